Source: an optimization exercise on an open RTL-to-GDS flow (aim: small area, a short achievable clock period and few clock cycles). Production flows keep margins and buffers that such runs may drop.
Function was checked by simulation only, so behaviour that the tests miss may differ from the original.
Runs are listed by start time; runs that overlapped did not see each other's results, and the first one shown may already differ from the original design.
Some runs may be left out. An edit can pass the tests and still lose a function that they never use.
Power is estimated from default activity; no workload was simulated.

### flow/run.sh
#!/bin/bash
# synth_recipe.tcl (not shown) runs the flow's synth.tcl, then flattens the netlist and writes it again
# the make line also repeats each setting of config.mk as NAME=value (left out here)
make -C /OpenROAD-flow-scripts/flow DESIGN_CONFIG=/design/flow/config.mk WORK_HOME=/design/flow/orfs CLKGATE_MAP_FILE= SYNTH_SCRIPT=/design/flow/synth_recipe.tcl finish
### flow/config.mk
export PLATFORM = sky130hd
export DESIGN_NAME = cpu
export DESIGN_NICKNAME = cpu
export VERILOG_FILES = /design/flow/design.v
export SDC_FILE = /design/flow/constraint.sdc
export NUM_CORES = 4
export LEC_CHECK = 0
export CAP_MARGIN = 20
export CORE_MARGIN = 2
export CORE_UTILIZATION = 30
export PLACE_DENSITY = 0.45
export SLEW_MARGIN = 20
### flow/constraint.sdc
create_clock -name core_clock -period 18.0 [get_ports {CLOCK}]
set_input_delay 3.6000 -clock core_clock [delete_from_list [all_inputs] [get_ports {CLOCK}]]
set_output_delay 3.6000 -clock core_clock [all_outputs]
set_load 0.01 [all_outputs]
### flow/design.v
module Banco_reg (
    input  wire        Clk,
    input  wire        Reset,
    input  wire        RegWrite,
    input  wire [4:0]  ReadReg1,
    input  wire [4:0]  ReadReg2,
    input  wire [4:0]  WriteReg,
    input  wire [31:0] WriteData,
    output wire [31:0] ReadData1,
    output wire [31:0] ReadData2
);
reg [31:0] Reg [0:31];
integer i;
assign ReadData1 = Reg[ReadReg1];
assign ReadData2 = Reg[ReadReg2];
always @(posedge Clk or posedge Reset) begin
    if (Reset) begin
        for (i = 0; i < 32; i = i + 1)
            Reg[i] <= 32'd0;
    end else if (RegWrite) begin
        Reg[WriteReg] <= WriteData;
    end
end
endmodule
module Instr_Reg (
    input  wire        Clk,
    input  wire        Reset,
    input  wire        Load_ir,
    input  wire [31:0] Entrada,
    output reg  [5:0]  Instr31_26,
    output reg  [4:0]  Instr25_21,
    output reg  [4:0]  Instr20_16,
    output reg  [15:0] Instr15_0
);
always @(posedge Clk or posedge Reset) begin
    if (Reset) begin
        Instr31_26 <= 6'd0;
        Instr25_21 <= 5'd0;
        Instr20_16 <= 5'd0;
        Instr15_0  <= 16'd0;
    end else if (Load_ir) begin
        Instr31_26 <= Entrada[31:26];
        Instr25_21 <= Entrada[25:21];
        Instr20_16 <= Entrada[20:16];
        Instr15_0  <= Entrada[15:0];
    end
end
endmodule
module RegDesloc (
    input  wire        Clk,
    input  wire        Reset,
    input  wire [2:0]  Shift,
    input  wire [4:0]  N,
    input  wire [31:0] Entrada,
    output wire [31:0] Saida
);
reg [31:0] temp;
assign Saida = temp;
always @(posedge Clk or posedge Reset) begin
    if (Reset)
        temp <= 32'd0;
    else begin
        case (Shift)
            3'b001: temp <= Entrada;
            3'b010: temp <= temp << N;
            3'b011: temp <= temp >> N;
            3'b100: temp <= $signed(temp) >>> N;
            3'b101: temp <= (temp >> N) | (temp << (6'd32 - {1'b0, N}));
            3'b110: temp <= (temp << N) | (temp >> (6'd32 - {1'b0, N}));
            default: temp <= temp;
        endcase
    end
end
endmodule
module Registrador (
    input  wire        Clk,
    input  wire        Reset,
    input  wire        Load,
    input  wire [31:0] Entrada,
    output reg  [31:0] Saida
);
always @(posedge Clk or posedge Reset) begin
    if (Reset)
        Saida <= 32'd0;
    else if (Load)
        Saida <= Entrada;
end
endmodule
module Ula32 (
    input  wire [31:0] A,
    input  wire [31:0] B,
    input  wire [2:0]  Seletor,
    output wire [31:0] S,
    output wire        Overflow,
    output wire        Negativo,
    output wire        z,
    output wire        Igual,
    output wire        Maior,
    output wire        Menor
);
reg  [31:0] s_temp;
reg  [31:0] novo_B;
wire [31:0] soma_temp;
wire [31:0] carry_temp;
wire        igual_temp;
wire        overflow_temp;
always @(*) begin
    case (Seletor)
        3'b001:  novo_B = B;
        3'b100:  novo_B = 32'd1;
        default: novo_B = ~B;
    endcase
end
genvar k;
assign soma_temp[0]  = A[0] ^ novo_B[0] ^ Seletor[1];
assign carry_temp[0] = (Seletor[1] & (A[0] | novo_B[0])) | (A[0] & novo_B[0]);
generate
    for (k = 1; k < 32; k = k + 1) begin : g_add
        assign soma_temp[k]  = A[k] ^ novo_B[k] ^ carry_temp[k-1];
        assign carry_temp[k] = (carry_temp[k-1] & (A[k] | novo_B[k])) | (A[k] & novo_B[k]);
    end
endgenerate
always @(*) begin
    case (Seletor)
        3'b000:  s_temp = A;
        3'b001:  s_temp = soma_temp;
        3'b010:  s_temp = soma_temp;
        3'b011:  s_temp = A & B;
        3'b110:  s_temp = A ^ B;
        3'b101:  s_temp = ~A;
        3'b100:  s_temp = soma_temp;
        default: s_temp = 32'd0;
    endcase
end
assign S             = s_temp;
assign Negativo      = s_temp[31];
assign z             = (s_temp == 32'd0);
assign overflow_temp = carry_temp[31] ^ carry_temp[30];
assign Overflow      = overflow_temp;
assign igual_temp    = (soma_temp == 32'd0) ? ~overflow_temp : 1'b0;
assign Igual         = igual_temp;
assign Maior         = ((~soma_temp[31] & ~overflow_temp) | (overflow_temp & ~A[31])) & ~igual_temp;
assign Menor         = (soma_temp[31] & ~overflow_temp) | (overflow_temp & A[31]);
endmodule
module concatena_pc (
    input wire [27:0] shift_left_2_out,
    input wire [31:28] pc_out,
    output reg [31:0] concatena_pc_out
);
always @(*) begin
    concatena_pc_out <= {pc_out,shift_left_2_out};
end
endmodule
module controle(
    input clk,  
    input reset,
    input [5:0] opcode,  
    input [5:0] funct,
    input greater,  
    input equals,
    input lesser,
    input overflow,
    input zeroDiv,
    output reg memControl,  
    output reg PCControl, 
    output reg regControl,  
    output reg multControl, 
    output reg divControl,
    output reg memData,  
    output reg epcControl, 
    output reg aluOutControl,
    output reg IRControl,  
    output reg shiftSource,
    output reg shiftArtSource,
    output reg AControl,
    output reg BControl,
    output reg HILOControl,
    output reg muxHI,
    output reg muxLO,
    output reg[1:0] slsControl,  
    output reg[1:0] sssControl,  
    output reg[1:0] IorD, 
    output reg[1:0] muxAControl,
    output reg[1:0] muxBControl, 
    output reg[1:0] excptControl,  
    output reg[2:0] regDest,  
    output reg[2:0] PCSource, 
    output reg[2:0] shiftControl,  
    output reg[2:0] aluControl,  
    output reg[3:0] dataSource,  
    output reg [6:0] state 
);
    integer contador;
    parameter opADDI = 6'h8;
    parameter opADDIU = 6'h9;
	parameter opBEQ = 6'h4; 
    parameter opBNE = 6'h5; 
    parameter opBLE = 6'h6; 
    parameter opBGT = 6'h7;
    parameter opBLM = 6'h1;
	parameter opLB = 6'h20;
    parameter opLH = 6'h21; 
    parameter opLUI = 6'hF; 
    parameter opLW = 6'h23;
	parameter opSB = 6'h28; 
    parameter opSH = 6'h29; 
    parameter opSLTI = 6'hA; 
    parameter opSW = 6'h2B;
	parameter opJ = 6'h2; 
    parameter opJAL = 6'h3;
    parameter opRTYPE = 6'h0;  
    parameter fADD = 6'h20;
    parameter fSUB = 6'h22; 
    parameter fAND = 6'h24;
	parameter fDIV = 6'h1A;
    parameter fMULT = 6'h18;
	parameter fMFHI = 6'h10;
    parameter fMFLO = 6'h12;
    parameter fSLL = 6'h0;
    parameter fSLLV = 6'h4; 
    parameter fSLT = 6'h2a;
	parameter fSRA = 6'h3;
    parameter fSRAV = 6'h7;
    parameter fSRL = 6'h2;
    parameter fJR = 6'h8;
	parameter fBREAK = 6'hD;
	parameter fRTE = 6'h13;
    parameter fXCHG = 6'h5; 
    parameter START = 7'b0000000;
    parameter ADD = 7'b0000001;
    parameter ADD_AND_SUB = 7'b0000010;  
    parameter ADDI = 7'b0000011; 
    parameter ADDI_ADDIU = 7'b0000100;  
    parameter ADDIU = 7'b0000101;
    parameter AND = 7'b0000110;
    parameter BEQ = 7'b0000111;
    parameter BEQ2 = 7'b1010101;
    parameter BGT = 7'b0001000;
    parameter BGT2 = 7'b0111011;
    parameter BLE = 7'b0001001;
    parameter BLE2 = 7'b0111010;
    parameter BLM = 7'b0001010;
    parameter BLM2 = 7'b0001011;
    parameter BLM3 = 7'b0111101;
    parameter BLM_WAIT = 7'b0001100;
    parameter BNE = 7'b0001101;
    parameter BNE2 = 7'b1101011;
    parameter BREAK = 7'b00001111;
    parameter DECODE = 7'b0010000;
    parameter DIV = 7'b0010001;
    parameter DIV2 = 7'b1000011;
    parameter DIV_WAIT = 7'b1000001;
    parameter DIV0 = 7'b0010010;
    parameter EXCEPTION = 7'b0010011;
    parameter FETCH = 7'b0010100; 
    parameter FETCH2 = 7'b0010101;
    parameter FINAL_EXCEPTION = 7'b0001110;
    parameter J = 7'b0010110;
    parameter JAL1 = 7'b0010111;
    parameter JAL2 = 7'b0011000;
    parameter JR = 7'b0011001;
    parameter LOAD_WAIT = 7'b0011100;
    parameter LOAD_WAIT2 = 7'b1011100;
    parameter LOAD_SET = 7'b0111111; 
    parameter LUI = 7'b0011101;
    parameter LW_LH_LB = 7'b0011111;
    parameter MFHI = 7'b0100000;
    parameter MFLO = 7'b0100001;
    parameter MULT = 7'b0100010;
    parameter MULT2 = 7'b1000010;
    parameter MULT_WAIT = 7'b1000000;
    parameter NO_OPCODE = 7'b0100011;
    parameter OVERFLOWS = 7'b0100100;
    parameter RTE = 7'b0100101;
    parameter SB = 7'b0100110;  
    parameter SH = 7'b0100111;  
    parameter SHIFT_WAIT = 7'b1010111;
    parameter SLL = 7'b0101000;
    parameter SLLV = 7'b0101001;
    parameter SLT = 7'b0101010;
    parameter SLTI = 7'b0101011;
    parameter SRA = 7'b0101100;
    parameter SRAV = 7'b0101101;
    parameter SREG_OUT = 7'b0101110;  
    parameter SRL = 7'b0101111;
    parameter STORE_PC = 7'b0110000;  
    parameter STORE_SET = 7'b011110;
    parameter STORE_WAIT = 7'b0110001;
    parameter STORE_WAIT2 = 7'b1011101;
    parameter SUB = 7'b0110010;
    parameter SW = 7'b0110011;  
    parameter SW_SH_SB1 = 7'b0110100;
    parameter SW_SH_SB2 = 7'b0110101;
    parameter WAIT = 7'b0110110;
    parameter WAIT_FINAL = 7'b0111001;
    parameter XCHG1 = 7'b0110111;
    parameter XCHG2 = 7'b0111000;
    parameter EXC_WAIT = 7'b1111110;
    parameter BLM_WAIT2 = 7'b1111101;
    always @(posedge clk) begin
        if(reset) begin  
            memControl <= 1'b0;
            PCControl <= 1'b0; 
            regControl <= 1'b1; 
            multControl <= 1'b0;
            divControl <= 1'b0;
            memData <= 1'b0;
            epcControl <= 1'b0; 
            aluOutControl <= 1'b0;
            IRControl <= 1'b0; 
            shiftSource <= 1'b0;
            shiftArtSource <= 1'b0;            
            AControl <= 1'b0;
            BControl <= 1'b0;
            HILOControl <= 1'b0;
            muxHI <= 1'b0;
            muxLO <= 1'b0;
            slsControl <= 2'b0; 
            sssControl <= 2'b0; 
            IorD <= 2'b0; 
            muxAControl <= 2'b0;
            muxBControl <= 2'b0; 
            excptControl <= 2'b0; 
            regDest <= 3'b011; 
            PCSource <= 3'b0; 
            shiftControl <= 3'b0;
            aluControl <= 3'b0;   
            dataSource <= 4'b1010; 
            state <= FETCH;
        end
        else begin
            case(state)
               FETCH: begin
                    memControl <= 1'b0; 
                    PCControl <= 1'b1; 
                    regControl <= 1'b0;
                    multControl <= 1'b0;
                    divControl <= 1'b0;
                    memData <= 1'b0;
                    epcControl <= 1'b0; 
                    aluOutControl <= 1'b0;
                    IRControl <= 1'b0; 
                    shiftSource <= 1'b0;
                    shiftArtSource <= 1'b0;                    
                    AControl <= 1'b0;
                    BControl <= 1'b0;
                    HILOControl <= 1'b0;
                    muxHI <= 1'b0;
                    muxLO <= 1'b0;
                    slsControl <= 2'b0; 
                    sssControl <= 2'b0; 
                    IorD <= 2'b0; 
                    muxAControl <= 2'b0; 
                    muxBControl <= 2'b01; 
                    excptControl <= 2'b0; 
                    regDest <= 3'b0; 
                    PCSource <= 3'b0; 
                    shiftControl <= 3'b0;
                    aluControl <= 3'b001; 
                    dataSource <= 4'b0;
                    state <= FETCH2;
                end
                FETCH2: begin
                    memControl <= 1'b0; 
                    PCControl <= 1'b1; 
                    regControl <= 1'b0;
                    multControl <= 1'b0;
                    divControl <= 1'b0;
                    memData <= 1'b0;
                    epcControl <= 1'b0; 
                    aluOutControl <= 1'b0;
                    IRControl <= 1'b0; 
                    shiftSource <= 1'b0;
                    shiftArtSource <= 1'b0;                    
                    AControl <= 1'b0;
                    BControl <= 1'b0;
                    HILOControl <= 1'b0;
                    muxHI <= 1'b0;
                    muxLO <= 1'b0;
                    slsControl <= 2'b0; 
                    sssControl <= 2'b0; 
                    IorD <= 2'b0; 
                    muxAControl <= 2'b0;
                    muxBControl <= 2'b0; 
                    excptControl <= 2'b0; 
                    regDest <= 3'b0; 
                    PCSource <= 3'b0; 
                    shiftControl <= 3'b0;
                    aluControl <= 3'b0;   
                    dataSource <= 4'b0;
                    state <= WAIT;
                end
                WAIT: begin
                    memControl <= 1'b0;
                    PCControl <= 1'b0; 
                    regControl <= 1'b0;
                    multControl <= 1'b0;
                    divControl <= 1'b0;
                    memData <= 1'b0;
                    epcControl <= 1'b0; 
                    aluOutControl <= 1'b0;
                    IRControl <= 1'b1; 
                    shiftSource <= 1'b0;
                    shiftArtSource <= 1'b0;                    
                    AControl <= 1'b0;
                    BControl <= 1'b0;
                    HILOControl <= 1'b0;
                    muxHI <= 1'b0;
                    muxLO <= 1'b0;
                    slsControl <= 2'b0; 
                    sssControl <= 2'b0; 
                    IorD <= 2'b0; 
                    muxAControl <= 2'b0;
                    muxBControl <= 2'b0; 
                    excptControl <= 2'b0; 
                    regDest <= 3'b00; 
                    PCSource <= 3'b0; 
                    shiftControl <= 3'b0;
                    aluControl <= 3'b0;   
                    dataSource <= 4'b0;
                    state <= DECODE;
                end
                DECODE: begin
                    memControl <= 1'b0;
                    PCControl <= 1'b0; 
                    regControl <= 1'b0; 
                    multControl <= 1'b0;
                    divControl <= 1'b0;
                    memData <= 1'b0;
                    epcControl <= 1'b0; 
                    aluOutControl <= 1'b1; 
                    IRControl <= 1'b0; 
                    shiftSource <= 1'b0;
                    shiftArtSource <= 1'b0;                    
                    AControl <= 1'b1; 
                    BControl <= 1'b1;
                    HILOControl <= 1'b0;
                    muxHI <= 1'b0;
                    muxLO <= 1'b0;
                    slsControl <= 2'b0; 
                    sssControl <= 2'b0; 
                    IorD <= 2'b0; 
                    muxAControl <= 2'b0; 
                    muxBControl <= 2'b11; 
                    excptControl <= 2'b0; 
                    regDest <= 3'b0; 
                    PCSource <= 3'b0; 
                    shiftControl <= 3'b0;
                    aluControl <= 3'b001; 
                    dataSource <= 4'b0;
                    state <= START;
                end
                START: begin
                    case(opcode)
                        opRTYPE: begin
                            case(funct)
                                fADD: begin
                                    state <= ADD;
                                end
                                fSUB: begin
                                    state <= SUB;
                                end
                                fAND: begin
                                    state <= AND;
                                end
                                fDIV: begin
                                    state <= DIV;
                                end
                                fMULT: begin
                                    state <= MULT;
                                end
                                fMFHI: begin
                                    state <= MFHI;
                                end
                                fMFLO: begin
                                    state <= MFLO;
                                end
                                fSLL: begin
                                    state <= SLL;
                                end
                                fSRA: begin
                                    state <= SRA;
                                end
                                fSRAV: begin
                                    state <= SRAV;
                                end
                                fSRL: begin
                                    state <=SRL;
                                end
                                fSLLV: begin
                                    state <= SLLV;
                                end
                                fSLT: begin
                                    state <= SLT;
                                end
                                fJR: begin
                                    state <= JR;
                                end
                                fBREAK: begin
                                    state <= BREAK;
                                end
                                fRTE: begin
                                    state <= RTE;
                                end
                                fXCHG: begin
                                    state <= XCHG1;
                                end
                            endcase
                        end
                        opADDI: begin
                            state <= ADDI;
                        end
                        opADDIU: begin
                            state <= ADDIU;
                        end
                        opBEQ: begin
                            state <= BEQ;
                        end
                        opBNE: begin
                            state <= BNE;
                        end
                        opBLE: begin
                            state <= BLE;
                        end
                        opBGT: begin
                            state <= BGT;
                        end
                        opBLM: begin
                            state <= BLM;
                        end
                        opLB: begin
                            state <= LW_LH_LB;
                        end
                        opLH: begin
                            state <= LW_LH_LB;
                        end
                        opLW: begin
                            state <= LW_LH_LB;
                        end
                        opSB: begin
                            state <= SW_SH_SB1;
                        end
                        opSW: begin
                            state <= SW_SH_SB1;
                        end  
                        opSH: begin
                            state <= SW_SH_SB1;
                        end
                        opLUI: begin
                            state <= LUI;
                        end    
                        opSLTI: begin
                            state <= SLTI;
                        end
                        opJ: begin
                            state <= J;
                        end
                        opJAL: begin
                            state <= JAL1;
                        end 
                        default: begin  
							state <= NO_OPCODE;
                        end       
                    endcase                    
                end
                ADD: begin
                    memControl <= 1'b0; 
                    PCControl <= 1'b0;  
                    regControl <= 1'b0;
                    multControl <= 1'b0;
                    divControl <= 1'b0;
                    memData <= 1'b0;
                    epcControl <= 1'b0; 
                    aluOutControl <= 1'b1;
                    IRControl <= 1'b0; 
                    shiftSource <= 1'b0;
                    shiftArtSource <= 1'b0;                    
                    AControl <= 1'b0;
                    BControl <= 1'b0;
                    HILOControl <= 1'b0;
                    muxHI <= 1'b0;
                    muxLO <= 1'b0;
                    slsControl <= 2'b0; 
                    sssControl <= 2'b0; 
                    IorD <= 2'b0; 
                    muxAControl <= 2'b01;
                    muxBControl <= 2'b0; 
                    excptControl <= 2'b0; 
                    regDest <= 3'b00; 
                    PCSource <= 3'b0; 
                    shiftControl <= 3'b0;
                    aluControl <= 3'b001;
                    dataSource <= 4'b0;
                    state <= ADD_AND_SUB;
                end
                AND: begin
                    memControl <= 1'b0; 
                    PCControl <= 1'b0;  
                    regControl <= 1'b0;
                    multControl <= 1'b0;
                    divControl <= 1'b0;
                    memData <= 1'b0;
                    epcControl <= 1'b0; 
                    aluOutControl <= 1'b1;
                    IRControl <= 1'b0; 
                    shiftSource <= 1'b0;
                    shiftArtSource <= 1'b0;                    
                    AControl <= 1'b0;
                    BControl <= 1'b0;
                    HILOControl <= 1'b0;
                    muxHI <= 1'b0;
                    muxLO <= 1'b0;
                    slsControl <= 2'b0; 
                    sssControl <= 2'b0; 
                    IorD <= 2'b0; 
                    muxAControl <= 2'b01;
                    muxBControl <= 2'b0; 
                    excptControl <= 2'b0; 
                    regDest <= 3'b0; 
                    PCSource <= 3'b0; 
                    shiftControl <= 3'b0;
                    aluControl <= 3'b011; 
                    dataSource <= 4'b0;
                    state <= ADD_AND_SUB;
                end
                SUB: begin
                    memControl <= 1'b0; 
                    PCControl <= 1'b0;  
                    regControl <= 1'b0;
                    multControl <= 1'b0;
                    divControl <= 1'b0;
                    memData <= 1'b0;
                    epcControl <= 1'b0; 
                    aluOutControl <= 1'b1;
                    IRControl <= 1'b0; 
                    shiftSource <= 1'b0;
                    shiftArtSource <= 1'b0;                    
                    AControl <= 1'b0;
                    BControl <= 1'b0;
                    HILOControl <= 1'b0;
                    muxHI <= 1'b0;
                    muxLO <= 1'b0;
                    slsControl <= 2'b0; 
                    sssControl <= 2'b0; 
                    IorD <= 2'b0; 
                    muxAControl <= 2'b01; 
                    muxBControl <= 2'b0; 
                    excptControl <= 2'b0; 
                    regDest <= 3'b0; 
                    PCSource <= 3'b0; 
                    shiftControl <= 3'b0;
                    aluControl <= 3'b010;
                    dataSource <= 4'b0;
                    state <= ADD_AND_SUB;
                end
                ADD_AND_SUB: begin
                    memControl <= 1'b0; 
                    PCControl <= 1'b0;  
                    regControl <= 1'b1;
                    multControl <= 1'b0;
                    divControl <= 1'b0;
                    memData <= 1'b0;
                    epcControl <= 1'b0; 
                    aluOutControl <= 1'b0;
                    IRControl <= 1'b0; 
                    shiftSource <= 1'b0;
                    shiftArtSource <= 1'b0;                    
                    AControl <= 1'b0;
                    BControl <= 1'b0;
                    HILOControl <= 1'b0;
                    muxHI <= 1'b0;
                    muxLO <= 1'b0;
                    slsControl <= 2'b0; 
                    sssControl <= 2'b0; 
                    IorD <= 2'b0; 
                    muxAControl <= 2'b0;
                    muxBControl <= 2'b0; 
                    excptControl <= 2'b0; 
                    regDest <= 3'b001;
                    PCSource <= 3'b0; 
                    shiftControl <= 3'b0;
                    aluControl <= 3'b0;   
                    dataSource <= 4'b0;
                    if(overflow && funct != fAND) begin  
                        state <= OVERFLOWS;
                    end
                    else begin
						state <= WAIT_FINAL;                        
                    end
                end
                ADDI: begin
                    memControl <= 1'b0; 
                    PCControl <= 1'b0;  
                    regControl <= 1'b0;
                    multControl <= 1'b0;
                    divControl <= 1'b0;
                    memData <= 1'b0;
                    epcControl <= 1'b0; 
                    aluOutControl <= 1'b1;
                    IRControl <= 1'b0; 
                    shiftSource <= 1'b0;
                    shiftArtSource <= 1'b0;                      
                    AControl <= 1'b0;
                    BControl <= 1'b0;
                    HILOControl <= 1'b0;
                    muxHI <= 1'b0;
                    muxLO <= 1'b0;
                    slsControl <= 2'b0; 
                    sssControl <= 2'b0; 
                    IorD <= 2'b0; 
                    muxAControl <= 2'b01;
                    muxBControl <= 2'b10;
                    excptControl <= 2'b0; 
                    regDest <= 3'b0; 
                    PCSource <= 3'b0; 
                    shiftControl <= 3'b0;
                    aluControl <= 3'b001;
                    dataSource <= 4'b0;
                    state <= ADDI_ADDIU;
                end
                ADDIU: begin
                    memControl <= 1'b0; 
                    PCControl <= 1'b0;  
                    regControl <= 1'b0;
                    multControl <= 1'b0;
                    divControl <= 1'b0;
                    memData <= 1'b0;
                    epcControl <= 1'b0; 
                    aluOutControl <= 1'b1; 
                    IRControl <= 1'b0; 
                    shiftSource <= 1'b0;
                    shiftArtSource <= 1'b0;                    
                    AControl <= 1'b0;
                    BControl <= 1'b0;
                    HILOControl <= 1'b0;
                    muxHI <= 1'b0;
                    muxLO <= 1'b0;
                    slsControl <= 2'b0; 
                    sssControl <= 2'b0; 
                    IorD <= 2'b0; 
                    muxAControl <= 2'b01; 
                    muxBControl <= 2'b10; 
                    excptControl <= 2'b0; 
                    regDest <= 3'b0; 
                    PCSource <= 3'b0; 
                    shiftControl <= 3'b0;
                    aluControl <= 3'b001; 
                    dataSource <= 4'b0;
                    state <= ADDI_ADDIU;
                end
                ADDI_ADDIU: begin
                    memControl <= 1'b0; 
                    PCControl <= 1'b0;  
                    regControl <= 1'b1;
                    multControl <= 1'b0;
                    divControl <= 1'b0;
                    memData <= 1'b0;
                    epcControl <= 1'b0; 
                    aluOutControl <= 1'b0;
                    IRControl <= 1'b0; 
                    shiftSource <= 1'b0;
                    shiftArtSource <= 1'b0;                    
                    AControl <= 1'b0;
                    BControl <= 1'b0;
                    HILOControl <= 1'b0;
                    muxHI <= 1'b0;
                    muxLO <= 1'b0;
                    slsControl <= 2'b0; 
                    sssControl <= 2'b0; 
                    IorD <= 2'b0; 
                    muxAControl <= 2'b0;
                    muxBControl <= 2'b0; 
                    excptControl <= 2'b0; 
                    regDest <= 3'b0; 
                    PCSource <= 3'b0; 
                    shiftControl <= 3'b0;
                    aluControl <= 3'b0;   
                    dataSource <= 4'b0;
                    if(opcode == opADDI && overflow == 1'b1) begin
                        state <= OVERFLOWS;
                    end
                    else begin
                        state <= WAIT_FINAL;
                    end
                end
                JR: begin
                    memControl <= 1'b0; 
                    PCControl <= 1'b1;
                    regControl <= 1'b0;
                    multControl <= 1'b0;
                    divControl <= 1'b0;
                    memData <= 1'b0;
                    epcControl <= 1'b0; 
                    aluOutControl <= 1'b0;
                    IRControl <= 1'b0; 
                    shiftSource <= 1'b0;
                    shiftArtSource <= 1'b0;                    
                    AControl <= 1'b0;
                    BControl <= 1'b0;
                    HILOControl <= 1'b0;
                    muxHI <= 1'b0;
                    muxLO <= 1'b0;
                    slsControl <= 2'b0; 
                    sssControl <= 2'b0; 
                    IorD <= 2'b0; 
                    muxAControl <= 2'b01;
                    muxBControl <= 2'b0; 
                    excptControl <= 2'b0; 
                    regDest <= 3'b0; 
                    PCSource <= 3'b0; 
                    shiftControl <= 3'b0;
                    aluControl <= 3'b0; 
                    dataSource <= 4'b0;
                    state <= WAIT_FINAL;
                end
                MFHI: begin
                    memControl <= 1'b0; 
                    PCControl <= 1'b0;  
                    regControl <= 1'b1;
                    multControl <= 1'b0;
                    divControl <= 1'b0;
                    memData <= 1'b0;
                    epcControl <= 1'b0; 
                    aluOutControl <= 1'b0;
                    IRControl <= 1'b0; 
                    shiftSource <= 1'b0;
                    shiftArtSource <= 1'b0;                    
                    AControl <= 1'b0;
                    BControl <= 1'b0;
                    HILOControl <= 1'b0;
                    muxHI <= 1'b0;
                    muxLO <= 1'b0;
                    slsControl <= 2'b0; 
                    sssControl <= 2'b0; 
                    IorD <= 2'b0; 
                    muxAControl <= 2'b0;
                    muxBControl <= 2'b0; 
                    excptControl <= 2'b0; 
                    regDest <= 3'b001;
                    PCSource <= 3'b0; 
                    shiftControl <= 3'b0;
                    aluControl <= 3'b0;   
                    dataSource <= 4'b0011;
                    state <= WAIT_FINAL;
                end
                MFLO: begin
                    memControl <= 1'b0; 
                    PCControl <= 1'b0;  
                    regControl <= 1'b1;
                    multControl <= 1'b0;
                    divControl <= 1'b0;
                    memData <= 1'b0;
                    epcControl <= 1'b0; 
                    aluOutControl <= 1'b0;
                    IRControl <= 1'b0; 
                    shiftSource <= 1'b0;
                    shiftArtSource <= 1'b0;                    
                    AControl <= 1'b0;
                    BControl <= 1'b0;
                    HILOControl <= 1'b0;
                    muxHI <= 1'b0;
                    muxLO <= 1'b0;
                    slsControl <= 2'b0; 
                    sssControl <= 2'b0; 
                    IorD <= 2'b0; 
                    muxAControl <= 2'b0;
                    muxBControl <= 2'b0; 
                    excptControl <= 2'b0; 
                    regDest <= 3'b001;
                    PCSource <= 3'b0; 
                    shiftControl <= 3'b0;
                    aluControl <= 3'b0;   
                    dataSource <= 4'b0010;
                    state <= WAIT_FINAL;
                end
                SLL: begin
                    memControl <= 1'b0; 
                    PCControl <= 1'b0;  
                    regControl <= 1'b0;
                    multControl <= 1'b0;
                    divControl <= 1'b0;
                    memData <= 1'b0;
                    epcControl <= 1'b0; 
                    aluOutControl <= 1'b0;
                    IRControl <= 1'b0; 
                    shiftSource <= 1'b1;
                    shiftArtSource <= 1'b1;
                    AControl <= 1'b0;
                    BControl <= 1'b0;
                    HILOControl <= 1'b0;
                    muxHI <= 1'b0;
                    muxLO <= 1'b0;
                    slsControl <= 2'b0; 
                    sssControl <= 2'b0; 
                    IorD <= 2'b0; 
                    muxAControl <= 2'b0;
                    muxBControl <= 2'b0; 
                    excptControl <= 2'b0; 
                    regDest <= 3'b0; 
                    PCSource <= 3'b0; 
                    shiftControl <= 3'b1;
                    aluControl <= 3'b0;   
                    dataSource <= 4'b0;
                    state <= SHIFT_WAIT;
                end
                SRA: begin
                    memControl <= 1'b0; 
                    PCControl <= 1'b0;  
                    regControl <= 1'b0;
                    multControl <= 1'b0;
                    divControl <= 1'b0;
                    memData <= 1'b0;
                    epcControl <= 1'b0; 
                    aluOutControl <= 1'b0;
                    IRControl <= 1'b0; 
                    shiftSource <= 1'b1;
                    shiftArtSource <= 1'b1;
                    AControl <= 1'b0;
                    BControl <= 1'b0;
                    HILOControl <= 1'b0;
                    muxHI <= 1'b0;
                    muxLO <= 1'b0;
                    slsControl <= 2'b0; 
                    sssControl <= 2'b0; 
                    IorD <= 2'b0; 
                    muxAControl <= 2'b0;
                    muxBControl <= 2'b0; 
                    excptControl <= 2'b0; 
                    regDest <= 3'b0; 
                    PCSource <= 3'b0; 
                    shiftControl <= 3'b1;
                    aluControl <= 3'b0;   
                    dataSource <= 4'b0;
                    state <= SHIFT_WAIT;
                end
                SRL: begin
                    memControl <= 1'b0; 
                    PCControl <= 1'b0;  
                    regControl <= 1'b0;
                    multControl <= 1'b0;
                    divControl <= 1'b0;
                    memData <= 1'b0;
                    epcControl <= 1'b0; 
                    aluOutControl <= 1'b0;
                    IRControl <= 1'b0; 
                    shiftSource <= 1'b1;
                    shiftArtSource <= 1'b1;
                    AControl <= 1'b0;
                    BControl <= 1'b0;
                    HILOControl <= 1'b0;
                    muxHI <= 1'b0;
                    muxLO <= 1'b0;
                    slsControl <= 2'b0; 
                    sssControl <= 2'b0; 
                    IorD <= 2'b0; 
                    muxAControl <= 2'b0;
                    muxBControl <= 2'b0; 
                    excptControl <= 2'b0; 
                    regDest <= 3'b0; 
                    PCSource <= 3'b0; 
                    shiftControl <= 3'b1;
                    aluControl <= 3'b0;   
                    dataSource <= 4'b0;
                    state <= SHIFT_WAIT;
                end
                SLLV: begin 
                    memControl <= 1'b0; 
                    PCControl <= 1'b0;  
                    regControl <= 1'b0;
                    multControl <= 1'b0;
                    divControl <= 1'b0;
                    memData <= 1'b0;
                    epcControl <= 1'b0; 
                    aluOutControl <= 1'b0;
                    IRControl <= 1'b0; 
                    shiftSource <= 1'b0;
                    shiftArtSource <= 1'b0;
                    AControl <= 1'b0;
                    BControl <= 1'b0;
                    HILOControl <= 1'b0;
                    muxHI <= 1'b0;
                    muxLO <= 1'b0;
                    slsControl <= 2'b0; 
                    sssControl <= 2'b0; 
                    IorD <= 2'b0; 
                    muxAControl <= 2'b0;
                    muxBControl <= 2'b0; 
                    excptControl <= 2'b0; 
                    regDest <= 3'b0; 
                    PCSource <= 3'b0; 
                    shiftControl <= 3'b1;
                    aluControl <= 3'b0;   
                    dataSource <= 4'b0;
                    state <= SHIFT_WAIT;
                end
                SRAV: begin
                    memControl <= 1'b0; 
                    PCControl <= 1'b0;  
                    regControl <= 1'b0;
                    multControl <= 1'b0;
                    divControl <= 1'b0;
                    memData <= 1'b0;
                    epcControl <= 1'b0; 
                    aluOutControl <= 1'b0;
                    IRControl <= 1'b0; 
                    shiftSource <= 1'b0;
                    shiftArtSource <= 1'b0;
                    AControl <= 1'b0;
                    BControl <= 1'b0;
                    HILOControl <= 1'b0;
                    muxHI <= 1'b0;
                    muxLO <= 1'b0;
                    slsControl <= 2'b0; 
                    sssControl <= 2'b0; 
                    IorD <= 2'b0; 
                    muxAControl <= 2'b0;
                    muxBControl <= 2'b0; 
                    excptControl <= 2'b0; 
                    regDest <= 3'b0; 
                    PCSource <= 3'b0; 
                    shiftControl <= 3'b1;
                    aluControl <= 3'b0;   
                    dataSource <= 4'b0;
                    state <= SHIFT_WAIT;
                end
                SHIFT_WAIT: begin  
                    case(funct)
                        fSLL: begin  
                            memControl <= 1'b0; 
                            PCControl <= 1'b0;  
                            regControl <= 1'b0;
                            multControl <= 1'b0;
                            divControl <= 1'b0;
                            memData <= 1'b0;
                            epcControl <= 1'b0; 
                            aluOutControl <= 1'b0;
                            IRControl <= 1'b0; 
                            shiftSource <= 1'b1;
                            shiftArtSource <= 1'b1;
                            AControl <= 1'b0;
                            BControl <= 1'b0;
                            HILOControl <= 1'b0;
                            muxHI <= 1'b0;
                            muxLO <= 1'b0;
                            slsControl <= 2'b0; 
                            sssControl <= 2'b0; 
                            IorD <= 2'b0; 
                            muxAControl <= 2'b0;
                            muxBControl <= 2'b0; 
                            excptControl <= 2'b0; 
                            regDest <= 3'b0; 
                            PCSource <= 3'b0; 
                            shiftControl <= 3'b010;
                            aluControl <= 3'b0;   
                            dataSource <= 4'b0;
                        end
                        fSRA: begin  
                            memControl <= 1'b0; 
                            PCControl <= 1'b0;  
                            regControl <= 1'b0;
                            multControl <= 1'b0;
                            divControl <= 1'b0;
                            memData <= 1'b0;
                            epcControl <= 1'b0; 
                            aluOutControl <= 1'b0;
                            IRControl <= 1'b0; 
                            shiftSource <= 1'b1;
                            shiftArtSource <= 1'b1;
                            AControl <= 1'b0;
                            BControl <= 1'b0;
                            HILOControl <= 1'b0;
                            muxHI <= 1'b0;
                            muxLO <= 1'b0;
                            slsControl <= 2'b0; 
                            sssControl <= 2'b0; 
                            IorD <= 2'b0; 
                            muxAControl <= 2'b0;
                            muxBControl <= 2'b0; 
                            excptControl <= 2'b0; 
                            regDest <= 3'b0; 
                            PCSource <= 3'b0; 
                            shiftControl <= 3'b100;
                            aluControl <= 3'b0;   
                            dataSource <= 4'b0;
                        end
                        fSRL: begin  
                            memControl <= 1'b0; 
                            PCControl <= 1'b0;  
                            regControl <= 1'b0;
                            multControl <= 1'b0;
                            divControl <= 1'b0;
                            memData <= 1'b0;
                            epcControl <= 1'b0; 
                            aluOutControl <= 1'b0;
                            IRControl <= 1'b0; 
                            shiftSource <= 1'b1;
                            shiftArtSource <= 1'b1;
                            AControl <= 1'b0;
                            BControl <= 1'b0;
                            HILOControl <= 1'b0;
                            muxHI <= 1'b0;
                            muxLO <= 1'b0;
                            slsControl <= 2'b0; 
                            sssControl <= 2'b0; 
                            IorD <= 2'b0; 
                            muxAControl <= 2'b0;
                            muxBControl <= 2'b0; 
                            excptControl <= 2'b0; 
                            regDest <= 3'b0; 
                            PCSource <= 3'b0; 
                            shiftControl <= 3'b011;
                            aluControl <= 3'b0;   
                            dataSource <= 4'b0;
                        end
                        fSLLV: begin  
                            memControl <= 1'b0; 
                            PCControl <= 1'b0;  
                            regControl <= 1'b0;
                            multControl <= 1'b0;
                            divControl <= 1'b0;
                            memData <= 1'b0;
                            epcControl <= 1'b0; 
                            aluOutControl <= 1'b0;
                            IRControl <= 1'b0; 
                            shiftSource <= 1'b0;
                            shiftArtSource <= 1'b0;
                            AControl <= 1'b0;
                            BControl <= 1'b0;
                            HILOControl <= 1'b0;
                            muxHI <= 1'b0;
                            muxLO <= 1'b0;
                            slsControl <= 2'b0; 
                            sssControl <= 2'b0; 
                            IorD <= 2'b0; 
                            muxAControl <= 2'b0;
                            muxBControl <= 2'b0; 
                            excptControl <= 2'b0; 
                            regDest <= 3'b0; 
                            PCSource <= 3'b0; 
                            shiftControl <= 3'b010;
                            aluControl <= 3'b0;   
                            dataSource <= 4'b0;
                        end
                        fSRAV: begin  
                            memControl <= 1'b0; 
                            PCControl <= 1'b0;  
                            regControl <= 1'b0;
                            multControl <= 1'b0;
                            divControl <= 1'b0;
                            memData <= 1'b0;
                            epcControl <= 1'b0; 
                            aluOutControl <= 1'b0;
                            IRControl <= 1'b0; 
                            shiftSource <= 1'b0;
                            shiftArtSource <= 1'b0;
                            AControl <= 1'b0;
                            BControl <= 1'b0;
                            HILOControl <= 1'b0;
                            muxHI <= 1'b0;
                            muxLO <= 1'b0;
                            slsControl <= 2'b0; 
                            sssControl <= 2'b0; 
                            IorD <= 2'b0; 
                            muxAControl <= 2'b0;
                            muxBControl <= 2'b0; 
                            excptControl <= 2'b0; 
                            regDest <= 3'b0; 
                            PCSource <= 3'b0; 
                            shiftControl <= 3'b100;
                            aluControl <= 3'b0;   
                            dataSource <= 4'b0;
                        end
                    endcase
                    state <= SREG_OUT;                  
                end
                SREG_OUT: begin
                    memControl <= 1'b0; 
                    PCControl <= 1'b0;  
                    regControl <= 1'b1;
                    multControl <= 1'b0;
                    divControl <= 1'b0;
                    memData <= 1'b0;
                    epcControl <= 1'b0; 
                    aluOutControl <= 1'b0;
                    IRControl <= 1'b0; 
                    shiftSource <= 1'b0;
                    shiftArtSource <= 1'b0;                    
                    AControl <= 1'b0;
                    BControl <= 1'b0;
                    HILOControl <= 1'b0;
                    muxHI <= 1'b0;
                    muxLO <= 1'b0;
                    slsControl <= 2'b0; 
                    sssControl <= 2'b0; 
                    IorD <= 2'b0; 
                    muxAControl <= 2'b0;
                    muxBControl <= 2'b0; 
                    excptControl <= 2'b0; 
                    regDest <= 3'b001;
                    PCSource <= 3'b0; 
                    shiftControl <= 3'b0;
                    aluControl <= 3'b0;   
                    dataSource <= 4'b0100; 
                    state <= WAIT_FINAL;
                end
                SLT: begin
                    memControl <= 1'b0; 
                    PCControl <= 1'b0;  
                    regControl <= 1'b1;
                    multControl <= 1'b0;
                    divControl <= 1'b0;
                    memData <= 1'b0;
                    epcControl <= 1'b0; 
                    aluOutControl <= 1'b0;
                    IRControl <= 1'b0; 
                    shiftSource <= 1'b0;
                    shiftArtSource <= 1'b0;                    
                    AControl <= 1'b0;
                    BControl <= 1'b0;
                    HILOControl <= 1'b0;
                    muxHI <= 1'b0;
                    muxLO <= 1'b0;
                    slsControl <= 2'b0; 
                    sssControl <= 2'b0; 
                    IorD <= 2'b0; 
                    muxAControl <= 2'b01;
                    muxBControl <= 2'b00; 
                    excptControl <= 2'b0; 
                    regDest <= 3'b001;
                    PCSource <= 3'b0; 
                    shiftControl <= 3'b0;
                    aluControl <= 3'b111; 
                    dataSource <= 4'b0101;
                    state <= WAIT_FINAL;
                end
                BREAK: begin
                    memControl <= 1'b0; 
                    PCControl <= 1'b1; 
                    regControl <= 1'b0;
                    multControl <= 1'b0;
                    divControl <= 1'b0;
                    memData <= 1'b0;
                    epcControl <= 1'b0; 
                    aluOutControl <= 1'b0;
                    IRControl <= 1'b0; 
                    shiftSource <= 1'b0;
                    shiftArtSource <= 1'b0;                    
                    AControl <= 1'b0;
                    BControl <= 1'b0;
                    HILOControl <= 1'b0;
                    muxHI <= 1'b0;
                    muxLO <= 1'b0;
                    slsControl <= 2'b0; 
                    sssControl <= 2'b0; 
                    IorD <= 2'b0; 
                    muxAControl <= 2'b0; 
                    muxBControl <= 2'b01; 
                    excptControl <= 2'b0; 
                    regDest <= 3'b0; 
                    PCSource <= 3'b0; 
                    shiftControl <= 3'b0;
                    aluControl <= 3'b010;
                    dataSource <= 4'b0;
                    state <= WAIT_FINAL;
                end
                RTE: begin
                    memControl <= 1'b0; 
                    PCControl <= 1'b1; 
                    regControl <= 1'b0;
                    multControl <= 1'b0;
                    divControl <= 1'b0;
                    memData <= 1'b0;
                    epcControl <= 1'b0; 
                    aluOutControl <= 1'b0;
                    IRControl <= 1'b0; 
                    shiftSource <= 1'b0;
                    shiftArtSource <= 1'b0;                    
                    AControl <= 1'b0;
                    BControl <= 1'b0;
                    HILOControl <= 1'b0;
                    muxHI <= 1'b0;
                    muxLO <= 1'b0;
                    slsControl <= 2'b0; 
                    sssControl <= 2'b0; 
                    IorD <= 2'b0; 
                    muxAControl <= 2'b0;
                    muxBControl <= 2'b0; 
                    excptControl <= 2'b0; 
                    regDest <= 3'b0; 
                    PCSource <= 3'b100; 
                    shiftControl <= 3'b0;
                    aluControl <= 3'b0;   
                    dataSource <= 4'b0;
                    state <= WAIT_FINAL;
                end
                LUI: begin
                    memControl <= 1'b0; 
                    PCControl <= 1'b0;  
                    regControl <= 1'b1; 
                    multControl <= 1'b0;
                    divControl <= 1'b0;
                    memData <= 1'b0;
                    epcControl <= 1'b0; 
                    aluOutControl <= 1'b0;
                    IRControl <= 1'b0; 
                    shiftSource <= 1'b0;
                    shiftArtSource <= 1'b0;                    
                    AControl <= 1'b0;
                    BControl <= 1'b0;
                    HILOControl <= 1'b0;
                    muxHI <= 1'b0;
                    muxLO <= 1'b0;
                    slsControl <= 2'b0; 
                    sssControl <= 2'b0; 
                    IorD <= 2'b0; 
                    muxAControl <= 2'b0;
                    muxBControl <= 2'b0; 
                    excptControl <= 2'b0; 
                    regDest <= 3'b0; 
                    PCSource <= 3'b0; 
                    shiftControl <= 3'b0;
                    aluControl <= 3'b0;   
                    dataSource <= 4'b0111;
                    state <= WAIT_FINAL;
                end
                J: begin
                    memControl <= 1'b0; 
                    PCControl <= 1'b1;
                    regControl <= 1'b0;
                    multControl <= 1'b0;
                    divControl <= 1'b0;
                    memData <= 1'b0;
                    epcControl <= 1'b0; 
                    aluOutControl <= 1'b0;
                    IRControl <= 1'b0; 
                    shiftSource <= 1'b0;
                    shiftArtSource <= 1'b0;                    
                    AControl <= 1'b0;
                    BControl <= 1'b0;
                    HILOControl <= 1'b0;
                    muxHI <= 1'b0;
                    muxLO <= 1'b0;
                    slsControl <= 2'b0; 
                    sssControl <= 2'b0; 
                    IorD <= 2'b0; 
                    muxAControl <= 2'b0;
                    muxBControl <= 2'b0; 
                    excptControl <= 2'b0; 
                    regDest <= 3'b0; 
                    PCSource <= 3'b010;
                    shiftControl <= 3'b0;
                    aluControl <= 3'b0;   
                    dataSource <= 4'b0;
                    state <= WAIT_FINAL;
                end
                SLTI: begin
                    memControl <= 1'b0; 
                    PCControl <= 1'b0;  
                    regControl <= 1'b1;
                    multControl <= 1'b0;
                    divControl <= 1'b0;
                    memData <= 1'b0;
                    epcControl <= 1'b0; 
                    aluOutControl <= 1'b0;
                    IRControl <= 1'b0; 
                    shiftSource <= 1'b0;
                    shiftArtSource <= 1'b0;                    
                    AControl <= 1'b0;
                    BControl <= 1'b0;
                    HILOControl <= 1'b0;
                    muxHI <= 1'b0;
                    muxLO <= 1'b0;
                    slsControl <= 2'b0; 
                    sssControl <= 2'b0; 
                    IorD <= 2'b0; 
                    muxAControl <= 2'b01;
                    muxBControl <= 2'b10;
                    excptControl <= 2'b0; 
                    regDest <= 3'b0;
                    PCSource <= 3'b0; 
                    shiftControl <= 3'b0;
                    aluControl <= 3'b111;
                    dataSource <= 4'b0101;
                    state <= WAIT_FINAL;
                end
                JAL1: begin
                    memControl <= 1'b0; 
                    PCControl <= 1'b0;  
                    regControl <= 1'b0;
                    multControl <= 1'b0;
                    divControl <= 1'b0;
                    memData <= 1'b0;
                    epcControl <= 1'b0; 
                    aluOutControl <= 1'b1;
                    IRControl <= 1'b0; 
                    shiftSource <= 1'b0;
                    shiftArtSource <= 1'b0;                    
                    AControl <= 1'b0;
                    BControl <= 1'b0;
                    HILOControl <= 1'b0;
                    muxHI <= 1'b0;
                    muxLO <= 1'b0;
                    slsControl <= 2'b0; 
                    sssControl <= 2'b0; 
                    IorD <= 2'b0; 
                    muxAControl <= 2'b0;
                    muxBControl <= 2'b0; 
                    excptControl <= 2'b0; 
                    regDest <= 3'b0; 
                    PCSource <= 3'b0; 
                    shiftControl <= 3'b0;
                    aluControl <= 3'b0; 
                    dataSource <= 4'b0;
                    state <= JAL2;
                end
                JAL2: begin
                    memControl <= 1'b0; 
                    PCControl <= 1'b1;
                    regControl <= 1'b1;
                    multControl <= 1'b0;
                    divControl <= 1'b0;
                    memData <= 1'b0;
                    epcControl <= 1'b0; 
                    aluOutControl <= 1'b0;
                    IRControl <= 1'b0; 
                    shiftSource <= 1'b0;
                    shiftArtSource <= 1'b0;                    
                    AControl <= 1'b0;
                    BControl <= 1'b0;
                    HILOControl <= 1'b0;
                    muxHI <= 1'b0;
                    muxLO <= 1'b0;
                    slsControl <= 2'b0; 
                    sssControl <= 2'b0; 
                    IorD <= 2'b0; 
                    muxAControl <= 2'b0;
                    muxBControl <= 2'b0; 
                    excptControl <= 2'b0; 
                    regDest <= 3'b010;
                    PCSource <= 3'b010;
                    shiftControl <= 3'b0;
                    aluControl <= 3'b0;   
                    dataSource <= 4'b0;
                    state <= WAIT_FINAL;
                end
                XCHG2: begin
                    memControl <= 1'b0; 
                    PCControl <= 1'b0;  
                    regControl <= 1'b1;
                    multControl <= 1'b0;
                    divControl <= 1'b0;
                    memData <= 1'b0;
                    epcControl <= 1'b0; 
                    aluOutControl <= 1'b0;
                    IRControl <= 1'b0; 
                    shiftSource <= 1'b0;
                    shiftArtSource <= 1'b0;                    
                    AControl <= 1'b0;
                    BControl <= 1'b0;
                    HILOControl <= 1'b0;
                    muxHI <= 1'b0;
                    muxLO <= 1'b0;
                    slsControl <= 2'b0; 
                    sssControl <= 2'b0; 
                    IorD <= 2'b0; 
                    muxAControl <= 2'b0;
                    muxBControl <= 2'b0; 
                    excptControl <= 2'b0; 
                    regDest <= 3'b100;
                    PCSource <= 3'b0; 
                    shiftControl <= 3'b0;
                    aluControl <= 3'b0;   
                    dataSource <= 4'b1001;
                    state <= WAIT_FINAL;
                end
                XCHG1: begin
                    memControl <= 1'b0; 
                    PCControl <= 1'b0;  
                    regControl <= 1'b1;
                    multControl <= 1'b0;
                    divControl <= 1'b0;
                    memData <= 1'b0;
                    epcControl <= 1'b0; 
                    aluOutControl <= 1'b0;
                    IRControl <= 1'b0; 
                    shiftSource <= 1'b0;
                    shiftArtSource <= 1'b0;                    
                    AControl <= 1'b0;
                    BControl <= 1'b0;
                    HILOControl <= 1'b0;
                    muxHI <= 1'b0;
                    muxLO <= 1'b0;
                    slsControl <= 2'b0; 
                    sssControl <= 2'b0; 
                    IorD <= 2'b0; 
                    muxAControl <= 2'b0;
                    muxBControl <= 2'b0; 
                    excptControl <= 2'b0; 
                    regDest <= 3'b0; 
                    PCSource <= 3'b0; 
                    shiftControl <= 3'b0;
                    aluControl <= 3'b0;   
                    dataSource <= 4'b1000;
                    state <= XCHG2;
                end
                LW_LH_LB: begin
                    memControl <= 1'b0; 
                    PCControl <= 1'b0;  
                    regControl <= 1'b0;
                    multControl <= 1'b0;
                    divControl <= 1'b0;
                    memData <= 1'b0; 
                    epcControl <= 1'b0; 
                    aluOutControl <= 1'b0;
                    IRControl <= 1'b0; 
                    shiftSource <= 1'b0;
                    shiftArtSource <= 1'b0;                    
                    AControl <= 1'b0;
                    BControl <= 1'b0;
                    HILOControl <= 1'b0;
                    muxHI <= 1'b0;
                    muxLO <= 1'b0;
                    slsControl <= 2'b0; 
                    sssControl <= 2'b0; 
                    IorD <= 2'b10; 
                    muxAControl <= 2'b01;
                    muxBControl <= 2'b10; 
                    excptControl <= 2'b0; 
                    regDest <= 3'b0; 
                    PCSource <= 3'b0; 
                    shiftControl <= 3'b0;
                    aluControl <= 3'b001;
                    dataSource <= 4'b0;
                    state <= LOAD_WAIT;
                end
                LOAD_WAIT: begin
                    memControl <= 1'b0; 
                    PCControl <= 1'b0;  
                    regControl <= 1'b0;
                    multControl <= 1'b0;
                    divControl <= 1'b0;
                    memData <= 1'b0;
                    epcControl <= 1'b0; 
                    aluOutControl <= 1'b0;
                    IRControl <= 1'b0; 
                    shiftSource <= 1'b0;
                    shiftArtSource <= 1'b0;                    
                    AControl <= 1'b0;
                    BControl <= 1'b0;
                    HILOControl <= 1'b0;
                    muxHI <= 1'b0;
                    muxLO <= 1'b0;
                    slsControl <= 2'b0; 
                    sssControl <= 2'b0; 
                    IorD <= 2'b0; 
                    muxAControl <= 2'b0;
                    muxBControl <= 2'b0; 
                    excptControl <= 2'b0; 
                    regDest <= 3'b0; 
                    PCSource <= 3'b0; 
                    shiftControl <= 3'b0;
                    aluControl <= 3'b0;   
                    dataSource <= 4'b0;
                    state <= LOAD_WAIT2;
                end
                LOAD_WAIT2: begin  
                    memControl <= 1'b0; 
                    PCControl <= 1'b0;  
                    regControl <= 1'b0;
                    multControl <= 1'b0;
                    divControl <= 1'b0;
                    memData <= 1'b1;
                    epcControl <= 1'b0; 
                    aluOutControl <= 1'b0;
                    IRControl <= 1'b0; 
                    shiftSource <= 1'b0;
                    shiftArtSource <= 1'b0;                    
                    AControl <= 1'b0;
                    BControl <= 1'b0;
                    HILOControl <= 1'b0;
                    muxHI <= 1'b0;
                    muxLO <= 1'b0;
                    slsControl <= 2'b0; 
                    sssControl <= 2'b0; 
                    IorD <= 2'b0; 
                    muxAControl <= 2'b0;
                    muxBControl <= 2'b0; 
                    excptControl <= 2'b0; 
                    regDest <= 3'b0; 
                    PCSource <= 3'b0; 
                    shiftControl <= 3'b0;
                    aluControl <= 3'b0;   
                    dataSource <= 4'b0;
                    state <= LOAD_SET;
                end
                LOAD_SET: begin  
                    case(opcode)
                        opLB: begin  
                            memControl <= 1'b0; 
                            PCControl <= 1'b0;  
                            regControl <= 1'b1;
                            multControl <= 1'b0;
                            divControl <= 1'b0;
                            memData <= 1'b0;
                            epcControl <= 1'b0; 
                            aluOutControl <= 1'b0;
                            IRControl <= 1'b0; 
                            shiftSource <= 1'b0;
                            shiftArtSource <= 1'b0;                            
                            AControl <= 1'b0;
                            BControl <= 1'b0;
                            HILOControl <= 1'b0;
                            muxHI <= 1'b0;
                            muxLO <= 1'b0;
                            slsControl <= 2'b0; 
                            sssControl <= 2'b0; 
                            IorD <= 2'b0; 
                            muxAControl <= 2'b0;
                            muxBControl <= 2'b0; 
                            excptControl <= 2'b0; 
                            regDest <= 3'b0; 
                            PCSource <= 3'b0; 
                            shiftControl <= 3'b0;
                            aluControl <= 3'b0;   
                            dataSource <= 4'b0001; 
                        end
                        opLH: begin  
                            memControl <= 1'b0; 
                            PCControl <= 1'b0;  
                            regControl <= 1'b1;
                            multControl <= 1'b0;
                            divControl <= 1'b0;
                            memData <= 1'b0;
                            epcControl <= 1'b0; 
                            aluOutControl <= 1'b0;
                            IRControl <= 1'b0; 
                            shiftSource <= 1'b0;
                            shiftArtSource <= 1'b0;                            
                            AControl <= 1'b0;
                            BControl <= 1'b0;
                            HILOControl <= 1'b0;
                            muxHI <= 1'b0;
                            muxLO <= 1'b0;
                            slsControl <= 2'b01;
                            sssControl <= 2'b0; 
                            IorD <= 2'b0; 
                            muxAControl <= 2'b0;
                            muxBControl <= 2'b0; 
                            excptControl <= 2'b0; 
                            regDest <= 3'b0; 
                            PCSource <= 3'b0; 
                            shiftControl <= 3'b0;
                            aluControl <= 3'b0;   
                            dataSource <= 4'b0001;
                        end
                        opLW: begin  
                            memControl <= 1'b0; 
                            PCControl <= 1'b0;  
                            regControl <= 1'b1;
                            multControl <= 1'b0;
                            divControl <= 1'b0;
                            memData <= 1'b0;
                            epcControl <= 1'b0; 
                            aluOutControl <= 1'b0;
                            IRControl <= 1'b0; 
                            shiftSource <= 1'b0;
                            shiftArtSource <= 1'b0;                            
                            AControl <= 1'b0;
                            BControl <= 1'b0;
                            HILOControl <= 1'b0;
                            muxHI <= 1'b0;
                            muxLO <= 1'b0;
                            slsControl <= 2'b11; 
                            sssControl <= 2'b0; 
                            IorD <= 2'b0; 
                            muxAControl <= 2'b0;
                            muxBControl <= 2'b0; 
                            excptControl <= 2'b0; 
                            regDest <= 3'b0; 
                            PCSource <= 3'b0; 
                            shiftControl <= 3'b0;
                            aluControl <= 3'b0;   
                            dataSource <= 4'b0001;
                        end
                    endcase
                    state <= WAIT_FINAL;                  
                end
                SW_SH_SB1: begin  
                    memControl <= 1'b0; 
                    PCControl <= 1'b0;  
                    regControl <= 1'b0;
                    multControl <= 1'b0;
                    divControl <= 1'b0;
                    memData <= 1'b0;
                    epcControl <= 1'b0; 
                    aluOutControl <= 1'b1;
                    IRControl <= 1'b0; 
                    shiftSource <= 1'b0;
                    shiftArtSource <= 1'b0;                    
                    AControl <= 1'b0;
                    BControl <= 1'b0;
                    HILOControl <= 1'b0;
                    muxHI <= 1'b0;
                    muxLO <= 1'b0;
                    slsControl <= 2'b0; 
                    sssControl <= 2'b0; 
                    IorD <= 2'b0; 
                    muxAControl <= 2'b01;
                    muxBControl <= 2'b10; 
                    excptControl <= 2'b0; 
                    regDest <= 3'b0; 
                    PCSource <= 3'b0; 
                    shiftControl <= 3'b0;
                    aluControl <= 3'b001; 
                    dataSource <= 4'b0;
                    state <= SW_SH_SB2;
                end
                SW_SH_SB2: begin  
                    memControl <= 1'b0;
                    PCControl <= 1'b0;  
                    regControl <= 1'b0;
                    multControl <= 1'b0;
                    divControl <= 1'b0;
                    memData <= 1'b1; 
                    epcControl <= 1'b0; 
                    aluOutControl <= 1'b0;
                    IRControl <= 1'b0; 
                    shiftSource <= 1'b0;
                    shiftArtSource <= 1'b0;                    
                    AControl <= 1'b0;
                    BControl <= 1'b0;
                    HILOControl <= 1'b0;
                    muxHI <= 1'b0;
                    muxLO <= 1'b0;
                    slsControl <= 2'b0; 
                    sssControl <= 2'b0; 
                    IorD <= 2'b01; 
                    muxAControl <= 2'b0;
                    muxBControl <= 2'b0; 
                    excptControl <= 2'b0; 
                    regDest <= 3'b0; 
                    PCSource <= 3'b0; 
                    shiftControl <= 3'b0;
                    aluControl <= 3'b0;   
                    dataSource <= 4'b0;
                    state <= STORE_WAIT;
                end
                STORE_WAIT: begin  
                    memControl <= 1'b0; 
                    PCControl <= 1'b0;  
                    regControl <= 1'b0;
                    multControl <= 1'b0;
                    divControl <= 1'b0;
                    memData <= 1'b0; 
                    epcControl <= 1'b0; 
                    aluOutControl <= 1'b0;
                    IRControl <= 1'b0; 
                    shiftSource <= 1'b0;
                    shiftArtSource <= 1'b0;                    
                    AControl <= 1'b0;
                    BControl <= 1'b0;
                    HILOControl <= 1'b0;
                    muxHI <= 1'b0;
                    muxLO <= 1'b0;
                    slsControl <= 2'b0; 
                    sssControl <= 2'b0; 
                    IorD <= 2'b0; 
                    muxAControl <= 2'b0;
                    muxBControl <= 2'b0; 
                    excptControl <= 2'b0; 
                    regDest <= 3'b0; 
                    PCSource <= 3'b0; 
                    shiftControl <= 3'b0;
                    aluControl <= 3'b0;   
                    dataSource <= 4'b0;
                    state <= STORE_WAIT2;
                end
                STORE_WAIT2: begin  
                    memControl <= 1'b0; 
                    PCControl <= 1'b0;  
                    regControl <= 1'b0;
                    multControl <= 1'b0;
                    divControl <= 1'b0;
                    memData <= 1'b1;
                    epcControl <= 1'b0; 
                    aluOutControl <= 1'b0;
                    IRControl <= 1'b0; 
                    shiftSource <= 1'b0;
                    shiftArtSource <= 1'b0;                    
                    AControl <= 1'b0;
                    BControl <= 1'b0;
                    HILOControl <= 1'b0;
                    muxHI <= 1'b0;
                    muxLO <= 1'b0;
                    slsControl <= 2'b0; 
                    sssControl <= 2'b0; 
                    IorD <= 2'b0; 
                    muxAControl <= 2'b0;
                    muxBControl <= 2'b0; 
                    excptControl <= 2'b0; 
                    regDest <= 3'b0; 
                    PCSource <= 3'b0; 
                    shiftControl <= 3'b0;
                    aluControl <= 3'b0;   
                    dataSource <= 4'b0;
                    state <= STORE_SET;
                end
                STORE_SET: begin  
                    case(opcode)
                        opSB: begin  
                            memControl <= 1'b1;
                            PCControl <= 1'b0;  
                            regControl <= 1'b0;
                            multControl <= 1'b0;
                            divControl <= 1'b0;
                            memData <= 1'b0; 
                            epcControl <= 1'b0; 
                            aluOutControl <= 1'b0;
                            IRControl <= 1'b0; 
                            shiftSource <= 1'b0;
                            shiftArtSource <= 1'b0;                            
                            AControl <= 1'b0;
                            BControl <= 1'b0;
                            HILOControl <= 1'b0;
                            muxHI <= 1'b0;
                            muxLO <= 1'b0;
                            slsControl <= 2'b0; 
                            sssControl <= 2'b0; 
                            IorD <= 2'b01; 
                            muxAControl <= 2'b0;
                            muxBControl <= 2'b0; 
                            excptControl <= 2'b0; 
                            regDest <= 3'b0; 
                            PCSource <= 3'b0; 
                            shiftControl <= 3'b0;
                            aluControl <= 3'b0;   
                            dataSource <= 4'b0; 
                        end
                        opSH: begin  
                            memControl <= 1'b1;
                            PCControl <= 1'b0;  
                            regControl <= 1'b0;
                            multControl <= 1'b0;
                            divControl <= 1'b0;
                            memData <= 1'b0; 
                            epcControl <= 1'b0; 
                            aluOutControl <= 1'b0;
                            IRControl <= 1'b0; 
                            shiftSource <= 1'b0;
                            shiftArtSource <= 1'b0;                            
                            AControl <= 1'b0;
                            BControl <= 1'b0;
                            HILOControl <= 1'b0;
                            muxHI <= 1'b0;
                            muxLO <= 1'b0;
                            slsControl <= 2'b0;
                            sssControl <= 2'b01; 
                            IorD <= 2'b01;
                            muxAControl <= 2'b0;
                            muxBControl <= 2'b0; 
                            excptControl <= 2'b0; 
                            regDest <= 3'b0; 
                            PCSource <= 3'b0; 
                            shiftControl <= 3'b0;
                            aluControl <= 3'b0;   
                            dataSource <= 4'b0;
                        end
                        opSW: begin  
                            memControl <= 1'b1; 
                            PCControl <= 1'b0;  
                            regControl <= 1'b0;
                            multControl <= 1'b0;
                            divControl <= 1'b0;
                            memData <= 1'b0; 
                            epcControl <= 1'b0; 
                            aluOutControl <= 1'b0;
                            IRControl <= 1'b0; 
                            shiftSource <= 1'b0;
                            shiftArtSource <= 1'b0;                            
                            AControl <= 1'b0;
                            BControl <= 1'b0;
                            HILOControl <= 1'b0;
                            muxHI <= 1'b0;
                            muxLO <= 1'b0;
                            slsControl <= 2'b0; 
                            sssControl <= 2'b10; 
                            IorD <= 2'b01; 
                            muxAControl <= 2'b0;
                            muxBControl <= 2'b0; 
                            excptControl <= 2'b0; 
                            regDest <= 3'b0; 
                            PCSource <= 3'b0; 
                            shiftControl <= 3'b0;
                            aluControl <= 3'b0;   
                            dataSource <= 4'b0;
                        end
                    endcase
                    state <= WAIT_FINAL;                  
                end
                BEQ: begin
                    memControl <= 1'b0; 
                    PCControl <= 1'b0;  
                    regControl <= 1'b0;
                    multControl <= 1'b0;
                    divControl <= 1'b0;
                    memData <= 1'b0;
                    epcControl <= 1'b0; 
                    aluOutControl <= 1'b0;
                    IRControl <= 1'b0; 
                    shiftSource <= 1'b0;
                    shiftArtSource <= 1'b0;                    
                    AControl <= 1'b0;
                    BControl <= 1'b0;
                    HILOControl <= 1'b0;
                    muxHI <= 1'b0;
                    muxLO <= 1'b0;
                    slsControl <= 2'b0; 
                    sssControl <= 2'b0; 
                    IorD <= 2'b0; 
                    muxAControl <= 2'b01;
                    muxBControl <= 2'b0;
                    excptControl <= 2'b0; 
                    regDest <= 3'b0; 
                    PCSource <= 3'b0; 
                    shiftControl <= 3'b0;
                    aluControl <= 3'b111;
                    dataSource <= 4'b0;
                    state <= BEQ2;
                end
                BEQ2: begin
                    if(equals) begin
                        memControl <= 1'b0; 
                        PCControl <= 1'b1;
                        regControl <= 1'b0;
                        multControl <= 1'b0;
                        divControl <= 1'b0;
                        memData <= 1'b0;
                        epcControl <= 1'b0; 
                        aluOutControl <= 1'b0;
                        IRControl <= 1'b0; 
                        shiftSource <= 1'b0;
                        shiftArtSource <= 1'b0;                        
                        AControl <= 1'b0;
                        BControl <= 1'b0;
                        HILOControl <= 1'b0;
                        muxHI <= 1'b0;
                        muxLO <= 1'b0;
                        slsControl <= 2'b0; 
                        sssControl <= 2'b0; 
                        IorD <= 2'b0; 
                        muxAControl <= 2'b0;
                        muxBControl <= 2'b0; 
                        excptControl <= 2'b0; 
                        regDest <= 3'b0; 
                        PCSource <= 3'b001;
                        shiftControl <= 3'b0;
                        aluControl <= 3'b0;   
                        dataSource <= 4'b0; 
                    end
                    else begin
                        memControl <= 1'b0; 
                        PCControl <= 1'b0;  
                        regControl <= 1'b0;
                        multControl <= 1'b0;
                        divControl <= 1'b0;
                        memData <= 1'b0;
                        epcControl <= 1'b0; 
                        aluOutControl <= 1'b0;
                        IRControl <= 1'b0; 
                        shiftSource <= 1'b0;
                        shiftArtSource <= 1'b0;                        
                        AControl <= 1'b0;
                        BControl <= 1'b0;
                        HILOControl <= 1'b0;
                        muxHI <= 1'b0;
                        muxLO <= 1'b0;
                        slsControl <= 2'b0; 
                        sssControl <= 2'b0; 
                        IorD <= 2'b0; 
                        muxAControl <= 2'b0;
                        muxBControl <= 2'b0; 
                        excptControl <= 2'b0; 
                        regDest <= 3'b0; 
                        PCSource <= 3'b0; 
                        shiftControl <= 3'b0;
                        aluControl <= 3'b0;   
                        dataSource <= 4'b0;
                    end
                    state <= WAIT_FINAL;
                end
                BNE: begin
                    memControl <= 1'b0; 
                    PCControl <= 1'b0;  
                    regControl <= 1'b0;
                    multControl <= 1'b0;
                    divControl <= 1'b0;
                    memData <= 1'b0;
                    epcControl <= 1'b0; 
                    aluOutControl <= 1'b0;
                    IRControl <= 1'b0; 
                    shiftSource <= 1'b0;
                    shiftArtSource <= 1'b0;                    
                    AControl <= 1'b0;
                    BControl <= 1'b0;
                    HILOControl <= 1'b0;
                    muxHI <= 1'b0;
                    muxLO <= 1'b0;
                    slsControl <= 2'b0; 
                    sssControl <= 2'b0; 
                    IorD <= 2'b0; 
                    muxAControl <= 2'b01;
                    muxBControl <= 2'b0;
                    excptControl <= 2'b0; 
                    regDest <= 3'b0; 
                    PCSource <= 3'b0; 
                    shiftControl <= 3'b0;
                    aluControl <= 3'b111;
                    dataSource <= 4'b0;
                    state <= BNE2;
                end
                BNE2: begin
                    if(equals == 1'b0) begin
                        memControl <= 1'b0; 
                        PCControl <= 1'b1;
                        regControl <= 1'b0;
                        multControl <= 1'b0;
                        divControl <= 1'b0;
                        memData <= 1'b0;
                        epcControl <= 1'b0; 
                        aluOutControl <= 1'b0;
                        IRControl <= 1'b0; 
                        shiftSource <= 1'b0;
                        shiftArtSource <= 1'b0;                        
                        AControl <= 1'b0;
                        BControl <= 1'b0;
                        HILOControl <= 1'b0;
                        muxHI <= 1'b0;
                        muxLO <= 1'b0;
                        slsControl <= 2'b0; 
                        sssControl <= 2'b0; 
                        IorD <= 2'b0; 
                        muxAControl <= 2'b0;
                        muxBControl <= 2'b0; 
                        excptControl <= 2'b0; 
                        regDest <= 3'b0; 
                        PCSource <= 3'b001;
                        shiftControl <= 3'b0;
                        aluControl <= 3'b0;   
                        dataSource <= 4'b0; 
                    end
                    else begin
                        memControl <= 1'b0; 
                        PCControl <= 1'b0;  
                        regControl <= 1'b0;
                        multControl <= 1'b0;
                        divControl <= 1'b0;
                        memData <= 1'b0;
                        epcControl <= 1'b0; 
                        aluOutControl <= 1'b0;
                        IRControl <= 1'b0; 
                        shiftSource <= 1'b0;
                        shiftArtSource <= 1'b0;                        
                        AControl <= 1'b0;
                        BControl <= 1'b0;
                        HILOControl <= 1'b0;
                        muxHI <= 1'b0;
                        muxLO <= 1'b0;
                        slsControl <= 2'b0; 
                        sssControl <= 2'b0; 
                        IorD <= 2'b0; 
                        muxAControl <= 2'b0;
                        muxBControl <= 2'b0; 
                        excptControl <= 2'b0; 
                        regDest <= 3'b0; 
                        PCSource <= 3'b0; 
                        shiftControl <= 3'b0;
                        aluControl <= 3'b0;   
                        dataSource <= 4'b0;
                    end
                    state <= WAIT_FINAL;
                end
                BLE: begin
                    memControl <= 1'b0; 
                    PCControl <= 1'b0;  
                    regControl <= 1'b0;
                    multControl <= 1'b0;
                    divControl <= 1'b0;
                    memData <= 1'b0;
                    epcControl <= 1'b0; 
                    aluOutControl <= 1'b0;
                    IRControl <= 1'b0; 
                    shiftSource <= 1'b0;
                    shiftArtSource <= 1'b0;                    
                    AControl <= 1'b0;
                    BControl <= 1'b0;
                    HILOControl <= 1'b0;
                    muxHI <= 1'b0;
                    muxLO <= 1'b0;
                    slsControl <= 2'b0; 
                    sssControl <= 2'b0; 
                    IorD <= 2'b0; 
                    muxAControl <= 2'b01;
                    muxBControl <= 2'b0;
                    excptControl <= 2'b0; 
                    regDest <= 3'b0; 
                    PCSource <= 3'b0; 
                    shiftControl <= 3'b0;
                    aluControl <= 3'b111;
                    dataSource <= 4'b0;
                    state <= BLE2;
                end
                BLE2: begin
                    if(greater == 1'b0) begin
                        memControl <= 1'b0; 
                        PCControl <= 1'b1;
                        regControl <= 1'b0;
                        multControl <= 1'b0;
                        divControl <= 1'b0;
                        memData <= 1'b0;
                        epcControl <= 1'b0; 
                        aluOutControl <= 1'b0;
                        IRControl <= 1'b0; 
                        shiftSource <= 1'b0;
                        shiftArtSource <= 1'b0;                        
                        AControl <= 1'b0;
                        BControl <= 1'b0;
                        HILOControl <= 1'b0;
                        muxHI <= 1'b0;
                        muxLO <= 1'b0;
                        slsControl <= 2'b0; 
                        sssControl <= 2'b0; 
                        IorD <= 2'b0; 
                        muxAControl <= 2'b0;
                        muxBControl <= 2'b0; 
                        excptControl <= 2'b0; 
                        regDest <= 3'b0; 
                        PCSource <= 3'b001;
                        shiftControl <= 3'b0;
                        aluControl <= 3'b0;   
                        dataSource <= 4'b0; 
                    end
                    else begin
                        memControl <= 1'b0; 
                        PCControl <= 1'b0;  
                        regControl <= 1'b0;
                        multControl <= 1'b0;
                        divControl <= 1'b0;
                        memData <= 1'b0;
                        epcControl <= 1'b0; 
                        aluOutControl <= 1'b0;
                        IRControl <= 1'b0; 
                        shiftSource <= 1'b0;
                        shiftArtSource <= 1'b0;                        
                        AControl <= 1'b0;
                        BControl <= 1'b0;
                        HILOControl <= 1'b0;
                        muxHI <= 1'b0;
                        muxLO <= 1'b0;
                        slsControl <= 2'b0; 
                        sssControl <= 2'b0; 
                        IorD <= 2'b0; 
                        muxAControl <= 2'b0;
                        muxBControl <= 2'b0; 
                        excptControl <= 2'b0; 
                        regDest <= 3'b0; 
                        PCSource <= 3'b0; 
                        shiftControl <= 3'b0;
                        aluControl <= 3'b0;   
                        dataSource <= 4'b0;
                    end
                    state <= WAIT_FINAL;
                end
                BGT: begin
                    memControl <= 1'b0; 
                    PCControl <= 1'b0;  
                    regControl <= 1'b0;
                    multControl <= 1'b0;
                    divControl <= 1'b0;
                    memData <= 1'b0;
                    epcControl <= 1'b0; 
                    aluOutControl <= 1'b0;
                    IRControl <= 1'b0; 
                    shiftSource <= 1'b0;
                    shiftArtSource <= 1'b0;                    
                    AControl <= 1'b0;
                    BControl <= 1'b0;
                    HILOControl <= 1'b0;
                    muxHI <= 1'b0;
                    muxLO <= 1'b0;
                    slsControl <= 2'b0; 
                    sssControl <= 2'b0; 
                    IorD <= 2'b0; 
                    muxAControl <= 2'b01;
                    muxBControl <= 2'b0;
                    excptControl <= 2'b0; 
                    regDest <= 3'b0; 
                    PCSource <= 3'b0; 
                    shiftControl <= 3'b0;
                    aluControl <= 3'b111;
                    dataSource <= 4'b0;
                    state <= BGT2;
                end
                BGT2: begin
                    if(greater) begin
                        memControl <= 1'b0; 
                        PCControl <= 1'b1;
                        regControl <= 1'b0;
                        multControl <= 1'b0;
                        divControl <= 1'b0;
                        memData <= 1'b0;
                        epcControl <= 1'b0; 
                        aluOutControl <= 1'b0;
                        IRControl <= 1'b0; 
                        shiftSource <= 1'b0;
                        shiftArtSource <= 1'b0;                        
                        AControl <= 1'b0;
                        BControl <= 1'b0;
                        HILOControl <= 1'b0;
                        muxHI <= 1'b0;
                        muxLO <= 1'b0;
                        slsControl <= 2'b0; 
                        sssControl <= 2'b0; 
                        IorD <= 2'b0; 
                        muxAControl <= 2'b0;
                        muxBControl <= 2'b0; 
                        excptControl <= 2'b0; 
                        regDest <= 3'b0; 
                        PCSource <= 3'b001;
                        shiftControl <= 3'b0;
                        aluControl <= 3'b0;   
                        dataSource <= 4'b0; 
                    end
                    else begin
                        memControl <= 1'b0; 
                        PCControl <= 1'b0;  
                        regControl <= 1'b0;
                        multControl <= 1'b0;
                        divControl <= 1'b0;
                        memData <= 1'b0;
                        epcControl <= 1'b0; 
                        aluOutControl <= 1'b0;
                        IRControl <= 1'b0; 
                        shiftSource <= 1'b0;
                        shiftArtSource <= 1'b0;                        
                        AControl <= 1'b0;
                        BControl <= 1'b0;
                        HILOControl <= 1'b0;
                        muxHI <= 1'b0;
                        muxLO <= 1'b0;
                        slsControl <= 2'b0; 
                        sssControl <= 2'b0; 
                        IorD <= 2'b0; 
                        muxAControl <= 2'b0;
                        muxBControl <= 2'b0; 
                        excptControl <= 2'b0; 
                        regDest <= 3'b0; 
                        PCSource <= 3'b0; 
                        shiftControl <= 3'b0;
                        aluControl <= 3'b0;   
                        dataSource <= 4'b0;
                    end
                    state <= WAIT_FINAL;
                end
                BLM: begin
                    memControl <= 1'b0; 
                    PCControl <= 1'b0;  
                    regControl <= 1'b0;
                    multControl <= 1'b0;
                    divControl <= 1'b0;
                    memData <= 1'b0;  
                    epcControl <= 1'b0; 
                    aluOutControl <= 1'b0;
                    IRControl <= 1'b0; 
                    shiftSource <= 1'b0;
                    shiftArtSource <= 1'b0;                    
                    AControl <= 1'b0;
                    BControl <= 1'b0;
                    HILOControl <= 1'b0;
                    muxHI <= 1'b0;
                    muxLO <= 1'b0;
                    slsControl <= 2'b0; 
                    sssControl <= 2'b0; 
                    IorD <= 2'b10; 
                    muxAControl <= 2'b01;
                    muxBControl <= 2'b0; 
                    excptControl <= 2'b0; 
                    regDest <= 3'b0; 
                    PCSource <= 3'b0; 
                    shiftControl <= 3'b0;
                    aluControl <= 3'b0;   
                    dataSource <= 4'b0;
                    state <= BLM_WAIT;
                end
                BLM_WAIT: begin
                    memControl <= 1'b0; 
                    PCControl <= 1'b0;  
                    regControl <= 1'b0;
                    multControl <= 1'b0;
                    divControl <= 1'b0;
                    memData <= 1'b0;
                    epcControl <= 1'b0; 
                    aluOutControl <= 1'b0;
                    IRControl <= 1'b0; 
                    shiftSource <= 1'b0;
                    shiftArtSource <= 1'b0;                    
                    AControl <= 1'b0;
                    BControl <= 1'b0;
                    HILOControl <= 1'b0;
                    muxHI <= 1'b0;
                    muxLO <= 1'b0;
                    slsControl <= 2'b0; 
                    sssControl <= 2'b0; 
                    IorD <= 2'b0; 
                    muxAControl <= 2'b0;
                    muxBControl <= 2'b0; 
                    excptControl <= 2'b0; 
                    regDest <= 3'b0; 
                    PCSource <= 3'b0; 
                    shiftControl <= 3'b0;
                    aluControl <= 3'b0;   
                    dataSource <= 4'b0;
                    state <= BLM_WAIT2;
                end
                BLM_WAIT2: begin  
                    memControl <= 1'b0; 
                    PCControl <= 1'b0;  
                    regControl <= 1'b0;
                    multControl <= 1'b0;
                    divControl <= 1'b0;
                    memData <= 1'b1;
                    epcControl <= 1'b0; 
                    aluOutControl <= 1'b0;
                    IRControl <= 1'b0; 
                    shiftSource <= 1'b0;
                    shiftArtSource <= 1'b0;                    
                    AControl <= 1'b0;
                    BControl <= 1'b0;
                    HILOControl <= 1'b0;
                    muxHI <= 1'b0;
                    muxLO <= 1'b0;
                    slsControl <= 2'b0; 
                    sssControl <= 2'b0; 
                    IorD <= 2'b0; 
                    muxAControl <= 2'b0;
                    muxBControl <= 2'b0; 
                    excptControl <= 2'b0; 
                    regDest <= 3'b0; 
                    PCSource <= 3'b0; 
                    shiftControl <= 3'b0;
                    aluControl <= 3'b0;   
                    dataSource <= 4'b0;
                    state <= BLM2;
                end
                BLM2: begin
                    memControl <= 1'b0; 
                    PCControl <= 1'b0;  
                    regControl <= 1'b0;
                    multControl <= 1'b0;
                    divControl <= 1'b0;
                    memData <= 1'b0;
                    epcControl <= 1'b0; 
                    aluOutControl <= 1'b0;
                    IRControl <= 1'b0; 
                    shiftSource <= 1'b0;
                    shiftArtSource <= 1'b0;                    
                    AControl <= 1'b0;
                    BControl <= 1'b0;
                    HILOControl <= 1'b0;
                    muxHI <= 1'b0;
                    muxLO <= 1'b0;
                    slsControl <= 2'b0; 
                    sssControl <= 2'b0; 
                    IorD <= 2'b0; 
                    muxAControl <= 2'b10;
                    muxBControl <= 2'b0; 
                    excptControl <= 2'b0; 
                    regDest <= 3'b0; 
                    PCSource <= 3'b0; 
                    shiftControl <= 3'b0;
                    aluControl <= 3'b111;
                    dataSource <= 4'b0;
                    state <= BLM3;
                end
                BLM3: begin
                    if(lesser) begin
                        memControl <= 1'b0; 
                        PCControl <= 1'b1;
                        regControl <= 1'b0;
                        multControl <= 1'b0;
                        divControl <= 1'b0;
                        memData <= 1'b0;
                        epcControl <= 1'b0; 
                        aluOutControl <= 1'b0;
                        IRControl <= 1'b0; 
                        shiftSource <= 1'b0;
                        shiftArtSource <= 1'b0;                        
                        AControl <= 1'b0;
                        BControl <= 1'b0;
                        HILOControl <= 1'b0;
                        muxHI <= 1'b0;
                        muxLO <= 1'b0;
                        slsControl <= 2'b0; 
                        sssControl <= 2'b0; 
                        IorD <= 2'b0; 
                        muxAControl <= 2'b0;
                        muxBControl <= 2'b0; 
                        excptControl <= 2'b0; 
                        regDest <= 3'b0; 
                        PCSource <= 3'b001;
                        shiftControl <= 3'b0;
                        aluControl <= 3'b0;   
                        dataSource <= 4'b0; 
                    end
                    else begin
                        memControl <= 1'b0; 
                        PCControl <= 1'b0;  
                        regControl <= 1'b0;
                        multControl <= 1'b0;
                        divControl <= 1'b0;
                        memData <= 1'b0;
                        epcControl <= 1'b0; 
                        aluOutControl <= 1'b0;
                        IRControl <= 1'b0; 
                        shiftSource <= 1'b0;
                        shiftArtSource <= 1'b0;                        
                        AControl <= 1'b0;
                        BControl <= 1'b0;
                        HILOControl <= 1'b0;
                        muxHI <= 1'b0;
                        muxLO <= 1'b0;
                        slsControl <= 2'b0; 
                        sssControl <= 2'b0; 
                        IorD <= 2'b0; 
                        muxAControl <= 2'b0;
                        muxBControl <= 2'b0; 
                        excptControl <= 2'b0; 
                        regDest <= 3'b0; 
                        PCSource <= 3'b0; 
                        shiftControl <= 3'b0;
                        aluControl <= 3'b0;   
                        dataSource <= 4'b0;
                    end
                    state <= WAIT_FINAL;
                end
                DIV: begin
                    memControl <= 1'b0; 
                    PCControl <= 1'b0;  
                    regControl <= 1'b0;
                    multControl <= 1'b0;
                    divControl <= 1'b1;
                    memData <= 1'b0;
                    epcControl <= 1'b0; 
                    aluOutControl <= 1'b0;
                    IRControl <= 1'b0; 
                    shiftSource <= 1'b0;
                    shiftArtSource <= 1'b0;                    
                    AControl <= 1'b0;
                    BControl <= 1'b0;
                    HILOControl <= 1'b0;
                    muxHI <= 1'b0;
                    muxLO <= 1'b0;
                    slsControl <= 2'b0; 
                    sssControl <= 2'b0; 
                    IorD <= 2'b0; 
                    muxAControl <= 2'b0;
                    muxBControl <= 2'b0; 
                    excptControl <= 2'b0; 
                    regDest <= 3'b0; 
                    PCSource <= 3'b0; 
                    shiftControl <= 3'b0;
                    aluControl <= 3'b0;   
                    dataSource <= 4'b0;
                    contador = 0; 
                    state <= DIV_WAIT;
                end
                DIV_WAIT: begin 
                    memControl <= 1'b0; 
                    PCControl <= 1'b0;  
                    regControl <= 1'b0;
                    multControl <= 1'b0;
                    divControl <= 1'b0;
                    memData <= 1'b0;
                    epcControl <= 1'b0; 
                    aluOutControl <= 1'b0;
                    IRControl <= 1'b0; 
                    shiftSource <= 1'b0;
                    shiftArtSource <= 1'b0;                    
                    AControl <= 1'b0;
                    BControl <= 1'b0;
                    HILOControl <= 1'b1;
                    muxHI <= 1'b0;
                    muxLO <= 1'b0;
                    slsControl <= 2'b0; 
                    sssControl <= 2'b0; 
                    IorD <= 2'b0; 
                    muxAControl <= 2'b0;
                    muxBControl <= 2'b0; 
                    excptControl <= 2'b0; 
                    regDest <= 3'b0; 
                    PCSource <= 3'b0; 
                    shiftControl <= 3'b0;
                    aluControl <= 3'b0;   
                    dataSource <= 4'b0;
                    contador = contador + 1;
                    if(contador >= 33) begin
                        state <= DIV2;
                    end
                    else begin
                        state <= DIV_WAIT;
                    end
                end
                DIV2: begin
                    memControl <= 1'b0; 
                    PCControl <= 1'b0;  
                    regControl <= 1'b0;
                    multControl <= 1'b0;
                    divControl <= 1'b0;
                    memData <= 1'b0;
                    epcControl <= 1'b0; 
                    aluOutControl <= 1'b0;
                    IRControl <= 1'b0; 
                    shiftSource <= 1'b0;
                    shiftArtSource <= 1'b0;                    
                    AControl <= 1'b0;
                    BControl <= 1'b0;
                    HILOControl <= 1'b1;
                    muxHI <= 1'b0;
                    muxLO <= 1'b0;
                    slsControl <= 2'b0; 
                    sssControl <= 2'b0; 
                    IorD <= 2'b0; 
                    muxAControl <= 2'b0;
                    muxBControl <= 2'b0; 
                    excptControl <= 2'b0; 
                    regDest <= 3'b0; 
                    PCSource <= 3'b0; 
                    shiftControl <= 3'b0;
                    aluControl <= 3'b0;   
                    dataSource <= 4'b0;
                    if(zeroDiv) begin  
                       state <=  DIV0;
                    end
                    else begin
                       state <= WAIT_FINAL;
                    end
                end
                MULT: begin
                    memControl <= 1'b0; 
                    PCControl <= 1'b0;  
                    regControl <= 1'b0;
                    multControl <= 1'b1;
                    divControl <= 1'b0;
                    memData <= 1'b0;
                    epcControl <= 1'b0; 
                    aluOutControl <= 1'b0;
                    IRControl <= 1'b0; 
                    shiftSource <= 1'b0;
                    shiftArtSource <= 1'b0;                    
                    AControl <= 1'b0;
                    BControl <= 1'b0;
                    HILOControl <= 1'b0;
                    muxHI <= 1'b0;
                    muxLO <= 1'b0;
                    slsControl <= 2'b0; 
                    sssControl <= 2'b0; 
                    IorD <= 2'b0; 
                    muxAControl <= 2'b0;
                    muxBControl <= 2'b0; 
                    excptControl <= 2'b0; 
                    regDest <= 3'b0; 
                    PCSource <= 3'b0; 
                    shiftControl <= 3'b0;
                    aluControl <= 3'b0;   
                    dataSource <= 4'b0;
                    contador = 0; 
                    state <= MULT_WAIT;
                end
                MULT_WAIT: begin 
                    memControl <= 1'b0; 
                    PCControl <= 1'b0;  
                    regControl <= 1'b0;
                    multControl <= 1'b0;
                    divControl <= 1'b0;
                    memData <= 1'b0;
                    epcControl <= 1'b0; 
                    aluOutControl <= 1'b0;
                    IRControl <= 1'b0; 
                    shiftSource <= 1'b0;
                    shiftArtSource <= 1'b0;                    
                    AControl <= 1'b0;
                    BControl <= 1'b0;
                    HILOControl <= 1'b1;
                    muxHI <= 1'b1;
                    muxLO <= 1'b1;
                    slsControl <= 2'b0; 
                    sssControl <= 2'b0; 
                    IorD <= 2'b0; 
                    muxAControl <= 2'b0;
                    muxBControl <= 2'b0; 
                    excptControl <= 2'b0; 
                    regDest <= 3'b0; 
                    PCSource <= 3'b0; 
                    shiftControl <= 3'b0;
                    aluControl <= 3'b0;   
                    dataSource <= 4'b0;
                    contador = contador + 1;
                    if(contador >= 32) begin
                        state <= MULT2;
                    end
                    else begin
                        state <= MULT_WAIT;
                    end
                end
                MULT2: begin
                    memControl <= 1'b0; 
                    PCControl <= 1'b0;  
                    regControl <= 1'b0;
                    multControl <= 1'b0;
                    divControl <= 1'b0;
                    memData <= 1'b0;
                    epcControl <= 1'b0; 
                    aluOutControl <= 1'b0;
                    IRControl <= 1'b0; 
                    shiftSource <= 1'b0;
                    shiftArtSource <= 1'b0;                    
                    AControl <= 1'b0;
                    BControl <= 1'b0;
                    HILOControl <= 1'b1;
                    muxHI <= 1'b1;
                    muxLO <= 1'b1;
                    slsControl <= 2'b0; 
                    sssControl <= 2'b0; 
                    IorD <= 2'b0; 
                    muxAControl <= 2'b0;
                    muxBControl <= 2'b0; 
                    excptControl <= 2'b0; 
                    regDest <= 3'b0; 
                    PCSource <= 3'b0; 
                    shiftControl <= 3'b0;
                    aluControl <= 3'b0;   
                    dataSource <= 4'b0;
                    state <= WAIT_FINAL;
                end
                OVERFLOWS: begin  
                    memControl <= 1'b0; 
                    PCControl <= 1'b0;  
                    regControl <= 1'b0;
                    multControl <= 1'b0;
                    divControl <= 1'b0;
                    memData <= 1'b0;
                    epcControl <= 1'b1; 
                    aluOutControl <= 1'b0;
                    IRControl <= 1'b0; 
                    shiftSource <= 1'b0;
                    shiftArtSource <= 1'b0;                    
                    AControl <= 1'b0;
                    BControl <= 1'b0;
                    HILOControl <= 1'b0;
                    muxHI <= 1'b0;
                    muxLO <= 1'b0;
                    slsControl <= 2'b0; 
                    sssControl <= 2'b0; 
                    IorD <= 2'b11; 
                    muxAControl <= 2'b0;
                    muxBControl <= 2'b01; 
                    excptControl <= 2'b01; 
                    regDest <= 3'b0; 
                    PCSource <= 3'b0; 
                    shiftControl <= 3'b0;
                    aluControl <= 3'b001; 
                    dataSource <= 4'b0;
                    state <= EXC_WAIT;
                end
                NO_OPCODE: begin  
                    memControl <= 1'b0; 
                    PCControl <= 1'b0;  
                    regControl <= 1'b0;
                    multControl <= 1'b0;
                    divControl <= 1'b0;
                    memData <= 1'b0;
                    epcControl <= 1'b1; 
                    aluOutControl <= 1'b0;
                    IRControl <= 1'b0; 
                    shiftSource <= 1'b0;
                    shiftArtSource <= 1'b0;                    
                    AControl <= 1'b0;
                    BControl <= 1'b0;
                    HILOControl <= 1'b0;
                    muxHI <= 1'b0;
                    muxLO <= 1'b0;
                    slsControl <= 2'b0; 
                    sssControl <= 2'b0; 
                    IorD <= 2'b11; 
                    muxAControl <= 2'b0;
                    muxBControl <= 2'b01; 
                    excptControl <= 2'b00; 
                    regDest <= 3'b0; 
                    PCSource <= 3'b0; 
                    shiftControl <= 3'b0;
                    aluControl <= 3'b001; 
                    dataSource <= 4'b0;
                    state <= EXC_WAIT;
                end
                DIV0: begin  
                    memControl <= 1'b0; 
                    PCControl <= 1'b0;  
                    regControl <= 1'b0;
                    multControl <= 1'b0;
                    divControl <= 1'b0;
                    memData <= 1'b0;
                    epcControl <= 1'b1; 
                    aluOutControl <= 1'b0;
                    IRControl <= 1'b0; 
                    shiftSource <= 1'b0;
                    shiftArtSource <= 1'b0;                    
                    AControl <= 1'b0;
                    BControl <= 1'b0;
                    HILOControl <= 1'b0;
                    muxHI <= 1'b0;
                    muxLO <= 1'b0;
                    slsControl <= 2'b0; 
                    sssControl <= 2'b0; 
                    IorD <= 2'b11; 
                    muxAControl <= 2'b0;
                    muxBControl <= 2'b01; 
                    excptControl <= 2'b10; 
                    regDest <= 3'b0; 
                    PCSource <= 3'b0; 
                    shiftControl <= 3'b0;
                    aluControl <= 3'b001; 
                    dataSource <= 4'b0;
                    state <= EXC_WAIT;
                end
                EXC_WAIT: begin  
                    memControl <= 1'b0; 
                    PCControl <= 1'b0;  
                    regControl <= 1'b0;
                    multControl <= 1'b0;
                    divControl <= 1'b0;
                    memData <= 1'b0;
                    epcControl <= 1'b0; 
                    aluOutControl <= 1'b0;
                    IRControl <= 1'b0; 
                    shiftSource <= 1'b0;
                    shiftArtSource <= 1'b0;                    
                    AControl <= 1'b0;
                    BControl <= 1'b0;
                    HILOControl <= 1'b0;
                    muxHI <= 1'b0;
                    muxLO <= 1'b0;
                    slsControl <= 2'b0; 
                    sssControl <= 2'b0; 
                    IorD <= 2'b0; 
                    muxAControl <= 2'b0;
                    muxBControl <= 2'b0; 
                    excptControl <= 2'b0; 
                    regDest <= 3'b0; 
                    PCSource <= 3'b0; 
                    shiftControl <= 3'b0;
                    aluControl <= 3'b0;   
                    dataSource <= 4'b0;
                    state <= EXCEPTION;
                end
                EXCEPTION: begin
                    memControl <= 1'b0; 
                    PCControl <= 1'b0;  
                    regControl <= 1'b0;
                    multControl <= 1'b0;
                    divControl <= 1'b0;
                    memData <= 1'b1;
                    epcControl <= 1'b0; 
                    aluOutControl <= 1'b0;
                    IRControl <= 1'b0; 
                    shiftSource <= 1'b0;
                    shiftArtSource <= 1'b0;                    
                    AControl <= 1'b0;
                    BControl <= 1'b0;
                    HILOControl <= 1'b0;
                    muxHI <= 1'b0;
                    muxLO <= 1'b0;
                    slsControl <= 2'b0; 
                    sssControl <= 2'b0; 
                    IorD <= 2'b0; 
                    muxAControl <= 2'b0;
                    muxBControl <= 2'b0; 
                    excptControl <= 2'b0; 
                    regDest <= 3'b0; 
                    PCSource <= 3'b0; 
                    shiftControl <= 3'b0;
                    aluControl <= 3'b0;   
                    dataSource <= 4'b0;
                    state <= FINAL_EXCEPTION;
                end
                FINAL_EXCEPTION: begin
                    memControl <= 1'b0; 
                    PCControl <= 1'b1;
                    regControl <= 1'b0;
                    multControl <= 1'b0;
                    divControl <= 1'b0;
                    memData <= 1'b0;
                    epcControl <= 1'b0; 
                    aluOutControl <= 1'b0;
                    IRControl <= 1'b0; 
                    shiftSource <= 1'b0;
                    shiftArtSource <= 1'b0;                    
                    AControl <= 1'b0;
                    BControl <= 1'b0;
                    HILOControl <= 1'b0;
                    muxHI <= 1'b0;
                    muxLO <= 1'b0;
                    slsControl <= 2'b0; 
                    sssControl <= 2'b0; 
                    IorD <= 2'b0; 
                    muxAControl <= 2'b0;
                    muxBControl <= 2'b0; 
                    excptControl <= 2'b0; 
                    regDest <= 3'b0; 
                    PCSource <= 3'b011;
                    shiftControl <= 3'b0;
                    aluControl <= 3'b0;   
                    dataSource <= 4'b0;
                    state <= WAIT_FINAL;
                end
                WAIT_FINAL: begin  
                    memControl <= 1'b0; 
                    PCControl <= 1'b0; 
                    regControl <= 1'b0;
                    multControl <= 1'b0;
                    divControl <= 1'b0;
                    memData <= 1'b0;
                    epcControl <= 1'b0; 
                    aluOutControl <= 1'b0;
                    IRControl <= 1'b0; 
                    shiftSource <= 1'b0;
                    shiftArtSource <= 1'b0;                    
                    AControl <= 1'b0;
                    BControl <= 1'b0;
                    HILOControl <= 1'b0;
                    muxHI <= 1'b0;
                    muxLO <= 1'b0;
                    slsControl <= 2'b0; 
                    sssControl <= 2'b0; 
                    IorD <= 2'b0; 
                    muxAControl <= 2'b0;
                    muxBControl <= 2'b0; 
                    excptControl <= 2'b0; 
                    regDest <= 3'b0; 
                    PCSource <= 3'b0; 
                    shiftControl <= 3'b0;
                    aluControl <= 3'b0;   
                    dataSource <= 4'b0;
                    state <= FETCH;
                end
            endcase                 
        end
    end
endmodule
module div (
    input wire [31:0] regA_out,
    input wire [31:0] regB_out,
    input wire clock,
    input wire reset,
    input wire divControl,
    output reg zeroDiv,
    output reg [31:0] hi_entrance,
    output reg [31:0] lo_entrance
);
reg signed[63:0] Divisor;
reg signed[63:0] Resto;
reg signed[63:0] RestoAux;
reg signed[31:0] Quociente;
reg ativado;
integer Ciclos;
reg[31:0] aux;
reg[31:0] aux1;
reg zd_v;
reg [31:0] hi_v;
reg [31:0] lo_v;
always @(posedge clock) begin
        if (reset == 1) begin
                hi_v = 32'b0;
                lo_v = 32'b0;
                Resto = 64'b0;
                Divisor = 64'b0;
                Ciclos = 0;
                RestoAux = 64'b0;
                ativado = 1'b0;
                zd_v = 1'b0;
                end
        if (divControl == 1) begin
                zd_v = 0;
                Divisor = {regB_out,32'b0};
                Resto = {32'b0,regA_out};
                RestoAux = 64'b0;
                Quociente = 32'b0;
                Ciclos = 0;
                ativado = 1'b1;
                if (regB_out[31] == 1'b1) begin
                        aux = ~regB_out + 1;
                        Divisor = {aux, 32'b0};
                        end
                if (regA_out[31] == 1'b1) begin
                        aux1 = ~regA_out + 1;
                        Resto = {32'b0,aux1};
                        end
                end
        if(ativado && regB_out == 32'b0) begin
                zd_v = 1'b1;
                hi_v = 32'b0;
                lo_v = 32'b0;
                end
        if (ativado == 1'b1 && zd_v == 1'b0) begin             
                if (Ciclos < 33) begin
                        RestoAux = ~Divisor + 1;
                        Ciclos = Ciclos + 1;
                        RestoAux = RestoAux + Resto;
                        case(RestoAux[63])
                                        1'b1: begin
                                                Quociente = Quociente <<< 1;                                             
                                                Divisor = Divisor >> 1;
                                                Quociente[0] = 1'b0;
                                                end
                                        1'b0: begin
                                                Quociente = Quociente <<< 1;
                                                Resto = RestoAux;
                                                Divisor = Divisor >> 1;
                                                Quociente[0] = 1'b1;
                                                end
                                endcase
                        end
                else begin                     
                        hi_v = Resto;
                        lo_v = Quociente;
                        ativado = 1'b0;
                        if (regA_out[31] == 1'b1 && regB_out[31] == 1'b1) begin
                                hi_v = ~hi_v + 1;
                                end
                        else if (regB_out[31] == 1'b1) begin
                                lo_v = ~lo_v+ 1;
                                end
                        else if (regA_out[31] == 1'b1) begin
                                hi_v = ~hi_v + 1;
                                lo_v= ~lo_v + 1;
                                end
                        end
                end
                zeroDiv <= zd_v;
        hi_entrance <= hi_v;
        lo_entrance <= lo_v;
        end
endmodule
module inst_concatener (
    input wire [15:0] Instr15_0,
    input wire [4:0] Instr20_16,
    input wire [4:0] Instr25_21,
    output reg [25:0] inst_concatener_out
);
always @(*) begin
    inst_concatener_out <= {Instr25_21, Instr20_16, Instr15_0};
end
endmodule
module mult (
    input wire [31:0] regA_out,
    input wire [31:0] regB_out,
    input wire multControl,
    input wire clock,
    input wire reset,
    output reg [31:0] hi_entrance,
    output reg [31:0] lo_entrance
);
reg [65:0] A_aux;    
reg [32:0] Negativ;
reg [65:0] ANeg;
reg [65:0] Produto;
integer counter;
reg [31:0] hi_v;   
reg [31:0] lo_v;
always @ (posedge clock) begin
    if(reset) begin
        hi_v = 32'd0;
        lo_v = 32'd0;
        A_aux = 66'd0;
        Negativ = 33'd0;
        ANeg = 66'd0;
        Produto = 66'd0;
        counter = -1;
    end
    if(multControl) begin
        counter = 32;
        Negativ = ~{regA_out[31], regA_out} + 1;
        A_aux = {regA_out[31], regA_out[31:0], 33'd0};
        ANeg = {Negativ[32:0], 33'd0};
        Produto = {33'd0, regB_out[31:0], 1'b0};
    end
    case(Produto[1:0])
        2'b01: begin
         Produto = Produto + A_aux;
        end
        2'b10: begin
         Produto = Produto + ANeg;
        end
    endcase
    Produto = {Produto[65], Produto[65:1]};
    if(counter > 0) begin
        counter = counter - 1;
    end
    if(counter == 0) begin
        hi_v = Produto[64:33];
        lo_v = Produto[32:1];
        counter = -1;
    end
    if(counter == -1) begin
        A_aux = 66'd0;
        ANeg = 66'd0;
        Produto = 66'd0;
        Negativ = 33'd0;
    end
    hi_entrance <= hi_v;
    lo_entrance <= lo_v;
end
endmodule
module mux_a (
    input wire  [1:0]  mux_a_control,
    input wire  [31:0] pc_out,
    input wire  [31:0] regA_out,
    input wire  [31:0] mdr_out,
    output reg [31:0] mux_a_out
);
always @(*) begin
    case(mux_a_control)
        2'b00 : mux_a_out <= pc_out;
        2'b01 : mux_a_out <= regA_out;
        2'b10 : mux_a_out <= mdr_out;
        default : mux_a_out <= 32'd0;
    endcase
end
endmodule
module mux_b (
    input wire  [1:0]  mux_b_control,
    input wire  [31:0] regB_out,
    input wire  [31:0] singExtend16_32_out,
    input wire  [31:0] shift_left_2_mux_out,
    output reg [31:0] mux_b_out
);
always @(*) begin
    case(mux_b_control)
        2'b00 : mux_b_out <= regB_out;
        2'b01 : mux_b_out <= 32'd4;
        2'b10 : mux_b_out <= singExtend16_32_out;
        2'b11 : mux_b_out <= shift_left_2_mux_out;
    endcase
end
endmodule
module mux_data_source (
    input wire [3:0] mux_dataSource_control,
    input wire [31:0] AluOut_out,
    input wire [31:0] SLS_out,
    input wire [31:0] LO_out,
    input wire [31:0] HI_out,
    input wire [31:0] shiftReg_out,
    input wire [31:0] LT_out,
    input wire [31:0] signalExtend_out,
    input wire [31:0] shiftleft16_out,
    input wire [31:0] regA_out,
    input wire [31:0] regB_out,
    output reg [31:0] mux_dataSource_out
);
always @(*) begin
    case (mux_dataSource_control)
        4'b0000 : mux_dataSource_out <= AluOut_out;
        4'b0001 : mux_dataSource_out <= SLS_out;
        4'b0010 : mux_dataSource_out <= LO_out;
        4'b0011 : mux_dataSource_out <= HI_out;
        4'b0100 : mux_dataSource_out <= shiftReg_out;
        4'b0101 : mux_dataSource_out <= LT_out;
        4'b0110 : mux_dataSource_out <= signalExtend_out;
        4'b0111 : mux_dataSource_out <= shiftleft16_out;
        4'b1000 : mux_dataSource_out <= regA_out;
        4'b1001 : mux_dataSource_out <= regB_out;
        4'b1010 : mux_dataSource_out <= 32'd227;
        default : mux_dataSource_out <= 32'd0;
    endcase
end
endmodule
module mux_excpt (
    input wire [1:0] excpt_Control,
    output reg [31:0] mux_excpt_out
);
always @(*) begin
    case (excpt_Control)
        2'b00 : mux_excpt_out <= 32'd253;
        2'b01 : mux_excpt_out <= 32'd254;
        2'b10 : mux_excpt_out <= 32'd255;
        default : mux_excpt_out <= 32'd0;
    endcase
end
endmodule
module mux_hi (
    input wire mux_hi_control,
    input wire [31:0] hi_div_out,
    input wire [31:0] hi_mult_out,
    output reg [31:0] mux_hi_out
);
    always @* begin
        case (mux_hi_control)
            1'b0: mux_hi_out <= hi_div_out;
            1'b1: mux_hi_out <= hi_mult_out;
        endcase
    end
endmodule
module mux_iord(
    input wire  [1:0]  mux_iord_control,
    input wire  [31:0] pc_out,
    input wire  [31:0] aluOut_out,
    input wire  [31:0] ula_out,
    input wire  [31:0] exec_out,
    output reg [31:0] mux_iord_out
);
always @(*) begin
    case (mux_iord_control)
        2'b00 : mux_iord_out <= pc_out;
        2'b01 : mux_iord_out <= aluOut_out;
        2'b10 : mux_iord_out <= ula_out;
        2'b11 : mux_iord_out <= exec_out;
    endcase
end
endmodule
module mux_lo (
    input wire mux_lo_control,
    input wire [31:0] lo_div_out,
    input wire [31:0] lo_mult_out,
    output reg [31:0] mux_lo_out
);
    always @* begin
        case (mux_lo_control)
            1'b0: mux_lo_out <= lo_div_out;
            1'b1: mux_lo_out <= lo_mult_out;
        endcase
    end
endmodule
module mux_pc_source (
    input wire [2:0] mux_pc_source_control,
    input wire [31:0] ULA_out,
    input wire [31:0] AluOut_out,
    input wire [31:0] concatena_pc_out,
    input wire [31:0] mdr_out,
    input wire [31:0] epc_out,
    output reg [31:0] mux_pc_source_out
);
always @(*) begin
    case (mux_pc_source_control)
        3'b000 : mux_pc_source_out <= ULA_out;
        3'b001 : mux_pc_source_out <= AluOut_out;
        3'b010 : mux_pc_source_out <= concatena_pc_out;
        3'b011 : mux_pc_source_out <= mdr_out;
        3'b100 : mux_pc_source_out <= epc_out;
        default : mux_pc_source_out <= 32'd0;
    endcase
end
endmodule
module mux_regDest(
    input wire  [2:0]  mux_regDest_control,
    input wire [25:21] inst25_21_out,
    input wire  [20:16] inst20_16_out,
    input wire  [15:11] inst15_11_out,
    output reg [4:0] mux_regDest_out
);
always @(*) begin
    case (mux_regDest_control)
        3'b000 : mux_regDest_out <= inst20_16_out;
        3'b001 : mux_regDest_out <= inst15_11_out;
        3'b010 : mux_regDest_out <= 5'd31;
        3'b011 : mux_regDest_out <= 5'd29;
        3'b100 : mux_regDest_out <= inst25_21_out;
        default : mux_regDest_out <= 5'd0;
    endcase
end
endmodule
module mux_shiftART(
    input wire  mux_shiftART_control,
    input wire  [4:0] regB_out,
    input wire  [10:6] Instr15_0,
    output reg [4:0] mux_shiftART_out
);
always @(*) begin
    case (mux_shiftART_control)
        1'b0 : mux_shiftART_out <= regB_out;
        1'b1 : mux_shiftART_out <= Instr15_0;
    endcase
end
endmodule
module mux_shiftSource(
    input wire  mux_shiftSource_control,
    input wire  [31:0] regA_out,
    input wire  [31:0] regB_out,
    output reg [31:0] mux_shiftSource_out
);
always @(*) begin
    case (mux_shiftSource_control)
        1'b0 : mux_shiftSource_out <= regA_out;
        1'b1 : mux_shiftSource_out <= regB_out;
    endcase
end
endmodule
module set_load_size (
    input wire [31:0] memory_data_register_out,
    input wire [1:0] set_load_size_control,
    output reg [31:0] set_load_size_out
);
always @(*) begin
    case (set_load_size_control)
        2'b00 : set_load_size_out <= {24'd0,memory_data_register_out[7:0]};
        2'b01 : set_load_size_out <= {16'd0,memory_data_register_out[15:0]};
        default : set_load_size_out <= memory_data_register_out;
    endcase
end
endmodule
module set_store_size (
    input wire [1:0] set_store_size_control,
    input wire [31:0] b_out,
    input wire [31:0] memory_data_register_out,
    output reg [31:0] set_store_size_out
);
    always @(*) begin
        case (set_store_size_control)
            2'b00 : set_store_size_out <= {memory_data_register_out[31:8],b_out[7:0]};
            2'b01 : set_store_size_out <= {memory_data_register_out[31:16],b_out[15:0]};
            2'b10 : set_store_size_out <= b_out[31:0];
            default : set_store_size_out <= 32'd0;
        endcase
    end
endmodule
module shift_left_16 (
    input wire [15:0] Instr15_0,
    output reg [31:0] shift_left_16_out
);
    always @(*) begin
        shift_left_16_out <= {Instr15_0, 16'd0};
    end
endmodule
module shift_left_2 (
    input wire [25:0] inst_concatener_out,
    output reg [27:0] shift_left_2_out
);
always @(*) begin
    shift_left_2_out <= inst_concatener_out << 2;
end
endmodule
module shift_left_2_mux (
    input wire [31:0] inst_concatener_out,
    output reg [31:0] shift_left_2_mux_out
);
always @(*) begin
    shift_left_2_mux_out <= inst_concatener_out << 2;
end
endmodule
module sign_extend_16_32 (
    input wire [15:0] Instr15_0,
    output reg [31:0] sign_extend_16_32_out
);
    always @(*) sign_extend_16_32_out <= $signed(Instr15_0);
endmodule
module sign_extend_1_32(
    input wire onebit_LT_out,
    output reg [31:0] sign_extend_out
);
always @(*) sign_extend_out <= {31'd0, onebit_LT_out};
endmodule
module cpu(
	CLOCK,
	RESET,
	mem_address,
	mem_wr,
	mem_wdata,
	mem_rdata
);
input	CLOCK;
input	RESET;
output wire	[31:0] mem_address;
output wire	mem_wr;
output wire	[31:0] mem_wdata;
input wire	[31:0] mem_rdata;
wire	[15:0] Instr15_0;
wire	[31:0] Saida;
wire	[31:0] Saida_b;
wire	SYNTHESIZED_WIRE_0;
wire	[31:0] SYNTHESIZED_WIRE_1;
wire	SYNTHESIZED_WIRE_2;
wire	[31:0] SYNTHESIZED_WIRE_90;
wire	SYNTHESIZED_WIRE_4;
wire	[31:0] SYNTHESIZED_WIRE_5;
wire	SYNTHESIZED_WIRE_6;
wire	SYNTHESIZED_WIRE_91;
 wire	[31:0] HI_in;
wire	SYNTHESIZED_WIRE_10;
 wire	[31:0] SYNTHESIZED_WIRE_11;
wire	[31:0] Mem_in;
wire	[31:0] SYNTHESIZED_WIRE_92;
wire	[1:0] SYNTHESIZED_WIRE_14;
wire	[1:0] SYNTHESIZED_WIRE_16;
 wire	[31:0] SYNTHESIZED_WIRE_17;
  wire	[4:0] SYNTHESIZED_WIRE_18;
wire	[2:0] SYNTHESIZED_WIRE_19;
wire	SYNTHESIZED_WIRE_20;
wire	SYNTHESIZED_WIRE_22;
wire	[4:0] Instr20_16;
wire	[4:0] Instr25_21;
wire	[25:0] SYNTHESIZED_WIRE_26;
wire	SYNTHESIZED_WIRE_27;
 wire	[31:0] SYNTHESIZED_WIRE_95;
wire	[27:0] SYNTHESIZED_WIRE_29;
 wire	[31:0] SYNTHESIZED_WIRE_96;
wire	SYNTHESIZED_WIRE_97;
wire	[1:0] SYNTHESIZED_WIRE_32;
wire	[31:0] SYNTHESIZED_WIRE_98;
wire	[31:0] SYNTHESIZED_WIRE_34;
wire	[1:0] SYNTHESIZED_WIRE_35;
wire	SYNTHESIZED_WIRE_37;
wire	SYNTHESIZED_WIRE_39;
 wire	Reg_write;
wire	[31:0] Write_data;
wire	[4:0] Write_reg;
wire	[31:0] SYNTHESIZED_WIRE_46;
wire	[31:0] SYNTHESIZED_WIRE_47;
wire	[31:0] SYNTHESIZED_WIRE_48;
wire	[3:0] SYNTHESIZED_WIRE_49;
wire	[31:0] SYNTHESIZED_WIRE_51;
 wire	[31:0] SYNTHESIZED_WIRE_52;
wire	[31:0] SYNTHESIZED_WIRE_54;
wire	[1:0] SYNTHESIZED_WIRE_56;
 wire	[31:0] SYNTHESIZED_WIRE_57;
wire	SYNTHESIZED_WIRE_58;
  wire	[31:0] SYNTHESIZED_WIRE_59;
wire	[31:0] SYNTHESIZED_WIRE_60;
wire	SYNTHESIZED_WIRE_61;
  wire	[31:0] SYNTHESIZED_WIRE_62;
wire	[31:0] SYNTHESIZED_WIRE_63;
wire	[31:0] SYNTHESIZED_WIRE_65;
 wire	[31:0] EPC_out;
wire	[2:0] SYNTHESIZED_WIRE_68;
wire	[1:0] SYNTHESIZED_WIRE_70;
wire	[31:0] SYNTHESIZED_WIRE_71;
wire	[2:0] SYNTHESIZED_WIRE_74;
 wire	[31:0] muxA_out;
 wire	[31:0] muxB_out;
wire	[2:0] SYNTHESIZED_WIRE_77;
wire	SYNTHESIZED_WIRE_78;
wire	SYNTHESIZED_WIRE_79;
wire	SYNTHESIZED_WIRE_81;
wire	SYNTHESIZED_WIRE_82;
wire	[5:0] Instr31_26;
 wire	[31:0] LO_in;
wire	SYNTHESIZED_WIRE_86;
wire	SYNTHESIZED_WIRE_88;
 wire	[31:0] PC_in;
Registrador	b2v_A(
	.Clk(CLOCK),
	.Reset(RESET),
	.Load(SYNTHESIZED_WIRE_0),
	.Entrada(SYNTHESIZED_WIRE_1),
	.Saida(SYNTHESIZED_WIRE_57));
Registrador	b2v_ALUout(
	.Clk(CLOCK),
	.Reset(RESET),
	.Load(SYNTHESIZED_WIRE_2),
	.Entrada(SYNTHESIZED_WIRE_90),
	.Saida(SYNTHESIZED_WIRE_98));
Registrador	b2v_B(
	.Clk(CLOCK),
	.Reset(RESET),
	.Load(SYNTHESIZED_WIRE_4),
	.Entrada(SYNTHESIZED_WIRE_5),
	.Saida(Saida_b));
Registrador	b2v_EPC(
	.Clk(CLOCK),
	.Reset(RESET),
	.Load(SYNTHESIZED_WIRE_6),
	.Entrada(SYNTHESIZED_WIRE_90),
	.Saida(EPC_out));
Registrador	b2v_HI(
	.Clk(CLOCK),
	.Reset(RESET),
	.Load(SYNTHESIZED_WIRE_91),
	.Entrada(HI_in),
	.Saida(SYNTHESIZED_WIRE_46));
assign	mem_address = SYNTHESIZED_WIRE_11;
assign	mem_wr = SYNTHESIZED_WIRE_10;
assign	mem_wdata = Mem_in;
assign	SYNTHESIZED_WIRE_95 = mem_rdata;
set_store_size	b2v_inst10(
	.b_out(Saida_b),
	.memory_data_register_out(SYNTHESIZED_WIRE_92),
	.set_store_size_control(SYNTHESIZED_WIRE_14),
	.set_store_size_out(Mem_in));
set_load_size	b2v_inst11(
	.memory_data_register_out(SYNTHESIZED_WIRE_92),
	.set_load_size_control(SYNTHESIZED_WIRE_16),
	.set_load_size_out(SYNTHESIZED_WIRE_54));
RegDesloc	b2v_inst12(
	.Clk(CLOCK),
	.Reset(RESET),
	.Entrada(SYNTHESIZED_WIRE_17),
	.N(SYNTHESIZED_WIRE_18),
	.Shift(SYNTHESIZED_WIRE_19),
	.Saida(SYNTHESIZED_WIRE_52));
mult	b2v_inst14(
	.multControl(SYNTHESIZED_WIRE_20),
	.clock(CLOCK),
	.reset(RESET),
	.regA_out(SYNTHESIZED_WIRE_57),
	.regB_out(Saida_b),
	.hi_entrance(SYNTHESIZED_WIRE_60),
	.lo_entrance(SYNTHESIZED_WIRE_63));
div	b2v_inst15(
	.clock(CLOCK),
	.reset(RESET),
	.divControl(SYNTHESIZED_WIRE_22),
	.regA_out(SYNTHESIZED_WIRE_57),
	.regB_out(Saida_b),
	.zeroDiv(SYNTHESIZED_WIRE_82),
	.hi_entrance(SYNTHESIZED_WIRE_59),
	.lo_entrance(SYNTHESIZED_WIRE_62));
inst_concatener	b2v_inst18(
	.Instr15_0(Instr15_0),
	.Instr20_16(Instr20_16),
	.Instr25_21(Instr25_21),
	.inst_concatener_out(SYNTHESIZED_WIRE_26));
shift_left_2	b2v_inst19(
	.inst_concatener_out(SYNTHESIZED_WIRE_26),
	.shift_left_2_out(SYNTHESIZED_WIRE_29));
Instr_Reg	b2v_inst2(
	.Clk(CLOCK),
	.Reset(RESET),
	.Load_ir(SYNTHESIZED_WIRE_27),
	.Entrada(SYNTHESIZED_WIRE_95),
	.Instr15_0(Instr15_0),
	.Instr20_16(Instr20_16),
	.Instr25_21(Instr25_21),
	.Instr31_26(Instr31_26));
concatena_pc	b2v_inst20(
	.pc_out(Saida[31:28]),
	.shift_left_2_out(SYNTHESIZED_WIRE_29),
	.concatena_pc_out(SYNTHESIZED_WIRE_65));
shift_left_2_mux	b2v_inst21(
	.inst_concatener_out(SYNTHESIZED_WIRE_96),
	.shift_left_2_mux_out(SYNTHESIZED_WIRE_71));
sign_extend_1_32	b2v_inst22(
	.onebit_LT_out(SYNTHESIZED_WIRE_97),
	.sign_extend_out(SYNTHESIZED_WIRE_48));
shift_left_16	b2v_inst23(
	.Instr15_0(Instr15_0),
	.shift_left_16_out(SYNTHESIZED_WIRE_51));
mux_excpt	b2v_inst25(
	.excpt_Control(SYNTHESIZED_WIRE_32),
	.mux_excpt_out(SYNTHESIZED_WIRE_34));
mux_iord	b2v_inst26(
	.aluOut_out(SYNTHESIZED_WIRE_98),
	.exec_out(SYNTHESIZED_WIRE_34),
	.mux_iord_control(SYNTHESIZED_WIRE_35),
	.pc_out(Saida),
	.ula_out(SYNTHESIZED_WIRE_90),
	.mux_iord_out(SYNTHESIZED_WIRE_11));
mux_shiftSource	b2v_inst27(
	.mux_shiftSource_control(SYNTHESIZED_WIRE_37),
	.regA_out(SYNTHESIZED_WIRE_57),
	.regB_out(Saida_b),
	.mux_shiftSource_out(SYNTHESIZED_WIRE_17));
mux_shiftART	b2v_inst28(
	.mux_shiftART_control(SYNTHESIZED_WIRE_39),
	.Instr15_0(Instr15_0[10:6]),
	.regB_out(Saida_b[4:0]),
	.mux_shiftART_out(SYNTHESIZED_WIRE_18));
Banco_reg	b2v_inst3(
	.Clk(CLOCK),
	.Reset(RESET),
	.RegWrite(Reg_write),
	.ReadReg1(Instr25_21),
	.ReadReg2(Instr20_16),
	.WriteData(Write_data),
	.WriteReg(Write_reg),
	.ReadData1(SYNTHESIZED_WIRE_1),
	.ReadData2(SYNTHESIZED_WIRE_5));
mux_data_source	b2v_inst30(
	.AluOut_out(SYNTHESIZED_WIRE_98),
	.HI_out(SYNTHESIZED_WIRE_46),
	.LO_out(SYNTHESIZED_WIRE_47),
	.LT_out(SYNTHESIZED_WIRE_48),
	.mux_dataSource_control(SYNTHESIZED_WIRE_49),
	.regA_out(SYNTHESIZED_WIRE_57),
	.regB_out(Saida_b),
	.shiftleft16_out(SYNTHESIZED_WIRE_51),
	.shiftReg_out(SYNTHESIZED_WIRE_52),
	.signalExtend_out(SYNTHESIZED_WIRE_96),
	.SLS_out(SYNTHESIZED_WIRE_54),
	.mux_dataSource_out(Write_data));
mux_a	b2v_inst31(
	.mdr_out(SYNTHESIZED_WIRE_92),
	.mux_a_control(SYNTHESIZED_WIRE_56),
	.pc_out(Saida),
	.regA_out(SYNTHESIZED_WIRE_57),
	.mux_a_out(muxA_out));
mux_hi	b2v_inst33(
	.mux_hi_control(SYNTHESIZED_WIRE_58),
	.hi_div_out(SYNTHESIZED_WIRE_59),
	.hi_mult_out(SYNTHESIZED_WIRE_60),
	.mux_hi_out(HI_in));
mux_lo	b2v_inst34(
	.mux_lo_control(SYNTHESIZED_WIRE_61),
	.lo_div_out(SYNTHESIZED_WIRE_62),
	.lo_mult_out(SYNTHESIZED_WIRE_63),
	.mux_lo_out(LO_in));
mux_pc_source	b2v_inst35(
	.AluOut_out(SYNTHESIZED_WIRE_98),
	.concatena_pc_out(SYNTHESIZED_WIRE_65),
	.epc_out(EPC_out),
	.mdr_out(SYNTHESIZED_WIRE_92),
	.mux_pc_source_control(SYNTHESIZED_WIRE_68),
	.ULA_out(SYNTHESIZED_WIRE_90),
	.mux_pc_source_out(PC_in));
mux_b	b2v_inst36(
	.mux_b_control(SYNTHESIZED_WIRE_70),
	.regB_out(Saida_b),
	.shift_left_2_mux_out(SYNTHESIZED_WIRE_71),
	.singExtend16_32_out(SYNTHESIZED_WIRE_96),
	.mux_b_out(muxB_out));
mux_regDest	b2v_inst37(
	.inst15_11_out(Instr15_0[15:11]),
	.inst20_16_out(Instr20_16),
	.inst25_21_out(Instr25_21),
	.mux_regDest_control(SYNTHESIZED_WIRE_74),
	.mux_regDest_out(Write_reg));
sign_extend_16_32	b2v_inst38(
	.Instr15_0(Instr15_0),
	.sign_extend_16_32_out(SYNTHESIZED_WIRE_96));
Ula32	b2v_inst6(
	.A(muxA_out),
	.B(muxB_out),
	.Seletor(SYNTHESIZED_WIRE_77),
	.Overflow(SYNTHESIZED_WIRE_81),
	.Igual(SYNTHESIZED_WIRE_79),
	.Maior(SYNTHESIZED_WIRE_78),
	.Menor(SYNTHESIZED_WIRE_97),
	.S(SYNTHESIZED_WIRE_90));
controle	b2v_inst7(
	.clk(CLOCK),
	.reset(RESET),
	.greater(SYNTHESIZED_WIRE_78),
	.equals(SYNTHESIZED_WIRE_79),
	.lesser(SYNTHESIZED_WIRE_97),
	.overflow(SYNTHESIZED_WIRE_81),
	.zeroDiv(SYNTHESIZED_WIRE_82),
	.funct(Instr15_0[5:0]),
	.opcode(Instr31_26),
	.memControl(SYNTHESIZED_WIRE_10),
	.PCControl(SYNTHESIZED_WIRE_88),
	.regControl(Reg_write),
	.multControl(SYNTHESIZED_WIRE_20),
	.divControl(SYNTHESIZED_WIRE_22),
	.memData(SYNTHESIZED_WIRE_86),
	.epcControl(SYNTHESIZED_WIRE_6),
	.aluOutControl(SYNTHESIZED_WIRE_2),
	.IRControl(SYNTHESIZED_WIRE_27),
	.shiftSource(SYNTHESIZED_WIRE_37),
	.shiftArtSource(SYNTHESIZED_WIRE_39),
	.AControl(SYNTHESIZED_WIRE_0),
	.BControl(SYNTHESIZED_WIRE_4),
	.HILOControl(SYNTHESIZED_WIRE_91),
	.muxHI(SYNTHESIZED_WIRE_58),
	.muxLO(SYNTHESIZED_WIRE_61),
	.aluControl(SYNTHESIZED_WIRE_77),
	.dataSource(SYNTHESIZED_WIRE_49),
	.excptControl(SYNTHESIZED_WIRE_32),
	.IorD(SYNTHESIZED_WIRE_35),
	.muxAControl(SYNTHESIZED_WIRE_56),
	.muxBControl(SYNTHESIZED_WIRE_70),
	.PCSource(SYNTHESIZED_WIRE_68),
	.regDest(SYNTHESIZED_WIRE_74),
	.shiftControl(SYNTHESIZED_WIRE_19),
	.slsControl(SYNTHESIZED_WIRE_16),
	.sssControl(SYNTHESIZED_WIRE_14));
	defparam	b2v_inst7.ADD = 7'b0000001;
	defparam	b2v_inst7.ADD_AND_SUB = 7'b0000010;
	defparam	b2v_inst7.ADDI = 7'b0000011;
	defparam	b2v_inst7.ADDI_ADDIU = 7'b0000100;
	defparam	b2v_inst7.ADDIU = 7'b0000101;
	defparam	b2v_inst7.AND = 7'b0000110;
	defparam	b2v_inst7.BEQ = 7'b0000111;
	defparam	b2v_inst7.BEQ2 = 7'b1010101;
	defparam	b2v_inst7.BGT = 7'b0001000;
	defparam	b2v_inst7.BGT2 = 7'b0111011;
	defparam	b2v_inst7.BLE = 7'b0001001;
	defparam	b2v_inst7.BLE2 = 7'b0111010;
	defparam	b2v_inst7.BLM = 7'b0001010;
	defparam	b2v_inst7.BLM2 = 7'b0001011;
	defparam	b2v_inst7.BLM3 = 7'b0111101;
	defparam	b2v_inst7.BLM_WAIT = 7'b0001100;
	defparam	b2v_inst7.BNE = 7'b0001101;
	defparam	b2v_inst7.BNE2 = 7'b1101011;
	defparam	b2v_inst7.BREAK = 7'b0001111;
	defparam	b2v_inst7.DECODE = 7'b0010000;
	defparam	b2v_inst7.DIV = 7'b0010001;
	defparam	b2v_inst7.DIV0 = 7'b0010010;
	defparam	b2v_inst7.DIV2 = 7'b1000011;
	defparam	b2v_inst7.DIV_WAIT = 7'b1000001;
	defparam	b2v_inst7.EXCEPTION = 7'b0010011;
	defparam	b2v_inst7.fADD = 6'b100000;
	defparam	b2v_inst7.fAND = 6'b100100;
	defparam	b2v_inst7.fBREAK = 6'b001101;
	defparam	b2v_inst7.fDIV = 6'b011010;
	defparam	b2v_inst7.FETCH = 7'b0010100;
	defparam	b2v_inst7.FETCH2 = 7'b0010101;
	defparam	b2v_inst7.FINAL_EXCEPTION = 7'b0001110;
	defparam	b2v_inst7.fJR = 6'b001000;
	defparam	b2v_inst7.fMFHI = 6'b010000;
	defparam	b2v_inst7.fMFLO = 6'b010010;
	defparam	b2v_inst7.fMULT = 6'b011000;
	defparam	b2v_inst7.fRTE = 6'b010011;
	defparam	b2v_inst7.fSLL = 6'b000000;
	defparam	b2v_inst7.fSLLV = 6'b000100;
	defparam	b2v_inst7.fSLT = 6'b101010;
	defparam	b2v_inst7.fSRA = 6'b000011;
	defparam	b2v_inst7.fSRAV = 6'b000111;
	defparam	b2v_inst7.fSRL = 6'b000010;
	defparam	b2v_inst7.fSUB = 6'b100010;
	defparam	b2v_inst7.fXCHG = 6'b000101;
	defparam	b2v_inst7.J = 7'b0010110;
	defparam	b2v_inst7.JAL1 = 7'b0010111;
	defparam	b2v_inst7.JAL2 = 7'b0011000;
	defparam	b2v_inst7.JR = 7'b0011001;
	defparam	b2v_inst7.LOAD_SET = 7'b0111111;
	defparam	b2v_inst7.LOAD_WAIT = 7'b0011100;
	defparam	b2v_inst7.LUI = 7'b0011101;
	defparam	b2v_inst7.LW_LH_LB = 7'b0011111;
	defparam	b2v_inst7.MFHI = 7'b0100000;
	defparam	b2v_inst7.MFLO = 7'b0100001;
	defparam	b2v_inst7.MULT = 7'b0100010;
	defparam	b2v_inst7.MULT2 = 7'b1000010;
	defparam	b2v_inst7.MULT_WAIT = 7'b1000000;
	defparam	b2v_inst7.NO_OPCODE = 7'b0100011;
	defparam	b2v_inst7.opADDI = 6'b001000;
	defparam	b2v_inst7.opADDIU = 6'b001001;
	defparam	b2v_inst7.opBEQ = 6'b000100;
	defparam	b2v_inst7.opBGT = 6'b000111;
	defparam	b2v_inst7.opBLE = 6'b000110;
	defparam	b2v_inst7.opBLM = 6'b000001;
	defparam	b2v_inst7.opBNE = 6'b000101;
	defparam	b2v_inst7.opJ = 6'b000010;
	defparam	b2v_inst7.opJAL = 6'b000011;
	defparam	b2v_inst7.opLB = 6'b100000;
	defparam	b2v_inst7.opLH = 6'b100001;
	defparam	b2v_inst7.opLUI = 6'b001111;
	defparam	b2v_inst7.opLW = 6'b100011;
	defparam	b2v_inst7.opRTYPE = 6'b000000;
	defparam	b2v_inst7.opSB = 6'b101000;
	defparam	b2v_inst7.opSH = 6'b101001;
	defparam	b2v_inst7.opSLTI = 6'b001010;
	defparam	b2v_inst7.opSW = 6'b101011;
	defparam	b2v_inst7.OVERFLOWS = 7'b0100100;
	defparam	b2v_inst7.RTE = 7'b0100101;
	defparam	b2v_inst7.SB = 7'b0100110;
	defparam	b2v_inst7.SH = 7'b0100111;
	defparam	b2v_inst7.SLL = 7'b0101000;
	defparam	b2v_inst7.SLLV = 7'b0101001;
	defparam	b2v_inst7.SLT = 7'b0101010;
	defparam	b2v_inst7.SLTI = 7'b0101011;
	defparam	b2v_inst7.SRA = 7'b0101100;
	defparam	b2v_inst7.SRAV = 7'b0101101;
	defparam	b2v_inst7.SREG_OUT = 7'b0101110;
	defparam	b2v_inst7.SRL = 7'b0101111;
	defparam	b2v_inst7.START = 7'b0000000;
	defparam	b2v_inst7.STORE_PC = 7'b0110000;
	defparam	b2v_inst7.STORE_SET = 7'b0011110;
	defparam	b2v_inst7.STORE_WAIT = 7'b0110001;
	defparam	b2v_inst7.SUB = 7'b0110010;
	defparam	b2v_inst7.SW = 7'b0110011;
	defparam	b2v_inst7.SW_SH_SB1 = 7'b0110100;
	defparam	b2v_inst7.SW_SH_SB2 = 7'b0110101;
	defparam	b2v_inst7.WAIT = 7'b0110110;
	defparam	b2v_inst7.WAIT_FINAL = 7'b0111001;
	defparam	b2v_inst7.XCHG1 = 7'b0110111;
	defparam	b2v_inst7.XCHG2 = 7'b0111000;
Registrador	b2v_LO(
	.Clk(CLOCK),
	.Reset(RESET),
	.Load(SYNTHESIZED_WIRE_91),
	.Entrada(LO_in),
	.Saida(SYNTHESIZED_WIRE_47));
Registrador	b2v_Memory_Data_Register(
	.Clk(CLOCK),
	.Reset(RESET),
	.Load(SYNTHESIZED_WIRE_86),
	.Entrada(SYNTHESIZED_WIRE_95),
	.Saida(SYNTHESIZED_WIRE_92));
Registrador	b2v_PC(
	.Clk(CLOCK),
	.Reset(RESET),
	.Load(SYNTHESIZED_WIRE_88),
	.Entrada(PC_in),
	.Saida(Saida));
endmodule
==> run_results.csv, run 1 <==
group,metric,value,unit
status,status,"no timing/DRC/antenna violations",
placement,dp_hpwl,433,mm
grt,grt_busiest_layer,"met2",
job,cap_violations,0,
drt,avgViaCountPerCell,6.19,
clock_network,path_clk_slew,0.06,ns
clock_network,clkLatencyLatePin,1.01,ns
setup_path,cp_max_fo,16,
drt,ant_nets,0,
grt,use_met1,0.422,
floorplanning,die_w,618,um
synth,syn_inst,13400,
setup_path,cp.required,14.40,ns
clock_network,ctsHoldBuffers,0,
sta,finalHoldViolations,0,
floorplanning,io_pins,99,
clock_network,clockBufferDepth,4,
synth,ys_ff_latch,1975,
synth,synth_top_area_share,0.297,
sta,timing.final.crit_share,0.971,
synth,post-synth-top-area-cell,"dfrtp_1",
drt,route.vias.total,113000,
sta,clock.fmax,57.2,MHz
synth,synthArstFlopShare,0.681,
layout,multiInputGateArea,0.0617,sq mm
pwr,pwr-share-seq,0.278,
sta,drv_slew,0,
setup_path,cpMaxStageDelayCell,"fa_1",
placement,port_buffers,98,
setup_path,critical_path.max_stage_delay,0.64,ns
grt,grt_pass1_wl,882,mm
pwr,swShare,0.502,
grt,gr-usage-met2,0.472,
placement,gp_congestion,0.987,
drt,wl_per_cell,35.5,um
sta,finClkSkew,0.127,ns
clock_network,htreeDepth,4,
pwr,power_density,206,mW/mm^2
floorplanning,start_util,0.301,
floorplanning,core-area,0.376,sq mm
synth,synth_flop_cell,"dfrtp_1",
layout,seq_area,0.0473,sq mm
grt,antenna_found_initial,59,
sta,rsz0062_at_grt,"false",
synth,syn_area_per_cell,8.45,sq um
setup_path,end_kind,"primary output",
floorplanning,die-area,0.382,sq mm
pwr,power.switching,13.4,mW
synth,syn_area,0.113,sq mm
clock_network,cts_inserted_buffers,238,
grt,grt_overflow,0,
layout,final_area,0.129,sq mm
setup_path,critPathKind,"flip-flop to primary output",
synth,yosys_warnings,29,
grt,grt_max_degree,145,
setup_path,cp-start-kind,"flip-flop",
layout,postLayoutCoreUtil,0.344,
clock_network,root_buffer,"clkbuf_16",
synth,synth-seq-area-share,0.417,
floorplanning,num_rows,225,
placement,place_area,0.120,sq mm
synth,syn-num-nets,13600,
layout,nNetsFinal,13200,
drt,wirelength,646,mm
floorplanning,die_height,618,um
setup_path,cp.arrival,13.87,ns
clock_network,cts_num_sinks,1975,
drt,drc,0,
layout,nFillCells,39100,
pwr,p_leak,51.7,nW
layout,area_delta_synth_final,14.0,%
grt,grtUsageTotal,0.326,
synth,synth-edff-count,96,
pwr,p_comb_frac,0.523,
setup_path,crit_family,"adder cells",
setup_path,critPathMostFrequentCell,"fa_1",
sta,setup_viol,0,
sta,tns,0,ns
pwr,vdd.ir_drop.worst,0.182,mV
drt,drt-initial-drc-count,15500,
sta,worst_pin_slew,1.28,ns
setup_path,path_buf_inv,4,
grt,grt_pass1_vias,104000,
pwr,clockPowerShare,0.199,
layout,drive_gt1_frac,0.0898,
clock_network,cts_tree,"built",
pwr,internal-power,13.3,mW
synth,synthTopCellsByArea,"dfrtp_1, dfxtp_1, a21oi_1",
pwr,fin_total_pwr,26.6,mW
sta,fin_crit,17.47,ns
drt,firstDrtPassIters,7,
sta,relSlewSlack,0.150,
min_path,hold_class,"flip-flop to flip-flop",
grt,met3_usage,0.0997,
synth,ys_types,99,
state kept, by name (all words and copies together) (netlist names), 64 cells and up:
name,flops
b2v_inst3.Reg,1024
b2v_inst14.ANeg,66
b2v_inst14.A_aux,66
b2v_inst14.Produto,65
b2v_inst15.Divisor,64
b2v_inst15.Resto,64
placed cells by master (no fill, tap or decap), types with 47 or more instances in the layout:
cell	Yosys	routed
a211oi_1	66	59
a21o_1	125	125
a21oi_1	1308	1298
a221oi_1	566	566
a22o_1	507	507
a22oi_1	200	200
a31oi_1	78	78
and2_1	98	96
and3_1	129	128
buf_4	5	430
clkbuf_16	0	246
clkbuf_8	0	50
clkdlybuf4s50_1	0	97
dfrtp_1	1344	1342
dfxtp_1	535	518
edfxtp_1	96	96
ha_1	174	173
inv_1	227	225
mux2_2	89	88
mux2i_1	495	493
nand2_1	1585	1570
nand2b_1	47	47
nand3_1	177	177
nand4_1	203	203
nor2_1	1624	1542
nor2_4	0	79
nor2b_1	57	55
nor3_1	157	149
nor4_1	59	56
o21ai_0	984	974
o221ai_1	78	65
o22ai_1	175	175
o31ai_1	64	64
or3_1	52	50
xnor2_1	217	212
xor2_1	117	116
logic make-up (layout without fill, tap and decap cells):
kind of cell | Yosys count | after routing | share of synthesized area
compound gates | 4515 | 4515 | 0.262
simple gates | 4331 | 4331 | 0.167
flops | 1975 | 1975 | 0.417
buf+inv | 1437 | 1219 | 0.0484
mux | 590 | 590 | 0.0538
xor+xnor | 334 | 334 | 0.0258
fa+ha+maj | 209 | 209 | 0.0254
other cells | 0 | 28 | 0
worst register-to-register path, delay by kind of cell (launching register included):
| kind | cells | cell delay, ns |
|---|---|---|
| and+or+nand+nor | 3 | 0.72 |
| adders and majority gates | 32 | 9.97 |
| AOI/OAI and AO/OA | 6 | 1.25 |
| DFF | 1 | 0.57 |
| muxes | 1 | 0.13 |
| buffers and inverters | 3 | 0.20 |
| xor gates and xnor gates | 1 | 0.65 |
layer usage:
metal | routed length, um | part of all wire
met1 | 259000 | 0.40
met3 | 72800 | 0.11
met4 | 48100 | 0.074
met5 | 477 | 0.00074
met2 | 266000 | 0.41
power groups by stage:
stage               clock (mW)  combinational [mW]  sequential, mW
global placement             0                13.4            7.42
CTS                       5.34                13.4            7.35
global route              5.53                14.6            7.52
finish                    5.30                13.9            7.42
floorplan                    0                8.31            6.58
detailed placement           0                13.3            7.42
repair_timing:
item                       CTS  global route
gates resized for setup      0             2
setup buffers                0             1
setup endpoints to repair    0             1
final cells by class:
cell class              count  area share
multi-input cells        9979       0.478
flip-flops and latches   1975       0.366
clock buffers             338      0.0543
well taps                4994      0.0484
repair buffers            540      0.0345
clock inverters           106      0.0108
inverters                 235     0.00690
diodes                     28    0.000543
metrics by stage:
stage / std cells / worst slack [ns] / hold WS [ns]
finish: 18200 / 0.530 / 0.451
global route: 18200 / 0.0361 / 0.470
CTS: 18200 / 0.324 / 0.454
detailed placement: 17700 / 1.39 / 0.441
global placement: 17700 / 1.36 / 0.435
floorplan: 13400 / 2.47 / 0.424
cell usage after synthesis, drive strengths merged, types with 217 or more instances:
library cell / n
a21oi: 1309
a221oi: 566
a22o: 507
clkbuf: 1079
dfrtp: 1344
dfxtp: 535
inv: 229
mux2i: 495
nand2: 1585
nor2: 1625
o21ai: 995
xnor2: 217
worst paths after layout:
kind | start | endpoint | slack, ns | cells past startpoint
worst max-delay path | b2v_inst7.muxAControl[0] | mem_address[31] | 0.53 | 44
worst min-delay path | b2v_inst15.lo_entrance[2] | b2v_inst15.lo_entrance[2] | 0.45 | 2
worst max register to register | b2v_inst7.muxAControl[0] | b2v_inst7.PCControl | 4.42 | 46
worst min register to register | b2v_inst15.lo_entrance[2] | b2v_inst15.lo_entrance[2] | 0.45 | 2
max in group asynchronous | RESET | b2v_inst3.Reg[19][18] | 10.53 | 7
min in group asynchronous | RESET | b2v_LO.Saida[23] | 2.91 | 2
Testbench counts, summed over its fixed seeds: cycles 198,153.
==> run 2, diff against run 1 <==
==> flow/design.v (replaced) <==
module cpu (
    input  wire        CLOCK,
    input  wire        RESET,
    output wire [31:0] mem_address,
    output wire        mem_wr,
    output wire [31:0] mem_wdata,
    input  wire [31:0] mem_rdata
);
reg  [31:0] maddr;
reg         mwr;
reg  [31:0] mwdata;
assign mem_address = maddr;
assign mem_wr      = mwr;
assign mem_wdata   = mwdata;
localparam [5:0] OP_R = 6'h00, OP_BLM = 6'h01, OP_J = 6'h02, OP_JAL = 6'h03,
                 OP_BEQ = 6'h04, OP_BNE = 6'h05, OP_BLE = 6'h06, OP_BGT = 6'h07,
                 OP_ADDI = 6'h08, OP_ADDIU = 6'h09, OP_SLTI = 6'h0A, OP_LUI = 6'h0F,
                 OP_LB = 6'h20, OP_LH = 6'h21, OP_LW = 6'h23, OP_SB = 6'h28,
                 OP_SH = 6'h29, OP_SW = 6'h2B;
localparam [5:0] F_SLL = 6'h00, F_SRL = 6'h02, F_SRA = 6'h03, F_SLLV = 6'h04,
                 F_XCHG = 6'h05, F_SRAV = 6'h07, F_JR = 6'h08, F_BREAK = 6'h0D,
                 F_MFHI = 6'h10, F_MFLO = 6'h12, F_RTE = 6'h13, F_MULT = 6'h18,
                 F_DIV = 6'h1A, F_ADD = 6'h20, F_SUB = 6'h22, F_AND = 6'h24,
                 F_SLT = 6'h2A;
localparam [1:0] K_LOAD = 2'd0, K_BLM = 2'd1, K_SBSH = 2'd2, K_VEC = 2'd3;
reg  [31:0] fpc;             
reg         fv0, fv1, fv2;   
reg  [31:0] q0, q1, q2, q3;  
reg  [2:0]  qn;
reg         ev;
reg  [31:0] eir;
reg  [31:0] ea, eb;
reg  [31:0] epc4;
reg  [1:0]  estep;
reg         l1v, l2v, l3v, l4v;
reg  [1:0]  l1k, l2k, l3k, l4k;
reg  [4:0]  l1r, l2r, l3r, l4r;
reg  [1:0]  l1s, l2s, l3s, l4s;    
reg  [31:0] ldr;
reg  [31:0] epc_r;
reg  [31:0] rf [0:31];
reg  [31:0] rvalid;
reg  [33:0] H;
reg  [31:0] L;
reg  [31:0] M;
reg         mdb, mdiv, ybit, negq, negr;
reg  [1:0]  mph;             
reg  [3:0]  mcnt;
wire [5:0]  e_op = eir[31:26];
wire [4:0]  e_rs = eir[25:21];
wire [4:0]  e_rt = eir[20:16];
wire [4:0]  e_rd = eir[15:11];
wire [4:0]  e_sh = eir[10:6];
wire [5:0]  e_fn = eir[5:0];
wire [31:0] e_simm = {{16{eir[15]}}, eir[15:0]};
wire        e_R = (e_op == OP_R);
wire i_add   = e_R && e_fn == F_ADD;
wire i_sub   = e_R && e_fn == F_SUB;
wire i_and   = e_R && e_fn == F_AND;
wire i_slt   = e_R && e_fn == F_SLT;
wire i_sll   = e_R && e_fn == F_SLL;
wire i_srl   = e_R && e_fn == F_SRL;
wire i_sra   = e_R && e_fn == F_SRA;
wire i_sllv  = e_R && e_fn == F_SLLV;
wire i_srav  = e_R && e_fn == F_SRAV;
wire i_xchg  = e_R && e_fn == F_XCHG;
wire i_jr    = e_R && e_fn == F_JR;
wire i_break = e_R && e_fn == F_BREAK;
wire i_mfhi  = e_R && e_fn == F_MFHI;
wire i_mflo  = e_R && e_fn == F_MFLO;
wire i_rte   = e_R && e_fn == F_RTE;
wire i_mult  = e_R && e_fn == F_MULT;
wire i_div   = e_R && e_fn == F_DIV;
wire i_addi  = e_op == OP_ADDI;
wire i_addiu = e_op == OP_ADDIU;
wire i_slti  = e_op == OP_SLTI;
wire i_lui   = e_op == OP_LUI;
wire i_beq   = e_op == OP_BEQ;
wire i_bne   = e_op == OP_BNE;
wire i_ble   = e_op == OP_BLE;
wire i_bgt   = e_op == OP_BGT;
wire i_blm   = e_op == OP_BLM;
wire i_j     = e_op == OP_J;
wire i_jal   = e_op == OP_JAL;
wire i_lb    = e_op == OP_LB;
wire i_lh    = e_op == OP_LH;
wire i_lw    = e_op == OP_LW;
wire i_sb    = e_op == OP_SB;
wire i_sh    = e_op == OP_SH;
wire i_sw    = e_op == OP_SW;
wire i_load  = i_lb | i_lh | i_lw;
wire i_und   = !(e_R | i_blm | i_j | i_jal | i_beq | i_bne | i_ble | i_bgt |
                 i_addi | i_addiu | i_slti | i_lui | i_load | i_sb | i_sh | i_sw);
wire        use_imm = i_addi | i_addiu | i_slti | i_load | i_sb | i_sh | i_sw;
wire        do_sub  = i_sub | i_slt | i_slti | i_ble | i_bgt | i_blm;
wire [31:0] opb     = use_imm ? e_simm : eb;
wire [31:0] opb_x   = do_sub ? ~opb : opb;
wire [31:0] sum     = ea + opb_x + {31'd0, do_sub};
wire        ovf     = (ea[31] == opb_x[31]) && (sum[31] != ea[31]);
wire        lt      = sum[31] ^ ovf;
wire        eq      = (ea == eb);
wire        sh_var   = i_sllv | i_srav;
wire [31:0] sh_in    = sh_var ? ea : eb;
wire [4:0]  sh_amt   = sh_var ? eb[4:0] : e_sh;
wire        sh_left  = i_sll | i_sllv;
wire        sh_arith = i_sra | i_srav;
reg  [31:0] sh_rev;
integer k;
always @(*) for (k = 0; k < 32; k = k + 1) sh_rev[k] = sh_in[31 - k];
wire [31:0] sh_src   = sh_left ? sh_rev : sh_in;
wire [31:0] sh_r     = $signed({sh_arith & sh_in[31], sh_src}) >>> sh_amt;
reg  [31:0] sh_out;
always @(*) for (k = 0; k < 32; k = k + 1) sh_out[k] = sh_left ? sh_r[31 - k] : sh_r[k];
wire        wb_load = l4v && l4k == K_LOAD;
reg  [31:0] wb_ldata;
always @(*) begin
    case (l4s)
        2'd0:    wb_ldata = {24'd0, ldr[7:0]};
        2'd1:    wb_ldata = {16'd0, ldr[15:0]};
        default: wb_ldata = ldr;
    endcase
end
reg  [31:0] e_res;
always @(*) begin
    if (i_add | i_sub | i_addi | i_addiu) e_res = sum;
    else if (i_and)                       e_res = ea & eb;
    else if (i_slt | i_slti)              e_res = {31'd0, lt};
    else if (i_lui)                       e_res = {eir[15:0], 16'd0};
    else if (i_mfhi)                      e_res = H[31:0];
    else if (i_mflo)                      e_res = L;
    else if (i_jal)                       e_res = epc4;
    else if (i_xchg)                      e_res = (estep == 2'd0) ? ea : eb;
    else                                  e_res = sh_out;
end
wire e_writes = i_add | i_sub | i_and | i_slt | i_sll | i_srl | i_sra | i_sllv |
                i_srav | i_mfhi | i_mflo | i_addi | i_addiu | i_slti | i_lui |
                i_jal | i_xchg;
reg  [4:0] e_wa;
always @(*) begin
    if (i_jal)                    e_wa = 5'd31;
    else if (i_xchg)              e_wa = (estep == 2'd0) ? e_rt : e_rs;
    else if (e_R)                 e_wa = e_rd;
    else                          e_wa = e_rt;
end
wire md_use  = i_mult | i_div | i_mfhi | i_mflo;
wire e_wait  = ((i_sb | i_sh | i_blm) && estep == 2'd1 && !(l3v && (l3k == K_SBSH || l3k == K_BLM))) ||
               (estep == 2'd3 && !(l4v && l4k == K_VEC)) ||
               i_break;
wire e_go    = ev && !e_wait && !(md_use && mdb) && !(e_writes && estep != 2'd3 && wb_load);
wire trap_ovf = (i_add | i_sub | i_addi) && ovf;
wire trap_div = i_div && (eb == 32'd0);
wire trap_now = e_go && estep == 2'd0 && (trap_ovf || trap_div || i_und);
wire [11:0] st_a   = ea[11:0] + eir[11:0];
wire [11:0] win_l  = fpc[11:0] - epc4[11:0];
wire [11:0] st_d   = st_a + 12'd3 - epc4[11:0];
wire        st_ovl = (win_l != 12'd0) && (st_d < win_l + 12'd3);
wire br_take = (i_beq & eq) | (i_bne & ~eq) | (i_ble & ~(~lt & ~eq)) | (i_bgt & ~lt & ~eq);
wire [31:0] br_tgt = epc4 + {e_simm[29:0], 2'b00};
reg         e_done;       
reg         e_we;
reg         dop, dwr;     
reg  [31:0] daddr, dwdata;
reg         l1_push;
reg  [1:0]  l1_kind;
reg         redirect;
reg  [31:0] rtgt;
reg  [1:0]  estep_n;
reg         blm_cap;
always @(*) begin
    e_done = 1'b0; e_we = 1'b0; dop = 1'b0; dwr = 1'b0;
    daddr = sum; dwdata = eb; l1_push = 1'b0; l1_kind = K_LOAD;
    redirect = 1'b0; rtgt = br_tgt; estep_n = estep; blm_cap = 1'b0;
    if (ev && (i_sb | i_sh | i_blm) && estep == 2'd1 && l3v) begin
        if (l3k == K_BLM) begin blm_cap = 1'b1; estep_n = 2'd2; end
        if (l3k == K_SBSH) begin
            dop = 1'b1; dwr = 1'b1;
            dwdata = i_sb ? {mem_rdata[31:8], eb[7:0]} : {mem_rdata[31:16], eb[15:0]};
            e_done = 1'b1;
            if (st_ovl) begin redirect = 1'b1; rtgt = epc4; end
        end
    end
    if (e_go) begin
        if (estep == 2'd3) begin
            redirect = 1'b1; rtgt = ldr; e_done = 1'b1;
        end else if (trap_now) begin
            e_we = trap_ovf;
            dop = 1'b1; dwr = 1'b0;
            daddr = trap_div ? 32'd255 : (trap_ovf ? 32'd254 : 32'd253);
            l1_push = 1'b1; l1_kind = K_VEC;
            estep_n = 2'd3;
        end else if (i_xchg) begin
            e_we = 1'b1;
            if (estep == 2'd0) estep_n = 2'd1;
            else e_done = 1'b1;
        end else if (i_load) begin
            dop = 1'b1; l1_push = 1'b1; l1_kind = K_LOAD; e_done = 1'b1;
        end else if (i_sw) begin
            dop = 1'b1; dwr = 1'b1; e_done = 1'b1;
            if (st_ovl) begin redirect = 1'b1; rtgt = epc4; end
        end else if (i_sb | i_sh) begin
            if (estep == 2'd0) begin
                dop = 1'b1; l1_push = 1'b1; l1_kind = K_SBSH; estep_n = 2'd1;
            end
        end else if (i_blm) begin
            if (estep == 2'd0) begin
                dop = 1'b1; daddr = ea; l1_push = 1'b1; l1_kind = K_BLM; estep_n = 2'd1;
            end else if (estep == 2'd2) begin
                e_done = 1'b1;
                if (lt) redirect = 1'b1;
            end
        end else begin
            e_we = e_writes;
            e_done = 1'b1;
            if (i_beq | i_bne | i_ble | i_bgt) redirect = br_take;
            if (i_j | i_jal) begin redirect = 1'b1; rtgt = {epc4[31:28], eir[25:0], 2'b00}; end
            if (i_jr)  begin redirect = 1'b1; rtgt = ea; end
            if (i_rte) begin redirect = 1'b1; rtgt = epc_r; end
        end
    end
end
wire        we    = wb_load | e_we;
wire [4:0]  waddr = wb_load ? l4r : e_wa;
wire [31:0] wdata = wb_load ? wb_ldata : e_res;
wire        qv   = (qn != 3'd0);
wire [5:0]  d_op = q0[31:26];
wire [4:0]  d_rs = q0[25:21];
wire [4:0]  d_rt = q0[20:16];
wire [4:0]  d_rd = q0[15:11];
wire        d_R  = (d_op == OP_R);
wire        d_use_rs = !(d_op == OP_J || d_op == OP_JAL || d_op == OP_LUI);
wire pe = ev && i_load;
function automatic pend_hit(input [4:0] r);
    pend_hit = (pe && e_rt == r) ||
               (l1v && l1k == K_LOAD && l1r == r) ||
               (l2v && l2k == K_LOAD && l2r == r) ||
               (l3v && l3k == K_LOAD && l3r == r);
endfunction
wire d_hazard = (d_use_rs && pend_hit(d_rs)) || pend_hit(d_rt) ||
                (d_R && pend_hit(d_rd)) || (d_op == OP_JAL && pend_hit(5'd31));
wire xfer = qv && (!ev || e_done) && !d_hazard;
wire [31:0] rs_rf  = rvalid[d_rs] ? rf[d_rs] : ((d_rs == 5'd29) ? 32'd227 : 32'd0);
wire [31:0] rt_rf  = rvalid[d_rt] ? rf[d_rt] : ((d_rt == 5'd29) ? 32'd227 : 32'd0);
wire [31:0] d_rsv  = (we && waddr == d_rs) ? wdata : rs_rf;
wire [31:0] d_rtv  = (we && waddr == d_rt) ? wdata : rt_rf;
wire [2:0]  nfl    = qn + {2'd0, fv0} + {2'd0, fv1} + {2'd0, fv2};
wire [31:0] d_pc4  = fpc - {27'd0, nfl - 3'd1, 2'b00};
wire        push   = fv2;
wire [2:0]  qn_pop = qn - {2'd0, xfer};
wire [2:0]  qn_nxt = qn_pop + {2'd0, push};
wire        credit = (qn_nxt + {2'd0, fv0} + {2'd0, fv1}) <= 3'd3;
wire        md_start_mul = e_go && estep == 2'd0 && i_mult;
wire        md_start_div = e_go && estep == 2'd0 && i_div && !trap_div;
wire        md_zero      = e_go && estep == 2'd0 && trap_div;
function automatic [33:0] booth(input [2:0] t, input [31:0] m);
    case (t)
        3'b001, 3'b010: booth = {{2{m[31]}}, m};
        3'b011:         booth = {m[31], m, 1'b0};
        3'b100:         booth = ~{m[31], m, 1'b0};
        3'b101, 3'b110: booth = ~{{2{m[31]}}, m};
        default:        booth = 34'd0;
    endcase
endfunction
reg  [33:0] x1, y1, x2, y2;
reg         c1, c2;
wire [33:0] s1 = x1 + y1 + {33'd0, c1};
wire [32:0] r1 = s1[33] ? {H[31:0], L[31]} : s1[32:0];
wire [33:0] h1m = {{2{s1[33]}}, s1[33:2]};
always @(*) begin
    x2 = 34'd0; y2 = 34'd0; c2 = 1'b0;
    x1 = 34'd0; y1 = 34'd0; c1 = 1'b0;
    if (mph == 2'd0 && !mdiv) begin
        x1 = H; y1 = booth({L[1:0], ybit}, M); c1 = L[1] & ~(L[0] & ybit);
        x2 = h1m; y2 = booth(L[3:1], M); c2 = L[3] & ~(L[2] & L[1]);
    end else if (mph == 2'd0) begin
        x1 = {1'b0, H[31:0], L[31]}; y1 = ~{2'b00, M}; c1 = 1'b1;
        x2 = {r1, L[30]};            y2 = ~{2'b00, M}; c2 = 1'b1;
    end else if (mph == 2'd1) begin
        x1 = 34'd0; y1 = ~{2'b00, L}; c1 = 1'b1;
        x2 = 34'd0; y2 = ~{2'b00, M}; c2 = 1'b1;
    end else begin
        x1 = 34'd0; y1 = ~{2'b00, L}; c1 = 1'b1;
        x2 = 34'd0; y2 = ~{2'b00, H[31:0]}; c2 = 1'b1;
    end
end
wire [33:0] s2 = x2 + y2 + {33'd0, c2};
always @(posedge CLOCK or posedge RESET) begin
    if (RESET) begin
        H <= 34'd0; L <= 32'd0; mdb <= 1'b0; mdiv <= 1'b0; mph <= 2'd0; mcnt <= 4'd0;
        ybit <= 1'b0; negq <= 1'b0; negr <= 1'b0;
    end else if (md_zero) begin
        H <= 34'd0; L <= 32'd0;
    end else if (md_start_mul) begin
        H <= 34'd0; L <= eb; M <= ea; ybit <= 1'b0; mdb <= 1'b1; mdiv <= 1'b0;
        mph <= 2'd0; mcnt <= 4'd7;
    end else if (md_start_div) begin
        H <= 34'd0; L <= ea; M <= eb; mdb <= 1'b1; mdiv <= 1'b1; mph <= 2'd1;
        mcnt <= 4'd15; negq <= ea[31] ^ eb[31]; negr <= ea[31];
    end else if (mdb) begin
        case (mph)
            2'd0: begin
                if (!mdiv) begin
                    H <= {{2{s2[33]}}, s2[33:2]};
                    L <= {s2[1:0], s1[1:0], L[31:4]};
                    ybit <= L[3];
                    if (mcnt == 4'd0) mdb <= 1'b0;
                end else begin
                    H <= {2'b00, s2[33] ? {r1[30:0], L[30]} : s2[31:0]};
                    L <= {L[29:0], ~s1[33], ~s2[33]};
                    if (mcnt == 4'd0) mph <= 2'd2;
                end
                mcnt <= mcnt - 4'd1;
            end
            2'd1: begin
                if (L[31]) L <= s1[31:0];
                if (M[31]) M <= s2[31:0];
                mph <= 2'd0;
            end
            default: begin
                if (negq) L <= s1[31:0];
                if (negr) H <= {2'b00, s2[31:0]};
                mdb <= 1'b0; mph <= 2'd0;
            end
        endcase
    end
end
always @(posedge CLOCK or posedge RESET) begin
    if (RESET) begin
        maddr <= 32'd0; mwr <= 1'b0; fpc <= 32'd4;
        fv0 <= 1'b1; fv1 <= 1'b0; fv2 <= 1'b0; qn <= 3'd0;
        ev <= 1'b0; estep <= 2'd0;
        l1v <= 1'b0; l2v <= 1'b0; l3v <= 1'b0; l4v <= 1'b0;
        epc_r <= 32'd0; rvalid <= 32'd0;
    end else begin
        if (dop) begin
            maddr <= daddr; mwr <= dwr; fv0 <= 1'b0;
            fpc <= redirect ? rtgt : fpc;
        end else if (redirect) begin
            maddr <= rtgt; mwr <= 1'b0; fv0 <= 1'b1; fpc <= rtgt + 32'd4;
        end else if (credit) begin
            maddr <= fpc; mwr <= 1'b0; fv0 <= 1'b1; fpc <= fpc + 32'd4;
        end else begin
            mwr <= 1'b0; fv0 <= 1'b0;
        end
        fv1 <= fv0 & ~redirect;
        fv2 <= fv1 & ~redirect;
        qn  <= redirect ? 3'd0 : qn_nxt;
        if (redirect)      ev <= 1'b0;
        else if (xfer)     ev <= 1'b1;
        else if (e_done)   ev <= 1'b0;
        if (xfer)          estep <= 2'd0;
        else               estep <= estep_n;
        if (trap_now) epc_r <= {epc4[31:2] + 30'd1, epc4[1:0]};
        l1v <= l1_push; l2v <= l1v; l3v <= l2v; l4v <= l3v;
        if (we) rvalid[waddr] <= 1'b1;
    end
end
always @(posedge CLOCK) begin
    if (dop) mwdata <= dwdata;
    if (xfer) begin
        q0 <= (push && qn_pop == 3'd0) ? mem_rdata : q1;
        q1 <= (push && qn_pop == 3'd1) ? mem_rdata : q2;
        q2 <= (push && qn_pop == 3'd2) ? mem_rdata : q3;
        q3 <= mem_rdata;
    end else if (push) begin
        if (qn == 3'd0) q0 <= mem_rdata;
        if (qn == 3'd1) q1 <= mem_rdata;
        if (qn == 3'd2) q2 <= mem_rdata;
        if (qn == 3'd3) q3 <= mem_rdata;
    end
    if (xfer) begin
        eir  <= q0;
        ea   <= d_rsv;
        eb   <= d_rtv;
        epc4 <= d_pc4;
    end else if (blm_cap) begin
        ea   <= mem_rdata;
    end
    l1k <= l1_kind; l1r <= e_rt; l1s <= i_lb ? 2'd0 : (i_lh ? 2'd1 : 2'd2);
    l2k <= l1k; l2r <= l1r; l2s <= l1s;
    l3k <= l2k; l3r <= l2r; l3s <= l2s;
    l4k <= l3k; l4r <= l3r; l4s <= l3s;
    if (l3v) ldr <= mem_rdata;
    if (we) rf[waddr] <= wdata;
end
endmodule
==> run 2 against run 1 <==
Compared with the run above: hold slack worse by 0.13 ns; flip-flop and latch count down 335; core utilization down 0.068 points; critical path type is now flip-flop to flip-flop; routed wire length down 32%; global-route usage down 6.8 points; critical path depth down 6; area after synthesis down 13%; largest cell class unchanged.
==> run_results.csv, run 2 <==
group,metric,value,unit
min_path,holdPathEnd,"l3s[1]",
grt,grtUsageTotal,0.258,
floorplanning,start_util,0.301,
grt,grt_max_degree,104,
drt,route.vias.total,75000,
setup_path,cp.arrival,13.75,ns
sta,drv_slew,0,
sta,worst_pin_slew,1.30,ns
min_path,hold_class,"flip-flop to flip-flop",
sta,clock.fmax,77.0,MHz
drt,ant_nets,0,
floorplanning,num_rows,210,
layout,layout_common_cells,"edfxtp_1, mux4_2, nand2_1, nor2_1, a21oi_1",
sta,finalHoldViolations,0,
synth,ys_types,102,
setup_path,cp_max_fo,52,
grt,grt_overflow,0,
clock_network,htreeDepth,4,
sta,finClkSkew,0.0739,ns
setup_path,r2r-end,"H[30]",
synth,syn_area,0.0984,sq mm
clock_network,clkLatencyLatePin,0.90,ns
synth,ys_ff_latch,1640,
clock_network,cts_num_sinks,1640,
grt,grt_pass1_vias,73200,
clock_network,root_buffer,"clkbuf_16",
drt,wl_per_cell,35.3,um
setup_path,end_kind,"flip-flop",
drt,drt-initial-drc-count,8694,
sta,timing.final.crit_share,0.721,
clock_network,post-cts-setup-buffers,0,
clock_network,cts_inserted_buffers,196,
clock_network,ctsHoldBuffers,0,
clock_network,cts_tree,"built",
floorplanning,io_pins,99,
layout,drive_gt1_frac,0.203,
setup_path,critical_path.max_stage_delay,0.89,ns
synth,syn_inst,7920,
floorplanning,die-area,0.333,sq mm
layout,nNetsFinal,8180,
synth,post-synth-top-area-cell,"edfxtp_1",
min_path,holdPathStages,0,
sta,hold_slack,0.325,ns
sta,setup_viol,0,
setup_path,critPathKind,"flip-flop to flip-flop",
layout,layout_commonest_cell,"edfxtp_1",
synth,yosys-top-cells-count,"edfxtp_1, mux4_2, nand2_1, nor2_1, a21oi_1",
drt,wirelength,439,mm
grt,grt_pass1_wl,606,mm
drt,avgViaCountPerCell,6.04,
setup_path,cp.required,18.77,ns
floorplanning,die_height,577,um
synth,synthArstFlopShare,0.133,
synth,syn_area_per_cell,12.4,sq um
clock_network,cts_resized,0,
setup_path,cpMaxStageDelayCell,"nor2_1",
clock_network,path_clk_slew,0.06,ns
setup_path,reg2reg_slack,5.02,ns
synth,syn-num-nets,8195,
synth,synth-edff-count,1376,
synth,synth_flop_cell,"edfxtp_1",
drt,firstDrtPassIters,9,
setup_path,reg2reg_from,"mph[1]",
synth,synth.most_common_cell,"edfxtp_1",
synth,yosys_warnings,1,
placement,dp_hpwl,296,mm
floorplanning,die_w,577,um
placement,port_buffers,98,
sta,fin_crit,12.98,ns
drt,drc,0,
synth,synth-seq-area-share,0.485,
job,cap_violations,0,
placement,place_area,0.106,sq mm
layout,largest_reg_flops,1024,
sta,relSlewSlack,0.133,
status,status,"no timing/DRC/antenna violations",
sta,tns,0,ns
synth,synthTopCellsByArea,"edfxtp_1, mux4_2, dfrtp_1",
layout,final_area,0.112,sq mm
setup_path,cp-start-kind,"flip-flop",
min_path,hp-start,"l2s[1]",
layout,regMostFlops,"rf",
layout,area_delta_synth_final,13.9,%
placement,gp_congestion,0.997,
grt,antenna_found_initial,36,
setup_path,reg2reg_depth,38,
clock_network,clockBufferDepth,4,
setup_path,critPathMostFrequentCell,"o21ai_0",
synth,synth_top_area_share,0.420,
floorplanning,core-area,0.327,sq mm
sta,rsz0062_at_grt,"false",
==> run 2: worst max path at each step <==
stage | from | to | depth (start not counted)
finish | mph[1] | H[30] | 38
global route | mph[1] | H[30] | 38
CTS | mph[1] | H[30] | 38
detailed placement | mph[1] | H[12] | 37
global placement | mph[1] | H[30] | 38
floorplan | eir[28] | fpc[17] | 34
==> run 2: cell families (layout without fill, tap and decap cells) <==
logic type	Yosys count	in the layout	synth area share
xor gates and xnor gates	369	369	0.0328
adders and majority gates	243	243	0.0326
and+or+nand+nor	1810	1810	0.0837
other	0	18	0
AOI/OAI and AO/OA	1865	1865	0.124
DFF	1640	1640	0.485
muxes	1192	1192	0.211
buffers and inverters	801	949	0.0309
==> run 2: final cells by class <==
cell class	count	area [sq um]
Clock buffer	242	5230
Inverter	164	624
Antenna cell	18	45.0
Tap cell	4346	5440
Timing Repair Buffer	424	3530
Clock inverter	119	1120
Fill cell	32100	215000
Multi-Input combinational cell	5479	48300
Sequential cell	1640	47700
==> run 2: routing by layer <==
| layer | vias to the layer above | part of all wire | global-route usage |
|---|---|---|---|
| met5 | - | 0.00027 | 0 |
| li1 | 31200 | - | - |
| met3 | 903 | 0.077 | 0.0425 |
| met2 | 3879 | 0.46 | 0.410 |
| met4 | 18 | 0.057 | 0.130 |
| met1 | 39000 | 0.41 | 0.341 |
==> run 2: through the flow <==
step,util,worst slack (ns),instances
after floorplan,-,6.80,7920
after global placement,0.323,5.42,12000
after detailed placement,0.323,5.44,12100
after CTS,0.343,5.35,12400
after global routing,0.343,4.53,12400
final,0.343,5.02,12400
==> run 2: critical path, delay by kind of cell, from the launching register on <==
family | cells | cell delay (ns)
AND/OR/NAND/NOR | 8 | 2.89
XOR/XNOR | 2 | 0.65
flip-flops | 1 | 0.62
multiplexers | 1 | 0.29
buffers and inverters | 2 | 0.98
adder cells (fa/ha/maj) | 2 | 0.56
AO/OA/AOI/OAI | 23 | 6.75
Testbench counts for the RTL of run 2, summed over its fixed seeds: cycles 38,927.
Power of run 2 is not shown: the default activity estimate is doubtful for this run.
==> run 3, diff against run 2 <==
==> flow/design.v (replaced) <==
module cpu (
    input  wire        CLOCK,
    input  wire        RESET,
    output wire [31:0] mem_address,
    output wire        mem_wr,
    output wire [31:0] mem_wdata,
    input  wire [31:0] mem_rdata
);
reg  [31:0] maddr;
reg         mwr;
reg  [31:0] mwdata;
assign mem_address = maddr;
assign mem_wr      = mwr;
assign mem_wdata   = mwdata;
reg         rst_q;
always @(posedge CLOCK) rst_q <= RESET;
localparam [5:0] OP_R = 6'h00, OP_BLM = 6'h01, OP_J = 6'h02, OP_JAL = 6'h03,
                 OP_BEQ = 6'h04, OP_BNE = 6'h05, OP_BLE = 6'h06, OP_BGT = 6'h07,
                 OP_ADDI = 6'h08, OP_ADDIU = 6'h09, OP_SLTI = 6'h0A, OP_LUI = 6'h0F,
                 OP_LB = 6'h20, OP_LH = 6'h21, OP_LW = 6'h23, OP_SB = 6'h28,
                 OP_SH = 6'h29, OP_SW = 6'h2B;
localparam [5:0] F_SLL = 6'h00, F_SRL = 6'h02, F_SRA = 6'h03, F_SLLV = 6'h04,
                 F_XCHG = 6'h05, F_SRAV = 6'h07, F_JR = 6'h08, F_BREAK = 6'h0D,
                 F_MFHI = 6'h10, F_MFLO = 6'h12, F_RTE = 6'h13, F_MULT = 6'h18,
                 F_DIV = 6'h1A, F_ADD = 6'h20, F_SUB = 6'h22, F_AND = 6'h24,
                 F_SLT = 6'h2A;
localparam [1:0] K_LOAD = 2'd0, K_BLM = 2'd1, K_SBSH = 2'd2, K_VEC = 2'd3;
reg  [31:0] fl;              
reg         fli;             
reg         fv0, fv1, fv2;   
reg  [31:0] q0, q1, q2, q3;  
reg  [2:0]  qn;
reg         ev;
reg  [25:0] ef;              
reg  [31:0] ea, eb;
reg  [31:0] epc4;
reg  [31:0] e_btgt;          
reg  [1:0]  estep;
reg         tw;              
reg         tv;              
reg  [1:0]  tcause;          
reg e_add, e_and, e_slt, e_shift, e_lui, e_mfhi, e_mflo, e_jal, e_xchg;
reg e_wr, e_useimm, e_sub;
reg e_beq, e_bne, e_ble, e_bgt, e_blm, e_j, e_jr, e_rte, e_break;
reg e_load, e_sw, e_sbh, e_sb;
reg e_ovt, e_div, e_mult, e_und, e_md;
reg e_shvar, e_shleft, e_sharith;
reg [1:0] e_lsz;
reg [4:0] e_wa0;
reg         l1v, l2v, l3v, l4v;
reg  [1:0]  l1k, l2k, l3k, l4k;
reg  [4:0]  l1r, l2r, l3r, l4r;
reg  [1:0]  l1s, l2s, l3s, l4s;    
reg  [31:0] ldr;
reg  [31:0] epc_r;
reg  [31:0] rf [0:31];
reg  [31:0] rvalid;
reg  [33:0] H;
reg  [31:0] L;
reg  [31:0] M;
reg         mdb, ybit, negq, negr;
reg         m_mul, m_div, m_nega, m_negb, m_negq, m_negr;   
reg  [4:0]  mcnt;
wire [31:0] fl_p4  = fl + 32'd4;
wire [31:0] fpc    = fli ? fl_p4 : fl;    
wire [4:0]  e_rs   = ef[25:21];
wire [4:0]  e_rt   = ef[20:16];
wire [4:0]  e_sh   = ef[10:6];
wire [31:0] e_simm = {{16{ef[15]}}, ef[15:0]};
wire [31:0] opb     = e_useimm ? e_simm : eb;
wire [31:0] opb_x   = e_sub ? ~opb : opb;
wire [32:0] sum_c   = {ea, 1'b1} + {opb_x, e_sub};
wire [31:0] sum     = sum_c[32:1];
wire        ovf     = (ea[31] == opb_x[31]) && (sum[31] != ea[31]);
wire        lt      = sum[31] ^ ovf;
wire        eq      = (ea == eb);
wire        blt     = $signed(ea) < $signed(eb);    
wire [31:0] sh_in  = e_shvar ? ea : eb;
wire [4:0]  sh_amt = e_shvar ? eb[4:0] : e_sh;
reg  [31:0] sh_rev;
integer k;
always @(*) for (k = 0; k < 32; k = k + 1) sh_rev[k] = sh_in[31 - k];
wire [31:0] sh_src = e_shleft ? sh_rev : sh_in;
wire [31:0] sh_r   = $signed({e_sharith & sh_in[31], sh_src}) >>> sh_amt;
reg  [31:0] sh_out;
always @(*) for (k = 0; k < 32; k = k + 1) sh_out[k] = e_shleft ? sh_r[31 - k] : sh_r[k];
wire        wb_load = l4v && l4k == K_LOAD;
reg  [31:0] wb_ldata;
always @(*) begin
    case (l4s)
        2'd0:    wb_ldata = {24'd0, ldr[7:0]};
        2'd1:    wb_ldata = {16'd0, ldr[15:0]};
        default: wb_ldata = ldr;
    endcase
end
reg  [31:0] e_res;
always @(*) begin
    e_res = 32'd0;
    if (e_add)   e_res = e_res | sum;
    if (e_and)   e_res = e_res | (ea & eb);
    if (e_slt)   e_res = e_res | {31'd0, lt};
    if (e_shift) e_res = e_res | sh_out;
    if (e_lui)   e_res = e_res | {ef[15:0], 16'd0};
    if (e_mfhi)  e_res = e_res | H[31:0];
    if (e_mflo)  e_res = e_res | L;
    if (e_jal)   e_res = e_res | epc4;
    if (e_xchg)  e_res = e_res | ((estep == 2'd0) ? ea : eb);
end
wire [4:0] e_wa = (e_xchg && estep != 2'd0) ? e_rs : e_wa0;
wire e_wait = ((e_sbh | e_blm) && estep == 2'd1) || e_break;
wire e_go   = ev && !e_wait && !(e_md && mdb) && !(e_wr && wb_load);
wire trap_ovf = e_ovt && ovf;
wire trap_div = e_div && (eb == 32'd0);
wire trap_now = e_go && estep == 2'd0 && (trap_ovf || trap_div || e_und);
wire sbh_wr  = ev && e_sbh && estep == 2'd1 && l3v && l3k == K_SBSH;
wire blm_cap = ev && e_blm && estep == 2'd1 && l3v && l3k == K_BLM;
wire [11:0] st_a   = ea[11:0] + ef[11:0];
wire [11:0] win_l  = fpc[11:0] - epc4[11:0];    
wire [11:0] st_d   = st_a - (epc4[11:0] - 12'd3);
wire        st_ovl = (win_l != 12'd0) && (st_d < win_l + 12'd3);
reg  [31:0] rtgt;
always @(*) begin
    if (tw)                    rtgt = ldr;
    else if (e_sw | e_sbh)     rtgt = epc4;
    else if (e_j)              rtgt = {epc4[31:28], ef[25:0], 2'b00};
    else if (e_jr)             rtgt = ea;
    else if (e_rte)            rtgt = epc_r;
    else                       rtgt = e_btgt;
end
wire simple   = !(e_load | e_sw | e_sbh | e_blm | e_xchg) && estep == 2'd0;
wire br_take  = (e_beq & eq) | (e_bne & ~eq) | (e_ble & (blt | eq)) | (e_bgt & ~blt & ~eq);
wire vec_in   = tw && l4v && l4k == K_VEC;
wire redirect = vec_in ||
                (e_go && e_sw && st_ovl) ||
                (sbh_wr && st_ovl) ||
                (e_go && e_blm && estep == 2'd2 && blt) ||
                (e_go && simple && !trap_now && (br_take | e_j | e_jr | e_rte));
wire e_done = sbh_wr ||
              (e_go && (e_load | e_sw | (e_blm & estep == 2'd2) | (e_xchg & estep == 2'd1) | simple));
wire e_we   = e_go && e_wr && (estep == 2'd0 || (e_xchg && estep == 2'd1));
wire dop_vec = tv;
wire dop_ld  = !tv && e_go && estep == 2'd0 && (e_load | e_sw | e_sbh | e_blm);
wire dop     = dop_vec | dop_ld | sbh_wr;
wire dwr     = sbh_wr | (dop_ld & e_sw);
wire [31:0] daddr = dop_vec ? {30'd63, tcause} + 32'd1 :
                    (e_blm ? ea : sum);
wire [31:0] dwdata = sbh_wr ? (e_sb ? {mem_rdata[31:8], eb[7:0]} : {mem_rdata[31:16], eb[15:0]}) : eb;
wire        l1_push = dop_vec | dop_ld & ~e_sw;
wire [1:0]  l1_kind = dop_vec ? K_VEC : (e_blm ? K_BLM : (e_sbh ? K_SBSH : K_LOAD));
reg [1:0] estep_n;
always @(*) begin
    estep_n = estep;
    if (blm_cap) estep_n = 2'd2;
    if (e_go && estep == 2'd0) begin
        if (e_xchg)         estep_n = 2'd1;
        else if (e_sbh | e_blm)  estep_n = 2'd1;
    end
end
wire        we    = wb_load | e_we;
wire [4:0]  waddr = wb_load ? l4r : e_wa;
wire [31:0] wdata = wb_load ? wb_ldata : e_res;
wire        qv   = (qn != 3'd0);
wire [5:0]  d_op = q0[31:26];
wire [5:0]  d_fn = q0[5:0];
wire [4:0]  d_rs = q0[25:21];
wire [4:0]  d_rt = q0[20:16];
wire [4:0]  d_rd = q0[15:11];
wire        d_R  = (d_op == OP_R);
wire        d_use_rs = !(d_op == OP_J || d_op == OP_JAL || d_op == OP_LUI);
wire pe = ev && e_load;
function automatic pend_hit(input [4:0] r);
    pend_hit = (pe && e_rt == r) ||
               (l1v && l1k == K_LOAD && l1r == r) ||
               (l2v && l2k == K_LOAD && l2r == r) ||
               (l3v && l3k == K_LOAD && l3r == r);
endfunction
wire d_hazard = (d_use_rs && pend_hit(d_rs)) || pend_hit(d_rt) ||
                (d_R && pend_hit(d_rd)) || (d_op == OP_JAL && pend_hit(5'd31));
wire xfer = qv && !tw && (!ev || e_done) && !d_hazard;
wire [31:0] rs_rf  = rvalid[d_rs] ? rf[d_rs] : ((d_rs == 5'd29) ? 32'd227 : 32'd0);
wire [31:0] rt_rf  = rvalid[d_rt] ? rf[d_rt] : ((d_rt == 5'd29) ? 32'd227 : 32'd0);
wire [31:0] d_rsv  = (we && waddr == d_rs) ? wdata : rs_rf;
wire [31:0] d_rtv  = (we && waddr == d_rt) ? wdata : rt_rf;
wire [2:0]  nfl    = qn + {2'd0, fv0} + {2'd0, fv1} + {2'd0, fv2};
wire [31:0] d_pc4  = fpc - {27'd0, nfl - 3'd1, 2'b00};
wire [16:0] d_boff = {q0[15], q0[15:0]} - {14'd0, nfl - 3'd1};
wire [31:0] d_btgt = {fpc[31:2] + {{13{d_boff[16]}}, d_boff}, fpc[1:0]};
wire f_add  = d_R && d_fn == F_ADD,   f_sub  = d_R && d_fn == F_SUB;
wire f_and  = d_R && d_fn == F_AND,   f_slt  = d_R && d_fn == F_SLT;
wire f_sll  = d_R && d_fn == F_SLL,   f_srl  = d_R && d_fn == F_SRL;
wire f_sra  = d_R && d_fn == F_SRA,   f_sllv = d_R && d_fn == F_SLLV;
wire f_srav = d_R && d_fn == F_SRAV,  f_xchg = d_R && d_fn == F_XCHG;
wire f_jr   = d_R && d_fn == F_JR,    f_brk  = d_R && d_fn == F_BREAK;
wire f_mfhi = d_R && d_fn == F_MFHI,  f_mflo = d_R && d_fn == F_MFLO;
wire f_rte  = d_R && d_fn == F_RTE,   f_mult = d_R && d_fn == F_MULT;
wire f_div  = d_R && d_fn == F_DIV;
wire o_addi = d_op == OP_ADDI, o_addiu = d_op == OP_ADDIU, o_slti = d_op == OP_SLTI;
wire o_lui  = d_op == OP_LUI,  o_beq = d_op == OP_BEQ, o_bne = d_op == OP_BNE;
wire o_ble  = d_op == OP_BLE,  o_bgt = d_op == OP_BGT, o_blm = d_op == OP_BLM;
wire o_j    = d_op == OP_J,    o_jal = d_op == OP_JAL;
wire o_lb   = d_op == OP_LB,   o_lh = d_op == OP_LH, o_lw = d_op == OP_LW;
wire o_sb   = d_op == OP_SB,   o_sh = d_op == OP_SH, o_sw = d_op == OP_SW;
wire o_ld   = o_lb | o_lh | o_lw;
wire o_und  = !(d_R | o_blm | o_j | o_jal | o_beq | o_bne | o_ble | o_bgt |
                o_addi | o_addiu | o_slti | o_lui | o_ld | o_sb | o_sh | o_sw);
wire f_shift = f_sll | f_srl | f_sra | f_sllv | f_srav;
wire d_wr    = f_add | f_sub | f_and | f_slt | f_shift | f_mfhi | f_mflo |
               o_addi | o_addiu | o_slti | o_lui | o_jal | f_xchg;
wire [4:0] d_wa = o_jal ? 5'd31 : ((d_R && !f_xchg) ? d_rd : d_rt);
wire        push   = fv2;
wire [2:0]  qn_pop = qn - {2'd0, xfer};
wire [2:0]  qn_nxt = qn_pop + {2'd0, push};
wire [2:0]  occ    = qn + {2'd0, push} + {2'd0, fv0} + {2'd0, fv1};
wire        credit = xfer ? (occ <= 3'd4) : (occ <= 3'd3);
wire md_start_mul = e_go && estep == 2'd0 && e_mult;
wire md_start_div = e_go && estep == 2'd0 && e_div && !trap_div;
wire md_zero      = e_go && estep == 2'd0 && trap_div;
function automatic [34:0] booth(input [2:0] t, input [31:0] m);
    case (t)
        3'b001, 3'b010: booth = {1'b0, {2{m[31]}}, m};
        3'b011:         booth = {1'b0, m[31], m, 1'b0};
        3'b100:         booth = {1'b1, ~{m[31], m, 1'b0}};
        3'b101, 3'b110: booth = {1'b1, ~{{2{m[31]}}, m}};
        default:        booth = 35'd0;
    endcase
endfunction
wire [34:0] bd1 = booth({L[1:0], ybit}, M);
wire [34:0] bd2 = booth(L[3:1], M);
wire [35:0] hx  = {{2{H[33]}}, H};
wire [35:0] ax1 = {{2{bd1[33]}}, bd1[33:0]};
wire [35:0] ax2 = {bd2[33:0], bd2[34], bd2[34]};
wire [35:0] cs_s = hx ^ ax1 ^ ax2;
wire [35:0] cs_c = {((hx & ax1) | (hx & ax2) | (ax1 & ax2)), bd1[34]} ;
wire [31:0] negv = m_negb ? M : (m_negr ? H[31:0] : L);
wire [35:0] ad_x = m_mul ? cs_s : (m_div ? {3'b000, H[31:0], L[31]} : 36'd0);
wire [35:0] ad_y = m_mul ? cs_c[35:0] : ~{4'b0000, (m_div ? M : negv)};
wire        ad_c = m_mul ? bd2[34] : 1'b1;
wire [36:0] ad_s = {ad_x, 1'b1} + {ad_y, ad_c};
wire [35:0] S    = ad_s[36:1];
wire        dq   = ~S[35];
always @(posedge CLOCK) begin
    if (rst_q) begin
        H <= 34'd0; L <= 32'd0; mdb <= 1'b0;
        m_mul <= 1'b0; m_div <= 1'b0; m_nega <= 1'b0; m_negb <= 1'b0; m_negq <= 1'b0; m_negr <= 1'b0;
    end else if (md_zero) begin
        H <= 34'd0; L <= 32'd0;
    end else if (md_start_mul) begin
        H <= 34'd0; L <= eb; M <= ea; ybit <= 1'b0; mdb <= 1'b1; m_mul <= 1'b1; mcnt <= 5'd7;
    end else if (md_start_div) begin
        H <= 34'd0; L <= ea; M <= eb; mdb <= 1'b1; mcnt <= 5'd31;
        negq <= ea[31] ^ eb[31]; negr <= ea[31];
        m_nega <= ea[31]; m_negb <= !ea[31] && eb[31]; m_div <= !ea[31] && !eb[31];
    end else begin
        if (m_mul) begin
            H <= {{2{S[35]}}, S[35:4]};
            L <= {S[3:0], L[31:4]};
            ybit <= L[3];
            mcnt <= mcnt - 5'd1;
            if (mcnt == 5'd0) begin m_mul <= 1'b0; mdb <= 1'b0; end
        end
        if (m_nega) begin
            L <= S[31:0];
            m_nega <= 1'b0; m_negb <= M[31]; m_div <= !M[31];
        end
        if (m_negb) begin
            M <= S[31:0];
            m_negb <= 1'b0; m_div <= 1'b1;
        end
        if (m_div) begin
            H <= {2'b00, dq ? S[31:0] : {H[30:0], L[31]}};
            L <= {L[30:0], dq};
            mcnt <= mcnt - 5'd1;
            if (mcnt == 5'd0) begin
                m_div <= 1'b0; m_negq <= negq; m_negr <= !negq && negr;
                if (!negq && !negr) mdb <= 1'b0;
            end
        end
        if (m_negq) begin
            L <= S[31:0];
            m_negq <= 1'b0; m_negr <= negr;
            if (!negr) mdb <= 1'b0;
        end
        if (m_negr) begin
            H <= {2'b00, S[31:0]};
            m_negr <= 1'b0; mdb <= 1'b0;
        end
    end
end
always @(posedge CLOCK) begin
    if (rst_q) begin
        maddr <= 32'd0; mwr <= 1'b0; fl <= 32'd0; fli <= 1'b1;
        fv0 <= 1'b1; fv1 <= 1'b0; fv2 <= 1'b0; qn <= 3'd0;
        ev <= 1'b0; estep <= 2'd0; tw <= 1'b0; tv <= 1'b0;
        l1v <= 1'b0; l2v <= 1'b0; l3v <= 1'b0; l4v <= 1'b0;
        epc_r <= 32'd0; rvalid <= 32'd0;
    end else begin
        if (dop) begin
            maddr <= daddr; mwr <= dwr; fv0 <= 1'b0;
            if (redirect) begin fl <= rtgt; fli <= 1'b0; end
        end else if (redirect) begin
            maddr <= rtgt; mwr <= 1'b0; fv0 <= 1'b1; fl <= rtgt; fli <= 1'b1;
        end else if (credit) begin
            maddr <= fpc; mwr <= 1'b0; fv0 <= 1'b1; fl <= fpc; fli <= 1'b1;
        end else begin
            mwr <= 1'b0; fv0 <= 1'b0;
        end
        fv1 <= fv0 & ~redirect;
        fv2 <= fv1 & ~redirect;
        qn  <= redirect ? 3'd0 : qn_nxt;
        if (redirect | trap_now) ev <= 1'b0;
        else if (xfer)     ev <= 1'b1;
        else if (e_done)   ev <= 1'b0;
        if (xfer)          estep <= 2'd0;
        else               estep <= estep_n;
        if (trap_now) epc_r <= {epc4[31:2] + 30'd1, epc4[1:0]};
        if (trap_now) begin
            tv <= 1'b1;
            tcause <= trap_div ? 2'd2 : (trap_ovf ? 2'd1 : 2'd0);
        end else tv <= 1'b0;
        if (trap_now) tw <= 1'b1;
        else if (vec_in) tw <= 1'b0;
        l1v <= l1_push; l2v <= l1v; l3v <= l2v; l4v <= l3v;
        if (we) rvalid[waddr] <= 1'b1;
    end
end
always @(posedge CLOCK) begin
    mwdata <= dwdata;
    if (xfer) begin
        q0 <= (push && qn_pop == 3'd0) ? mem_rdata : q1;
        q1 <= (push && qn_pop == 3'd1) ? mem_rdata : q2;
        q2 <= (push && qn_pop == 3'd2) ? mem_rdata : q3;
        q3 <= mem_rdata;
    end else if (push) begin
        if (qn == 3'd0) q0 <= mem_rdata;
        if (qn == 3'd1) q1 <= mem_rdata;
        if (qn == 3'd2) q2 <= mem_rdata;
        if (qn == 3'd3) q3 <= mem_rdata;
    end
    if (xfer) begin
        ef   <= q0[25:0];
        ea   <= d_rsv;
        eb   <= d_rtv;
        epc4 <= d_pc4;
        e_btgt <= d_btgt;
        e_add <= f_add | f_sub | o_addi | o_addiu;
        e_and <= f_and;  e_slt <= f_slt | o_slti;  e_shift <= f_shift;
        e_lui <= o_lui;  e_mfhi <= f_mfhi;  e_mflo <= f_mflo;  e_jal <= o_jal;
        e_xchg <= f_xchg;
        e_wr <= d_wr;  e_wa0 <= d_wa;
        e_useimm <= o_addi | o_addiu | o_slti | o_ld | o_sb | o_sh | o_sw;
        e_sub <= f_sub | f_slt | o_slti | o_ble | o_bgt | o_blm;
        e_beq <= o_beq;  e_bne <= o_bne;  e_ble <= o_ble;  e_bgt <= o_bgt;  e_blm <= o_blm;
        e_j <= o_j | o_jal;  e_jr <= f_jr;  e_rte <= f_rte;  e_break <= f_brk;
        e_load <= o_ld;  e_sw <= o_sw;  e_sbh <= o_sb | o_sh;  e_sb <= o_sb;
        e_lsz <= o_lb ? 2'd0 : (o_lh ? 2'd1 : 2'd2);
        e_ovt <= f_add | f_sub | o_addi;  e_div <= f_div;  e_mult <= f_mult;  e_und <= o_und;
        e_md <= f_mult | f_div | f_mfhi | f_mflo;
        e_shvar <= f_sllv | f_srav;  e_shleft <= f_sll | f_sllv;  e_sharith <= f_sra | f_srav;
    end else if (blm_cap) begin
        ea   <= mem_rdata;
    end
    l1k <= l1_kind; l1r <= e_rt; l1s <= e_lsz;
    l2k <= l1k; l2r <= l1r; l2s <= l1s;
    l3k <= l2k; l3r <= l2r; l3s <= l2s;
    l4k <= l3k; l4r <= l3r; l4s <= l3s;
    if (l3v) ldr <= mem_rdata;
    if (we) rf[waddr] <= wdata;
end
endmodule
==> run 3 against run 2 <==
Compared with the run above: still clean on timing, DRC and antenna; cell area about the same; setup slack improved by 6.0 ns; sequential share of layout area grew 0.71 points; cell count shrank 1.5%; core utilization is essentially flat; die area barely moved; hold slack got worse by 0.00063 ns; flip-flop and latch count rose by 74.
==> run_results.csv, run 3 <==
group,metric,value,unit
layout,nNetsFinal,8024,
status,status,"no timing/DRC/antenna violations",
grt,grt_pass1_wl,582,mm
placement,port_buffers,98,
drt,drc,0,
synth,synth-seq-area-share,0.493,
floorplanning,core-area,0.327,sq mm
floorplanning,die-area,0.333,sq mm
clock_network,ctsHoldBuffers,0,
synth,synth_top_area_share,0.433,
clock_network,htreeDepth,4,
grt,grt_overflow,0,
sta,finClkSkew,0.0744,ns
sta,worst_pin_slew,1.26,ns
clock_network,path_clk_slew,0.07,ns
grt,grt_max_degree,114,
clock_network,post-cts-setup-buffers,0,
layout,layout_commonest_cell,"edfxtp_1",
floorplanning,die_height,577,um
setup_path,cp_max_fo,25,
sta,hold_slack,0.325,ns
setup_path,end_kind,"flip-flop",
synth,syn_area_per_cell,12.8,sq um
setup_path,cp-start-kind,"flip-flop",
sta,clock.fmax,143,MHz
sta,finalHoldViolations,0,
synth,ys_types,108,
setup_path,critPathKind,"flip-flop to flip-flop",
setup_path,reg2reg_from,"L[1]",
setup_path,critical_path.endpoint,"H[25]",
sta,drv_slew,0,
clock_network,clockBufferDepth,4,
floorplanning,io_pins,99,
job,cap_violations,0,
synth,syn_inst,7716,
min_path,holdPathStages,0,
grt,grt_pass1_vias,71100,
layout,nFillCells,32000,
synth,yosys-top-cells-count,"edfxtp_1, mux4_2, nor2_1, nand2_1, a21oi_1",
clock_network,root_buffer,"clkbuf_16",
clock_network,cts_tree,"built",
layout,largest_reg_flops,1024,
drt,avgViaCountPerCell,5.94,
grt,grtUsageTotal,0.248,
clock_network,cts_inserted_buffers,205,
drt,firstDrtPassIters,8,
drt,ant_nets,0,
layout,multiInputGateArea,0.0472,sq mm
drt,wl_per_cell,34.6,um
synth,synthArstFlopShare,0,
setup_path,cp-startpoint,"L[1]",
layout,area_delta_synth_final,13.9,%
sta,rsz0062_at_grt,"false",
setup_path,reg2reg_depth,20,
min_path,hold_class,"flip-flop to flip-flop",
drt,wirelength,423,mm
clock_network,cts_resized,0,
layout,seq_area,0.0486,sq mm
sta,timing.final.crit_share,0.389,
placement,dp_hpwl,279,mm
drt,route.vias.total,72700,
floorplanning,die_w,577,um
setup_path,reg2reg_slack,11.00,ns
synth,syn-num-nets,8030,
layout,drive_gt1_frac,0.204,
synth,synth_flop_cell,"edfxtp_1",
setup_path,r2r-end,"H[25]",
floorplanning,start_util,0.301,
sta,fin_crit,7.00,ns
setup_path,cp.arrival,7.77,ns
grt,antenna_found_initial,34,
setup_path,cp.required,18.77,ns
synth,ys_ff_latch,1714,
synth,yosys_warnings,1,
sta,relSlewSlack,0.158,
synth,synth.most_common_cell,"edfxtp_1",
layout,regMostFlops,"rf",
drt,drt-initial-drc-count,9575,
sta,tns,0,ns
sta,setup_viol,0,
layout,layout_common_cells,"edfxtp_1, mux4_2, nor2_1, nand2_1, a21oi_1",
synth,synth-edff-count,1418,
synth,synthTopCellsByArea,"edfxtp_1, mux4_2, dfxtp_1",
layout,postLayoutCoreUtil,0.343,
floorplanning,num_rows,210,
sta,worst_slack,11.00,ns
clock_network,cts_num_sinks,1714,
placement,place_ws,10.59,ns
synth,post-synth-top-area-cell,"edfxtp_1",
synth,syn_area,0.0984,sq mm
clock_network,clkLatencyLatePin,0.90,ns
placement,gp_congestion,0.976,
## run 3: cell count changes in the layout (fill, tap and decap cells not counted), moves of 37 or more
cell and delta:
a21oi_1 -64, buf_4 -53, dfrtp_1 -211, dfxtp_1 +242
edfxtp_1 +42, inv_1 +89, mux2i_1 -48, nand2_1 -156
nor2_1 +49, o221ai_1 -69, o31ai_1 -37, xnor2_1 +103
xor2_1 -55
## run 3: worst max-delay path: stages, from the launching register on
cell      delay (ns)
dfxtp_2         0.80
buf_4           0.52
nor2_1          0.12
nand2_1         0.56
nor2_1          0.08
a211oi_1        0.28
fa_1            0.48
o21ai_0         0.18
ha_1            0.32
a21oi_1         0.23
o211ai_1        0.13
buf_4           0.18
a211o_1         0.27
o21ai_0         0.47
a31oi_1         0.23
o21a_1          0.28
o211a_1         0.31
o31ai_1         0.71
buf_4           0.29
a22oi_1         0.09
a221oi_1        0.35
## run 3: metrics by stage
| stage | area (sq um) | std cells |
|---|---|---|
| 2_1_floorplan | 98400 | 7716 |
| 3_3_place_gp | 105000 | 11800 |
| 3_5_place_dp | 105000 | 11800 |
| 4_1_cts | 112000 | 12200 |
| 5_1_grt | 112000 | 12200 |
| 6_report | 112000 | 12200 |
## run 3: kinds of logic after synthesis
group / count (synthesis) / share of synthesized area
flops: 1714 / 0.493
compound gates: 1687 / 0.114
simple gates: 1646 / 0.0766
mux: 1133 / 0.206
buf+inv: 837 / 0.0334
xor+xnor: 418 / 0.0374
fa+ha+maj: 281 / 0.0400
## run 3: worst min-delay path by stage
stage | endpoint | startpoint
3_3_place_gp | l2s[1] | l1s[1]
5_1_grt | l4s[0] | l3s[0]
4_1_cts | l2s[1] | l1s[1]
6_report | l2s[1] | l1s[1]
3_5_place_dp | l2s[1] | l1s[1]
2_1_floorplan | l2s[0] | l1s[0]
## run 3: final cells by class
cell class / instances / area share
Sequential cell: 1714 / 0.433
Clock inverter: 112 / 0.0105
Timing Repair Buffer: 371 / 0.0280
Tap cell: 4346 / 0.0485
Antenna cell: 16 / 0.000357
Multi-Input combinational cell: 5165 / 0.421
Clock buffer: 264 / 0.0501
Inverter: 253 / 0.00852
## run 3: per-layer routing
layer  track usage  vias to the layer above  part of all wire
li1              -                    30200                 -
met1         0.326                    37900              0.40
met2         0.399                     3676              0.46
met3        0.0384                      900             0.077
met4         0.121                       12             0.055
met5             0                        -           0.00018
Testbench counts for the RTL of run 3, summed over its fixed seeds: cycles 39,975.
Power of run 3 is not shown: the default activity estimate is doubtful for this run.
==> run 4, diff against run 3 <==
--- a/flow/design.v
+++ b/flow/design.v
@@ -30,6 +30,7 @@
 reg         fv0, fv1, fv2;   
 reg  [31:0] q0, q1, q2, q3;  
 reg  [2:0]  qn;
+reg  [2:0]  nfl;             
 reg         ev;
 reg  [25:0] ef;              
 reg  [31:0] ea, eb;
@@ -39,6 +40,11 @@
 reg         tw;              
 reg         tv;              
 reg  [1:0]  tcause;          
+reg         sbp;             
+reg         sbs;             
+reg  [31:0] sba;
+reg  [15:0] sbd;
+reg         sbb;             
 reg e_add, e_and, e_slt, e_shift, e_lui, e_mfhi, e_mflo, e_jal, e_xchg;
 reg e_wr, e_useimm, e_sub;
 reg e_beq, e_bne, e_ble, e_bgt, e_blm, e_j, e_jr, e_rte, e_break;
@@ -62,6 +68,7 @@
 reg         m_mul, m_div, m_nega, m_negb, m_negq, m_negr;   
 reg  [4:0]  mcnt;
 wire [31:0] fl_p4  = fl + 32'd4;
+wire        f_issue;         
 wire [31:0] fpc    = fli ? fl_p4 : fl;    
 wire [4:0]  e_rs   = ef[25:21];
 wire [4:0]  e_rt   = ef[20:16];
@@ -107,15 +114,16 @@
     if (e_xchg)  e_res = e_res | ((estep == 2'd0) ? ea : eb);
 end
 wire [4:0] e_wa = (e_xchg && estep != 2'd0) ? e_rs : e_wa0;
-wire e_wait = ((e_sbh | e_blm) && estep == 2'd1) || e_break;
+wire e_mem  = e_load | e_sw | e_sbh | e_blm;
+wire e_wait = (e_blm && estep == 2'd1) || e_break || (e_mem && estep == 2'd0 && sbp);
 wire e_go   = ev && !e_wait && !(e_md && mdb) && !(e_wr && wb_load);
 wire trap_ovf = e_ovt && ovf;
 wire trap_div = e_div && (eb == 32'd0);
 wire trap_now = e_go && estep == 2'd0 && (trap_ovf || trap_div || e_und);
-wire sbh_wr  = ev && e_sbh && estep == 2'd1 && l3v && l3k == K_SBSH;
+wire sbh_wr  = l3v && l3k == K_SBSH;
 wire blm_cap = ev && e_blm && estep == 2'd1 && l3v && l3k == K_BLM;
 wire [11:0] st_a   = ea[11:0] + ef[11:0];
-wire [11:0] win_l  = fpc[11:0] - epc4[11:0];    
+wire [11:0] win_l  = {7'd0, nfl, 2'b00};
 wire [11:0] st_d   = st_a - (epc4[11:0] - 12'd3);
 wire        st_ovl = (win_l != 12'd0) && (st_d < win_l + 12'd3);
 reg  [31:0] rtgt;
@@ -132,19 +140,18 @@
 wire vec_in   = tw && l4v && l4k == K_VEC;
 wire redirect = vec_in ||
                 (e_go && e_sw && st_ovl) ||
-                (sbh_wr && st_ovl) ||
+                (e_go && e_sbh && estep == 2'd0 && st_ovl) ||
                 (e_go && e_blm && estep == 2'd2 && blt) ||
                 (e_go && simple && !trap_now && (br_take | e_j | e_jr | e_rte));
-wire e_done = sbh_wr ||
-              (e_go && (e_load | e_sw | (e_blm & estep == 2'd2) | (e_xchg & estep == 2'd1) | simple));
+wire e_done = (e_go && (e_load | e_sw | (e_sbh & estep == 2'd0) | (e_blm & estep == 2'd2) | (e_xchg & estep == 2'd1) | simple));
 wire e_we   = e_go && e_wr && (estep == 2'd0 || (e_xchg && estep == 2'd1));
-wire dop_vec = tv;
+wire dop_vec = tv && !sbp;
 wire dop_ld  = !tv && e_go && estep == 2'd0 && (e_load | e_sw | e_sbh | e_blm);
 wire dop     = dop_vec | dop_ld | sbh_wr;
 wire dwr     = sbh_wr | (dop_ld & e_sw);
-wire [31:0] daddr = dop_vec ? {30'd63, tcause} + 32'd1 :
+wire [31:0] daddr = sbh_wr ? sba : dop_vec ? {30'd63, tcause} + 32'd1 :
                     (e_blm ? ea : sum);
-wire [31:0] dwdata = sbh_wr ? (e_sb ? {mem_rdata[31:8], eb[7:0]} : {mem_rdata[31:16], eb[15:0]}) : eb;
+wire [31:0] dwdata = sbh_wr ? (sbb ? {mem_rdata[31:8], sbd[7:0]} : {mem_rdata[31:16], sbd}) : eb;
 wire        l1_push = dop_vec | dop_ld & ~e_sw;
 wire [1:0]  l1_kind = dop_vec ? K_VEC : (e_blm ? K_BLM : (e_sbh ? K_SBSH : K_LOAD));
 reg [1:0] estep_n;
@@ -153,7 +160,7 @@
     if (blm_cap) estep_n = 2'd2;
     if (e_go && estep == 2'd0) begin
         if (e_xchg)         estep_n = 2'd1;
-        else if (e_sbh | e_blm)  estep_n = 2'd1;
+        else if (e_blm)  estep_n = 2'd1;
     end
 end
 wire        we    = wb_load | e_we;
@@ -181,10 +188,10 @@
 wire [31:0] rt_rf  = rvalid[d_rt] ? rf[d_rt] : ((d_rt == 5'd29) ? 32'd227 : 32'd0);
 wire [31:0] d_rsv  = (we && waddr == d_rs) ? wdata : rs_rf;
 wire [31:0] d_rtv  = (we && waddr == d_rt) ? wdata : rt_rf;
-wire [2:0]  nfl    = qn + {2'd0, fv0} + {2'd0, fv1} + {2'd0, fv2};
-wire [31:0] d_pc4  = fpc - {27'd0, nfl - 3'd1, 2'b00};
-wire [16:0] d_boff = {q0[15], q0[15:0]} - {14'd0, nfl - 3'd1};
-wire [31:0] d_btgt = {fpc[31:2] + {{13{d_boff[16]}}, d_boff}, fpc[1:0]};
+wire [4:0]  d_off  = (fli ? 5'd8 : 5'd4) - {nfl, 2'b00};
+wire [31:0] d_pc4  = fl + {{27{d_off[4]}}, d_off};
+wire [16:0] d_boff = {q0[15], q0[15:0]} + {{14{d_off[4]}}, d_off[4:2]};
+wire [31:0] d_btgt = fl + {{13{d_boff[16]}}, d_boff, 2'b00};
 wire f_add  = d_R && d_fn == F_ADD,   f_sub  = d_R && d_fn == F_SUB;
 wire f_and  = d_R && d_fn == F_AND,   f_slt  = d_R && d_fn == F_SLT;
 wire f_sll  = d_R && d_fn == F_SLL,   f_srl  = d_R && d_fn == F_SRL;
@@ -208,10 +215,13 @@
                o_addi | o_addiu | o_slti | o_lui | o_jal | f_xchg;
 wire [4:0] d_wa = o_jal ? 5'd31 : ((d_R && !f_xchg) ? d_rd : d_rt);
 wire        push   = fv2;
-wire [2:0]  qn_pop = qn - {2'd0, xfer};
-wire [2:0]  qn_nxt = qn_pop + {2'd0, push};
-wire [2:0]  occ    = qn + {2'd0, push} + {2'd0, fv0} + {2'd0, fv1};
-wire        credit = xfer ? (occ <= 3'd4) : (occ <= 3'd3);
+wire [2:0]  qn_nxt = qn - {2'd0, xfer} + {2'd0, push};
+wire [2:0]  occ    = nfl;
+wire [11:0] sb_fd  = fpc[11:0] - sba[11:0] + 12'd3;
+wire        credit = (xfer ? (occ <= 3'd4) : (occ <= 3'd3)) && !(sbp && (sbs || sb_fd < 12'd7));
+assign      f_issue = !dop && (redirect ? !sbp : credit);
+wire [3:0]  qa = push ? {qn == 3'd4, qn == 3'd3, qn == 3'd2, qn == 3'd1} : 4'd0;
+wire [3:0]  qb = push ? {qn == 3'd3, qn == 3'd2, qn == 3'd1, qn == 3'd0} : 4'd0;
 wire md_start_mul = e_go && estep == 2'd0 && e_mult;
 wire md_start_div = e_go && estep == 2'd0 && e_div && !trap_div;
 wire md_zero      = e_go && estep == 2'd0 && trap_div;
@@ -289,14 +299,16 @@
 always @(posedge CLOCK) begin
     if (rst_q) begin
         maddr <= 32'd0; mwr <= 1'b0; fl <= 32'd0; fli <= 1'b1;
-        fv0 <= 1'b1; fv1 <= 1'b0; fv2 <= 1'b0; qn <= 3'd0;
-        ev <= 1'b0; estep <= 2'd0; tw <= 1'b0; tv <= 1'b0;
+        fv0 <= 1'b1; fv1 <= 1'b0; fv2 <= 1'b0; qn <= 3'd0; nfl <= 3'd1;
+        ev <= 1'b0; estep <= 2'd0; tw <= 1'b0; tv <= 1'b0; sbp <= 1'b0;
         l1v <= 1'b0; l2v <= 1'b0; l3v <= 1'b0; l4v <= 1'b0;
         epc_r <= 32'd0; rvalid <= 32'd0;
     end else begin
         if (dop) begin
             maddr <= daddr; mwr <= dwr; fv0 <= 1'b0;
             if (redirect) begin fl <= rtgt; fli <= 1'b0; end
+        end else if (redirect && sbp) begin
+            fl <= rtgt; fli <= 1'b0; mwr <= 1'b0; fv0 <= 1'b0;
         end else if (redirect) begin
             maddr <= rtgt; mwr <= 1'b0; fv0 <= 1'b1; fl <= rtgt; fli <= 1'b1;
         end else if (credit) begin
@@ -307,6 +319,7 @@
         fv1 <= fv0 & ~redirect;
         fv2 <= fv1 & ~redirect;
         qn  <= redirect ? 3'd0 : qn_nxt;
+        nfl <= redirect ? {2'd0, f_issue} : nfl - {2'd0, xfer} + {2'd0, f_issue};
         if (redirect | trap_now) ev <= 1'b0;
         else if (xfer)     ev <= 1'b1;
         else if (e_done)   ev <= 1'b0;
@@ -316,7 +329,10 @@
         if (trap_now) begin
             tv <= 1'b1;
             tcause <= trap_div ? 2'd2 : (trap_ovf ? 2'd1 : 2'd0);
-        end else tv <= 1'b0;
+        end else if (dop_vec) tv <= 1'b0;
+        if (dop_ld && e_sbh) begin
+            sbp <= 1'b1; sbs <= st_ovl; sba <= sum; sbd <= eb[15:0]; sbb <= e_sb;
+        end else if (sbh_wr) sbp <= 1'b0;
         if (trap_now) tw <= 1'b1;
         else if (vec_in) tw <= 1'b0;
         l1v <= l1_push; l2v <= l1v; l3v <= l2v; l4v <= l3v;
@@ -325,17 +341,10 @@
 end
 always @(posedge CLOCK) begin
     mwdata <= dwdata;
-    if (xfer) begin
-        q0 <= (push && qn_pop == 3'd0) ? mem_rdata : q1;
-        q1 <= (push && qn_pop == 3'd1) ? mem_rdata : q2;
-        q2 <= (push && qn_pop == 3'd2) ? mem_rdata : q3;
-        q3 <= mem_rdata;
-    end else if (push) begin
-        if (qn == 3'd0) q0 <= mem_rdata;
-        if (qn == 3'd1) q1 <= mem_rdata;
-        if (qn == 3'd2) q2 <= mem_rdata;
-        if (qn == 3'd3) q3 <= mem_rdata;
-    end
+    if (xfer | qb[0]) q0 <= xfer ? (qa[0] ? mem_rdata : q1) : mem_rdata;
+    if (xfer | qb[1]) q1 <= xfer ? (qa[1] ? mem_rdata : q2) : mem_rdata;
+    if (xfer | qb[2]) q2 <= xfer ? (qa[2] ? mem_rdata : q3) : mem_rdata;
+    if (xfer | qb[3]) q3 <= mem_rdata;
     if (xfer) begin
         ef   <= q0[25:0];
         ea   <= d_rsv;
==> run 4 against run 3 <==
Compared with the run above: via count increased by 2.3%; critical path depth increased by 6; clock skew decreased by 0.0024 ns; cell area increased by 2.4%; cell count increased by 3.0%; synthesized cell count increased by 2.7%; critical path type unchanged; flip-flop and latch count increased by 54.
==> run_results.csv, run 4 <==
group,metric,value,unit
synth,synth-edff-count,1468,
clock_network,clockBufferDepth,4,
synth,ys_types,111,
setup_path,cp-start-kind,"flip-flop",
synth,synthArstFlopShare,0,
setup_path,cp.required,18.64,ns
drt,route.vias.total,74400,
floorplanning,die_height,585,um
sta,rsz0062_at_grt,"false",
grt,grt_overflow,0,
sta,timing.final.crit_share,0.380,
floorplanning,io_pins,99,
sta,finalHoldViolations,0,
clock_network,cts_num_sinks,1768,
grt,grt_pass1_vias,72400,
sta,worst_slack,11.16,ns
grt,grt_max_degree,120,
setup_path,r2r-end,"e_btgt[30]",
layout,layout_common_cells,"edfxtp_1, mux4_2, nor2_1, nand2_1, a21oi_1",
grt,grtUsageTotal,0.251,
setup_path,cp_max_fo,42,
synth,ys_ff_latch,1768,
layout,layout_commonest_cell,"edfxtp_1",
drt,firstDrtPassIters,9,
min_path,hp-start,"l3s[1]",
floorplanning,die_w,585,um
synth,yosys_warnings,1,
drt,drt-initial-drc-count,8916,
placement,place_area,0.108,sq mm
synth,syn_area,0.101,sq mm
placement,place_ws,11.30,ns
synth,synth-seq-area-share,0.495,
placement,dp_hpwl,293,mm
synth,yosys-top-cells-count,"edfxtp_1, mux4_2, nor2_1, nand2_1, a21oi_1",
synth,post-synth-top-area-cell,"edfxtp_1",
clock_network,root_buffer,"clkbuf_16",
layout,largest_reg_flops,1024,
grt,antenna_found_initial,30,
clock_network,clkLatencyLatePin,0.92,ns
floorplanning,die-area,0.342,sq mm
sta,drv_slew,0,
clock_network,post-cts-setup-buffers,0,
drt,ant_nets,0,
synth,synth_flop_cell,"edfxtp_1",
grt,grt_pass1_wl,603,mm
floorplanning,start_util,0.301,
clock_network,cts_resized,0,
synth,syn_area_per_cell,12.8,sq um
synth,syn_inst,7921,
clock_network,cts_inserted_buffers,210,
setup_path,reg2reg_slack,11.16,ns
synth,synth_top_area_share,0.436,
setup_path,reg2reg_depth,26,
layout,area_delta_synth_final,13.4,%
min_path,hold_class,"flip-flop to flip-flop",
setup_path,critical_path.endpoint,"e_btgt[30]",
floorplanning,num_rows,213,
clock_network,htreeDepth,4,
layout,drive_gt1_frac,0.198,
layout,regMostFlops,"rf",
sta,relSlewSlack,0.164,
drt,wl_per_cell,34.8,um
placement,gp_congestion,0.961,
sta,tns,0,ns
drt,wirelength,439,mm
status,status,"no timing/DRC/antenna violations",
synth,synthTopCellsByArea,"edfxtp_1, mux4_2, dfxtp_1",
drt,drc,0,
synth,syn-num-nets,8274,
sta,finClkSkew,0.0720,ns
placement,port_buffers,98,
sta,setup_viol,0,
synth,synth.most_common_cell,"edfxtp_1",
clock_network,cts_tree,"built",
sta,worst_pin_slew,1.24,ns
layout,nFillCells,32900,
setup_path,critPathKind,"flip-flop to flip-flop",
setup_path,cp.arrival,7.49,ns
clock_network,path_clk_slew,0.06,ns
job,cap_violations,0,
clock_network,ctsHoldBuffers,0,
setup_path,reg2reg_from,"fli",
setup_path,end_kind,"flip-flop",
layout,final_area,0.115,sq mm
drt,avgViaCountPerCell,5.90,
layout,nNetsFinal,8254,
setup_path,cp-startpoint,"fli",
sta,clock.fmax,146,MHz
sta,fin_crit,6.84,ns
floorplanning,core-area,0.336,sq mm
==> run 4: changes by cell type in the layout (fill, tap and decap cells not counted), sizes merged, moves of 15 or more <==
cell,previous run,this run
clkbuf,265,280
a211oi,188,131
ha,224,264
mux2i,277,304
or3,42,57
o21ai,370,392
xor2,112,133
xnor2,306,240
a221oi,76,127
nand3,139,122
edfxtp,1418,1468
o22ai,22,50
==> run 4: kinds of logic (layout without fill, tap and decap cells) <==
logic type | after synthesis | count (layout) | share of synthesized area
XOR/XNOR | 375 | 375 | 0.0327
AND/OR/NAND/NOR | 1679 | 1679 | 0.0763
other | 0 | 16 | 0
buffers and inverters | 834 | 987 | 0.0321
flip-flops | 1768 | 1768 | 0.495
adder cells (fa/ha/maj) | 320 | 320 | 0.0436
multiplexers | 1164 | 1164 | 0.203
AO/OA/AOI/OAI | 1781 | 1781 | 0.118
==> run 4: layout make-up <==
cell class | count | area (sq um) | share of cell area
sequential | 1768 | 50100 | 0.437
multi-input combinational | 5319 | 48300 | 0.421
clock buffer | 280 | 5830 | 0.0508
tap | 4515 | 5650 | 0.0492
timing repair buffer | 357 | 2960 | 0.0258
inverter | 245 | 927 | 0.00808
clock inverter | 105 | 887 | 0.00773
antenna | 16 | 40.0 | 0.000349
==> run 4: how the worst min path moves through the flow <==
stage / cells past startpoint / end
floorplan: 0 / l2s[0]
global placement: 0 / l4s[1]
detailed placement: 0 / l4s[1]
CTS: 0 / l4s[1]
global route: 0 / l4s[1]
finish: 0 / l4s[1]
==> run 4: metal layers <==
layer	vias to the layer above	GRT usage	routed length, um
met2	3507	0.409	206000
met1	38800	0.328	178000
met4	12	0.124	25300
met5	-	0	76
met3	867	0.0348	29500
li1	31200	-	-
==> run 4: metrics by stage <==
step | cells | util | hold slack [ns]
finish | 12600 | 0.341 | 0.326
global route | 12600 | 0.341 | 0.336
CTS | 12600 | 0.341 | 0.326
detailed placement | 12200 | 0.321 | 0.312
global placement | 12200 | 0.321 | 0.311
floorplan | 7921 | - | 0.310
==> run 4: worst max-delay path, stage by stage, from the launching register on <==
cell      delay, ns
dfxtp_1        0.56
ha_1           0.21
inv_1          0.05
fa_1           0.40
xnor2_2        0.16
buf_4          0.45
ha_1           0.39
nor2b_1        0.17
o31a_1         0.28
o211ai_1       0.24
a21boi_0       0.12
o21a_1         0.19
o41ai_1        0.55
o21ai_0        0.25
nor3_1         0.17
mux2_2         0.38
ha_1           0.35
a21o_1         0.20
a21o_1         0.17
a21oi_1        0.14
o21a_1         0.15
o21a_1         0.12
o31ai_1        0.08
nor4_1         0.31
o41ai_1        0.15
a21oi_1        0.19
xnor2_1        0.08
Testbench counts for the RTL of run 4, summed over its fixed seeds: cycles 38,933.
Power of run 4 is not shown: default switching activity piles up to over one toggle a cycle in this logic, so the estimate is an artifact.
==> run 5, diff against run 4 <==
--- a/flow/design.v
+++ b/flow/design.v
@@ -47,17 +47,16 @@
 reg         sbb;             
 reg e_add, e_and, e_slt, e_shift, e_lui, e_mfhi, e_mflo, e_jal, e_xchg;
 reg e_wr, e_useimm, e_sub;
-reg e_beq, e_bne, e_ble, e_bgt, e_blm, e_j, e_jr, e_rte, e_break;
+reg e_beq, e_bne, e_ble, e_bgt, e_blm, e_break;
 reg e_load, e_sw, e_sbh, e_sb;
 reg e_ovt, e_div, e_mult, e_und, e_md;
 reg e_shvar, e_shleft, e_sharith;
 reg [1:0] e_lsz;
 reg [4:0] e_wa0;
-reg         l1v, l2v, l3v, l4v;
-reg  [1:0]  l1k, l2k, l3k, l4k;
-reg  [4:0]  l1r, l2r, l3r, l4r;
-reg  [1:0]  l1s, l2s, l3s, l4s;    
-reg  [31:0] ldr;
+reg         l1v, l2v, l3v;
+reg  [1:0]  l1k, l2k, l3k;
+reg  [4:0]  l1r, l2r, l3r;
+reg  [1:0]  l1s, l2s, l3s;    
 reg  [31:0] epc_r;
 reg  [31:0] rf [0:31];
 reg  [31:0] rvalid;
@@ -91,13 +90,13 @@
 wire [31:0] sh_r   = $signed({e_sharith & sh_in[31], sh_src}) >>> sh_amt;
 reg  [31:0] sh_out;
 always @(*) for (k = 0; k < 32; k = k + 1) sh_out[k] = e_shleft ? sh_r[31 - k] : sh_r[k];
-wire        wb_load = l4v && l4k == K_LOAD;
+wire        wb_load = l3v && l3k == K_LOAD;
 reg  [31:0] wb_ldata;
 always @(*) begin
-    case (l4s)
-        2'd0:    wb_ldata = {24'd0, ldr[7:0]};
-        2'd1:    wb_ldata = {16'd0, ldr[15:0]};
-        default: wb_ldata = ldr;
+    case (l3s)
+        2'd0:    wb_ldata = {24'd0, mem_rdata[7:0]};
+        2'd1:    wb_ldata = {16'd0, mem_rdata[15:0]};
+        default: wb_ldata = mem_rdata;
     endcase
 end
 reg  [31:0] e_res;
@@ -128,21 +127,18 @@
 wire        st_ovl = (win_l != 12'd0) && (st_d < win_l + 12'd3);
 reg  [31:0] rtgt;
 always @(*) begin
-    if (tw)                    rtgt = ldr;
+    if (tw)                    rtgt = mem_rdata;
     else if (e_sw | e_sbh)     rtgt = epc4;
-    else if (e_j)              rtgt = {epc4[31:28], ef[25:0], 2'b00};
-    else if (e_jr)             rtgt = ea;
-    else if (e_rte)            rtgt = epc_r;
     else                       rtgt = e_btgt;
 end
 wire simple   = !(e_load | e_sw | e_sbh | e_blm | e_xchg) && estep == 2'd0;
 wire br_take  = (e_beq & eq) | (e_bne & ~eq) | (e_ble & (blt | eq)) | (e_bgt & ~blt & ~eq);
-wire vec_in   = tw && l4v && l4k == K_VEC;
+wire vec_in   = tw && l3v && l3k == K_VEC;
 wire redirect = vec_in ||
                 (e_go && e_sw && st_ovl) ||
                 (e_go && e_sbh && estep == 2'd0 && st_ovl) ||
                 (e_go && e_blm && estep == 2'd2 && blt) ||
-                (e_go && simple && !trap_now && (br_take | e_j | e_jr | e_rte));
+                (e_go && simple && !trap_now && br_take);
 wire e_done = (e_go && (e_load | e_sw | (e_sbh & estep == 2'd0) | (e_blm & estep == 2'd2) | (e_xchg & estep == 2'd1) | simple));
 wire e_we   = e_go && e_wr && (estep == 2'd0 || (e_xchg && estep == 2'd1));
 wire dop_vec = tv && !sbp;
@@ -164,7 +160,7 @@
     end
 end
 wire        we    = wb_load | e_we;
-wire [4:0]  waddr = wb_load ? l4r : e_wa;
+wire [4:0]  waddr = wb_load ? l3r : e_wa;
 wire [31:0] wdata = wb_load ? wb_ldata : e_res;
 wire        qv   = (qn != 3'd0);
 wire [5:0]  d_op = q0[31:26];
@@ -178,8 +174,7 @@
 function automatic pend_hit(input [4:0] r);
     pend_hit = (pe && e_rt == r) ||
                (l1v && l1k == K_LOAD && l1r == r) ||
-               (l2v && l2k == K_LOAD && l2r == r) ||
-               (l3v && l3k == K_LOAD && l3r == r);
+               (l2v && l2k == K_LOAD && l2r == r);
 endfunction
 wire d_hazard = (d_use_rs && pend_hit(d_rs)) || pend_hit(d_rt) ||
                 (d_R && pend_hit(d_rd)) || (d_op == OP_JAL && pend_hit(5'd31));
@@ -219,7 +214,11 @@
 wire [2:0]  occ    = nfl;
 wire [11:0] sb_fd  = fpc[11:0] - sba[11:0] + 12'd3;
 wire        credit = (xfer ? (occ <= 3'd4) : (occ <= 3'd3)) && !(sbp && (sbs || sb_fd < 12'd7));
-assign      f_issue = !dop && (redirect ? !sbp : credit);
+wire        dredir  = xfer && (o_j | o_jal | f_jr | f_rte) && !redirect && !trap_now;
+wire        anyredir = redirect | dredir;
+wire [31:0] dtgt    = f_jr ? d_rsv : (f_rte ? epc_r : {d_pc4[31:28], q0[25:0], 2'b00});
+wire [31:0] atgt    = redirect ? rtgt : dtgt;
+assign      f_issue = !dop && (anyredir ? !sbp : credit);
 wire [3:0]  qa = push ? {qn == 3'd4, qn == 3'd3, qn == 3'd2, qn == 3'd1} : 4'd0;
 wire [3:0]  qb = push ? {qn == 3'd3, qn == 3'd2, qn == 3'd1, qn == 3'd0} : 4'd0;
 wire md_start_mul = e_go && estep == 2'd0 && e_mult;
@@ -301,25 +300,25 @@
         maddr <= 32'd0; mwr <= 1'b0; fl <= 32'd0; fli <= 1'b1;
         fv0 <= 1'b1; fv1 <= 1'b0; fv2 <= 1'b0; qn <= 3'd0; nfl <= 3'd1;
         ev <= 1'b0; estep <= 2'd0; tw <= 1'b0; tv <= 1'b0; sbp <= 1'b0;
-        l1v <= 1'b0; l2v <= 1'b0; l3v <= 1'b0; l4v <= 1'b0;
+        l1v <= 1'b0; l2v <= 1'b0; l3v <= 1'b0;
         epc_r <= 32'd0; rvalid <= 32'd0;
     end else begin
         if (dop) begin
             maddr <= daddr; mwr <= dwr; fv0 <= 1'b0;
-            if (redirect) begin fl <= rtgt; fli <= 1'b0; end
-        end else if (redirect && sbp) begin
-            fl <= rtgt; fli <= 1'b0; mwr <= 1'b0; fv0 <= 1'b0;
-        end else if (redirect) begin
-            maddr <= rtgt; mwr <= 1'b0; fv0 <= 1'b1; fl <= rtgt; fli <= 1'b1;
+            if (anyredir) begin fl <= atgt; fli <= 1'b0; end
+        end else if (anyredir && sbp) begin
+            fl <= atgt; fli <= 1'b0; mwr <= 1'b0; fv0 <= 1'b0;
+        end else if (anyredir) begin
+            maddr <= atgt; mwr <= 1'b0; fv0 <= 1'b1; fl <= atgt; fli <= 1'b1;
         end else if (credit) begin
             maddr <= fpc; mwr <= 1'b0; fv0 <= 1'b1; fl <= fpc; fli <= 1'b1;
         end else begin
             mwr <= 1'b0; fv0 <= 1'b0;
         end
-        fv1 <= fv0 & ~redirect;
-        fv2 <= fv1 & ~redirect;
-        qn  <= redirect ? 3'd0 : qn_nxt;
-        nfl <= redirect ? {2'd0, f_issue} : nfl - {2'd0, xfer} + {2'd0, f_issue};
+        fv1 <= fv0 & ~anyredir;
+        fv2 <= fv1 & ~anyredir;
+        qn  <= anyredir ? 3'd0 : qn_nxt;
+        nfl <= anyredir ? {2'd0, f_issue} : nfl - {2'd0, xfer} + {2'd0, f_issue};
         if (redirect | trap_now) ev <= 1'b0;
         else if (xfer)     ev <= 1'b1;
         else if (e_done)   ev <= 1'b0;
@@ -335,7 +334,7 @@
         end else if (sbh_wr) sbp <= 1'b0;
         if (trap_now) tw <= 1'b1;
         else if (vec_in) tw <= 1'b0;
-        l1v <= l1_push; l2v <= l1v; l3v <= l2v; l4v <= l3v;
+        l1v <= l1_push; l2v <= l1v; l3v <= l2v;
         if (we) rvalid[waddr] <= 1'b1;
     end
 end
@@ -359,7 +358,7 @@
         e_useimm <= o_addi | o_addiu | o_slti | o_ld | o_sb | o_sh | o_sw;
         e_sub <= f_sub | f_slt | o_slti | o_ble | o_bgt | o_blm;
         e_beq <= o_beq;  e_bne <= o_bne;  e_ble <= o_ble;  e_bgt <= o_bgt;  e_blm <= o_blm;
-        e_j <= o_j | o_jal;  e_jr <= f_jr;  e_rte <= f_rte;  e_break <= f_brk;
+  e_break <= f_brk;
         e_load <= o_ld;  e_sw <= o_sw;  e_sbh <= o_sb | o_sh;  e_sb <= o_sb;
         e_lsz <= o_lb ? 2'd0 : (o_lh ? 2'd1 : 2'd2);
         e_ovt <= f_add | f_sub | o_addi;  e_div <= f_div;  e_mult <= f_mult;  e_und <= o_und;
@@ -371,8 +370,6 @@
     l1k <= l1_kind; l1r <= e_rt; l1s <= e_lsz;
     l2k <= l1k; l2r <= l1r; l2s <= l1s;
     l3k <= l2k; l3r <= l2r; l3s <= l2s;
-    l4k <= l3k; l4r <= l3r; l4s <= l3s;
-    if (l3v) ldr <= mem_rdata;
     if (we) rf[waddr] <= wdata;
 end
 endmodule
==> flow/flow/run.sh (new file) <==
#!/bin/bash
# The standard layout (standard.sh: standard synthesis, floorplan, placement,
# CTS, routing), with the setup repair asked to leave a large slack margin so that it
# sizes and buffers the critical paths for a short achieved period. The clock period
# and the constraints are unchanged. make's output goes to flow_make.log here; each
# ORFS step also writes its own log under orfs/logs/.
set -euo pipefail
bash standard.sh SETUP_SLACK_MARGIN=12.5 TNS_END_PERCENT=100 finish > flow_make.log 2>&1
==> flow/standard.sh (new file) <==
#!/bin/bash
# synth_recipe.tcl (not shown) runs the flow's synth.tcl, then flattens the netlist and writes it again
# the make line also repeats each setting of config.mk as NAME=value (left out here)
make -C /OpenROAD-flow-scripts/flow DESIGN_CONFIG=/design/flow/config.mk WORK_HOME=/design/flow/orfs CLKGATE_MAP_FILE= SYNTH_SCRIPT=/design/flow/synth_recipe.tcl "${@:-finish}"
removed: flow/run.sh
==> run 5 against run 4 <==
Compared with the run above: routed wire length is 5.2% higher; flip-flop and latch count is 45 lower; still clean; critical path depth is 22 lower; cell area is 2.8% higher; setup slack better by 1.2 ns; area after synthesis hardly changed; clock-buffer cell count is 10 lower; highest routed layer unchanged; via count is 5.6% higher; fmax is 22% higher; global-route usage is 1.2 points higher.
==> run_results.csv, run 5 <==
group,metric,value,unit
layout,largest_reg_flops,1024,
status,status,"no timing/DRC/antenna violations",
synth,ys_types,105,
synth,synth-seq-area-share,0.482,
setup_path,worstPathCellList,"clkdlybuf4s50_1 > buf_4 > o22ai_1 > clkinvlp_4",
placement,place_area,0.109,sq mm
placement,gp_congestion,1.01,
clock_network,cts_tree,"built",
layout,area_delta_synth_final,16.6,%
synth,synth.most_common_cell,"edfxtp_1",
setup_path,reg2reg_from,"nfl[1]",
layout,layout_commonest_cell,"edfxtp_1",
drt,wl_per_cell,35.4,um
sta,finClkSkew,0.0581,ns
grt,grtUsageTotal,0.263,
sta,worst_pin_slew,1.14,ns
layout,regMostFlops,"rf",
grt,gr-usage-met2,0.414,
synth,synthArstFlopShare,0,
sta,fin_crit,5.61,ns
synth,syn_area_per_cell,12.3,sq um
sta,tns,0,ns
sta,finalHoldViolations,0,
floorplanning,io_pins,99,
clock_network,cts_num_sinks,1723,
sta,rsz0062_at_grt,"true",
floorplanning,start_util,0.301,
sta,clock.fmax,178,MHz
placement,place_ws,10.10,ns
floorplanning,num_rows,213,
drt,drc,0,
grt,grt_pass1_vias,76100,
placement,dp_hpwl,307,mm
layout,drive_gt1_frac,0.227,
synth,post-synth-top-area-cell,"edfxtp_1",
setup_path,cp.arrival,6.04,ns
floorplanning,core-area,0.336,sq mm
clock_network,root_buffer,"clkbuf_16",
synth,ys_ff_latch,1723,
layout,multiInputGateArea,0.0504,sq mm
min_path,hp-start,"l2s[0]",
synth,yosys_warnings,1,
layout,nNetsFinal,8707,
min_path,hold_class,"flip-flop to flip-flop",
synth,syn-num-nets,8591,
setup_path,end_kind,"flip-flop",
sta,worst_slack,12.39,ns
setup_path,critPathKind,"primary input to flip-flop",
setup_path,cpMaxStageDelayCell,"clkinvlp_4",
setup_path,cp-start-kind,"primary input",
drt,firstDrtPassIters,8,
setup_path,cp.required,18.43,ns
grt,grt_busiest_layer,"met2",
min_path,holdPathEnd,"l3s[0]",
setup_path,reg2reg_slack,12.43,ns
drt,avgViaCountPerCell,6.01,
floorplanning,die_height,585,um
setup_path,critical_path.max_stage_delay,0.92,ns
sta,timing.final.crit_share,0.312,
drt,route.vias.total,78500,
clock_network,path_clk_slew,0.06,ns
setup_path,r2r-end,"e_btgt[30]",
synth,synth_flop_cell,"edfxtp_1",
grt,use_met1,0.344,
floorplanning,die_w,585,um
grt,grt_max_degree,105,
setup_path,reg2reg_depth,29,
synth,yosys-top-cells-count,"edfxtp_1, mux4_2, nor2_1, nand2_1, a21oi_1",
placement,port_buffers,98,
drt,ant_nets,0,
floorplanning,die-area,0.342,sq mm
sta,drv_slew,0,
synth,synthTopCellsByArea,"edfxtp_1, mux4_2, dfxtp_1",
drt,wirelength,462,mm
synth,synth-edff-count,1433,
clock_network,htreeDepth,4,
min_path,holdPathStages,0,
synth,synth_top_area_share,0.425,
setup_path,cp_max_fo,32,
sta,hold_slack,0.326,ns
grt,grt_overflow,0,
grt,antenna_found_initial,48,
layout,nFillCells,32900,
clock_network,clkLatencyLatePin,0.93,ns
sta,relSlewSlack,0.220,
clock_network,clockBufferDepth,4,
drt,drt-initial-drc-count,9738,
grt,met3_usage,0.0457,
clock_network,cts_inserted_buffers,208,
layout,layout_common_cells,"edfxtp_1, mux4_2, nor2_1, nand2_1, a21oi_1",
sta,setup_viol,0,
grt,grt_pass1_wl,631,mm
synth,syn_inst,8237,
layout,seq_area,0.0489,sq mm
layout,final_area,0.118,sq mm
synth,syn_area,0.101,sq mm
job,cap_violations,0,
## run 5: cell types whose count changed after synthesis, sizes merged, moves of 27 or more
cell    before   now
nand2b      30    58
edfxtp    1468  1433
or3         57    27
nor2       593   620
a221oi     127    68
nor3       126   192
clkbuf     385   425
nand2      478   535
nand3      122   152
xor2       133    84
a211oi     131   216
xnor2      240   284
o22ai       50    95
## run 5: worst max path at each step
stage,depth (start not counted),slack (ns),from,to
floorplan,27,12.25,nfl[0],e_btgt[31]
global placement,22,10.05,e_useimm,nfl[2]
detailed placement,22,10.10,e_useimm,nfl[2]
CTS,26,12.30,nfl[1],e_btgt[31]
global route,29,12.16,nfl[1],e_btgt[30]
finish,4,12.39,mem_rdata[1],rf[9][1]
## run 5: critical path: cells and delay by family
kind	cells	cell delay, ns
buffers and inverters	3	1.53
AOI/OAI and AO/OA	1	0.83
## run 5: layout make-up
cell class,count,share of cell area
multi-input combinational,5622,0.427
sequential,1723,0.415
clock buffer,270,0.0485
tap,4515,0.0479
timing repair buffer,541,0.0410
clock inverter,118,0.0114
inverter,256,0.00853
antenna,21,0.000445
timing repair inverter,1,0.0000424
## run 5: logic make-up (layout without fill, tap and decap cells)
group | after synthesis | in the layout | share of synthesized area
AOI/OAI and AO/OA | 1960 | 1961 | 0.130
xor gates and xnor gates | 369 | 369 | 0.0321
adders and majority gates | 320 | 320 | 0.0436
buffers and inverters | 894 | 1186 | 0.0347
DFF | 1723 | 1723 | 0.482
muxes | 1101 | 1101 | 0.193
other | 0 | 21 | 0
and+or+nand+nor | 1870 | 1871 | 0.0846
## run 5: layer usage
layer  share of wire  vias up  wire, um
met5         0.00030        -       138
met4           0.063       20     29000
met3           0.080     1042     37000
met2            0.45     4158    210000
met1            0.40    40700    186000
li1                -    32600         -
## run 5: per-stage QoR
step                instances  utilization
finish                  13100        0.351
global route            13100        0.351
CTS                     13000        0.348
detailed placement      12500        0.323
global placement        12500        0.323
floorplan                8237            -
## run 5: what timing repair did
| item | 4_1_cts | 5_1_grt |
|---|---|---|
| endpoints found under the setup margin | 710 | 207 |
| resized for setup | 170 | 129 |
| buffers inserted | 64 | 33 |
| hold buffers | 0 | 0 |
| gates cloned | 9 | 3 |
| pin swaps | 52 | 70 |
Testbench counts for the RTL of run 5, summed over its fixed seeds: cycles 38,149.
Power of run 5 is not shown: the default activity estimate is doubtful for this run.
==> run 6, diff against run 5 <==
==> flow/flow/run.sh (replaced) <==
#!/bin/bash
# The standard layout (standard.sh: standard synthesis, floorplan, placement,
# CTS, routing) with two changes to how it is optimised; the clock period and the
# constraints are unchanged:
#  - the setup repair is asked to leave a large slack margin, so that it sizes and
#    buffers the critical paths for a short achieved period;
#  - the input and output ports are buffered, as usual, but with buf_4 instead of the
#    slow delay cell the tool picks by itself.
# make's output goes to flow_make.log here; each ORFS step also writes its own log
# under orfs/logs/.
set -euo pipefail
bash standard.sh SETUP_SLACK_MARGIN=12.5 TNS_END_PERCENT=100 \
  "BUFFER_PORTS_ARGS=-buffer_cell sky130_fd_sc_hd__buf_4" finish > flow_make.log 2>&1
--- a/flow/config.mk
+++ b/flow/config.mk
@@ -7,6 +7,6 @@
 export LEC_CHECK = 0
 export CAP_MARGIN = 20
 export CORE_MARGIN = 2
-export CORE_UTILIZATION = 30
-export PLACE_DENSITY = 0.45
+export CORE_UTILIZATION = 50
+export PLACE_DENSITY = 0.65
 export SLEW_MARGIN = 20
==> run 6 against run 5 <==
Compared with the run above: still clean; setup slack worse by 0.065 ns; area after synthesis stayed put; non-clock buffer count is 62 lower; synthesized cell count stayed put; flip-flop and latch count stayed put; sequential share of layout area is 1.4 points higher; first-iteration DRC count is 32% higher; core utilization is 22 points higher; routed wire length is 9.6% lower; fmax is 1.1% lower; critical path type is now flip-flop to flip-flop.
==> run_results.csv, run 6 <==
group,metric,value,unit
sta,finClkSkew,0.0613,ns
sta,fin_crit,5.68,ns
placement,dp_hpwl,274,mm
synth,syn_area,0.101,sq mm
setup_path,cp-start-kind,"flip-flop",
drt,drt-initial-drc-count,12800,
synth,yosys_warnings,1,
setup_path,crit_family,"compound AO/OA/AOI/OAI gates",
floorplanning,die-area,0.206,sq mm
grt,antenna_found_initial,34,
status,status,"no timing/DRC/antenna violations",
synth,synth_top_area_share,0.425,
clock_network,htreeDepth,4,
floorplanning,io_pins,99,
drt,wirelength,418,mm
synth,synth-seq-area-share,0.482,
sta,relSlewSlack,0.0936,
setup_path,critPathKind,"flip-flop to flip-flop",
floorplanning,core-area,0.202,sq mm
min_path,hp-start,"l1s[0]",
synth,ys_ff_latch,1723,
min_path,holdPathEnd,"l2s[0]",
drt,ant_nets,0,
synth,syn_inst,8237,
placement,gp_congestion,1.05,
sta,drv_slew,0,
setup_path,reg2reg_from,"nfl[1]",
layout,area_delta_synth_final,12.7,%
clock_network,cts_tree,"built",
layout,nFillCells,16300,
floorplanning,num_rows,165,
synth,synth-edff-count,1433,
clock_network,clockBufferDepth,3,
sta,tns,0,ns
clock_network,path_clk_slew,0.06,ns
placement,place_area,0.106,sq mm
layout,layout_commonest_cell,"edfxtp_1",
clock_network,ctsHoldBuffers,0,
setup_path,critPathMostFrequentCell,"a21oi_2",
synth,synth_flop_cell,"edfxtp_1",
setup_path,path_buf_inv,1,
drt,drc,0,
setup_path,reg2reg_depth,26,
synth,post-synth-top-area-cell,"edfxtp_1",
setup_path,critical_path.max_stage_delay,0.61,ns
synth,synth.most_common_cell,"edfxtp_1",
layout,drive_gt1_frac,0.224,
grt,grt_pass1_vias,74900,
layout,nNetsFinal,8624,
setup_path,end_kind,"flip-flop",
grt,grt_max_degree,118,
sta,worst_pin_slew,1.35,ns
clock_network,root_buffer,"clkbuf_16",
setup_path,cp.arrival,6.28,ns
min_path,holdPathStages,0,
floorplanning,die_w,454,um
drt,route.vias.total,79900,
grt,grt_pass1_wl,575,mm
synth,ys_types,105,
grt,grtUsageTotal,0.396,
sta,finalHoldViolations,0,
layout,final_area,0.114,sq mm
sta,clock.fmax,176,MHz
clock_network,cts_inserted_buffers,185,
sta,timing.final.crit_share,0.315,
drt,firstDrtPassIters,8,
setup_path,cp-startpoint,"nfl[1]",
grt,grt_overflow,0,
floorplanning,die_height,454,um
setup_path,reg2reg_slack,12.32,ns
floorplanning,start_util,0.502,
setup_path,worst-path-stages,26,
synth,yosys-top-cells-count,"edfxtp_1, mux4_2, nor2_1, nand2_1, a21oi_1",
setup_path,cp_max_fo,5,
clock_network,clkLatencyLatePin,0.89,ns
drt,wl_per_cell,37.5,um
layout,largest_reg_flops,1024,
min_path,hold_class,"flip-flop to flip-flop",
synth,syn_area_per_cell,12.3,sq um
synth,syn-num-nets,8591,
placement,port_buffers,98,
layout,layout_common_cells,"edfxtp_1, mux4_2, nor2_1, nand2_1, buf_4",
synth,synthTopCellsByArea,"edfxtp_1, mux4_2, dfxtp_1",
sta,hold_slack,0.327,ns
layout,regMostFlops,"rf",
drt,avgViaCountPerCell,7.18,
setup_path,r2r-end,"e_btgt[31]",
clock_network,cts_num_sinks,1723,
sta,rsz0062_at_grt,"true",
sta,setup_viol,0,
setup_path,cpMaxStageDelayCell,"fa_2",
job,cap_violations,0,
synth,synthArstFlopShare,0,
setup_path,cp.required,18.61,ns
==> run 6: worst max path at each step <==
stage	endpoint	slack [ns]
final	e_btgt[31]	12.32
after global routing	e_btgt[31]	12.19
after CTS	e_btgt[31]	12.34
after detailed placement	H[7]	10.65
after global placement	nfl[2]	10.72
after floorplan	e_btgt[31]	12.25
==> run 6: repair_timing <==
item | CTS | global route
gates cloned | 9 | 5
gates resized for setup | 124 | 117
setup buffers | 63 | 47
setup endpoints to repair | 386 | 162
pin swaps | 41 | 64
==> run 6: final cells by class <==
cell class	instances	area [sq um]	area share
antenna	29	72.6	0.000636
clock buffer	248	5050	0.0442
clock inverter	97	1100	0.00967
inverter	256	992	0.00869
multi-input combinational	5625	50400	0.442
sequential	1723	48900	0.429
tap	2672	3340	0.0293
timing repair buffer	479	4230	0.0370
==> run 6: per-stage QoR <==
step / util / worst slack, ns / instances
after detailed placement: 0.524 / 10.65 / 10600
after global routing: 0.566 / 12.19 / 11100
after CTS: 0.560 / 12.34 / 11000
final: 0.566 / 12.32 / 11100
after floorplan: - / 12.25 / 8237
after global placement: 0.523 / 10.72 / 10600
==> run 6: logic make-up (layout without fill, tap and decap cells) <==
logic type | count (synthesis) | after routing | share of synthesized area
AO/OA/AOI/OAI | 1960 | 1962 | 0.130
AND/OR/NAND/NOR | 1870 | 1873 | 0.0846
flip-flops | 1723 | 1723 | 0.482
multiplexers | 1101 | 1101 | 0.193
buffers and inverters | 894 | 1080 | 0.0347
XOR/XNOR | 369 | 369 | 0.0321
adder cells (fa/ha/maj) | 320 | 320 | 0.0436
other | 0 | 29 | 0
==> run 6: worst register-to-register path, cell delays in order, from the launching register on <==
cell and delay [ns]:
dfxtp_4 0.39, clkinvlp_4 0.16, fa_2 0.62, ha_4 0.21
a21o_1 0.18, a21oi_2 0.18, o21ai_2 0.08, a21oi_2 0.20
o21bai_1 0.12, a21oi_2 0.19, o21ai_2 0.11, o41ai_4 0.37
o21bai_1 0.14, a21oi_2 0.15, xnor2_1 0.16, ha_1 0.28
a21o_1 0.16, a21o_1 0.18, a21oi_2 0.16, nor2b_1 0.07
a211oi_2 0.25, a21oi_2 0.13, a41oi_2 0.21, a21oi_2 0.10
a2111o_1 0.38, a21oi_2 0.14, xnor2_1 0.07
==> run 6: routing by layer <==
metal	up-vias	routed length, um	track usage
li1	32400	-	-
met1	40000	150000	0.509
met2	5993	184000	0.589
met3	1426	51000	0.109
met4	18	32800	0.262
met5	-	120	0
Power of run 6 is not shown: the default activity estimate is doubtful for this run.
==> run 7, diff against run 6 <==
--- a/flow/design.v
+++ b/flow/design.v
@@ -35,7 +35,6 @@
 reg  [25:0] ef;              
 reg  [31:0] ea, eb;
 reg  [31:0] epc4;
-reg  [31:0] e_btgt;          
 reg  [1:0]  estep;
 reg         tw;              
 reg         tv;              
@@ -125,11 +124,12 @@
 wire [11:0] win_l  = {7'd0, nfl, 2'b00};
 wire [11:0] st_d   = st_a - (epc4[11:0] - 12'd3);
 wire        st_ovl = (win_l != 12'd0) && (st_d < win_l + 12'd3);
+wire [31:0] e_btgt = epc4 + {e_simm[29:0], 2'b00};
 reg  [31:0] rtgt;
 always @(*) begin
     if (tw)                    rtgt = mem_rdata;
     else if (e_sw | e_sbh)     rtgt = epc4;
-    else                       rtgt = e_btgt;
+    else                       rtgt = e_btgt;    
 end
 wire simple   = !(e_load | e_sw | e_sbh | e_blm | e_xchg) && estep == 2'd0;
 wire br_take  = (e_beq & eq) | (e_bne & ~eq) | (e_ble & (blt | eq)) | (e_bgt & ~blt & ~eq);
@@ -185,8 +185,6 @@
 wire [31:0] d_rtv  = (we && waddr == d_rt) ? wdata : rt_rf;
 wire [4:0]  d_off  = (fli ? 5'd8 : 5'd4) - {nfl, 2'b00};
 wire [31:0] d_pc4  = fl + {{27{d_off[4]}}, d_off};
-wire [16:0] d_boff = {q0[15], q0[15:0]} + {{14{d_off[4]}}, d_off[4:2]};
-wire [31:0] d_btgt = fl + {{13{d_boff[16]}}, d_boff, 2'b00};
 wire f_add  = d_R && d_fn == F_ADD,   f_sub  = d_R && d_fn == F_SUB;
 wire f_and  = d_R && d_fn == F_AND,   f_slt  = d_R && d_fn == F_SLT;
 wire f_sll  = d_R && d_fn == F_SLL,   f_srl  = d_R && d_fn == F_SRL;
@@ -349,7 +347,6 @@
         ea   <= d_rsv;
         eb   <= d_rtv;
         epc4 <= d_pc4;
-        e_btgt <= d_btgt;
         e_add <= f_add | f_sub | o_addi | o_addiu;
         e_and <= f_and;  e_slt <= f_slt | o_slti;  e_shift <= f_shift;
         e_lui <= o_lui;  e_mfhi <= f_mfhi;  e_mflo <= f_mflo;  e_jal <= o_jal;
--- a/flow/flow/run.sh
+++ b/flow/flow/run.sh
@@ -9,5 +9,5 @@
 # make's output goes to flow_make.log here; each ORFS step also writes its own log
 # under orfs/logs/.
 set -euo pipefail
-bash standard.sh SETUP_SLACK_MARGIN=12.5 TNS_END_PERCENT=100 \
+bash standard.sh SETUP_SLACK_MARGIN=13 TNS_END_PERCENT=100 \
   "BUFFER_PORTS_ARGS=-buffer_cell sky130_fd_sc_hd__buf_4" finish > flow_make.log 2>&1
--- a/flow/config.mk
+++ b/flow/config.mk
@@ -5,7 +5,8 @@
 export SDC_FILE = /design/flow/constraint.sdc
 export NUM_CORES = 4
 export LEC_CHECK = 0
-export CAP_MARGIN = 20
+export ABC_AREA = 1
+export CAP_MARGIN = 30
 export CORE_MARGIN = 2
 export CORE_UTILIZATION = 50
 export PLACE_DENSITY = 0.65
==> run 7 against run 6 <==
Compared with the run above: setup slack better by 0.45 ns; critical path depth is 11 lower; core utilization is 0.18 points lower; sequential share of layout area down 0.59 points; cell count up 33%; fmax up 8.6%; first-iteration DRC count up 35%; synthesized cell count grew 46%; clock-buffer cell count down 3; die area shrank 0.13%; routed wire length is 16% higher; register-to-register slack better by 0.45 ns.
==> run_results.csv, run 7 <==
group,metric,value,unit
status,status,"no timing/DRC/antenna violations",
sta,finalHoldViolations,0,
drt,wirelength,484,mm
min_path,holdPathStages,0,
placement,port_buffers,98,
drt,avgViaCountPerCell,6.82,
grt,grtUsageTotal,0.452,
layout,seq_area,0.0480,sq mm
setup_path,end_kind,"flip-flop",
setup_path,reg2reg_from,"eb[0]",
sta,clock.fmax,191,MHz
sta,tns,0,ns
setup_path,cp.arrival,5.99,ns
layout,drive_gt1_frac,0.0985,
drt,drt-initial-drc-count,17300,
synth,synth_top_area_share,0.417,
layout,nNetsFinal,12300,
grt,antenna_found_initial,45,
layout,final_area,0.114,sq mm
sta,drv_slew,0,
layout,layout_common_cells,"o21ai_0, nand2_1, edfxtp_1, nand3_1, a21oi_1",
synth,synth-edff-count,1403,
grt,grt_pass1_vias,90700,
setup_path,r2r-end,"L[2]",
sta,setup_viol,0,
grt,grt_max_degree,223,
drt,ant_nets,0,
drt,wl_per_cell,32.8,um
layout,nFillCells,18200,
setup_path,cp-start-kind,"flip-flop",
layout,multiInputGateArea,0.0472,sq mm
clock_network,clockBufferDepth,3,
placement,place_area,0.105,sq mm
synth,syn_inst,12100,
min_path,hold_class,"flip-flop to flip-flop",
clock_network,root_buffer,"clkbuf_16",
clock_network,cts_inserted_buffers,187,
min_path,holdPathEnd,"l2s[0]",
grt,grt_pass1_wl,668,mm
drt,route.vias.total,101000,
sta,relSlewSlack,0.201,
sta,fin_crit,5.23,ns
clock_network,cts_tree,"built",
drt,firstDrtPassIters,9,
synth,yosys-top-cells-count,"o21ai_0, nand2_1, edfxtp_1, nand3_1, a21oi_1",
synth,synthTopCellsByArea,"edfxtp_1, o21ai_0, nand3_1",
floorplanning,num_rows,165,
setup_path,cp_max_fo,42,
clock_network,path_clk_slew,0.06,ns
synth,syn_area_per_cell,8.39,sq um
clock_network,clkLatencyLatePin,0.89,ns
synth,yosys_warnings,1,
layout,largest_reg_flops,1024,
synth,syn_area,0.101,sq mm
floorplanning,die-area,0.206,sq mm
clock_network,htreeDepth,4,
synth,post-synth-top-area-cell,"edfxtp_1",
sta,finClkSkew,0.0641,ns
synth,ys_ff_latch,1693,
floorplanning,core-area,0.201,sq mm
clock_network,cts_num_sinks,1693,
synth,synth_flop_cell,"edfxtp_1",
min_path,hp-start,"l1s[0]",
synth,synth.most_common_cell,"o21ai_0",
drt,drc,0,
setup_path,cp.required,18.76,ns
floorplanning,die_height,454,um
synth,syn-num-nets,12400,
setup_path,critPathKind,"flip-flop to flip-flop",
layout,regMostFlops,"rf",
placement,gp_congestion,1.09,
job,cap_violations,0,
setup_path,reg2reg_depth,15,
layout,area_delta_synth_final,12.4,%
synth,synthArstFlopShare,0,
grt,grt_overflow,0,
sta,timing.final.crit_share,0.290,
synth,ys_types,79,
sta,hold_slack,0.327,ns
placement,dp_hpwl,318,mm
layout,layout_commonest_cell,"o21ai_0",
floorplanning,die_w,454,um
synth,synth-seq-area-share,0.474,
setup_path,reg2reg_slack,12.77,ns
floorplanning,io_pins,99,
sta,rsz0062_at_grt,"true",
floorplanning,start_util,0.502,
sta,worst_pin_slew,1.20,ns
==> run 7: cell types whose count changed after synthesis, moves of 663 or more <==
cell,before,now
nand2_1,534,1582
mux4_2,663,0
a21oi_1,444,1290
nand3_1,152,1318
o21ai_0,390,1789
inv_1,253,1105
==> run 7: logic make-up (layout without fill, tap and decap cells) <==
family,count (synthesis),after routing,synth area share
AND/OR/NAND/NOR,3813,3819,0.165
flip-flops,1693,1693,0.474
buffers and inverters,1976,1990,0.0756
multiplexers,4,4,0.000396
AO/OA/AOI/OAI,4052,4053,0.225
other,0,12,0
adder cells (fa/ha/maj),302,302,0.0414
XOR/XNOR,212,213,0.0184
==> run 7: cell type report <==
class	instances	share of cell area
Antenna cell	12	0.000264
Timing Repair inverter	1	0.0000661
Sequential cell	1693	0.423
Clock inverter	101	0.0102
Clock buffer	245	0.0451
Inverter	1171	0.0395
Multi-Input combinational cell	8391	0.415
Tap cell	2672	0.0294
Timing Repair Buffer	472	0.0379
==> run 7: worst max path at each step <==
stage               start      to  slack [ns]  cells past startpoint
floorplan           e_blm   qn[2]       13.02                     20
global placement    ea[1]  nfl[2]       11.64                     25
detailed placement  ea[1]  nfl[2]       11.70                     25
CTS                  L[1]   H[13]       12.95                     25
global route        ea[1]  nfl[2]       12.58                     26
finish              eb[0]    L[2]       12.77                     15
==> run 7: per-stage QoR <==
| step | setup slack [ns] | utilization | std cells |
|---|---|---|---|
| after floorplan | 13.02 | - | 12100 |
| after global placement | 11.64 | 0.518 | 14300 |
| after detailed placement | 11.70 | 0.519 | 14300 |
| after CTS | 12.95 | 0.556 | 14700 |
| after global routing | 12.58 | 0.564 | 14700 |
| final | 12.77 | 0.564 | 14800 |
==> run 7: critical path, cell delays in order (launching register included) <==
cell      delay [ns]
edfxtp_1        0.59
buf_4           0.26
inv_1           0.13
nand3_1         0.17
nor3_1          0.12
nand4_1         0.44
inv_1           0.30
nor2_1          0.47
inv_1           0.24
nor2_2          0.12
buf_4           0.51
clkinv_2        0.44
buf_16          0.29
o22ai_1         0.57
nor3_1          0.18
a211oi_1        0.24
==> run 7: metal layers <==
metal / wire length (um) / vias up / GRT usage
met5: 404 / - / 0.00490
met4: 40700 / 44 / 0.312
met3: 64000 / 1826 / 0.121
met2: 204000 / 8014 / 0.662
met1: 175000 / 47900 / 0.583
li1: - / 42900 / -
==> run 7: timing repair <==
item                       4_1_cts  5_1_grt
gates cloned                     7        7
hold buffers                     0        0
pin swaps                       19       42
setup endpoints to repair      233      192
setup buffers                   45       42
gates resized for setup        158      248
Testbench counts for the RTL of run 7, summed over its fixed seeds: cycles 38,149.
Power of run 7 is not shown: default switching activity piles up to over one toggle a cycle in this logic, so the estimate is an artifact.
==> run 8, diff against run 7 <==
--- a/flow/config.mk
+++ b/flow/config.mk
@@ -5,7 +5,6 @@
 export SDC_FILE = /design/flow/constraint.sdc
 export NUM_CORES = 4
 export LEC_CHECK = 0
-export ABC_AREA = 1
 export CAP_MARGIN = 30
 export CORE_MARGIN = 2
 export CORE_UTILIZATION = 50
==> run 8 against run 7 <==
Compared with the run above: hold slack better by 0.0023 ns; first-iteration DRC count fell by 21%; global-route usage shrank 2.8 points; sequential share of layout area shrank 0.74 points; highest routed layer unchanged.
==> run_results.csv, run 8 <==
group,metric,value,unit
synth,synth.most_common_cell,"edfxtp_1",
synth,muxShareOfSynthArea,0.180,
grt,grt_max_degree,91,
status,status,"no timing/DRC/antenna violations",
synth,synth-seq-area-share,0.479,
sta,setup_viol,0,
floorplanning,io_pins,99,
sta,timing.final.crit_share,0.294,
floorplanning,die-area,0.204,sq mm
synth,synth-edff-count,1403,
layout,final_cell_count_no_fill,11400,
synth,yosys_warnings,1,
clock_network,clkLatencyLatePin,0.87,ns
setup_path,end_kind,"flip-flop",
sta,fin_crit,5.30,ns
drt,drt-initial-drc-count,13600,
synth,synth_flop_cell,"edfxtp_1",
floorplanning,die_height,451,um
synth,syn_area_per_cell,11.9,sq um
synth,synth_top_area_share,0.421,
floorplanning,die_w,451,um
layout,seq_area,0.0481,sq mm
clock_network,cts_num_sinks,1693,
floorplanning,core-area,0.199,sq mm
setup_path,cp-start-kind,"flip-flop",
setup_path,cp_max_fo,8,
placement,place_inst,10800,
clock_network,htreeDepth,4,
grt,met3_usage,0.135,
clock_network,root_buffer,"clkbuf_16",
grt,use_met1,0.549,
synth,yosys-top-cells-count,"edfxtp_1, nor2_1, nand2_1, mux4_2, clkbuf_1",
sta,clock.fmax,189,MHz
grt,grt_pass1_wl,609,mm
placement,place_ws,11.38,ns
synth,ys_types,114,
clock_network,path_clk_slew,0.07,ns
layout,regMostFlops,"rf",
synth,syn_inst,8389,
setup_path,critPathKind,"flip-flop to flip-flop",
sta,rsz0062_at_grt,"true",
grt,gr-usage-met2,0.615,
sta,worst_pin_slew,1.26,ns
clock_network,clockBufferDepth,3,
sta,worst_slack,12.70,ns
floorplanning,num_rows,164,
synth,synthTopCellsByArea,"edfxtp_1, mux4_2, dfxtp_1",
drt,avgViaCountPerCell,7.29,
synth,synth_compound_area_frac,0.143,
synth,synthArstFlopShare,0,
drt,route.vias.total,82900,
layout,largest_reg_flops,1024,
sta,finalHoldViolations,0,
drt,firstDrtPassIters,7,
sta,drv_slew,0,
synth,synth-xor-area-share,0.0299,
grt,grt_pass1_vias,77300,
layout,area_delta_synth_final,15.7,%
grt,grtUsageTotal,0.424,
sta,relSlewSlack,0.162,
job,cap_violations,0,
synth,synth_top_family_by_area,"multiplexers",
layout,layout_commonest_cell,"edfxtp_1",
drt,ant_nets,0,
layout,multiInputGateArea,0.0514,sq mm
grt,grt_overflow,0,
drt,drc,0,
synth,syn-num-nets,8725,
placement,port_buffers,98,
clock_network,cts_inserted_buffers,182,
synth,syn_area,0.100,sq mm
sta,tns,0,ns
clock_network,cts_tree,"built",
synth,post-synth-top-area-cell,"edfxtp_1",
min_path,hold_class,"flip-flop to flip-flop",
synth,ys_ff_latch,1693,
layout,drive_gt1_frac,0.248,
synth,synth_fa_ha_area_frac,0.0418,
drt,wirelength,444,mm
setup_path,cp.arrival,6.06,ns
layout,nFillCells,16000,
placement,gp_congestion,1.08,
layout,layout_common_cells,"edfxtp_1, nand2_1, mux4_2, nor2_1, buf_4",
floorplanning,start_util,0.502,
setup_path,cp.required,18.77,ns
layout,nNetsFinal,8888,
grt,antenna_found_initial,31,
grt,grt_busiest_layer,"met2",
drt,wl_per_cell,39.1,um
synth,yosys.area_share.simple,0.0911,
placement,dp_hpwl,287,mm
sta,finClkSkew,0.0705,ns
run 8: cell types whose count changed after synthesis, sizes merged, moves of 566 or more:
cell	previous run	this run
nand2	1594	586
o21ai	1838	436
mux4	0	566
a21oi	1292	481
nand3	1325	167
inv	1135	230
run 8: cell type report:
class | count | area share
Multi-Input combinational cell | 5814 | 0.444
Sequential cell | 1693 | 0.415
Timing Repair Buffer | 621 | 0.0497
Clock buffer | 229 | 0.0432
Tap cell | 2656 | 0.0287
Clock inverter | 109 | 0.0108
Inverter | 236 | 0.00811
Timing Repair inverter | 4 | 0.000259
Antenna cell | 10 | 0.000216
run 8: path summary, 6_finish.rpt:
path                            startpoint     end  slack, ns  cells past startpoint
worst max register to register    e_useimm  nfl[1]      12.70                     21
worst min register to register      l1s[0]  l2s[0]       0.33                      0
worst min-delay path                l1s[0]  l2s[0]       0.33                      0
worst max-delay path              e_useimm  nfl[1]      12.70                     21
run 8: cell families after synthesis:
family,Yosys count
adder cells (fa/ha/maj),302
AO/OA/AOI/OAI,2120
flip-flops,1693
XOR/XNOR,342
multiplexers,1076
buffers and inverters,887
AND/OR/NAND/NOR,1969
run 8: what timing repair did:
action / CTS / global route
setup buffers: 115 / 75
resized for setup: 370 / 235
endpoints found under the setup margin: 1064 / 524
pin swaps: 80 / 71
hold buffers: 0 / 0
cloned: 16 / 8
run 8: worst max-delay path, stage by stage, from the launching register on:
cell      delay [ns]
edfxtp_1        0.43
buf_12          0.18
buf_12          0.15
mux2i_1         0.13
xnor2_1         0.26
ha_2            0.38
nor3_1          0.23
nor2_2          0.13
a32oi_4         0.33
a21oi_2         0.12
o2111a_2        0.29
or3_4           0.37
and3b_2         0.26
a211oi_4        0.28
buf_12          0.15
mux2i_4         0.25
nand2_4         0.09
ha_4            0.28
inv_2           0.04
ha_4            0.15
fa_2            0.51
and3_4          0.16
run 8: stage by stage:
stage / utilization / hold WS, ns / cell area, sq um
after floorplan: - / 0.310 / 100000
after CTS: 0.571 / 0.330 / 114000
after global routing: 0.581 / 0.338 / 116000
after global placement: 0.524 / 0.313 / 105000
after detailed placement: 0.525 / 0.315 / 105000
final: 0.581 / 0.330 / 116000
run 8: metal layers:
metal / vias to the layer above / wire, um
met3: 1610 / 60700
li1: 33300 / -
met5: - / 248
met2: 6507 / 188000
met1: 41500 / 159000
met4: 36 / 37000
Power of run 8 is left out for the same reason.
==> run 9, diff against run 8 <==
--- a/flow/flow/run.sh
+++ b/flow/flow/run.sh
@@ -9,5 +9,5 @@
 # make's output goes to flow_make.log here; each ORFS step also writes its own log
 # under orfs/logs/.
 set -euo pipefail
-bash standard.sh SETUP_SLACK_MARGIN=13 TNS_END_PERCENT=100 \
+bash standard.sh SETUP_SLACK_MARGIN=13.4 TNS_END_PERCENT=100 \
   "BUFFER_PORTS_ARGS=-buffer_cell sky130_fd_sc_hd__buf_4" finish > flow_make.log 2>&1
--- a/flow/config.mk
+++ b/flow/config.mk
@@ -5,6 +5,7 @@
 export SDC_FILE = /design/flow/constraint.sdc
 export NUM_CORES = 4
 export LEC_CHECK = 0
+export ABC_AREA = 1
 export CAP_MARGIN = 30
 export CORE_MARGIN = 2
 export CORE_UTILIZATION = 50
==> run 9 against run 8 <==
Compared with the run above: now fails the layout checks on max-slew violations; via count increased by 24%; sequential share of layout area shrank 0.65 points; cell count up 31%; global-route usage rose by 3.7 points; routed wire length increased by 12%; clock-buffer cell count grew 12; die area up 0.97%; synthesized cell count grew 44%.
==> run_results.csv, run 9 <==
group,metric,value,unit
layout,regMostFlops,"rf",
placement,place_ws,11.56,ns
setup_path,cp.arrival,5.94,ns
min_path,hold_class,"flip-flop to flip-flop",
setup_path,cp-start-kind,"flip-flop",
placement,dp_hpwl,322,mm
layout,nFillCells,17600,
layout,multiInputGateArea,0.0490,sq mm
drt,firstDrtPassIters,10,
synth,yosys-top-cells-count,"o21ai_0, nand2_1, edfxtp_1, nand3_1, a21oi_1",
sta,tns,0,ns
clock_network,clockBufferDepth,3,
grt,grt_overflow,0,
setup_path,critPathKind,"flip-flop to flip-flop",
layout,postLayoutCoreUtil,0.584,
layout,nNetsFinal,12400,
clock_network,cts_num_sinks,1693,
synth,synthArstFlopShare,0,
synth,syn-num-nets,12400,
layout,drive_gt1_frac,0.136,
layout,layout_common_cells,"o21ai_0, nand2_1, edfxtp_1, nand3_1, a21oi_1",
floorplanning,num_rows,165,
clock_network,cts_tree,"built",
synth,post-synth-top-area-cell,"edfxtp_1",
synth,syn_area_per_cell,8.39,sq um
grt,grt_pass1_vias,92400,
layout,seq_area,0.0481,sq mm
sta,timing.final.crit_share,0.286,
floorplanning,die-area,0.206,sq mm
grt,antenna_found_initial,40,
clock_network,htreeDepth,4,
drt,route.vias.total,102000,
sta,setup_viol,0,
synth,synth.most_common_cell,"o21ai_0",
grt,grtUsageTotal,0.461,
synth,synthTopCellsByArea,"edfxtp_1, o21ai_0, nand3_1",
sta,finalHoldViolations,0,
sta,relSlewSlack,-0.0280,
setup_path,cp.required,18.80,ns
synth,synth-edff-count,1403,
placement,gp_congestion,1.12,
sta,clock.fmax,194,MHz
clock_network,cts_inserted_buffers,187,
sta,worst_pin_slew,1.54,ns
drt,drt-initial-drc-count,18500,
status,failed_checks,"max-slew violations",
floorplanning,die_height,454,um
sta,finClkSkew,0.0599,ns
grt,grt_pass1_wl,680,mm
floorplanning,io_pins,99,
synth,synth-seq-area-share,0.474,
setup_path,end_kind,"flip-flop",
grt,grt_max_degree,225,
placement,port_buffers,98,
synth,syn_inst,12100,
floorplanning,die_w,454,um
layout,largest_reg_flops,1024,
job,cap_violations,0,
sta,fin_crit,5.14,ns
sta,worst_slack,12.86,ns
layout,layout_commonest_cell,"o21ai_0",
drt,wirelength,499,mm
clock_network,clkLatencyLatePin,0.90,ns
sta,rsz0062_at_grt,"true",
floorplanning,core-area,0.201,sq mm
drt,avgViaCountPerCell,6.86,
drt,drc,0,
synth,ys_types,79,
floorplanning,start_util,0.502,
drt,wl_per_cell,33.4,um
synth,synth_top_area_share,0.417,
synth,synth_flop_cell,"edfxtp_1",
sta,drv_slew,54,
synth,syn_area,0.101,sq mm
clock_network,path_clk_slew,0.06,ns
drt,ant_nets,0,
setup_path,cp_max_fo,18,
synth,ys_ff_latch,1693,
clock_network,root_buffer,"clkbuf_16",
layout,area_delta_synth_final,16.4,%
synth,yosys_warnings,1,
sta,hold_slack,0.330,ns
status,status,"failed layout checks",
run 9: repair_timing:
item,CTS,global route
gates resized for setup,467,513
hold endpoints to repair,0,0
pin swaps,55,137
hold buffers,0,0
setup endpoints to repair,698,380
gates cloned,20,18
buffers inserted,99,139
run 9: per-layer routing:
| layer | global-route usage | share of wire | vias to the layer above |
|---|---|---|---|
| met4 | 0.314 | 0.084 | 30 |
| met1 | 0.592 | 0.36 | 48700 |
| met3 | 0.132 | 0.14 | 2039 |
| met2 | 0.672 | 0.42 | 8402 |
| li1 | - | - | 43200 |
| met5 | 0 | 0.00062 | - |
run 9: through the flow:
step	std cells	area [sq um]
finish	14900	118000
global route	14900	118000
CTS	14800	114000
detailed placement	14300	105000
global placement	14300	104000
floorplan	12100	101000
run 9: final timing paths:
check / startpoint / end / cells past startpoint / slack [ns]
max: ef[15] / maddr[22] / 20 / 12.86
min: l1s[1] / l2s[1] / 0 / 0.33
max reg2reg: ef[15] / maddr[22] / 20 / 12.86
min reg2reg: l1s[1] / l2s[1] / 0 / 0.33
run 9: kinds of logic (layout without fill, tap and decap cells):
| kind of cell | after synthesis | after routing | synth area share |
|---|---|---|---|
| multiplexers | 4 | 4 | 0.000396 |
| flip-flops | 1693 | 1693 | 0.474 |
| other | 0 | 25 | 0 |
| buffers and inverters | 1976 | 2150 | 0.0756 |
| adder cells (fa/ha/maj) | 302 | 302 | 0.0414 |
| AO/OA/AOI/OAI | 4052 | 4057 | 0.225 |
| AND/OR/NAND/NOR | 3813 | 3824 | 0.165 |
| XOR/XNOR | 212 | 212 | 0.0184 |
run 9: critical path: stages, from the launching register on:
cell and delay (ns):
edfxtp_1 0.32, buf_4 0.34, nand2_8 0.18, o21ai_0 0.16, xor2_1 0.18, ha_2 0.34
a21oi_1 0.32, o21ai_0 0.32, a21oi_1 0.21, nand3_1 0.20, xor2_2 0.37, nand2_1 0.32
nand3b_1 0.24, nand2_1 0.20, nand3_1 0.18, nand3_1 0.30, nand2_2 0.31, nand2_1 0.12
nand2_1 0.19, nand3_1 0.11, a21oi_1 0.13
run 9: layout make-up:
cell class | count | area share
timing repair inverter | 4 | 0.000245
timing repair buffer | 623 | 0.0523
multi-input combinational | 8399 | 0.416
sequential | 1693 | 0.409
inverter | 1171 | 0.0389
clock inverter | 111 | 0.0118
antenna | 25 | 0.000532
tap | 2672 | 0.0284
clock buffer | 241 | 0.0429
Power of run 9 is left out for the same reason.

[port drivers added, routing unchanged]
No port has a modelled driver above. Below, the same layouts with a new extraction and two added sets of constraints.
Step 1 assumes that a clkbuf_16 drives the clock port and a buf_2 every other input.
Step 2 times the ports against the registers' clock, not the clock port: input delays grow and output delays shrink by t, the midpoint of the rising clock arrivals with the driver on.
a / b / c = ideal / step 1 / step 2; a / b = the first two.
run	shift t [ns]	setup WS [ns]	pins driven straight from the clock port
run 1	1.053	0.530 / 0.422 / 1.475	1
run 2	0.961	5.018 / 5.018 / 5.018	1
run 3	0.958	11.000 / 11.000 / 11.000	1
run 4	0.980	11.157 / 11.157 / 11.157	1
run 5	0.990	12.389 / 12.421 / 11.467	1
run 6	0.949	12.324 / 12.324 / 11.573	1
run 7	0.958	12.773 / 12.773 / 12.215	1
run 8	0.919	12.702 / 12.702 / 12.208	1
run 9	0.961	12.856 / 12.856 / 12.394	1
The setup slack of run 5, which loses most, moves by +0.032 ns with the drivers and by -0.922 ns with both steps.
